Source: an optimization exercise on an open RTL-to-GDS flow (aim: small area). Production flows keep margins and buffers that such runs may drop. The RTL was checked by simulation tests, not by an equivalence proof against the original design. Runs are listed by start time; runs that overlapped did not see each other's results, and the first one shown may already differ from the original design. Not every run is shown, and edits may drop behaviour that the tests do not exercise. The clock port is modelled as an ideal driver, which makes a skipped or thinned clock tree look cheaper than it is; a real chip needs a root buffer or a tree. No activity file was given, so power comes from the tool's default toggle rates.

## flow/run.sh

```bash
#!/bin/bash
# synth_recipe.tcl (not shown) runs the flow's synth.tcl, then flattens the netlist and writes it again
# the make line also repeats each setting of config.mk as NAME=value (left out here)
make -C /OpenROAD-flow-scripts/flow DESIGN_CONFIG=/design/flow/config.mk WORK_HOME=/design/flow/orfs CLKGATE_MAP_FILE= SYNTH_SCRIPT=/design/flow/synth_recipe.tcl finish
```

## flow/config.mk

```make
export PLATFORM = sky130hd
export DESIGN_NAME = pong_vpg
export DESIGN_NICKNAME = pong_vpg
export VERILOG_FILES = /design/flow/design.v
export SDC_FILE = /design/flow/constraint.sdc
export NUM_CORES = 4
export LEC_CHECK = 0
export CAP_MARGIN = 20
export CORE_MARGIN = 2
export CORE_UTILIZATION = 40
export SLEW_MARGIN = 20
```

## flow/constraint.sdc

```tcl
create_clock -name core_clock -period 4.5 [get_ports {clk}]
set_input_delay 0.9000 -clock core_clock [delete_from_list [all_inputs] [get_ports {clk}]]
set_output_delay 0.9000 -clock core_clock [all_outputs]
set_load 0.01 [all_outputs]
```

## flow/design.v

```verilog
module vga_generator(                                    
  input						clk,                
  input						reset_n,                                                
  input			[11:0]	h_total,           
  input			[11:0]	h_sync,           
  input			[11:0]	h_start,             
  input			[11:0]	h_end,                                                    
  input			[11:0]	v_total,           
  input			[11:0]	v_sync,            
  input			[11:0]	v_start,           
  input			[11:0]	v_end, 
  input			[11:0]	v_active_14, 
  input			[11:0]	v_active_24, 
  input			[11:0]	v_active_34,
		input        [15:0] pongbar1_y_input,
		input        [15:0] pongbar2_y_input,
		input        [15:0] bal_x_input,
		input        [15:0] bal_y_input,
  output	reg				vga_hs,             
  output	reg				vga_vs,           
  output	reg				vga_de,
  output	reg	[7:0]		vga_r,
  output	reg	[7:0]		vga_g,
  output	reg	[7:0]		vga_b  
);
reg	[11:0]	h_count;
wire	[11:0]	teller;
reg	[11:0]	pixel_x;
reg	[8:0]		pixel_y;
reg	[11:0]	v_count;
reg				h_act; 
reg				h_act_d;
reg				v_act; 
reg				v_act_d; 
reg				pre_vga_de;
wire				h_max, hs_end, hr_start, hr_end;
wire				v_max, vs_end, vr_start, vr_end;
wire				v_act_14, v_act_24, v_act_34;
reg				boarder;
reg	[3:0]		color_mode;
localparam [7:0] PONG_RED = 8'hff;
assign h_max = h_count == h_total;
assign teller = h_count == h_total;
assign hs_end = h_count >= h_sync;
assign hr_start = h_count == h_start; 
assign hr_end = h_count == h_end;
assign v_max = v_count == v_total;
assign vs_end = v_count >= v_sync;
assign vr_start = v_count == v_start; 
assign vr_end = v_count == v_end;
assign v_act_14 = v_count == v_active_14; 
assign v_act_24 = v_count == v_active_24; 
assign v_act_34 = v_count == v_active_34;
always @ (posedge clk or negedge reset_n)
	if (!reset_n)
	begin
		h_act_d	<=	1'b0;
		h_count	<=	12'b0;
		pixel_x	<=	8'b0;
		vga_hs	<=	1'b1;
		h_act		<=	1'b0;
	end
	else
	begin
		h_act_d	<=	h_act;
		if (h_max)
			h_count	<=	12'b0;
		else
			h_count	<=	h_count + 12'b1;
		if (h_act_d)
			pixel_x	<=	pixel_x + 8'b1;
		else
			pixel_x	<=	8'b0;
		if (hs_end && !h_max)
			vga_hs	<=	1'b1;
		else
			vga_hs	<=	1'b0;
		if (hr_start)
			h_act		<=	1'b1;
		else if (hr_end)
			h_act		<=	1'b0;
	end
always@(posedge clk or negedge reset_n)
	if(!reset_n)
	begin
		v_act_d		<=	1'b0;
		v_count		<=	12'b0;
		vga_vs		<=	1'b1;
		v_act			<=	1'b0;
		color_mode	<=	4'b0;
	end
	else 
	begin		
		if (h_max)
		begin		  
			v_act_d	  <=	v_act;
			if (v_max)
				v_count	<=	12'b0;
			else
				v_count	<=	v_count + 12'b1;
			if (vs_end && !v_max)
				vga_vs	<=	1'b1;
			else
				vga_vs	<=	1'b0;
			if (v_act_d)
				pixel_y	<=	pixel_y + 8'b1;
			else
				pixel_y	<=	8'b0;
			if (vr_start)
				v_act <=	1'b1;
			else if (vr_end)
				v_act <=	1'b0;
			if (vr_start)
				color_mode[0] <=	1'b1;
			else if (v_act_14)
				color_mode[0] <=	1'b0;
			if (v_act_14)
				color_mode[1] <=	1'b1;
			else if (v_act_24)
				color_mode[1] <=	1'b0;
			if (v_act_24)
				color_mode[2] <=	1'b1;
			else if (v_act_34)
				color_mode[2] <=	1'b0;
			if (v_act_34)
				color_mode[3] <=	1'b1;
			else if (vr_end)
				color_mode[3] <=	1'b0;
		end
	end
always @(posedge clk or negedge reset_n)
begin
	if (!reset_n)
	begin
		vga_de		<=	1'b0;
		pre_vga_de	<=	1'b0;
		boarder		<=	1'b0;		
	end
	else
	begin
		vga_de		<=	pre_vga_de;
		pre_vga_de	<=	v_act && h_act;
		if (pixel_x >= 8'h0 && pixel_x < 8'hA && pixel_y >= pongbar1_y_input && pixel_y < (pongbar1_y_input+ 8'h28)) 
			{vga_r, vga_g, vga_b}	<=	{PONG_RED,8'h00,8'h00};
		else if (pixel_x >= 16'd630 && pixel_x < 16'd640 && pixel_y >= pongbar2_y_input && pixel_y < (pongbar2_y_input+ 8'h28))
			{vga_r, vga_g, vga_b}	<=	{PONG_RED,8'h00,8'h00};
		else if (pixel_x == bal_x_input && pixel_y == bal_y_input)
			{vga_r, vga_g, vga_b}	<=	{PONG_RED,8'h00,8'h00};
		else
		   {vga_r, vga_g, vga_b}	<=	{8'd0,8'd0,8'd125};
	end
end	
endmodule
module pong_vpg(
	input				clk,
	input				reset_n,
	input		[3:0]		mode,
	input		[15:0]		pongbar1_y_input,
	input		[15:0]		pongbar2_y_input,
	input		[15:0]		bal_x_input,
	input		[15:0]		bal_y_input,
	output				vpg_de,
	output				vpg_hs,
	output				vpg_vs,
	output		[7:0]		vpg_r,
	output		[7:0]		vpg_g,
	output		[7:0]		vpg_b
);
reg  [11:0] h_total, h_sync, h_start, h_end;
reg  [11:0] v_total, v_sync, v_start, v_end;
reg  [11:0] v_active_14, v_active_24, v_active_34;
vga_generator u_vga_generator (
	.clk(clk),
	.reset_n(reset_n),
	.h_total(h_total),
	.h_sync(h_sync),
	.h_start(h_start),
	.h_end(h_end),
	.v_total(v_total),
	.v_sync(v_sync),
	.v_start(v_start),
	.v_end(v_end),
	.v_active_14(v_active_14),
	.v_active_24(v_active_24),
	.v_active_34(v_active_34),
	.vga_hs(vpg_hs),
	.vga_vs(vpg_vs),
	.vga_de(vpg_de),
	.vga_r(vpg_r),
	.vga_g(vpg_g),
	.vga_b(vpg_b),
	.pongbar1_y_input(pongbar1_y_input[15:0]),
	.pongbar2_y_input(pongbar2_y_input[15:0]),
	.bal_x_input(bal_x_input[15:0]),
	.bal_y_input(bal_y_input[15:0]));
always @(*)
begin
	case (mode)
		0: begin  
			{h_total, h_sync, h_start, h_end} = {12'd799, 12'd95, 12'd141, 12'd781};
			{v_total, v_sync, v_start, v_end} = {12'd524, 12'd1, 12'd34, 12'd514};
			{v_active_14, v_active_24, v_active_34} = {12'd154, 12'd274, 12'd394};
		end
		1: begin  
			{h_total, h_sync, h_start, h_end} = {12'd857, 12'd61, 12'd119, 12'd839};
			{v_total, v_sync, v_start, v_end} = {12'd524, 12'd5, 12'd35, 12'd515};
			{v_active_14, v_active_24, v_active_34} = {12'd155, 12'd275, 12'd395};
		end
		2: begin  
			{h_total, h_sync, h_start, h_end} = {12'd1343, 12'd135, 12'd293, 12'd1317};
			{v_total, v_sync, v_start, v_end} = {12'd805, 12'd5, 12'd34, 12'd802};
			{v_active_14, v_active_24, v_active_34} = {12'd226, 12'd418, 12'd610};
		end
		3: begin  
			{h_total, h_sync, h_start, h_end} = {12'd1687, 12'd111, 12'd357, 12'd1637};
			{v_total, v_sync, v_start, v_end} = {12'd1065, 12'd2, 12'd40, 12'd1064};
			{v_active_14, v_active_24, v_active_34} = {12'd296, 12'd552, 12'd808};
		end
		4: begin  
			{h_total, h_sync, h_start, h_end} = {12'd2199, 12'd43, 12'd189, 12'd2109};
			{v_total, v_sync, v_start, v_end} = {12'd1124, 12'd4, 12'd40, 12'd1120};
			{v_active_14, v_active_24, v_active_34} = {12'd310, 12'd580, 12'd850};
		end
		default: begin  
			{h_total, h_sync, h_start, h_end} = {12'd2199, 12'd43, 12'd189, 12'd2109};
			{v_total, v_sync, v_start, v_end} = {12'd1124, 12'd4, 12'd40, 12'd1120};
			{v_active_14, v_active_24, v_active_34} = {12'd310, 12'd580, 12'd850};
		end
	endcase
end
endmodule
```

==> results.json, run 1 <==
{
  "antennaDiodeCount": 0,
  "ctsLongestPathBuffers": 2,
  "fillers": 1157,
  "fin_skew_ps": 5.42,
  "critPathKind": "input port to register",
  "cpMaxStageDelayCell": "clkdlybuf4s50_1",
  "yosysTopAreaCell": "dfrtp_1",
  "die_y_um": 114,
  "ys_async_sr_fraction_pct": 80.0,
  "area_growth_pct": 20.4,
  "gp_congestion": 0.885,
  "cts_resized": 0,
  "hold_viol_final": 0,
  "grt_pass1_vias": 4064,
  "path_delay_family": "simple AND/OR/NAND/NOR gates",
  "cts_hold_buf": 0,
  "hold_ws_ps": 357,
  "path_cells": "clkdlybuf4s50_1, nor4b_2, xnor2_1, nand2b_1, nor4_2, buf_4, or4b_1, a21o_1",
  "finalMaxSlewViolations": 0,
  "cts_max_level": 2,
  "first_pass_iters": 4,
  "port_buffers": 86,
  "fin_crit_sh_pct": 81.4,
  "ir_worst_vdd_mv": 0.172,
  "cts_root_buf": "clkbuf_16",
  "relSlewSlack_pct": 58.8,
  "end_kind": "register",
  "synth_top_area_share_pct": 21.6,
  "p_leak_nw": 2.39,
  "grt_antenna_before_repair": 0,
  "sw_frac_of_total_pct": 23.6,
  "fin_ws_ps": 839,
  "rows": 40,
  "report.final.setup_viol": 0,
  "synth-edff-count": 11,
  "via_count": 4170,
  "path_buf_inv": 2,
  "syn-instance-count": 549,
  "crit_path_max_incr_delay_ps": 830,
  "drc": 0,
  "min_path_type": "register to register",
  "status": "complete, no violations",
  "required_ps": 4680,
  "clk_latency_ps": 280,
  "post_cts_buffers": 0,
  "start_kind": "input port",
  "clkPwrFrac_pct": 36.2,
  "intPower_uw": 832,
  "wl_per_cell_um": 16.0,
  "worstPathMaxFanout": 21,
  "worstMarginPinSlew_ps": 617,
  "cts_made_buffers": 5,
  "ant_nets": 0,
  "grt_use_total_pct": 18.9,
  "cts.sinks": 55,
  "seq_area_frac_synth_pct": 29.5,
  "num_io_pins": 97,
  "ys_ff_latch": 55,
  "ys_types": 61,
  "wirelength_um": 12200,
  "initial_utilization_pct": 40.8,
  "core_sq_um": 11900,
  "netlist_top_cells_area": "dfrtp_1 22%, ha_1 12%, xnor2_1 7.0%",
  "grt_pass1_wl_um": 20100,
  "syn_avg_cell_area_sq_um": 8.85,
  "grt_start_max_net_pins": 29,
  "rsz0062_at_grt": "false",
  "yosys-top-cells-count": "47 x ha_1, 42 x dfrtp_1, 39 x xnor2_1",
  "ys_warn_count": 2,
  "min_period_ps": 3660,
  "powerDensity_nw_per_um2": 186,
  "p_switching_uw": 256,
  "pwr-share-comb_pct": 17.0,
  "gr-total-overflow": 0,
  "finalSetupTns_ps": 0,
  "drive_gt1_share_pct": 3.59,
  "drv_cap": 0,
  "cts_tree": "done",
  "viasPerCell": 5.49,
  "seqPwrFrac_pct": 46.9,
  "arrival_ps": 3840,
  "drt-initial-drc-count": 213,
  "hpwl_um": 9490,
  "synth_ff_type": "dfrtp_1",
  "clock.fmax_ghz": 0.273,
  "layout.nets": 729,
  "die-area_sq_um": 13000,
  "synth.cell_area_sq_um": 4860,
  "power_mw": 1.09,
  "chipWidth_um": 114,
  "clk_pin_slew_ps": 70,
  "yosysMostFrequentCell": "ha_1",
  "pre_cts_slack_ps": 526
}
-- power groups by stage --
stage	clock network, mW	registers, mW	logic, mW
2_1_floorplan	0	0.521	0.0918
3_3_place_gp	0	0.520	0.181
3_5_place_dp	0	0.520	0.184
4_1_cts	0.413	0.510	0.186
5_1_grt	0.433	0.510	0.205
6_report	0.393	0.510	0.184
-- per-layer routing --
layer  GRT usage [%]  share of wire [%]  vias to the layer above
met5               0                  0                        -
met3            2.54                5.2                        6
met2            32.3                 46                      117
met4            4.47               0.87                        0
li1                -                  -                     2081
met1            25.4                 48                     1966
-- flip-flops by register name, summed over array words and instances, names as in the netlist, 9 cells and up --
register / cells
u_vga_generator.v_count: 12
u_vga_generator.h_count: 12
u_vga_generator.pixel_y: 9
u_vga_generator.pixel_x: 12
-- path summary, 6_finish.rpt --
| check | startpoint | to | slack (ps) | depth (start not counted) |
|---|---|---|---|---|
| setup / recovery | mode[1] | u_vga_generator.v_act | 840 | 8 |
| hold / removal | u_vga_generator.pre_vga_de | u_vga_generator.vga_de | 360 | 0 |
| setup reg to reg | u_vga_generator.h_count[8] | u_vga_generator.v_act | 1970 | 6 |
| hold reg to reg | u_vga_generator.pre_vga_de | u_vga_generator.vga_de | 360 | 0 |
| max in group asynchronous | reset_n | u_vga_generator.vga_de | 3180 | 2 |
| min in group asynchronous | reset_n | u_vga_generator.pixel_x[10] | 570 | 1 |
-- placed cells by master (no fill, tap or decap), types with 6 or more instances in the layout --
master and instances:
xnor2_1 39, and3_1 10, o21ai_0 29, mux2i_1 6
edfxtp_1 11, xor2_1 22, nor4_1 12, clkdlybuf4s50_1 85
nor2b_1 12, nand2b_1 12, conb_1 10, nor2_1 28
or3_1 9, inv_1 30, ha_1 47, nand4_1 13
a21boi_0 7, a2bb2oi_1 6, and2_1 15, a21oi_1 15
o31ai_1 9, nand2_1 28, nor3_1 15, o211ai_1 6
nand3_1 20, dfrtp_1 42
-- worst register-to-register path, cell delays in order, from the launching register on --
cell	delay, ps
dfrtp_1	540
nor3b_1	280
o2111ai_1	120
and2_1	260
or4_1	770
nor4_1	390
a21o_1	120
-- layout make-up --
cell class	instances	area [sq um]	area share [%]
clock buffer	6	139	2.38
clock inverter	2	16.3	0.278
inverter	31	116	1.99
multi-input combinational	431	3080	52.8
sequential	55	1430	24.5
tap	147	184	3.15
timing repair buffer	88	871	14.9
-- stage by stage --
step           instances  utilization [%]  area [sq um]
2_1_floorplan        558                -          4890
3_3_place_gp         752             47.8          5690
3_5_place_dp         752             47.8          5690
4_1_cts              760             49.1          5840
5_1_grt              760             49.1          5840
6_report             760             49.1          5840
-- logic make-up (layout without fill, tap and decap cells) --
| kind of cell | after synthesis | after routing | share of synthesized area, % |
|---|---|---|---|
| AOI/OAI and AO/OA | 112 | 112 | 15.5 |
| xor gates and xnor gates | 61 | 61 | 11.0 |
| adders and majority gates | 47 | 47 | 12.1 |
| buffers and inverters | 72 | 127 | 7.65 |
| DFF | 55 | 55 | 29.5 |
| muxes | 7 | 7 | 1.47 |
| other | 1 | 10 | 0.0772 |
| and+or+nand+nor | 194 | 194 | 22.6 |
==> inputs of run 2 (changes only) <==
==> flow/design.v (replaced) <==
module vga_generator(
	input				clk,
	input				reset_n,
	input		[3:0]		mode,
	input		[15:0]		pongbar1_y_input,
	input		[15:0]		pongbar2_y_input,
	input		[15:0]		bal_x_input,
	input		[15:0]		bal_y_input,
	output	reg			vga_hs,
	output	reg			vga_vs,
	output	reg			vga_de,
	output		[7:0]		vga_r,
	output		[7:0]		vga_g,
	output		[7:0]		vga_b
);
reg [11:0] U0, UW, WA, HSU;
reg [10:0] Y0, YW, YA, VSU;
always @(*)
begin
	case (mode)
		0: begin
			{U0, UW, WA, HSU} = {12'd3953, 12'd656, 12'd640, 12'd4048};
			{Y0, YW, YA, VSU} = {11'd2012, 11'd488, 11'd478, 11'd2013};
		end
		1: begin
			{U0, UW, WA, HSU} = {12'd3975, 12'd736, 12'd720, 12'd4036};
			{Y0, YW, YA, VSU} = {11'd2011, 11'd487, 11'd478, 11'd2016};
		end
		2: begin
			{U0, UW, WA, HSU} = {12'd3801, 12'd1048, 12'd1024, 12'd3936};
			{Y0, YW, YA, VSU} = {11'd2012, 11'd769, 11'd766, 11'd2017};
		end
		3: begin
			{U0, UW, WA, HSU} = {12'd3737, 12'd1328, 12'd1280, 12'd3848};
			{Y0, YW, YA, VSU} = {11'd2006, 11'd1023, 11'd1022, 11'd2008};
		end
		default: begin
			{U0, UW, WA, HSU} = {12'd3905, 12'd2008, 12'd1920, 12'd3948};
			{Y0, YW, YA, VSU} = {11'd2006, 11'd1082, 11'd1078, 11'd2010};
		end
	endcase
end
reg  [11:0] hx;
reg  [10:0] vy;
reg         lit;
wire h_neg = hx[11];
wire v_neg = vy[10] & vy[9];
wire h_wrap = !h_neg && ((hx[10:0] & UW[10:0]) == UW[10:0]);
wire v_wrap = !v_neg && ((vy & YW) == YW);
always @(posedge clk)
begin
	if (!reset_n || h_wrap)
		hx <= U0;
	else
		hx <= hx + 12'd1;
	if (!reset_n || (h_wrap && v_wrap))
		vy <= Y0;
	else if (h_wrap)
		vy <= vy + 11'd1;
end
wire hs_next = h_neg ? (hx >= HSU) : !h_wrap;
wire vs_next = v_neg ? (vy >= VSU) : !v_wrap;
wire de_next = !h_neg && (hx < WA) && ((vy == 11'h7ff) || (!v_neg && vy <= YA));
always @(posedge clk or negedge reset_n)
	if (!reset_n)
	begin
		vga_hs <= 1'b1;
		vga_vs <= 1'b1;
		vga_de <= 1'b0;
	end
	else
	begin
		vga_hs <= hs_next;
		if (h_wrap)
			vga_vs <= vs_next;
		vga_de <= de_next;
	end
wire [10:0] x = hx[10:0];
wire [8:0]  y = v_neg ? 9'd0 : vy[8:0];
wire        right = x[9];
wire [15:0] bar = right ? pongbar2_y_input : pongbar1_y_input;
wire        bar_col = right ? (x >= 11'd630 && x < 11'd640) : (x < 11'd10);
wire [9:0]  dy = {1'b0, y} - {1'b0, bar[8:0]};
wire        bar_hit = bar_col && bar[15:9] == 7'd0 && !dy[9] && dy[8:0] < 9'd40;
wire        ball_hit = {5'd0, x} == bal_x_input && {7'd0, y} == bal_y_input;
always @(posedge clk)
	lit <= bar_hit || ball_hit;
assign vga_r = {8{lit}};
assign vga_g = 8'h00;
assign vga_b = lit ? 8'h00 : 8'd125;
endmodule
module pong_vpg(
	input				clk,
	input				reset_n,
	input		[3:0]		mode,
	input		[15:0]		pongbar1_y_input,
	input		[15:0]		pongbar2_y_input,
	input		[15:0]		bal_x_input,
	input		[15:0]		bal_y_input,
	output				vpg_de,
	output				vpg_hs,
	output				vpg_vs,
	output		[7:0]		vpg_r,
	output		[7:0]		vpg_g,
	output		[7:0]		vpg_b
);
vga_generator u_vga_generator (
	.clk(clk),
	.reset_n(reset_n),
	.mode(mode),
	.pongbar1_y_input(pongbar1_y_input),
	.pongbar2_y_input(pongbar2_y_input),
	.bal_x_input(bal_x_input),
	.bal_y_input(bal_y_input),
	.vga_hs(vpg_hs),
	.vga_vs(vpg_vs),
	.vga_de(vpg_de),
	.vga_r(vpg_r),
	.vga_g(vpg_g),
	.vga_b(vpg_b));
endmodule
==> run 2 against run 1 <==
Compared with the run above:
- design area is 31% lower
- hold slack better by 160 ps
- power is 36% lower
- global-route usage is 1.0 points higher
- register-to-register slack worse by 210 ps
- combinational power is 32% higher
- non-clock buffer count is 2 higher
- critical endpoint is now u_vga_generator.vy[1]
- highest routed layer unchanged
==> results.json, run 2 <==
{
  "status": "complete, no violations",
  "finalSetupTns_ps": 0,
  "worstMarginPinSlew_ps": 537,
  "die-area_sq_um": 8770,
  "cts_resized": 0,
  "via_count": 2969,
  "netlist_top_cells_area": "ha_1 16%, edfxtp_1 10%, dfxtp_1 8.1%",
  "post_cts_buffers": 0,
  "fin_cells": 565,
  "syn-instance-count": 402,
  "path_cells": "clkdlybuf4s50_1, nor3_1, nor2_1, ha_1, nor3_1, o211ai_1, or4_4, and2_1, inv_2",
  "synth_xor_area_share_pct": 9.54,
  "drc": 0,
  "cts_hold_buf": 0,
  "synth_mux_area_share_pct": 4.36,
  "met1_usage_pct": 27.9,
  "ys_types": 61,
  "cts_made_buffers": 3,
  "required_ps": 4440,
  "reg2reg_slack_ps": 1760,
  "grt_use_total_pct": 19.9,
  "layout_commonest_cell": "clkdlybuf4s50_1",
  "num_io_pins": 97,
  "power_uw": 695,
  "gp_congestion": 0.870,
  "p_leak_nw": 1.73,
  "r2r-start": "u_vga_generator.vy[9]",
  "synth-edff-count": 11,
  "drive_gt1_share_pct": 3.67,
  "report.final.setup_viol": 0,
  "ys_ff_latch": 27,
  "grt_start_max_net_pins": 20,
  "grtUsageMet2_pct": 32.7,
  "fin_skew_ps": 3.43,
  "rsz0062_at_grt": "false",
  "synth_fa_ha_area_share_pct": 16.0,
  "gr-total-overflow": 0,
  "synth_ff_type": "dfxtp_1",
  "end_kind": "register",
  "final_cell_mix": "86 x clkdlybuf4s50_1, 41 x ha_1, 37 x nand2_1",
  "cts_max_level": 1,
  "wirelength_um": 8800,
  "hold_viol_final": 0,
  "cts_tree": "done",
  "powerDensity_nw_per_um2": 171,
  "critPathKind": "input port to register",
  "drt-initial-drc-count": 154,
  "top_register": "u_vga_generator.hx",
  "ir_worst_vdd_mv": 0.118,
  "arrival_ps": 3790,
  "cp_common_cell": "nor3_1",
  "relSlewSlack_pct": 64.0,
  "grt_pass1_wl_um": 14000,
  "fin_crit_sh_pct": 85.4,
  "synth.cell_area_sq_um": 3210,
  "min_path_cells": 1,
  "worstPathMaxFanout": 19,
  "top_regs": "u_vga_generator.hx (12), u_vga_generator.vy (11)",
  "synth_simple_gate_area_share_pct": 21.8,
  "min_period_ps": 3840,
  "rows": 32,
  "hpwl_um": 7000,
  "first_pass_iters": 4,
  "layout.nets": 575,
  "min_path_type": "register to register",
  "core_sq_um": 7770,
  "path_delay_family": "simple AND/OR/NAND/NOR gates",
  "cts_root_buf": "clkbuf_8",
  "clk_pin_slew_ps": 100,
  "hold_end": "u_vga_generator.hx[0]",
  "die_y_um": 93.6,
  "clock.fmax_ghz": 0.260,
  "syn_avg_cell_area_sq_um": 8.00,
  "area_growth_pct": 26.2,
  "grt_antenna_before_repair": 0,
  "clk_latency_ps": 280,
  "cpMaxStageDelayCell": "clkdlybuf4s50_1",
  "hold_path.startpoint": "u_vga_generator.hx[0]",
  "ys_async_sr_fraction_pct": 11.1,
  "placed_cells_incl_taps": 561,
  "wl_per_cell_um": 15.6,
  "seq_area_frac_synth_pct": 20.8,
  "ctsLongestPathBuffers": 2,
  "r2r-end": "u_vga_generator.lit",
  "synth_compound_area_share_pct": 15.9,
  "yosysMostFrequentCell": "ha_1",
  "yosys-top-cells-count": "41 x ha_1, 37 x nand2_1, 28 x inv_1",
  "chipWidth_um": 93.6,
  "synth_top_area_share_pct": 16.0,
  "grt_pass1_vias": 2794,
  "ys_warn_count": 1,
  "largest_reg_flops": 12,
  "cts.sinks": 27,
  "drv_cap": 0,
  "met3_usage_pct": 2.98,
  "initial_utilization_pct": 41.4,
  "synth_top_family_by_area": "simple AND/OR/NAND/NOR gates",
  "crit_path_max_incr_delay_ps": 550,
  "viasPerCell": 5.25,
  "ant_nets": 0,
  "grt_busiest_layer": "met2",
  "port_buffers": 86,
  "path_buf_inv": 2,
  "rr_worst_depth": 9,
  "start_kind": "input port",
  "yosysTopAreaCell": "ha_1",
  "finalMaxSlewViolations": 0,
  "antennaDiodeCount": 0
}
## run 2: cell count changes after synthesis, moves of 13 or more
cell	delta
dfxtp_1	+13
dfrtp_1	-41
xor2_1	-13
xnor2_1	-13
o21ai_0	-17
## run 2: layer usage
metal | wire [um] | part of all wire, %
met1 | 4150 | 47
met2 | 3980 | 45
met5 | 0 | 0
met4 | 106 | 1.2
met3 | 557 | 6.3
## run 2: worst max-delay path by stage
stage	start	endpoint	slack [ps]	cells after the start
finish	mode[0]	u_vga_generator.vy[1]	660	9
detailed placement	mode[0]	u_vga_generator.vy[4]	360	9
CTS	mode[0]	u_vga_generator.vy[4]	650	9
global placement	mode[3]	u_vga_generator.vy[4]	400	9
floorplan	mode[0]	u_vga_generator.vy[1]	1190	12
global route	mode[0]	u_vga_generator.hx[6]	400	11
## run 2: logic make-up (layout without fill, tap and decap cells)
logic type | Yosys count | count (layout)
muxes | 14 | 14
AOI/OAI and AO/OA | 80 | 80
and+or+nand+nor | 132 | 132
other | 1 | 10
xor gates and xnor gates | 35 | 35
adders and majority gates | 41 | 41
buffers and inverters | 72 | 124
DFF | 27 | 27
## run 2: power by group
group	total [mW]	internal [mW]	switching, mW
Clock	0.147	0.0657	0.0808
Combinational	0.242	0.133	0.109
Sequential	0.307	0.271	0.0353
## run 2: cell type report
class	count	area, sq um
Timing Repair Buffer	90	891
Clock buffer	4	46.3
Inverter	30	113
Tap cell	102	128
Multi-Input combinational cell	312	2210
Fill cell	747	3710
Sequential cell	27	668
## run 2: metrics by stage
step / utilization (%) / instance area (sq um) / hold WS (ps) / setup WS [ps]
floorplan: - / 3250 / 435 / 1190
global placement: 51.6 / 4010 / 494 / 397
detailed placement: 51.6 / 4010 / 494 / 360
CTS: 52.2 / 4060 / 521 / 654
global route: 52.2 / 4060 / 555 / 400
finish: 52.2 / 4060 / 515 / 656
==> inputs of run 3 (changes only) <==
==> flow/design.v (replaced) <==
module vga_generator(
	input				clk,
	input				reset_n,
	input		[3:0]		mode,
	input		[15:0]		pongbar1_y_input,
	input		[15:0]		pongbar2_y_input,
	input		[15:0]		bal_x_input,
	input		[15:0]		bal_y_input,
	output	reg			vga_hs,
	output	reg			vga_vs,
	output	reg			vga_de,
	output		[7:0]		vga_r,
	output		[7:0]		vga_g,
	output		[7:0]		vga_b
);
wire m4 = mode[3] | mode[2];
wire m0 = !m4 && mode[1:0] == 2'd0;
wire m1 = !m4 && mode[1:0] == 2'd1;
wire m2 = !m4 && mode[1:0] == 2'd2;
wire m3 = !m4 && mode[1:0] == 2'd3;
reg  [11:0] U0;
reg  [10:0] Y0;
always @(*)
begin
	case ({m4, mode[1:0]})
		3'd0:    begin U0 = 12'd3953; Y0 = 11'd2012; end
		3'd1:    begin U0 = 12'd3975; Y0 = 11'd2011; end
		3'd2:    begin U0 = 12'd3801; Y0 = 11'd2012; end
		3'd3:    begin U0 = 12'd3737; Y0 = 11'd2006; end
		default: begin U0 = 12'd3905; Y0 = 11'd2006; end
	endcase
end
reg  [11:0] hx;
reg  [10:0] vy;
reg         lit;
wire [11:0] h = hx;
wire [10:0] v = vy;
wire h_up = h[11];
wire v_up = v[10] & v[9];
wire h_wrap = !h_up && (
	(m0 && h[9] && h[7] && h[4]) ||
	(m1 && h[9] && h[7] && h[6] && h[5]) ||
	(m2 && h[10] && h[4] && h[3]) ||
	(m3 && h[10] && h[8] && h[5] && h[4]) ||
	(m4 && h[10] && h[9] && h[8] && h[7] && h[6] && h[4] && h[3]));
wire v_wrap = !v_up && (
	(m0 && v[8] && v[7] && v[6] && v[5] && v[3]) ||
	(m1 && v[8] && v[7] && v[6] && v[5] && v[2] && v[1] && v[0]) ||
	(m2 && v[9] && v[8] && v[0]) ||
	(m3 && &v[9:0]) ||
	(m4 && v[10] && v[5] && v[4] && v[3] && v[1]));
wire h_sync_up =
	(m0 && h[7] && h[6] && (h[5] || h[4])) ||
	(m1 && h[6] && (h[5] || h[4] || h[3] || h[2])) ||
	(m2 && h[8] && (h[7] || (h[6] && h[5]))) ||
	(m3 && h[8] && (h[7] || h[6] || h[5] || h[4] || h[3])) ||
	(m4 && (h[7] || (h[6] && h[5] && (h[4] || (h[3] && h[2])))));
wire v_sync_up =
	(m0 && (v[5] || v[1] || v[0])) ||
	(m1 && v[5]) ||
	(m2 && v[5] && (v[4] || v[3] || v[2] || v[1] || v[0])) ||
	(m3 && (v[5] || v[3])) ||
	(m4 && (v[5] || (v[3] && (v[2] || v[1]))));
wire h_past =
	(m0 && h[9] && h[7]) ||
	(m1 && h[9] && h[7] && h[6] && (h[5] || h[4])) ||
	(m2 && h[10]) ||
	(m3 && h[10] && h[8]) ||
	(m4 && h[10] && h[9] && h[8] && h[7]);
wire v_past =
	((m0 || m1) && v[8] && v[7] && v[6] && (v[5] || (v[4] && v[3] && v[2] && v[1] && v[0]))) ||
	(m2 && v[9] && (v[8] || &v[7:0])) ||
	(m3 && &v[9:0]) ||
	(m4 && v[10] && v[5] && v[4] && (v[3] || (v[2] && v[1] && v[0])));
wire v_first = &v[5:0];
always @(posedge clk)
begin
	if (!reset_n || h_wrap)
		hx <= U0;
	else
		hx <= hx + 12'd1;
	if (!reset_n || (h_wrap && v_wrap))
		vy <= Y0;
	else
		vy <= vy + {10'd0, h_wrap};
end
wire hs_next = h_up ? h_sync_up : !h_wrap;
wire vs_next = v_up ? v_sync_up : !v_wrap;
wire de_next = !h_up && !h_past && (v_up ? v_first : !v_past);
always @(posedge clk or negedge reset_n)
	if (!reset_n)
	begin
		vga_hs <= 1'b1;
		vga_vs <= 1'b1;
		vga_de <= 1'b0;
	end
	else
	begin
		vga_hs <= hs_next;
		if (h_wrap)
			vga_vs <= vs_next;
		vga_de <= de_next;
	end
wire [10:0] x = hx[10:0];
wire [8:0]  y = v_up ? 9'd0 : vy[8:0];
wire        right = x[9];
wire [8:0]  bar = right ? pongbar2_y_input[8:0] : pongbar1_y_input[8:0];
wire        bar_hi = right ? (pongbar2_y_input[15:9] == 7'd0) : (pongbar1_y_input[15:9] == 7'd0);
wire        bar_col = !x[10] && (right ?
	(x[8:7] == 2'b00 && x[6] && x[5] && x[4] && (x[3] || (x[2] && x[1]))) :
	(x[8:4] == 5'd0 && !(x[3] && (x[2] || x[1]))));
wire [9:0]  dy = {1'b0, y} - {1'b0, bar};
wire        bar_hit = bar_col && bar_hi && !dy[9] && dy[8:0] < 9'd40;
wire        ball_hit = {5'd0, x} == bal_x_input && {7'd0, y} == bal_y_input;
always @(posedge clk)
	lit <= bar_hit || ball_hit;
assign vga_r = {8{lit}};
assign vga_g = 8'h00;
assign vga_b = lit ? 8'h00 : 8'd125;
endmodule
module pong_vpg(
	input				clk,
	input				reset_n,
	input		[3:0]		mode,
	input		[15:0]		pongbar1_y_input,
	input		[15:0]		pongbar2_y_input,
	input		[15:0]		bal_x_input,
	input		[15:0]		bal_y_input,
	output				vpg_de,
	output				vpg_hs,
	output				vpg_vs,
	output		[7:0]		vpg_r,
	output		[7:0]		vpg_g,
	output		[7:0]		vpg_b
);
vga_generator u_vga_generator (
	.clk(clk),
	.reset_n(reset_n),
	.mode(mode),
	.pongbar1_y_input(pongbar1_y_input),
	.pongbar2_y_input(pongbar2_y_input),
	.bal_x_input(bal_x_input),
	.bal_y_input(bal_y_input),
	.vga_hs(vpg_hs),
	.vga_vs(vpg_vs),
	.vga_de(vpg_de),
	.vga_r(vpg_r),
	.vga_g(vpg_g),
	.vga_b(vpg_b));
endmodule
==> flow/flow/run.sh (new file) <==
#!/bin/bash
# The standard layout (standard.sh) with two changes:
#  - Yosys's technology mapping (abc) runs an area-oriented ABC script,
#    flow/area.abc, instead of ORFS's speed script; the synthesis is
#    otherwise the standard one, so the registers are the same.
#  - the port buffers that global placement inserts are buf_1 cells.
# Each tool's full output is in the ORFS logs under orfs/logs/; make's
# output is in flow_make.log.
set -euo pipefail
here=$(pwd)
{
	head -n 1 synth_recipe.tcl
	echo "proc abc {args} { set i [lsearch \$args -script]; set args [lreplace \$args \$i [expr {\$i + 1}] -script $here/flow/area.abc]; yosys abc {*}\$args }"
	tail -n +2 synth_recipe.tcl
} > area_synth.tcl
sed "s#SYNTH_SCRIPT=[^ ]*#SYNTH_SCRIPT=$here/area_synth.tcl#" standard.sh > area_standard.sh
grep -q "SYNTH_SCRIPT=$here/area_synth.tcl" area_standard.sh
export BUFFER_PORTS_ARGS="-buffer_cell sky130_fd_sc_hd__buf_1"
bash area_standard.sh > flow_make.log 2>&1
==> flow/flow/area.abc (new file) <==
strash
ifraig
dc2
dc2
strash
&get -n
&dch -f
&nf -R 1000 -F 10 -C 32
&put
==> flow/standard.sh (new file) <==
#!/bin/bash
# synth_recipe.tcl (not shown) runs the flow's synth.tcl, then flattens the netlist and writes it again
# the make line also repeats each setting of config.mk as NAME=value (left out here)
make -C /OpenROAD-flow-scripts/flow DESIGN_CONFIG=/design/flow/config.mk WORK_HOME=/design/flow/orfs CLKGATE_MAP_FILE= SYNTH_SCRIPT=/design/flow/synth_recipe.tcl "${@:-finish}"
removed: flow/run.sh
==> run 3 against run 2 <==
Compared with the run above:
- synthesized area is 29% lower
- utilization is 4.6 points lower
- sequential power shrank 8.1%
- maximum frequency is 8.5% higher
- largest power group unchanged
- critical path depth rose by 9
- setup slack better by 300 ps
- combinational power decreased by 57%
- die area decreased by 28%
- sequential share of layout area grew 4.8 points
- synthesized cell count is 25% lower
- clock skew is 1.8 ps higher
==> results.json, run 3 <==
{
  "layout_commonest_cell": "buf_1",
  "pwr-share-comb_pct": 20.0,
  "worstPathMaxFanout": 8,
  "first_pass_iters": 4,
  "ys_ff_latch": 27,
  "chipWidth_um": 79.4,
  "fin_crit_sh_pct": 78.7,
  "sw_frac_of_total_pct": 30.8,
  "yosys-top-cells-count": "42 x nand2_1, 24 x dfxtp_1, 23 x buf_4",
  "required_ps": 4650,
  "viasPerCell": 5.54,
  "drc": 0,
  "largest_reg_flops": 12,
  "grt_pass1_vias": 2182,
  "synth_top_area_share_pct": 21.1,
  "powerDensity_nw_per_um2": 200,
  "fin_cells": 452,
  "clk_latency_ps": 270,
  "seq_area_frac_synth_pct": 24.6,
  "cts_made_buffers": 3,
  "report.final.setup_viol": 0,
  "cts_tree": "done",
  "top_register": "u_vga_generator.hx",
  "multi_input_area_sq_um": 1520,
  "grt_antenna_before_repair": 0,
  "status": "complete, no violations",
  "ir_worst_vdd_mv": 0.116,
  "post_cts_buffers": 0,
  "relSlewSlack_pct": 60.5,
  "drv_cap": 0,
  "ys_async_sr_fraction_pct": 11.1,
  "p_switching_uw": 162,
  "die-area_sq_um": 6300,
  "arrival_ps": 3690,
  "num_io_pins": 97,
  "syn-instance-count": 300,
  "path_buf_inv": 3,
  "crit_path_max_incr_delay_ps": 410,
  "finalMaxSlewViolations": 0,
  "start_kind": "input port",
  "ys_warn_count": 1,
  "critPathKind": "input port to register",
  "drive_gt1_share_pct": 2.37,
  "ys_types": 46,
  "drt-initial-drc-count": 113,
  "fin_skew_ps": 5.23,
  "final_cell_mix": "86 x buf_1, 42 x nand2_1, 24 x dfxtp_1",
  "hold_ws_ps": 457,
  "gr-total-overflow": 0,
  "die_y_um": 79.4,
  "cts_resized": 0,
  "area_growth_pct": 15.4,
  "rsz0062_at_grt": "false",
  "grt_use_total_pct": 20.8,
  "ctsLongestPathBuffers": 2,
  "grt_pass1_wl_um": 10400,
  "yosysTopAreaCell": "dfxtp_1",
  "antennaDiodeCount": 0,
  "path_delay_family": "simple AND/OR/NAND/NOR gates",
  "netlist_top_cells_area": "dfxtp_1 21%, buf_4 7.6%, nand2_1 6.9%",
  "rows": 27,
  "ant_nets": 0,
  "wirelength_um": 6490,
  "hpwl_um": 5220,
  "min_path_type": "input port to async pin",
  "cts.sinks": 27,
  "port_buffers": 86,
  "cts_hold_buf": 0,
  "cts_max_level": 1,
  "synth.cell_area_sq_um": 2270,
  "grt_start_max_net_pins": 15,
  "clock.fmax_ghz": 0.282,
  "seqCellArea_sq_um": 558,
  "initial_utilization_pct": 41.3,
  "core_sq_um": 5510,
  "path_cells": "buf_1, nor2_1, nand2_1, nor2_1, buf_4, nand4_1, o21ai_0, a21oi_1, or2_0, clkinv_1, ha_1, ha_1, nand2_1, nor2_1, nand2_1, nor3_1, xnor2_1, nand2_1",
  "gp_congestion": 0.911,
  "placed_cells_incl_taps": 448,
  "finalSetupTns_ps": 0,
  "synth_ff_type": "dfxtp_1",
  "via_count": 2505,
  "seqPwrFrac_pct": 53.7,
  "worstMarginPinSlew_ps": 587,
  "clk_pin_slew_ps": 90,
  "end_kind": "register",
  "layout.nets": 462,
  "min_period_ps": 3540,
  "cts_root_buf": "clkbuf_8",
  "hold_viol_final": 0,
  "p_leak_nw": 1.01,
  "fillers": 579,
  "cpMaxStageDelayCell": "nor2_1",
  "synth-edff-count": 0,
  "syn_avg_cell_area_sq_um": 7.57,
  "yosysMostFrequentCell": "nand2_1",
  "clkPwrFrac_pct": 26.3,
  "top_regs": "u_vga_generator.hx (12), u_vga_generator.vy (11)",
  "intPower_uw": 363,
  "wl_per_cell_um": 14.3,
  "cp_common_cell": "nand2_1"
}
run 3: cell count changes in the layout (fill, tap and decap cells not counted), sizes merged, moves of 16 or more:
cell	before	now
ha	41	11
clkdlybuf4s50	86	0
clkinv	0	16
xnor2	26	9
inv	30	0
buf	4	90
run 3: routing by layer:
| layer | routed length [um] | global-route usage [%] | part of all wire [%] |
|---|---|---|---|
| met5 | 0 | 0 | 0 |
| met4 | 74 | 5.69 | 1.1 |
| met3 | 475 | 2.83 | 7.3 |
| met2 | 2980 | 35.1 | 46 |
| met1 | 2950 | 27.8 | 45 |
run 3: power by group through the flow:
stage | logic, mW | clock network [mW] | registers, mW
floorplan | 0.0679 | 0 | 0.277
CTS | 0.105 | 0.143 | 0.281
global route | 0.120 | 0.152 | 0.285
detailed placement | 0.104 | 0 | 0.287
global placement | 0.105 | 0 | 0.286
finish | 0.105 | 0.138 | 0.282
run 3: cell families after synthesis:
| kind of cell | after synthesis | synth area share [%] |
|---|---|---|
| AOI/OAI and AO/OA | 72 | 20.6 |
| xor gates and xnor gates | 21 | 8.09 |
| adders and majority gates | 11 | 6.06 |
| buffers and inverters | 39 | 10.2 |
| DFF | 27 | 24.6 |
| muxes | 11 | 5.01 |
| other | 1 | 0.165 |
| and+or+nand+nor | 118 | 25.3 |
run 3: final timing paths:
check / startpoint / endpoint / slack, ps / cells after the start
min in group core_clock: u_vga_generator.hx[0] / u_vga_generator.hx[0] / 460 / 1
min: reset_n / u_vga_generator.vga_de / 460 / 1
max reg2reg: u_vga_generator.hx[7] / u_vga_generator.vy[10] / 1490 / 15
max in group asynchronous: reset_n / u_vga_generator.vga_vs / 3770 / 1
max: mode[2] / u_vga_generator.vy[10] / 960 / 18
min reg2reg: u_vga_generator.hx[0] / u_vga_generator.hx[0] / 460 / 1
run 3: through the flow:
step | power, mW | util [%] | setup slack [ps] | instance area (sq um)
after floorplan | 0.345 | - | 1160 | 2310
after global placement | 0.391 | 46.8 | 903 | 2580
after detailed placement | 0.391 | 46.8 | 727 | 2580
after CTS | 0.529 | 47.6 | 1010 | 2620
after global routing | 0.557 | 47.6 | 620 | 2620
final | 0.525 | 47.6 | 958 | 2620
run 3: final cells by class:
cell class | count | share of cell area (%)
clock buffers | 4 | 1.72
inverters | 16 | 2.29
multi-input cells | 243 | 57.8
flip-flops and latches | 27 | 21.3
well taps | 72 | 3.44
repair buffers | 90 | 13.5
==> inputs of run 4 (changes only) <==
--- a/flow/config.mk
+++ b/flow/config.mk
@@ -8,4 +8,7 @@
 export CAP_MARGIN = 20
 export CORE_MARGIN = 2
 export CORE_UTILIZATION = 40
+export CTS_BUF_LIST = sky130_fd_sc_hd__clkbuf_8
+export CTS_CLUSTER_DIAMETER = 100
+export CTS_CLUSTER_SIZE = 30
 export SLEW_MARGIN = 20
==> run 4 against run 3 <==
Compared with the run above:
- still clean
- combinational power is essentially flat
- hold slack worse by 0.75 ps
- count of clock-buffer cells in the layout shrank 1
- synthesized area unchanged
- sequential share of layout area did not move
- power down 0.42%
- design area did not move
- sequential power hardly changed
- final cell count unchanged
- non-clock buffer count unchanged
- via count grew 0.36%
- flip-flop and latch count unchanged
- largest power group unchanged
==> results.json, run 4 <==
{
  "status": "complete, no violations",
  "relSlewSlack_pct": 60.5,
  "first_pass_iters": 4,
  "worstPathMaxFanout": 8,
  "place_area_sq_um": 2580,
  "cts_resized": 0,
  "ys_async_sr_fraction_pct": 11.1,
  "synth_simple_gate_area_share_pct": 25.3,
  "hpwl_um": 5220,
  "placed_cells_incl_taps": 448,
  "synth_compound_area_share_pct": 20.6,
  "grtUsageMet2_pct": 35.1,
  "die_y_um": 79.4,
  "fin_util_pct": 47.6,
  "layout_commonest_cell": "buf_1",
  "start_kind": "input port",
  "drc": 0,
  "powerDensity_nw_per_um2": 200,
  "endpoint": "u_vga_generator.vy[10]",
  "synth_top_area_share_pct": 21.1,
  "arrival_ps": 3710,
  "ys_warn_count": 1,
  "ctsLongestPathBuffers": 2,
  "critPathKind": "input port to register",
  "ir_worst_vdd_mv": 0.116,
  "grt_pass1_vias": 2182,
  "grt_busiest_layer": "met2",
  "grt_antenna_before_repair": 0,
  "rows": 27,
  "grt_pass1_wl_um": 10400,
  "p_leak_nw": 1.02,
  "synth_fa_ha_area_share_pct": 6.06,
  "gp_congestion": 0.911,
  "clk_pin_slew_ps": 90,
  "required_ps": 4650,
  "area_growth_pct": 15.4,
  "via_count": 2514,
  "yosys-top-cells-count": "42 x nand2_1, 24 x dfxtp_1, 23 x buf_4",
  "chipWidth_um": 79.4,
  "gr-total-overflow": 0,
  "core_sq_um": 5510,
  "viasPerCell": 5.56,
  "port_buffers": 86,
  "grt_use_total_pct": 20.8,
  "path_delay_family": "simple AND/OR/NAND/NOR gates",
  "drt-initial-drc-count": 113,
  "synth_top_family_by_area": "simple AND/OR/NAND/NOR gates",
  "drv_cap": 0,
  "antennaDiodeCount": 0,
  "synth_mux_area_share_pct": 5.01,
  "final_area_sq_um": 2620,
  "cts_made_buffers": 3,
  "synth.cell_area_sq_um": 2270,
  "wirelength_um": 6510,
  "reg2reg_slack_ps": 1470,
  "crit_path_max_incr_delay_ps": 420,
  "cts_hold_buf": 0,
  "worstMarginPinSlew_ps": 587,
  "cts.sinks": 27,
  "netlist_top_cells_area": "dfxtp_1 21%, buf_4 7.6%, nand2_1 6.9%",
  "pre_cts_slack_ps": 727,
  "cts_tree": "done",
  "synth-edff-count": 0,
  "ant_nets": 0,
  "top_regs": "u_vga_generator.hx (12), u_vga_generator.vy (11)",
  "fin_crit_sh_pct": 79.0,
  "largest_reg_flops": 12,
  "path_depth": 18,
  "finalMaxSlewViolations": 0,
  "num_io_pins": 97,
  "finalSetupTns_ps": 0,
  "path_cells": "buf_1, nor2_1, nand2_1, nor2_1, buf_4, nand4_1, o21ai_0, a21oi_1, or2_0, clkinv_1, ha_1, ha_1, nand2_1, nor2_1, nand2_1, nor3_1, xnor2_1, nand2_1",
  "fin_cells": 452,
  "met1_usage_pct": 27.8,
  "r2r-start": "u_vga_generator.hx[7]",
  "end_kind": "register",
  "cp_common_cell": "nand2_1",
  "die-area_sq_um": 6300,
  "layout.nets": 462,
  "cts_max_level": 1,
  "critPathLaunch": "mode[2]",
  "grt_start_max_net_pins": 15,
  "clk_latency_ps": 270,
  "report.final.setup_viol": 0,
  "hold_viol_final": 0,
  "cpMaxStageDelayCell": "nor2_1",
  "cts_root_buf": "clkbuf_8",
  "drive_gt1_share_pct": 2.37,
  "synth_ff_type": "dfxtp_1",
  "yosysMostFrequentCell": "nand2_1",
  "fin_ws_ps": 945,
  "wl_per_cell_um": 14.4,
  "yosysTopAreaCell": "dfxtp_1",
  "clock.fmax_ghz": 0.281,
  "final_cell_mix": "86 x buf_1, 42 x nand2_1, 24 x dfxtp_1",
  "seq_area_frac_synth_pct": 24.6,
  "initial_utilization_pct": 41.3,
  "synth_xor_area_share_pct": 8.09,
  "min_period_ps": 3560,
  "ys_ff_latch": 27,
  "rr_worst_depth": 15,
  "syn_avg_cell_area_sq_um": 7.57,
  "syn-instance-count": 300,
  "rsz0062_at_grt": "false",
  "fin_skew_ps": 4.93,
  "ys_types": 46,
  "r2r-end": "u_vga_generator.vy[10]",
  "top_register": "u_vga_generator.hx",
  "met3_usage_pct": 2.83,
  "min_path_type": "input port to async pin",
  "path_buf_inv": 3,
  "post_cts_buffers": 0
}
-- run 4: changes by cell type in the layout (fill, tap and decap cells not counted), sizes merged --
cell and delta:
clkbuf -1, inv +1
-- run 4: worst min-delay path by stage --
stage | to | cells past startpoint | start | slack, ps
after detailed placement | u_vga_generator.hx[0] | 1 | u_vga_generator.hx[0] | 430
final | u_vga_generator.vga_de | 1 | reset_n | 460
after global placement | u_vga_generator.hx[0] | 1 | u_vga_generator.hx[0] | 420
after global routing | u_vga_generator.vga_de | 1 | reset_n | 460
after CTS | u_vga_generator.vga_de | 1 | reset_n | 450
after floorplan | u_vga_generator.hx[0] | 1 | u_vga_generator.hx[0] | 410
-- run 4: cell families (layout without fill, tap and decap cells) --
logic type                 Yosys count  count (layout)
xor gates and xnor gates            21              21
muxes                               11              11
buffers and inverters               39             110
adders and majority gates           11              11
other                                1              10
DFF                                 27              27
and+or+nand+nor                    118             118
AOI/OAI and AO/OA                   72              72
-- run 4: routing by layer --
metal / share of wire, % / vias to the layer above / routed length, um
met3: 6.6 / 7 / 432
met5: 0 / - / 0
li1: - / 1242 / -
met1: 46 / 1155 / 2990
met2: 46 / 110 / 3010
met4: 1.1 / 0 / 74
-- run 4: power by group --
| group | leakage, nW | switching, mW | internal, mW |
|---|---|---|---|
| combinational | 0.759 | 0.0578 | 0.0475 |
| sequential | 0.232 | 0.0296 | 0.252 |
| clock | 0.0269 | 0.0746 | 0.0613 |
-- run 4: worst register-to-register path: stages (launching register included) --
cell and delay (ps):
dfxtp_1 670, nand3_1 150, nor3_1 250, nand2_1 90, a211oi_1 210, a21oi_1 50
or2_0 280, clkinv_1 100, ha_1 170, ha_1 180, nand2_1 90, nor2_1 130
nand2_1 100, nor3_1 210, xnor2_1 150, nand2_1 70
-- run 4: per-stage QoR --
step	hold WS, ps	power, mW
after floorplan	406	0.345
after global placement	425	0.391
after detailed placement	431	0.391
after CTS	449	0.527
after global routing	462	0.555
final	456	0.523
-- run 4: layout make-up --
| class | count | area [sq um] |
|---|---|---|
| clock buffers | 3 | 41.3 |
| clock inverters | 1 | 3.75 |
| fillers | 579 | 2890 |
| inverters | 16 | 60.1 |
| multi-input cells | 243 | 1520 |
| flip-flops and latches | 27 | 558 |
| well taps | 72 | 90.1 |
| repair buffers | 90 | 353 |
==> inputs of run 5 (changes only) <==
--- a/flow/design.v
+++ b/flow/design.v
@@ -37,18 +37,6 @@
 wire [10:0] v = vy;
 wire h_up = h[11];
 wire v_up = v[10] & v[9];
-wire h_wrap = !h_up && (
-	(m0 && h[9] && h[7] && h[4]) ||
-	(m1 && h[9] && h[7] && h[6] && h[5]) ||
-	(m2 && h[10] && h[4] && h[3]) ||
-	(m3 && h[10] && h[8] && h[5] && h[4]) ||
-	(m4 && h[10] && h[9] && h[8] && h[7] && h[6] && h[4] && h[3]));
-wire v_wrap = !v_up && (
-	(m0 && v[8] && v[7] && v[6] && v[5] && v[3]) ||
-	(m1 && v[8] && v[7] && v[6] && v[5] && v[2] && v[1] && v[0]) ||
-	(m2 && v[9] && v[8] && v[0]) ||
-	(m3 && &v[9:0]) ||
-	(m4 && v[10] && v[5] && v[4] && v[3] && v[1]));
 wire h_sync_up =
 	(m0 && h[7] && h[6] && (h[5] || h[4])) ||
 	(m1 && h[6] && (h[5] || h[4] || h[3] || h[2])) ||
@@ -72,6 +60,18 @@
 	(m2 && v[9] && (v[8] || &v[7:0])) ||
 	(m3 && &v[9:0]) ||
 	(m4 && v[10] && v[5] && v[4] && (v[3] || (v[2] && v[1] && v[0])));
+wire h_wrap = !h_up && h_past && (
+	(m0 && h[4]) ||
+	(m1 && h[5]) ||
+	(m2 && h[4] && h[3]) ||
+	(m3 && h[5] && h[4]) ||
+	(m4 && h[6] && h[4] && h[3]));
+wire v_wrap = !v_up && v_past && (
+	(m0 && v[5] && v[3]) ||
+	(m1 && v[5] && v[2] && v[1] && v[0]) ||
+	(m2 && v[8] && v[0]) ||
+	m3 ||
+	(m4 && v[3] && v[1]));
 wire v_first = &v[5:0];
 always @(posedge clk)
 begin
@@ -109,8 +109,16 @@
 wire        bar_col = !x[10] && (right ?
 	(x[8:7] == 2'b00 && x[6] && x[5] && x[4] && (x[3] || (x[2] && x[1]))) :
 	(x[8:4] == 5'd0 && !(x[3] && (x[2] || x[1]))));
-wire [9:0]  dy = {1'b0, y} - {1'b0, bar};
-wire        bar_hit = bar_col && bar_hi && !dy[9] && dy[8:0] < 9'd40;
+wire [8:0]  nbar = ~bar;
+wire [9:0]  dc;
+wire [8:0]  dy;
+assign dc[0] = 1'b1;
+genvar i;
+generate for (i = 0; i < 9; i = i + 1) begin : g_dy
+	assign dy[i] = y[i] ^ nbar[i] ^ dc[i];
+	assign dc[i+1] = (y[i] & nbar[i]) | (y[i] & dc[i]) | (nbar[i] & dc[i]);
+end endgenerate
+wire        bar_hit = bar_col && bar_hi && dc[9] && dy[8:6] == 3'd0 && !(dy[5] && (dy[4] || dy[3]));
 wire        ball_hit = {5'd0, x} == bal_x_input && {7'd0, y} == bal_y_input;
 always @(posedge clk)
 	lit <= bar_hit || ball_hit;
--- a/flow/config.mk
+++ b/flow/config.mk
@@ -8,7 +8,4 @@
 export CAP_MARGIN = 20
 export CORE_MARGIN = 2
 export CORE_UTILIZATION = 40
-export CTS_BUF_LIST = sky130_fd_sc_hd__clkbuf_8
-export CTS_CLUSTER_DIAMETER = 100
-export CTS_CLUSTER_SIZE = 30
 export SLEW_MARGIN = 20
==> run 5 against run 4 <==
Compared with the run above:
- still clean on timing, DRC and antenna
- power grew 1.4%
- critical path depth shrank 1
- utilization grew 0.17 points
- final cell count shrank 2.4%
- die area shrank 2.6%
- design area shrank 1.5%
- critical path type unchanged
- largest cell class unchanged
- highest routed layer unchanged
==> results.json, run 5 <==
{
  "r2r-start": "u_vga_generator.hx[9]",
  "worstPathMaxFanout": 2,
  "netlist_top_cells_area": "dfxtp_1 22%, nand2_1 8.3%, buf_4 7.8%",
  "initial_utilization_pct": 40.9,
  "top_register": "u_vga_generator.hx",
  "finalSetupTns_ps": 0,
  "path_cells": "buf_1, mux2i_1, nand3_1, a311oi_1, a31oi_1, fa_1, clkinv_1, fa_1, clkinv_1, fa_1, fa_1, fa_1, fa_1, nand4b_1, nor4_1, nand3_1, o41ai_1",
  "drc": 0,
  "clock.fmax_ghz": 0.240,
  "ys_ff_latch": 27,
  "report.final.setup_viol": 0,
  "required_ps": 4670,
  "clk_latency_ps": 270,
  "fin_skew_ps": 4.73,
  "port_buffers": 86,
  "antennaDiodeCount": 0,
  "layout.nets": 449,
  "r2r-end": "u_vga_generator.lit",
  "gp_congestion": 0.862,
  "cts.sinks": 27,
  "grt_pass1_wl_um": 9800,
  "ir_worst_vdd_mv": 0.0961,
  "path_delay_family": "adder cells",
  "hold_end": "u_vga_generator.hx[0]",
  "syn-instance-count": 286,
  "yosysMostFrequentCell": "nand2_1",
  "chipWidth_um": 78.3,
  "rsz0062_at_grt": "false",
  "path_buf_inv": 3,
  "rows": 27,
  "min_path_type": "register to register",
  "drive_gt1_share_pct": 3.25,
  "ys_warn_count": 1,
  "min_path_cells": 1,
  "via_count": 2359,
  "grt_start_max_net_pins": 15,
  "fin_crit_sh_pct": 92.6,
  "drv_cap": 0,
  "final_cell_mix": "86 x buf_1, 49 x nand2_1, 24 x dfxtp_1",
  "hold_viol_final": 0,
  "powerDensity_nw_per_um2": 205,
  "largest_reg_flops": 12,
  "grt_antenna_before_repair": 0,
  "reg2reg_slack_ps": 490,
  "seq_area_frac_synth_pct": 25.2,
  "hold_ws_ps": 438,
  "cts_max_level": 1,
  "cp_common_cell": "fa_1",
  "ys_async_sr_fraction_pct": 11.1,
  "ys_types": 45,
  "grt_use_total_pct": 19.6,
  "num_io_pins": 97,
  "cpMaxStageDelayCell": "fa_1",
  "worstMarginPinSlew_ps": 558,
  "viasPerCell": 5.35,
  "rr_worst_depth": 16,
  "top_regs": "u_vga_generator.hx (12), u_vga_generator.vy (11)",
  "yosysTopAreaCell": "dfxtp_1",
  "hold_path.startpoint": "u_vga_generator.hx[0]",
  "min_period_ps": 4160,
  "die_y_um": 78.3,
  "core_sq_um": 5410,
  "relSlewSlack_pct": 62.8,
  "start_kind": "input port",
  "cts_resized": 0,
  "synth-edff-count": 0,
  "wl_per_cell_um": 13.7,
  "cts_made_buffers": 3,
  "area_growth_pct": 16.8,
  "ctsLongestPathBuffers": 2,
  "clk_pin_slew_ps": 90,
  "ant_nets": 0,
  "syn_avg_cell_area_sq_um": 7.73,
  "cts_tree": "done",
  "wirelength_um": 6050,
  "post_cts_buffers": 0,
  "layout_commonest_cell": "buf_1",
  "end_kind": "register",
  "grt_pass1_vias": 2154,
  "critPathKind": "input port to register",
  "gr-total-overflow": 0,
  "status": "complete, no violations",
  "hpwl_um": 5030,
  "cts_root_buf": "clkbuf_8",
  "p_leak_nw": 0.898,
  "cts_hold_buf": 0,
  "finalMaxSlewViolations": 0,
  "drt-initial-drc-count": 83,
  "yosys-top-cells-count": "49 x nand2_1, 24 x dfxtp_1, 23 x buf_4",
  "first_pass_iters": 4,
  "arrival_ps": 4340,
  "synth_ff_type": "dfxtp_1",
  "synth.cell_area_sq_um": 2210,
  "synth_top_area_share_pct": 21.7,
  "die-area_sq_um": 6140,
  "crit_path_max_incr_delay_ps": 490,
  "fin_util_pct": 47.8
}
## run 5: cell types whose count changed in the layout (fill, tap and decap cells not counted), sizes merged, moves of 5 or more
cell   before  now
nand2      42   49
nand4      11    4
nand3       9   14
fa          0    6
ha         11    3
mux2i       8    3
nor3       11    4
## run 5: area by class of cell
type,instances,area (sq um)
fill,555,2820
tap,72,90.1
sequential,27,558
timing repair buffer,93,375
clock buffer,4,45.0
inverter,15,56.3
multi-input combinational,230,1460
## run 5: worst reg2reg max path, delay by kind of cell (launching register included)
kind | cells | cell delay, ps
compound gates | 3 | 410
fa+ha+maj | 6 | 2180
buf+inv | 2 | 130
flops | 1 | 450
mux | 1 | 260
simple gates | 4 | 460
## run 5: per-stage QoR
step           setup WS, ps  cells  power, mW  cell area, sq um
2_1_floorplan           255    295      0.347              2240
3_3_place_gp           62.7    437      0.394              2540
3_5_place_dp           29.4    437      0.396              2540
4_1_cts                 309    441      0.535              2580
5_1_grt                41.8    441      0.566              2580
6_report                335    441      0.530              2580
## run 5: cell families (layout without fill, tap and decap cells)
family | count (synthesis) | after routing | synth area share [%]
adders and majority gates | 9 | 9 | 7.13
and+or+nand+nor | 114 | 114 | 24.0
other | 1 | 10 | 0.170
xor gates and xnor gates | 22 | 22 | 8.72
AOI/OAI and AO/OA | 65 | 65 | 19.5
buffers and inverters | 38 | 112 | 10.4
DFF | 27 | 27 | 25.2
muxes | 10 | 10 | 4.92
## run 5: how the worst max path moves through the flow
stage | start | end | slack, ps | depth (start not counted)
5_1_grt | pongbar2_y_input[1] | u_vga_generator.lit | 40 | 17
2_1_floorplan | pongbar2_y_input[0] | u_vga_generator.lit | 250 | 15
4_1_cts | pongbar2_y_input[0] | u_vga_generator.lit | 310 | 16
3_3_place_gp | pongbar2_y_input[0] | u_vga_generator.lit | 60 | 16
6_report | pongbar2_y_input[1] | u_vga_generator.lit | 340 | 17
3_5_place_dp | pongbar2_y_input[0] | u_vga_generator.lit | 30 | 16
## run 5: metal layers
layer / vias to the layer above / GRT usage, % / part of all wire [%]
li1: 1180 / - / -
met1: 1095 / 26.7 / 46
met2: 82 / 33.7 / 48
met3: 2 / 2.41 / 5.6
met4: 0 / 3.68 / 0.45
met5: - / 0 / 0
## run 5: power by group
group          switching, mW  total (mW)  leakage [nW]  internal [mW]
logic                 0.0621       0.113         0.643         0.0511
clock network         0.0768       0.140        0.0228         0.0634
registers             0.0242       0.277         0.232          0.253
==> inputs of run 6 (changes only) <==
--- a/flow/config.mk
+++ b/flow/config.mk
@@ -8,4 +8,5 @@
 export CAP_MARGIN = 20
 export CORE_MARGIN = 2
 export CORE_UTILIZATION = 40
+export GPL_TIMING_DRIVEN = 0
 export SLEW_MARGIN = 20
==> run 6 against run 5 <==
Compared with the run above:
- die area did not move
- critical path depth down 1
- first-iteration DRC count up 25%
- global-route usage is 0.083 points higher
- clock power rose by 4%
- register-to-register slack got worse by 150 ps
- maximum frequency fell by 2.2%
- non-clock buffer count grew 16
- clock skew decreased by 2.6 ps
- combinational power hardly changed
- synthesized area unchanged
- wire length grew 0.93%
- critical path type unchanged
- largest cell class unchanged
==> results.json, run 6 <==
{
  "status": "complete, no violations",
  "ant_nets": 0,
  "syn_avg_cell_area_sq_um": 7.73,
  "r2r-start": "u_vga_generator.hx[9]",
  "synth_mux_area_share_pct": 4.92,
  "gp_congestion": 0.864,
  "cts_made_buffers": 3,
  "clk_latency_ps": 280,
  "path_depth": 16,
  "synth_xor_area_share_pct": 8.72,
  "num_io_pins": 97,
  "synth.cell_area_sq_um": 2210,
  "fin_cells": 457,
  "cp_common_cell": "fa_1",
  "synth_top_area_share_pct": 21.7,
  "ctsLongestPathBuffers": 2,
  "hpwl_um": 4910,
  "path_cells": "buf_1, mux2_1, a311oi_1, a31oi_1, fa_1, clkinv_1, fa_1, clkinv_1, fa_1, fa_1, fa_1, fa_1, nand4b_1, nor4_2, nand3_1, o41ai_1",
  "rr_worst_depth": 16,
  "synth-edff-count": 0,
  "yosysTopAreaCell": "dfxtp_1",
  "wl_per_cell_um": 13.4,
  "grt_antenna_before_repair": 0,
  "viasPerCell": 5.22,
  "first_pass_iters": 4,
  "via_count": 2385,
  "arrival_ps": 4440,
  "clk_pin_slew_ps": 100,
  "critPathKind": "input port to register",
  "cts.sinks": 27,
  "die_y_um": 78.3,
  "fin_skew_ps": 2.11,
  "top_regs": "u_vga_generator.hx (12), u_vga_generator.vy (11)",
  "required_ps": 4680,
  "ys_warn_count": 1,
  "report.final.setup_viol": 0,
  "chipWidth_um": 78.3,
  "ys_async_sr_fraction_pct": 11.1,
  "core_sq_um": 5410,
  "placed_cells_incl_taps": 453,
  "start_kind": "input port",
  "gr-total-overflow": 0,
  "powerDensity_nw_per_um2": 197,
  "initial_utilization_pct": 40.9,
  "layout.nets": 465,
  "path_buf_inv": 3,
  "port_buffers": 86,
  "final_cell_mix": "86 x buf_1, 48 x nand2_1, 23 x buf_4, 23 x dfxtp_1, 18 x nor2_1",
  "min_path_type": "input port to async pin",
  "top_register": "u_vga_generator.hx",
  "yosysMostFrequentCell": "nand2_1",
  "grt_pass1_wl_um": 9850,
  "cpMaxStageDelayCell": "fa_1",
  "yosys-top-cells-count": "49 x nand2_1, 24 x dfxtp_1, 23 x buf_4",
  "relSlewSlack_pct": 62.9,
  "synth_simple_gate_area_share_pct": 24.0,
  "die-area_sq_um": 6140,
  "cts_root_buf": "clkbuf_8",
  "hold_viol_final": 0,
  "seq_area_frac_synth_pct": 25.2,
  "crit_path_max_incr_delay_ps": 490,
  "synth_top_family_by_area": "simple AND/OR/NAND/NOR gates",
  "finalMaxSlewViolations": 0,
  "syn-instance-count": 286,
  "path_delay_family": "adder cells",
  "drive_gt1_share_pct": 8.31,
  "ir_worst_vdd_mv": 0.108,
  "reg2reg_slack_ps": 340,
  "worstPathMaxFanout": 1,
  "clock.fmax_ghz": 0.235,
  "min_period_ps": 4260,
  "final_area_sq_um": 2720,
  "rsz0062_at_grt": "false",
  "ys_ff_latch": 27,
  "wirelength_um": 6110,
  "grt_start_max_net_pins": 17,
  "p_leak_nw": 0.983,
  "largest_reg_flops": 12,
  "grt_pass1_vias": 2037,
  "cts_tree": "done",
  "grt_use_total_pct": 19.7,
  "synth_compound_area_share_pct": 19.5,
  "end_kind": "register",
  "drv_cap": 0,
  "ys_types": 45,
  "drt-initial-drc-count": 104,
  "place_area_sq_um": 2660,
  "layout_commonest_cell": "buf_1",
  "drc": 0,
  "antennaDiodeCount": 0,
  "fin_crit_sh_pct": 94.7,
  "netlist_top_cells_area": "dfxtp_1 22%, nand2_1 8.3%, buf_4 7.8%",
  "worstMarginPinSlew_ps": 556,
  "synth_ff_type": "dfxtp_1",
  "rows": 27,
  "synth_fa_ha_area_share_pct": 7.13,
  "cts_hold_buf": 0,
  "r2r-end": "u_vga_generator.lit",
  "cts_max_level": 1,
  "area_growth_pct": 22.9
}
## run 6: cell counts after synthesis
Identical to the previous run, type by type.
## run 6: worst register-to-register path, stage by stage (launching register included)
cell	delay, ps
dfxtp_4	490
mux2i_1	270
nand3_1	100
a311oi_1	280
a31oi_1	80
fa_1	390
clkinv_1	60
fa_1	160
clkinv_1	70
fa_1	400
fa_1	400
fa_1	390
fa_1	490
nand4b_1	120
nor4_2	200
nand3_1	110
o41ai_1	60
## run 6: cell type report
cell class | count | area, sq um
buffer | 23 | 173
clock buffer | 4 | 45.0
fill | 585 | 2690
inverter | 15 | 56.3
multi-input combinational | 230 | 1470
sequential | 27 | 562
tap | 72 | 90.1
timing repair buffer | 86 | 323
## run 6: repair_timing
item / in CTS / in global routing
buffers inserted: 0 / 0
endpoints found under the setup margin: 1 / 4
resized for setup: 1 / 4
## run 6: worst max path at each step
stage / from / to
6_report: pongbar2_y_input[0] / u_vga_generator.lit
5_1_grt: pongbar2_y_input[0] / u_vga_generator.lit
4_1_cts: u_vga_generator.hx[9] / u_vga_generator.lit
3_5_place_dp: pongbar2_y_input[1] / u_vga_generator.lit
3_3_place_gp: pongbar2_y_input[1] / u_vga_generator.lit
2_1_floorplan: pongbar2_y_input[0] / u_vga_generator.lit
## run 6: logic make-up after synthesis
kind of cell,Yosys count
simple gates,114
compound gates,65
buf+inv,38
flops,27
xor+xnor,22
mux,10
fa+ha+maj,9
other cells,1
## run 6: layer usage
metal  vias to the layer above  part of all wire, %  GRT usage [%]
met4                         0                 0.88           4.56
li1                       1206                    -              -
met2                        92                   47           32.8
met1                      1082                   44           27.0
met5                         -                    0              0
met3                         5                  7.7           2.99
## run 6: power by group
part / switching [mW] / internal, mW / total, mW
logic: 0.0580 / 0.0532 / 0.111
clock network: 0.0811 / 0.0637 / 0.145
registers: 0.0283 / 0.252 / 0.280
## run 6: per-stage QoR
step	hold WS [ps]	total power, mW	utilization (%)	setup slack (ps)	TNS (ps)
finish	439	0.536	50.3	239	0
global route	454	0.568	50.3	48.7	0
CTS	442	0.539	50.0	205	0
detailed placement	418	0.396	49.2	-85.7	-85.7
global placement	413	0.395	49.2	-59.4	-89.9
floorplan	392	0.347	-	255	0
==> inputs of run 7 (changes only) <==
--- a/flow/flow/run.sh
+++ b/flow/flow/run.sh
@@ -16,4 +16,5 @@
 sed "s#SYNTH_SCRIPT=[^ ]*#SYNTH_SCRIPT=$here/area_synth.tcl#" standard.sh > area_standard.sh
 grep -q "SYNTH_SCRIPT=$here/area_synth.tcl" area_standard.sh
 export BUFFER_PORTS_ARGS="-buffer_cell sky130_fd_sc_hd__buf_1"
+export CTS_ARGS="-repair_clock_nets -root_buf sky130_fd_sc_hd__clkbuf_8 -buf_list sky130_fd_sc_hd__clkbuf_8"
 bash area_standard.sh > flow_make.log 2>&1
--- a/flow/config.mk
+++ b/flow/config.mk
@@ -8,5 +8,4 @@
 export CAP_MARGIN = 20
 export CORE_MARGIN = 2
 export CORE_UTILIZATION = 40
-export GPL_TIMING_DRIVEN = 0
 export SLEW_MARGIN = 20
==> run 7 against run 6 <==
Compared with the run above:
- still clean
- combinational power about the same
- register-to-register slack improved by 150 ps
- count of clock-buffer cells in the layout decreased by 1
- first-iteration DRC count decreased by 18%
- utilization decreased by 2.5 points
- wire length decreased by 0.70%
- synthesized area unchanged
- largest cell class unchanged
==> results.json, run 7 <==
{
  "netlist_top_cells_area": "dfxtp_1 22%, nand2_1 8.3%, buf_4 7.8%",
  "layout_commonest_cell": "buf_1",
  "critPathLaunch": "pongbar2_y_input[1]",
  "ys_ff_latch": 27,
  "grt_start_max_net_pins": 15,
  "cts_made_buffers": 3,
  "final_cell_mix": "86 x buf_1, 49 x nand2_1, 24 x dfxtp_1",
  "synth-edff-count": 0,
  "ys_async_sr_fraction_pct": 11.1,
  "die-area_sq_um": 6140,
  "largest_reg_flops": 12,
  "start_kind": "input port",
  "synth_top_area_share_pct": 21.7,
  "grt_use_total_pct": 19.6,
  "worstPathMaxFanout": 2,
  "antennaDiodeCount": 0,
  "area_growth_pct": 16.8,
  "critPathKind": "input port to register",
  "drc": 0,
  "min_period_ps": 4160,
  "first_pass_iters": 4,
  "clk_pin_slew_ps": 90,
  "yosysMostFrequentCell": "nand2_1",
  "fin_util_pct": 47.8,
  "finalMaxSlewViolations": 0,
  "drt-initial-drc-count": 85,
  "arrival_ps": 4340,
  "power_uw": 528,
  "gp_congestion": 0.862,
  "cts_hold_buf": 0,
  "cts_max_level": 1,
  "r2r-start": "u_vga_generator.hx[9]",
  "ant_nets": 0,
  "gr-total-overflow": 0,
  "clk_latency_ps": 270,
  "finalSetupTns_ps": 0,
  "fin_crit_sh_pct": 92.5,
  "relSlewSlack_pct": 62.7,
  "rows": 27,
  "hold_viol_final": 0,
  "wl_per_cell_um": 13.8,
  "drive_gt1_share_pct": 3.25,
  "num_io_pins": 97,
  "clock.fmax_ghz": 0.240,
  "rsz0062_at_grt": "false",
  "seq_area_frac_synth_pct": 25.2,
  "end_kind": "register",
  "grt_pass1_vias": 2154,
  "syn_avg_cell_area_sq_um": 7.73,
  "min_path_type": "register to register",
  "post_cts_buffers": 0,
  "yosys-top-cells-count": "49 x nand2_1, 24 x dfxtp_1, 23 x buf_4",
  "top_regs": "u_vga_generator.hx (12), u_vga_generator.vy (11)",
  "drv_cap": 0,
  "fin_skew_ps": 4.71,
  "layout.nets": 449,
  "synth_ff_type": "dfxtp_1",
  "cts_tree": "done",
  "report.final.setup_viol": 0,
  "syn-instance-count": 286,
  "hold_ws_ps": 438,
  "required_ps": 4670,
  "status": "complete, no violations",
  "p_leak_nw": 0.902,
  "top_register": "u_vga_generator.hx",
  "core_sq_um": 5410,
  "port_buffers": 86,
  "ir_worst_vdd_mv": 0.0963,
  "initial_utilization_pct": 40.9,
  "worstMarginPinSlew_ps": 559,
  "chipWidth_um": 78.3,
  "powerDensity_nw_per_um2": 205,
  "ys_warn_count": 1,
  "viasPerCell": 5.33,
  "wirelength_um": 6070,
  "via_count": 2351,
  "reg2reg_slack_ps": 490,
  "grt_antenna_before_repair": 0,
  "cts_root_buf": "clkbuf_8",
  "ctsLongestPathBuffers": 2,
  "grt_pass1_wl_um": 9800,
  "hpwl_um": 5030,
  "cts.sinks": 27,
  "yosysTopAreaCell": "dfxtp_1",
  "die_y_um": 78.3,
  "synth.cell_area_sq_um": 2210,
  "hold_path.startpoint": "u_vga_generator.hx[0]",
  "cts_resized": 0,
  "ys_types": 45
}
-- run 7: worst max-delay path, cell delays in order --
cell and delay, ps:
buf_1 70, mux2i_1 170, nand3_1 90, a311oi_1 270, a31oi_1 80, fa_1 380
clkinv_1 60, fa_1 160, clkinv_1 70, fa_1 380, fa_1 380, fa_1 390
fa_1 490, nand4b_1 100, nor4_1 170, nand3_1 100, o41ai_1 60
-- run 7: layout make-up --
type	instances	area, sq um
inverter	15	56.3
timing repair buffer	93	375
tap	72	90.1
clock buffer	3	41.3
sequential	27	558
clock inverter	1	3.75
fill	555	2820
multi-input combinational	230	1460
-- run 7: final timing paths --
check | to | cells after the start
hold reg to reg | u_vga_generator.hx[0] | 1
max in group asynchronous | u_vga_generator.vga_hs | 1
setup / recovery | u_vga_generator.lit | 17
min in group asynchronous | u_vga_generator.vga_de | 1
setup reg to reg | u_vga_generator.lit | 16
hold / removal | u_vga_generator.hx[0] | 1
-- run 7: cell families after synthesis --
group,synth area share (%)
compound gates,19.5
xor+xnor,8.72
fa+ha+maj,7.13
buf+inv,10.4
flops,25.2
mux,4.92
other cells,0.170
simple gates,24.0
-- run 7: layer usage --
metal / global-route usage [%] / up-vias / part of all wire [%]
li1: - / 1179 / -
met1: 26.7 / 1086 / 46
met2: 33.7 / 84 / 48
met3: 2.41 / 2 / 5.8
met4: 3.68 / 0 / 0.45
met5: 0 / - / 0
-- run 7: power by group --
group	switching, mW	leakage [nW]	total (mW)	internal, mW
logic	0.0622	0.643	0.113	0.0511
clock network	0.0772	0.0269	0.138	0.0612
registers	0.0242	0.232	0.277	0.253
-- run 7: through the flow --
stage	instance area (sq um)	worst slack, ps	cells
after floorplan	2240	255	295
after global placement	2540	62.7	437
after detailed placement	2540	29.4	437
after CTS	2580	309	441
after global routing	2580	42.0	441
final	2580	337	441
==> inputs of run 8 (changes only) <==
--- a/flow/flow/run.sh
+++ b/flow/flow/run.sh
@@ -16,5 +16,4 @@
 sed "s#SYNTH_SCRIPT=[^ ]*#SYNTH_SCRIPT=$here/area_synth.tcl#" standard.sh > area_standard.sh
 grep -q "SYNTH_SCRIPT=$here/area_synth.tcl" area_standard.sh
 export BUFFER_PORTS_ARGS="-buffer_cell sky130_fd_sc_hd__buf_1"
-export CTS_ARGS="-repair_clock_nets -root_buf sky130_fd_sc_hd__clkbuf_8 -buf_list sky130_fd_sc_hd__clkbuf_8"
 bash area_standard.sh > flow_make.log 2>&1
--- a/flow/config.mk
+++ b/flow/config.mk
@@ -5,7 +5,7 @@
 export SDC_FILE = /design/flow/constraint.sdc
 export NUM_CORES = 4
 export LEC_CHECK = 0
-export CAP_MARGIN = 20
+export CAP_MARGIN = 0
 export CORE_MARGIN = 2
 export CORE_UTILIZATION = 40
-export SLEW_MARGIN = 20
+export SLEW_MARGIN = 0
==> run 8 against run 7 <==
Compared with the run above:
- combinational power about the same
- count of clock-buffer cells in the layout rose by 1
- sequential share of layout area is the same
- non-clock buffer count unchanged
- power rose by 0.32%
- setup slack lost 2.3 ps
- critical path depth unchanged
- first-iteration DRC count down 2.4%
- synthesized area unchanged
- register-to-register slack about the same
- clock skew about the same
- largest cell class unchanged
==> results.json, run 8 <==
{
  "chipWidth_um": 78.3,
  "end_kind": "register",
  "die-area_sq_um": 6140,
  "wirelength_um": 6050,
  "fin_util_pct": 47.8,
  "synth_top_area_share_pct": 21.7,
  "critPathKind": "input port to register",
  "rr_worst_depth": 16,
  "hpwl_um": 5030,
  "powerDensity_nw_per_um2": 205,
  "fin_skew_ps": 4.73,
  "grt_pass1_wl_um": 9800,
  "cp_common_cell": "fa_1",
  "placed_cells_incl_taps": 437,
  "ctsLongestPathBuffers": 2,
  "drc": 0,
  "hold_end": "u_vga_generator.hx[0]",
  "grt_use_total_pct": 19.6,
  "top_register": "u_vga_generator.hx",
  "cpMaxStageDelayCell": "fa_1",
  "status": "complete, no violations",
  "met1Wirelength_um": 2800,
  "layout.nets": 449,
  "cts_made_buffers": 3,
  "finalSetupTns_ps": 0,
  "cts_hold_buf": 0,
  "top_regs": "u_vga_generator.hx (12), u_vga_generator.vy (11)",
  "num_io_pins": 97,
  "cts_root_buf": "clkbuf_8",
  "via_count": 2359,
  "ir_worst_vdd_mv": 0.0961,
  "syn_avg_cell_area_sq_um": 7.73,
  "ys_async_sr_fraction_pct": 11.1,
  "fin_cells": 441,
  "die_y_um": 78.3,
  "cts_max_level": 1,
  "yosysMostFrequentCell": "nand2_1",
  "cts_resized": 0,
  "grt_start_max_net_pins": 15,
  "start_kind": "input port",
  "min_path_cells": 1,
  "synth-edff-count": 0,
  "report.final.setup_viol": 0,
  "routed-wl-met2_um": 2880,
  "syn-instance-count": 286,
  "largest_reg_flops": 12,
  "grt_pass1_vias": 2154,
  "core_sq_um": 5410,
  "yosysTopAreaCell": "dfxtp_1",
  "fin_ws_ps": 335,
  "first_pass_iters": 4,
  "rows": 27,
  "place_area_sq_um": 2540,
  "r2r-end": "u_vga_generator.lit",
  "cts.sinks": 27,
  "rsz0062_at_grt": "false",
  "worstMarginPinSlew_ps": 558,
  "finalMaxSlewViolations": 0,
  "required_ps": 4670,
  "final_area_sq_um": 2580,
  "clock.fmax_ghz": 0.240,
  "ant_nets": 0,
  "initial_utilization_pct": 40.9,
  "area_growth_pct": 16.8,
  "fin_crit_sh_pct": 92.6,
  "r2r-start": "u_vga_generator.hx[9]",
  "hold_path.startpoint": "u_vga_generator.hx[0]",
  "port_buffers": 86,
  "gp_congestion": 0.862,
  "pre_cts_slack_ps": 29.4,
  "drive_gt1_share_pct": 3.25,
  "post_cts_buffers": 0,
  "seq_area_frac_synth_pct": 25.2,
  "worstPathMaxFanout": 2,
  "p_leak_nw": 0.898,
  "hold_viol_final": 0,
  "crit_path_max_incr_delay_ps": 490,
  "route.met3.wl_um": 340,
  "relSlewSlack_pct": 62.8,
  "arrival_ps": 4340,
  "path_cells": "buf_1, mux2i_1, nand3_1, a311oi_1, a31oi_1, fa_1, clkinv_1, fa_1, clkinv_1, fa_1, fa_1, fa_1, fa_1, nand4b_1, nor4_1, nand3_1, o41ai_1",
  "drt-initial-drc-count": 83,
  "antennaDiodeCount": 0,
  "gr-total-overflow": 0,
  "viasPerCell": 5.35,
  "clk_latency_ps": 270,
  "power_uw": 530,
  "drv_cap": 0,
  "yosys-top-cells-count": "49 x nand2_1, 24 x dfxtp_1, 23 x buf_4",
  "cts_tree": "done",
  "final_cell_mix": "86 x buf_1, 49 x nand2_1, 24 x dfxtp_1",
  "grt_antenna_before_repair": 0,
  "wl_per_cell_um": 13.7,
  "ys_types": 45,
  "synth.cell_area_sq_um": 2210,
  "min_period_ps": 4160,
  "min_path_type": "register to register",
  "ys_ff_latch": 27,
  "synth_ff_type": "dfxtp_1",
  "hold_ws_ps": 438,
  "ys_warn_count": 1,
  "top_layer_used": "met4",
  "reg2reg_slack_ps": 490,
  "layout_commonest_cell": "buf_1",
  "clk_pin_slew_ps": 90,
  "netlist_top_cells_area": "dfxtp_1 22%, nand2_1 8.3%, buf_4 7.8%"
}
run 8: per-layer routing:
metal	GRT usage, %	vias up
met5	0	-
met1	26.7	1095
met3	2.41	2
li1	-	1180
met4	3.68	0
met2	33.7	82
run 8: cells by family (layout without fill, tap and decap cells):
group | after synthesis | after routing | synth area share, %
mux | 10 | 10 | 4.92
compound gates | 65 | 65 | 19.5
fa+ha+maj | 9 | 9 | 7.13
buf+inv | 38 | 112 | 10.4
flops | 27 | 27 | 25.2
simple gates | 114 | 114 | 24.0
other cells | 1 | 10 | 0.170
xor+xnor | 22 | 22 | 8.72
run 8: worst max-delay path by stage:
stage / startpoint / end / slack [ps]
3_3_place_gp: pongbar2_y_input[0] / u_vga_generator.lit / 60
6_report: pongbar2_y_input[1] / u_vga_generator.lit / 340
2_1_floorplan: pongbar2_y_input[0] / u_vga_generator.lit / 250
5_1_grt: pongbar2_y_input[1] / u_vga_generator.lit / 40
3_5_place_dp: pongbar2_y_input[0] / u_vga_generator.lit / 30
4_1_cts: pongbar2_y_input[0] / u_vga_generator.lit / 310
run 8: where the power goes:
part | internal, mW | total (mW) | switching [mW]
Clock | 0.0634 | 0.140 | 0.0768
Sequential | 0.253 | 0.277 | 0.0242
Combinational | 0.0511 | 0.113 | 0.0621
run 8: layout make-up:
cell class,count,area (sq um)
tap,72,90.1
fill,555,2820
clock buffer,4,45.0
sequential,27,558
inverter,15,56.3
multi-input combinational,230,1460
timing repair buffer,93,375
run 8: worst max-delay path: cells and delay by family:
| kind | cells | cell delay (ps) |
|---|---|---|
| AO/OA/AOI/OAI | 3 | 410 |
| adder cells (fa/ha/maj) | 6 | 2180 |
| buffers and inverters | 3 | 200 |
| multiplexers | 1 | 170 |
| AND/OR/NAND/NOR | 4 | 460 |
==> inputs of run 9 (changes only) <==
--- a/flow/flow/run.sh
+++ b/flow/flow/run.sh
@@ -4,6 +4,8 @@
 #    flow/area.abc, instead of ORFS's speed script; the synthesis is
 #    otherwise the standard one, so the registers are the same.
 #  - the port buffers that global placement inserts are buf_1 cells.
+#  - global placement is not timing-driven (the later repair steps still
+#    fix timing); flow/pre_gpl.tcl removes synthesis's buffers before it.
 # Each tool's full output is in the ORFS logs under orfs/logs/; make's
 # output is in flow_make.log.
 set -euo pipefail
@@ -16,4 +18,6 @@
 sed "s#SYNTH_SCRIPT=[^ ]*#SYNTH_SCRIPT=$here/area_synth.tcl#" standard.sh > area_standard.sh
 grep -q "SYNTH_SCRIPT=$here/area_synth.tcl" area_standard.sh
 export BUFFER_PORTS_ARGS="-buffer_cell sky130_fd_sc_hd__buf_1"
+export GPL_TIMING_DRIVEN=0
+export PRE_GLOBAL_PLACE_TCL=$here/flow/pre_gpl.tcl
 bash area_standard.sh > flow_make.log 2>&1
==> flow/flow/pre_gpl.tcl (new file) <==
# Global placement runs without its timing-driven mode (GPL_TIMING_DRIVEN 0),
# which is what normally removes synthesis's buffers first; remove them here.
remove_buffers
--- a/flow/config.mk
+++ b/flow/config.mk
@@ -5,7 +5,7 @@
 export SDC_FILE = /design/flow/constraint.sdc
 export NUM_CORES = 4
 export LEC_CHECK = 0
-export CAP_MARGIN = 0
+export CAP_MARGIN = 20
 export CORE_MARGIN = 2
 export CORE_UTILIZATION = 40
-export SLEW_MARGIN = 0
+export SLEW_MARGIN = 20
==> run 9 against run 8 <==
Compared with the run above:
- clock skew decreased by 2.4 ps
- maximum frequency decreased by 3.7%
- wire length decreased by 5.8%
- synthesized cell count unchanged
- power decreased by 0.94%
- largest power group unchanged
==> results.json, run 9 <==
{
  "status": "complete, no violations",
  "finalMaxSlewViolations": 0,
  "ir_worst_vdd_mv": 0.130,
  "fin_skew_ps": 2.29,
  "cp_common_cell": "fa_1",
  "wl_per_cell_um": 13.1,
  "path_delay_family": "adder cells",
  "grt_pass1_vias": 2004,
  "via_count": 2293,
  "yosys-top-cells-count": "49 x nand2_1, 24 x dfxtp_1, 23 x buf_4",
  "gp_congestion": 0.887,
  "place_area_sq_um": 2480,
  "required_ps": 4680,
  "clock.fmax_ghz": 0.231,
  "worstPathMaxFanout": 2,
  "layout.nets": 442,
  "first_pass_iters": 4,
  "top_register": "u_vga_generator.hx",
  "path_buf_inv": 3,
  "core_sq_um": 5410,
  "end_kind": "register",
  "syn-instance-count": 286,
  "fin_util_pct": 46.9,
  "final_cell_mix": "86 x buf_1, 49 x nand2_1, 23 x dfxtp_1",
  "final_area_sq_um": 2540,
  "relSlewSlack_pct": 63.8,
  "gr-total-overflow": 0,
  "ys_warn_count": 1,
  "grt_use_total_pct": 18.7,
  "yosysMostFrequentCell": "nand2_1",
  "start_kind": "input port",
  "drv_cap": 0,
  "cts.sinks": 27,
  "min_period_ps": 4320,
  "p_leak_nw": 0.864,
  "synth.cell_area_sq_um": 2210,
  "top_regs": "u_vga_generator.hx (12), u_vga_generator.vy (11)",
  "port_buffers": 86,
  "reg2reg_slack_ps": 250,
  "r2r-start": "u_vga_generator.vy[9]",
  "grt_pass1_wl_um": 9200,
  "drc": 0,
  "ant_nets": 0,
  "arrival_ps": 4500,
  "grt_start_max_net_pins": 17,
  "area_growth_pct": 14.7,
  "report.final.setup_viol": 0,
  "num_io_pins": 97,
  "worstMarginPinSlew_ps": 543,
  "synth-edff-count": 0,
  "die-area_sq_um": 6140,
  "drive_gt1_share_pct": 1.93,
  "rsz0062_at_grt": "false",
  "chipWidth_um": 78.3,
  "min_path_type": "register to register",
  "ctsLongestPathBuffers": 2,
  "rows": 27,
  "netlist_top_cells_area": "dfxtp_1 22%, nand2_1 8.3%, buf_4 7.8%",
  "wirelength_um": 5700,
  "synth_top_area_share_pct": 21.7,
  "powerDensity_nw_per_um2": 207,
  "cpMaxStageDelayCell": "fa_1",
  "crit_path_max_incr_delay_ps": 490,
  "path_cells": "buf_1, mux2i_1, nand3_1, a311oi_1, a31oi_1, fa_1, clkinv_1, fa_1, clkinv_1, fa_1, fa_1, fa_1, fa_1, nand4b_1, nor4_1, nand3_1, o41ai_1",
  "antennaDiodeCount": 0,
  "grt_antenna_before_repair": 0,
  "cts_hold_buf": 0,
  "cts_root_buf": "clkbuf_8",
  "cts_made_buffers": 3,
  "rr_worst_depth": 16,
  "ys_async_sr_fraction_pct": 11.1,
  "layout_commonest_cell": "buf_1",
  "largest_reg_flops": 12,
  "finalSetupTns_ps": 0,
  "critPathLaunch": "pongbar2_y_input[1]",
  "seq_area_frac_synth_pct": 25.2,
  "ys_types": 45,
  "fin_crit_sh_pct": 96.1,
  "cts_max_level": 1,
  "critPathKind": "input port to register",
  "endpoint": "u_vga_generator.lit",
  "viasPerCell": 5.28,
  "clk_pin_slew_ps": 90,
  "r2r-end": "u_vga_generator.lit",
  "yosysTopAreaCell": "dfxtp_1",
  "syn_avg_cell_area_sq_um": 7.73,
  "hpwl_um": 4690,
  "initial_utilization_pct": 40.9,
  "die_y_um": 78.3,
  "path_depth": 17,
  "synth_ff_type": "dfxtp_1",
  "ys_ff_latch": 27,
  "clk_latency_ps": 280,
  "hold_viol_final": 0,
  "drt-initial-drc-count": 148,
  "cts_tree": "done"
}
==> run 9: changes by cell type in the layout (fill, tap and decap cells not counted) <==
cell and delta:
dfxtp_4 +1, nor2_1 -1, buf_4 -7, dfxtp_1 -1, nor2_2 +1
==> run 9: worst min-delay path by stage <==
| stage | startpoint | endpoint | slack [ps] | cells past startpoint |
|---|---|---|---|---|
| 2_1_floorplan | u_vga_generator.hx[0] | u_vga_generator.hx[0] | 390 | 1 |
| 3_3_place_gp | u_vga_generator.hx[0] | u_vga_generator.hx[0] | 410 | 1 |
| 3_5_place_dp | u_vga_generator.hx[0] | u_vga_generator.hx[0] | 410 | 1 |
| 4_1_cts | reset_n | u_vga_generator.vga_de | 440 | 1 |
| 5_1_grt | u_vga_generator.hx[0] | u_vga_generator.hx[0] | 460 | 1 |
| 6_report | u_vga_generator.hx[0] | u_vga_generator.hx[0] | 430 | 1 |
==> run 9: logic make-up (layout without fill, tap and decap cells) <==
kind of cell    count (synthesis)  in the layout  synth area share [%]
compound gates                 65             65                  19.5
xor+xnor                       22             22                  8.72
fa+ha+maj                       9              9                  7.13
buf+inv                        38            105                  10.4
flops                          27             27                  25.2
mux                            10             10                  4.92
other cells                     1             10                 0.170
simple gates                  114            114                  24.0
==> run 9: cell type report <==
type                       instances  area (sq um)
inverter                          15          56.3
clock buffer                       4          45.0
fill                             564          2870
tap                               72          90.1
sequential                        27           562
multi-input combinational        230          1460
timing repair buffer              86           323
==> run 9: stage by stage <==
| stage | hold WS (ps) | instances | power, mW | setup slack, ps |
|---|---|---|---|---|
| final | 430 | 434 | 0.525 | 177 |
| after floorplan | 392 | 295 | 0.347 | 255 |
| after global routing | 463 | 434 | 0.556 | 14.8 |
| after detailed placement | 414 | 430 | 0.388 | -119 |
| after CTS | 437 | 434 | 0.533 | 159 |
| after global placement | 412 | 430 | 0.388 | -91.2 |
==> run 9: where the power goes <==
group | switching (mW) | internal [mW]
sequential | 0.0271 | 0.252
clock | 0.0792 | 0.0636
combinational | 0.0559 | 0.0474
total | 0.162 | 0.363
==> run 9: routing by layer <==
metal / vias to the layer above / wire length [um] / GRT usage [%]
li1: 1161 / - / -
met1: 1030 / 2590 / 25.2
met2: 97 / 2690 / 31.6
met3: 5 / 373 / 2.53
met4: 0 / 49 / 4.74
met5: - / 0 / 0
==> run 9: repair_timing <==
action                     4_1_cts  5_1_grt
setup buffers                    0        0
resized for setup                1        2
pin swaps                        0        0
setup endpoints to repair        1        3
==> inputs of run 10 (changes only) <==
--- a/flow/design.v
+++ b/flow/design.v
@@ -7,7 +7,7 @@
 	input		[15:0]		bal_x_input,
 	input		[15:0]		bal_y_input,
 	output	reg			vga_hs,
-	output	reg			vga_vs,
+	output				vga_vs,
 	output	reg			vga_de,
 	output		[7:0]		vga_r,
 	output		[7:0]		vga_g,
@@ -44,11 +44,11 @@
 	(m3 && h[8] && (h[7] || h[6] || h[5] || h[4] || h[3])) ||
 	(m4 && (h[7] || (h[6] && h[5] && (h[4] || (h[3] && h[2])))));
 wire v_sync_up =
-	(m0 && (v[5] || v[1] || v[0])) ||
-	(m1 && v[5]) ||
-	(m2 && v[5] && (v[4] || v[3] || v[2] || v[1] || v[0])) ||
-	(m3 && (v[5] || v[3])) ||
-	(m4 && (v[5] || (v[3] && (v[2] || v[1]))));
+	(m0 && (v[5] || v[1])) ||
+	(m1 && v[5] && (v[4] || v[3] || v[2] || v[1] || v[0])) ||
+	(m2 && v[5] && (v[4] || v[3] || v[2] || v[1])) ||
+	(m3 && (v[5] || (v[3] && (v[2] || v[1] || v[0])))) ||
+	(m4 && (v[5] || (v[3] && (v[2] || (v[1] && v[0])))));
 wire h_past =
 	(m0 && h[9] && h[7]) ||
 	(m1 && h[9] && h[7] && h[6] && (h[5] || h[4])) ||
@@ -73,42 +73,60 @@
 	m3 ||
 	(m4 && v[3] && v[1]));
 wire v_first = &v[5:0];
+wire [12:0] hc;
+wire [11:0] hx_inc;
+wire [11:0] vc;
+wire [10:0] vy_inc;
+assign hc[0] = 1'b1;
+assign vc[0] = h_wrap;
+genvar k;
+generate
+	for (k = 0; k < 12; k = k + 1) begin : g_hinc
+		assign hx_inc[k] = hx[k] ^ hc[k];
+		assign hc[k+1] = hx[k] & hc[k];
+	end
+	for (k = 0; k < 11; k = k + 1) begin : g_vinc
+		assign vy_inc[k] = vy[k] ^ vc[k];
+		if (k < 10) begin : g_c
+			assign vc[k+1] = vy[k] & vc[k];
+		end
+	end
+endgenerate
 always @(posedge clk)
 begin
 	if (!reset_n || h_wrap)
 		hx <= U0;
 	else
-		hx <= hx + 12'd1;
+		hx <= hx_inc;
 	if (!reset_n || (h_wrap && v_wrap))
 		vy <= Y0;
 	else
-		vy <= vy + {10'd0, h_wrap};
+		vy <= vy_inc;
 end
 wire hs_next = h_up ? h_sync_up : !h_wrap;
-wire vs_next = v_up ? v_sync_up : !v_wrap;
+reg  first_line;
+assign vga_vs = first_line || !v_up || v_sync_up;
 wire de_next = !h_up && !h_past && (v_up ? v_first : !v_past);
 always @(posedge clk or negedge reset_n)
 	if (!reset_n)
 	begin
 		vga_hs <= 1'b1;
-		vga_vs <= 1'b1;
+		first_line <= 1'b1;
 		vga_de <= 1'b0;
 	end
 	else
 	begin
 		vga_hs <= hs_next;
 		if (h_wrap)
-			vga_vs <= vs_next;
+			first_line <= 1'b0;
 		vga_de <= de_next;
 	end
 wire [10:0] x = hx[10:0];
 wire [8:0]  y = v_up ? 9'd0 : vy[8:0];
-wire        right = x[9];
-wire [8:0]  bar = right ? pongbar2_y_input[8:0] : pongbar1_y_input[8:0];
-wire        bar_hi = right ? (pongbar2_y_input[15:9] == 7'd0) : (pongbar1_y_input[15:9] == 7'd0);
-wire        bar_col = !x[10] && (right ?
-	(x[8:7] == 2'b00 && x[6] && x[5] && x[4] && (x[3] || (x[2] && x[1]))) :
-	(x[8:4] == 5'd0 && !(x[3] && (x[2] || x[1]))));
+wire        left_col = x[10:4] == 7'd0 && !(x[3] && (x[2] || x[1]));
+wire        right_col = x[10:7] == 4'b0100 && x[6] && x[5] && x[4] && (x[3] || (x[2] && x[1]));
+wire [8:0]  bar = ({9{left_col}} & pongbar1_y_input[8:0]) | ({9{right_col}} & pongbar2_y_input[8:0]);
+wire        bar_on = (left_col && pongbar1_y_input[15:9] == 7'd0) || (right_col && pongbar2_y_input[15:9] == 7'd0);
 wire [8:0]  nbar = ~bar;
 wire [9:0]  dc;
 wire [8:0]  dy;
@@ -118,7 +136,7 @@
 	assign dy[i] = y[i] ^ nbar[i] ^ dc[i];
 	assign dc[i+1] = (y[i] & nbar[i]) | (y[i] & dc[i]) | (nbar[i] & dc[i]);
 end endgenerate
-wire        bar_hit = bar_col && bar_hi && dc[9] && dy[8:6] == 3'd0 && !(dy[5] && (dy[4] || dy[3]));
+wire        bar_hit = bar_on && dc[9] && dy[8:6] == 3'd0 && !(dy[5] && (dy[4] || dy[3]));
 wire        ball_hit = {5'd0, x} == bal_x_input && {7'd0, y} == bal_y_input;
 always @(posedge clk)
 	lit <= bar_hit || ball_hit;
--- a/flow/flow/run.sh
+++ b/flow/flow/run.sh
@@ -1,7 +1,8 @@
 #!/bin/bash
-# The standard layout (standard.sh) with two changes:
+# The standard layout (standard.sh) with these changes:
 #  - Yosys's technology mapping (abc) runs an area-oriented ABC script,
-#    flow/area.abc, instead of ORFS's speed script; the synthesis is
+#    flow/area.abc, instead of ORFS's speed script, and the synthesis
+#    skips extract_fa, leaving the adders' gates to ABC; the synthesis is
 #    otherwise the standard one, so the registers are the same.
 #  - the port buffers that global placement inserts are buf_1 cells.
 #  - global placement is not timing-driven (the later repair steps still
@@ -12,6 +13,7 @@
 here=$(pwd)
 {
 	head -n 1 synth_recipe.tcl
+	echo "proc extract_fa {args} { }"
 	echo "proc abc {args} { set i [lsearch \$args -script]; set args [lreplace \$args \$i [expr {\$i + 1}] -script $here/flow/area.abc]; yosys abc {*}\$args }"
 	tail -n +2 synth_recipe.tcl
 } > area_synth.tcl
--- a/flow/config.mk
+++ b/flow/config.mk
@@ -8,4 +8,5 @@
 export CAP_MARGIN = 20
 export CORE_MARGIN = 2
 export CORE_UTILIZATION = 40
+export SETUP_SLACK_MARGIN = 0.15
 export SLEW_MARGIN = 20
==> run 10 against run 9 <==
Compared with the run above:
- combinational power decreased by 9.8%
- critical path depth decreased by 6
- hold slack improved by 14 ps
- register-to-register slack gained 930 ps
- die area is 3.0% lower
- largest cell class unchanged
- first-iteration DRC count increased by 16%
- synthesized area down 3.1%
==> results.json, run 10 <==
{
  "gr-total-overflow": 0,
  "final_cell_mix": "86 x buf_1, 40 x nand2_1, 24 x dfxtp_1",
  "top_regs": "u_vga_generator.hx (12), u_vga_generator.vy (11)",
  "synth_top_area_share_pct": 22.4,
  "grt_start_max_net_pins": 22,
  "drt-initial-drc-count": 171,
  "required_ps": 4640,
  "grt_antenna_before_repair": 0,
  "path_delay_family": "simple AND/OR/NAND/NOR gates",
  "yosys-top-cells-count": "40 x nand2_1, 24 x dfxtp_1, 23 x buf_4",
  "rr_worst_depth": 14,
  "synth.cell_area_sq_um": 2140,
  "first_pass_iters": 5,
  "hpwl_um": 4800,
  "ant_nets": 0,
  "finalMaxSlewViolations": 0,
  "fillers": 542,
  "r2r-end": "u_vga_generator.lit",
  "sw_frac_of_total_pct": 30.4,
  "yosysMostFrequentCell": "nand2_1",
  "area_growth_pct": 15.7,
  "power_uw": 515,
  "reg2reg_slack_ps": 1180,
  "ys_ff_latch": 27,
  "ctsLongestPathBuffers": 2,
  "p_leak_nw": 0.835,
  "worstPathMaxFanout": 15,
  "crit_path_max_incr_delay_ps": 560,
  "wl_per_cell_um": 14.5,
  "arrival_ps": 3900,
  "synth_ff_type": "dfxtp_1",
  "num_io_pins": 97,
  "seq_area_frac_synth_pct": 26.1,
  "drv_cap": 0,
  "cts_max_level": 1,
  "path_depth": 11,
  "critPathKind": "input port to register",
  "powerDensity_nw_per_um2": 208,
  "viasPerCell": 5.57,
  "grt_pass1_wl_um": 10200,
  "antennaDiodeCount": 0,
  "rows": 26,
  "chipWidth_um": 77.2,
  "ys_warn_count": 1,
  "ir_worst_vdd_mv": 0.137,
  "cts_hold_buf": 0,
  "pwr-share-comb_pct": 18.0,
  "clk_pin_slew_ps": 100,
  "r2r-start": "u_vga_generator.hx[6]",
  "hold_viol_final": 0,
  "min_path_type": "input port to async pin",
  "syn-instance-count": 288,
  "rsz0062_at_grt": "false",
  "cts_tree": "done",
  "end_kind": "register",
  "die_y_um": 77.2,
  "drc": 0,
  "status": "complete, no violations",
  "yosysTopAreaCell": "dfxtp_1",
  "wirelength_um": 6300,
  "grt_pass1_vias": 2128,
  "ys_types": 49,
  "p_switching_uw": 157,
  "grt_use_total_pct": 20.9,
  "cts_resized": 0,
  "ys_async_sr_fraction_pct": 11.1,
  "final_area_sq_um": 2480,
  "cts_root_buf": "clkbuf_8",
  "start_kind": "input port",
  "layout.nets": 436,
  "synth-edff-count": 0,
  "place_area_sq_um": 2420,
  "clock.fmax_ghz": 0.266,
  "layout_commonest_cell": "buf_1",
  "clkPwrFrac_pct": 28.1,
  "drive_gt1_share_pct": 2.47,
  "relSlewSlack_pct": 33.8,
  "path_cells": "buf_1, nor2_1, nand2_1, nor2_1, o211ai_1, nand2_1, a32oi_1, nor3_2, a21boi_1, nor3b_1, o21bai_1",
  "syn_avg_cell_area_sq_um": 7.44,
  "fin_util_pct": 48.2,
  "min_period_ps": 3760,
  "cpMaxStageDelayCell": "nor2_1",
  "path_buf_inv": 1,
  "initial_utilization_pct": 41.7,
  "report.final.setup_viol": 0,
  "cts_made_buffers": 3,
  "die-area_sq_um": 5960,
  "seqCellArea_sq_um": 558,
  "core_sq_um": 5140,
  "top_register": "u_vga_generator.hx",
  "via_count": 2425,
  "largest_reg_flops": 12,
  "port_buffers": 86,
  "seqPwrFrac_pct": 53.8,
  "fin_crit_sh_pct": 83.5,
  "intPower_uw": 359,
  "fin_skew_ps": 8.41,
  "multi_input_area_sq_um": 1410,
  "cts.sinks": 27,
  "clk_latency_ps": 290,
  "post_cts_buffers": 0,
  "worstMarginPinSlew_ps": 991,
  "netlist_top_cells_area": "dfxtp_1 22%, buf_4 8.1%, nand2_1 7.0%",
  "gp_congestion": 0.873
}
-- run 10: cell types whose count changed in the layout (fill, tap and decap cells not counted), sizes merged, moves of 4 or more --
cell   previous run  this run
nand2            49        40
a21oi            14        22
a22oi             2         9
mux2              7         0
fa                6         0
xor2             11         5
a21o              3         7
and3              4         8
o21ai            14        18
-- run 10: layout make-up --
class                           instances  share of cell area [%]
Timing Repair Buffer                   87                    13.2
Multi-Input combinational cell        235                    56.9
Inverter                               12                    1.82
Clock inverter                          1                   0.303
Sequential cell                        27                    22.5
Tap cell                               70                    3.53
Clock buffer                            3                    1.67
-- run 10: worst max-delay path by stage --
| stage | startpoint | to |
|---|---|---|
| after CTS | mode[2] | u_vga_generator.vy[1] |
| final | mode[2] | u_vga_generator.vy[1] |
| after global placement | mode[2] | u_vga_generator.vy[1] |
| after global routing | mode[2] | u_vga_generator.vy[10] |
| after floorplan | mode[2] | u_vga_generator.vy[1] |
| after detailed placement | mode[2] | u_vga_generator.vy[1] |
-- run 10: power groups by stage --
stage | clock, mW | sequential, mW | combinational (mW)
after floorplan | 0 | 0.273 | 0.0612
after global placement | 0 | 0.281 | 0.0908
after detailed placement | 0 | 0.282 | 0.0924
after CTS | 0.149 | 0.276 | 0.0930
after global routing | 0.156 | 0.280 | 0.104
final | 0.145 | 0.278 | 0.0929
-- run 10: metrics by stage --
step           setup WS, ps  instances  setup TNS, ps  hold WS [ps]
2_1_floorplan           874        297              0           413
3_3_place_gp           -305        430           -934           449
3_5_place_dp          -50.1        431          -50.1           456
4_1_cts                 240        435              0           443
5_1_grt                 357        435              0           460
6_report                741        435              0           444
-- run 10: logic make-up after synthesis --
logic type	count (synthesis)	share of synthesized area, %
AOI/OAI and AO/OA	98	30.9
buffers and inverters	35	10.2
other	1	0.175
xor gates and xnor gates	20	8.88
and+or+nand+nor	106	23.4
adders and majority gates	1	0.467
DFF	27	26.1
-- run 10: routing by layer --
layer  up-vias  track usage [%]  part of all wire [%]
met5         -                0                     0
met4         0             5.71                   1.1
met3         5             2.94                   8.0
met2       117             33.4                    45
met1      1101             29.2                    46
li1       1202                -                     -
-- run 10: worst reg2reg max path: cells and delay by family (launching register included) --
family          cells  cell delay, ps
buf+inv             1             270
simple gates        6             980
fa+ha+maj           1             220
flops               1             610
compound gates      5            1070
xor+xnor            1              70
==> inputs of run 11 (changes only) <==
--- a/flow/flow/run.sh
+++ b/flow/flow/run.sh
@@ -5,8 +5,6 @@
 #    skips extract_fa, leaving the adders' gates to ABC; the synthesis is
 #    otherwise the standard one, so the registers are the same.
 #  - the port buffers that global placement inserts are buf_1 cells.
-#  - global placement is not timing-driven (the later repair steps still
-#    fix timing); flow/pre_gpl.tcl removes synthesis's buffers before it.
 # Each tool's full output is in the ORFS logs under orfs/logs/; make's
 # output is in flow_make.log.
 set -euo pipefail
@@ -20,6 +18,4 @@
 sed "s#SYNTH_SCRIPT=[^ ]*#SYNTH_SCRIPT=$here/area_synth.tcl#" standard.sh > area_standard.sh
 grep -q "SYNTH_SCRIPT=$here/area_synth.tcl" area_standard.sh
 export BUFFER_PORTS_ARGS="-buffer_cell sky130_fd_sc_hd__buf_1"
-export GPL_TIMING_DRIVEN=0
-export PRE_GLOBAL_PLACE_TCL=$here/flow/pre_gpl.tcl
 bash area_standard.sh > flow_make.log 2>&1
--- a/flow/config.mk
+++ b/flow/config.mk
@@ -8,5 +8,4 @@
 export CAP_MARGIN = 20
 export CORE_MARGIN = 2
 export CORE_UTILIZATION = 40
-export SETUP_SLACK_MARGIN = 0.15
 export SLEW_MARGIN = 20
removed: flow/flow/pre_gpl.tcl
==> run 11 against run 10 <==
Compared with the run above:
- still clean on timing, DRC and antenna
- sequential power barely moved
- critical endpoint is now vpg_vs
- largest power group unchanged
- largest cell class unchanged
- clock skew decreased by 3.0 ps
- final cell count rose by 0.46%
==> results.json, run 11 <==
{
  "clk_latency_ps": 270,
  "synth_top_area_share_pct": 22.4,
  "powerDensity_nw_per_um2": 204,
  "crit_path_max_incr_delay_ps": 540,
  "rows": 26,
  "rsz0062_at_grt": "false",
  "synth-edff-count": 0,
  "initial_utilization_pct": 41.7,
  "grt_pass1_wl_um": 10300,
  "synth_compound_area_share_pct": 30.9,
  "synth_fa_ha_area_share_pct": 0.467,
  "start_kind": "input port",
  "wirelength_um": 6310,
  "first_pass_iters": 4,
  "cpMaxStageDelayCell": "nor2_1",
  "cts_root_buf": "clkbuf_8",
  "grt_use_total_pct": 20.7,
  "r2r-start": "u_vga_generator.hx[6]",
  "finalSetupTns_ps": 0,
  "drv_cap": 0,
  "seqCellArea_sq_um": 558,
  "netlist_top_cells_area": "dfxtp_1 22%, buf_4 8.1%, nand2_1 7.0%",
  "synth_mux_area_share_pct": 0,
  "synth_top_family_by_area": "compound AO/OA/AOI/OAI gates",
  "top_register": "u_vga_generator.hx",
  "syn-instance-count": 288,
  "path_buf_inv": 2,
  "min_period_ps": 3440,
  "ant_nets": 0,
  "grt_pass1_vias": 2227,
  "cts_tree": "done",
  "grt_antenna_before_repair": 0,
  "hold_path.startpoint": "u_vga_generator.hx[0]",
  "yosys-top-cells-count": "40 x nand2_1, 24 x dfxtp_1, 23 x buf_4",
  "layout_commonest_cell": "buf_1",
  "cts_made_buffers": 3,
  "route.met3.wl_um": 700,
  "worstPathMaxFanout": 10,
  "fin_skew_ps": 5.40,
  "r2r-end": "u_vga_generator.lit",
  "critPathKind": "input port to primary output",
  "drive_gt1_share_pct": 2.18,
  "ir_worst_vdd_mv": 0.130,
  "synth_simple_gate_area_share_pct": 23.4,
  "met1Wirelength_um": 2820,
  "post_cts_buffers": 0,
  "cts_hold_buf": 0,
  "drc": 0,
  "die_y_um": 77.2,
  "grt_start_max_net_pins": 22,
  "fin_crit_sh_pct": 76.4,
  "port_buffers": 86,
  "fillers": 563,
  "ys_ff_latch": 27,
  "yosysMostFrequentCell": "nand2_1",
  "ctsLongestPathBuffers": 2,
  "synth_xor_area_share_pct": 8.88,
  "num_io_pins": 97,
  "pre_cts_slack_ps": 947,
  "ys_warn_count": 1,
  "gp_congestion": 0.877,
  "top_regs": "u_vga_generator.hx (12), u_vga_generator.vy (11)",
  "status": "complete, no violations",
  "layout.nets": 438,
  "seq_area_frac_synth_pct": 26.1,
  "end_kind": "primary output",
  "core_sq_um": 5140,
  "relSlewSlack_pct": 50.0,
  "clock.fmax_ghz": 0.291,
  "path_cells": "buf_1, nor2_1, nand2_1, nor2_1, o21ai_0, a211o_1, buf_1",
  "report.final.setup_viol": 0,
  "cts_resized": 0,
  "ys_async_sr_fraction_pct": 11.1,
  "die-area_sq_um": 5960,
  "via_count": 2472,
  "worstMarginPinSlew_ps": 744,
  "arrival_ps": 2540,
  "p_leak_nw": 0.845,
  "fin_util_pct": 48.3,
  "synth.cell_area_sq_um": 2140,
  "synth_ff_type": "dfxtp_1",
  "path_delay_family": "simple AND/OR/NAND/NOR gates",
  "cts.sinks": 27,
  "finalMaxSlewViolations": 0,
  "multi_input_area_sq_um": 1400,
  "min_path_type": "register to register",
  "viasPerCell": 5.66,
  "drt-initial-drc-count": 108,
  "cts_max_level": 1,
  "antennaDiodeCount": 0,
  "reg2reg_slack_ps": 1240,
  "hold_viol_final": 0,
  "largest_reg_flops": 12,
  "hold_end": "u_vga_generator.hx[0]",
  "gr-total-overflow": 0,
  "required_ps": 3600,
  "chipWidth_um": 77.2,
  "clk_pin_slew_ps": 90,
  "top_layer_used": "met4",
  "ys_types": 49,
  "routed-wl-met2_um": 2720,
  "rr_worst_depth": 13,
  "area_growth_pct": 15.8,
  "fin_ws_ps": 1060,
  "final_cell_mix": "86 x buf_1, 40 x nand2_1, 24 x dfxtp_1",
  "yosysTopAreaCell": "dfxtp_1",
  "hpwl_um": 4880,
  "wl_per_cell_um": 14.4,
  "min_path_cells": 1,
  "syn_avg_cell_area_sq_um": 7.44
}
==> run 11: logic make-up (layout without fill, tap and decap cells) <==
logic type,count (synthesis),after routing
AND/OR/NAND/NOR,106,106
buffers and inverters,35,105
other,1,10
flip-flops,27,27
adder cells (fa/ha/maj),1,1
XOR/XNOR,20,20
AO/OA/AOI/OAI,98,98
==> run 11: layout make-up <==
type	count	share of cell area [%]
Tap cell	70	3.53
Multi-Input combinational cell	235	56.4
Clock buffer	4	1.82
Timing Repair Buffer	89	13.9
Inverter	12	1.82
Sequential cell	27	22.5
==> run 11: stage by stage <==
step	cell area [sq um]	hold slack (ps)	cells	total power, mW
after detailed placement	2440	445	433	0.374
after global placement	2440	449	433	0.373
after CTS	2480	468	437	0.511
after floorplan	2180	413	297	0.334
after global routing	2480	483	437	0.538
final	2480	468	437	0.505
==> run 11: report_power, final <==
group	internal [mW]	switching [mW]
sequential	0.251	0.0261
clock	0.0633	0.0722
combinational	0.0452	0.0477
total	0.359	0.146
==> run 11: layer usage <==
layer / global-route usage [%] / vias up
li1: - / 1207
met5: 0 / -
met3: 3.41 / 8
met1: 28.6 / 1116
met4: 5.36 / 0
met2: 33.5 / 141
==> run 11: worst max-delay path by stage <==
stage | start | to | slack, ps | cells after the start
after floorplan | mode[2] | u_vga_generator.vy[1] | 870 | 10
after global placement | mode[2] | u_vga_generator.vy[5] | 990 | 12
after detailed placement | mode[2] | u_vga_generator.vy[5] | 950 | 14
after CTS | mode[2] | vpg_vs | 1070 | 7
after global routing | u_vga_generator.hx[6] | u_vga_generator.lit | 830 | 13
final | mode[2] | vpg_vs | 1060 | 7
==> inputs of run 12 (changes only) <==
==> flow/flow/area.abc (replaced) <==
strash
ifraig
dc2
dc2
strash
dch -f
map -a
&get -n
&dch -f
&nf -R 1000 -F 10 -C 32
&put
==> run 12 against run 11 <==
Compared with the run above:
- via count down 4.7%
- hold slack worse by 20 ps
- sequential share of layout area up 0.35 points
- largest power group unchanged
- highest routed layer unchanged
==> results.json, run 12 <==
{
  "cts_tree": "done",
  "gp_congestion": 0.895,
  "worstPathMaxFanout": 7,
  "drv_cap": 0,
  "ys_warn_count": 1,
  "yosysMostFrequentCell": "nand2_1",
  "die_y_um": 76.7,
  "syn-instance-count": 281,
  "cts_hold_buf": 0,
  "yosys-top-cells-count": "33 x nand2_1, 25 x a21oi_1, 24 x dfxtp_1",
  "critPathKind": "input port to register",
  "grt_start_max_net_pins": 15,
  "path_cells": "buf_1, nor2_1, nand2_1, nor2_1, o21ai_0, o22ai_1, nand2_1, clkinv_1, and3_1, and3_1, and4_1, nand2_1, a21boi_0, o21ai_0",
  "grt_use_total_pct": 20.9,
  "cts_resized": 0,
  "pwr-share-comb_pct": 18.9,
  "pre_cts_slack_ps": 854,
  "grt_antenna_before_repair": 0,
  "clkPwrFrac_pct": 27.4,
  "arrival_ps": 3550,
  "p_leak_nw": 0.803,
  "hold_viol_final": 0,
  "cts.sinks": 27,
  "critPathLaunch": "mode[2]",
  "chipWidth_um": 76.7,
  "required_ps": 4660,
  "num_io_pins": 97,
  "cts_made_buffers": 3,
  "finalSetupTns_ps": 0,
  "ant_nets": 0,
  "synth_top_area_share_pct": 22.7,
  "layout_commonest_cell": "buf_1",
  "clock.fmax_ghz": 0.294,
  "status": "complete, no violations",
  "antennaDiodeCount": 0,
  "viasPerCell": 5.49,
  "reg2reg_slack_ps": 1320,
  "ys_async_sr_fraction_pct": 11.1,
  "fillers": 526,
  "ys_types": 45,
  "seqCellArea_sq_um": 558,
  "synth_ff_type": "dfxtp_1",
  "start_kind": "input port",
  "core_sq_um": 5110,
  "layout.nets": 430,
  "hpwl_um": 4880,
  "drive_gt1_share_pct": 1.95,
  "report.final.setup_viol": 0,
  "initial_utilization_pct": 41.4,
  "grt_pass1_wl_um": 10100,
  "port_buffers": 86,
  "rows": 26,
  "largest_reg_flops": 12,
  "path_buf_inv": 2,
  "min_period_ps": 3400,
  "powerDensity_nw_per_um2": 207,
  "drc": 0,
  "ir_worst_vdd_mv": 0.121,
  "area_growth_pct": 15.7,
  "p_switching_uw": 149,
  "fin_ws_ps": 1100,
  "multi_input_area_sq_um": 1360,
  "top_regs": "u_vga_generator.hx (12), u_vga_generator.vy (11)",
  "rsz0062_at_grt": "false",
  "crit_path_max_incr_delay_ps": 380,
  "via_count": 2356,
  "rr_worst_depth": 11,
  "wl_per_cell_um": 14.3,
  "cp_common_cell": "nand2_1",
  "end_kind": "register",
  "cpMaxStageDelayCell": "nor2_1",
  "r2r-end": "u_vga_generator.lit",
  "synth-edff-count": 0,
  "gr-total-overflow": 0,
  "sw_frac_of_total_pct": 29.5,
  "seqPwrFrac_pct": 53.7,
  "syn_avg_cell_area_sq_um": 7.52,
  "first_pass_iters": 4,
  "intPower_uw": 356,
  "seq_area_frac_synth_pct": 26.4,
  "top_register": "u_vga_generator.hx",
  "die-area_sq_um": 5880,
  "yosysTopAreaCell": "dfxtp_1",
  "cts_max_level": 1,
  "final_cell_mix": "86 x buf_1, 33 x nand2_1, 25 x a21oi_1",
  "post_cts_buffers": 0,
  "cts_root_buf": "clkbuf_8",
  "finalMaxSlewViolations": 0,
  "r2r-start": "u_vga_generator.hx[5]",
  "path_delay_family": "simple AND/OR/NAND/NOR gates",
  "fin_crit_sh_pct": 75.5,
  "wirelength_um": 6130,
  "ys_ff_latch": 27,
  "clk_pin_slew_ps": 100,
  "clk_latency_ps": 270,
  "min_path_type": "input port to async pin",
  "drt-initial-drc-count": 119,
  "synth.cell_area_sq_um": 2110,
  "netlist_top_cells_area": "dfxtp_1 23%, buf_4 8.2%, a21oi_1 5.9%",
  "grt_pass1_vias": 2095,
  "ctsLongestPathBuffers": 2,
  "fin_skew_ps": 7.82
}
==> run 12: layout make-up <==
| class | count | share of cell area [%] |
|---|---|---|
| flip-flops and latches | 27 | 22.8 |
| clock buffers | 4 | 1.84 |
| inverters | 14 | 2.15 |
| well taps | 70 | 3.58 |
| repair buffers | 88 | 13.8 |
| multi-input cells | 226 | 55.8 |
==> run 12: through the flow <==
step                      hold WS (ps)  instances  util (%)  cell area (sq um)  power, mW
after CTS                          454        429      47.8               2440      0.508
after floorplan                    412        290         -               2150      0.331
final                              447        429      47.8               2440      0.505
after detailed placement           446        425      47.0               2400      0.371
after global routing               450        429      47.8               2440      0.531
after global placement             433        425      47.0               2400      0.371
==> run 12: logic make-up (layout without fill, tap and decap cells) <==
logic type | Yosys count | after routing | share of synthesized area [%]
compound gates | 97 | 97 | 30.5
simple gates | 92 | 92 | 20.9
buf+inv | 37 | 106 | 10.7
flops | 27 | 27 | 26.4
xor+xnor | 25 | 25 | 10.4
fa+ha+maj | 2 | 2 | 0.948
other cells | 1 | 10 | 0.178
==> run 12: worst max path at each step <==
stage | endpoint | cells after the start
2_1_floorplan | u_vga_generator.vy[10] | 13
3_3_place_gp | u_vga_generator.vy[10] | 14
3_5_place_dp | u_vga_generator.vy[10] | 14
4_1_cts | u_vga_generator.vy[10] | 14
5_1_grt | u_vga_generator.vy[10] | 16
6_report | u_vga_generator.vy[10] | 14
==> run 12: worst reg2reg max path: cells and delay by family, from the launching register on <==
kind / cells / cell delay, ps
AO/OA/AOI/OAI: 6 / 890
AND/OR/NAND/NOR: 2 / 880
adder cells (fa/ha/maj): 2 / 650
flip-flops: 1 / 440
XOR/XNOR: 1 / 190
==> run 12: power groups by stage <==
stage | sequential [mW] | combinational, mW | clock (mW)
6_report | 0.271 | 0.0956 | 0.138
5_1_grt | 0.273 | 0.107 | 0.151
4_1_cts | 0.271 | 0.0950 | 0.142
3_5_place_dp | 0.276 | 0.0944 | 0
3_3_place_gp | 0.276 | 0.0948 | 0
2_1_floorplan | 0.270 | 0.0613 | 0
==> run 12: routing by layer <==
layer / track usage [%] / wire [um] / up-vias
met5: 0 / 0 / -
met3: 2.94 / 480 / 4
li1: - / - / 1188
met2: 34.2 / 2770 / 116
met1: 29.3 / 2830 / 1048
met4: 4.00 / 47 / 0
==> inputs of run 13 (changes only) <==
--- a/flow/config.mk
+++ b/flow/config.mk
@@ -5,7 +5,7 @@
 export SDC_FILE = /design/flow/constraint.sdc
 export NUM_CORES = 4
 export LEC_CHECK = 0
-export CAP_MARGIN = 20
+export CAP_MARGIN = 0
 export CORE_MARGIN = 2
 export CORE_UTILIZATION = 40
-export SLEW_MARGIN = 20
+export SLEW_MARGIN = 0
==> run 13 against run 12 <==
Compared with the run above:
- still clean
- design area stayed put
- synthesized cell count stayed put
- setup slack stayed put
- register-to-register slack hardly changed
- die area stayed put
- first-iteration DRC count stayed put
- critical path type unchanged
==> results.json, run 13 <==
{
  "status": "complete, no violations",
  "ant_nets": 0,
  "finalMaxSlewViolations": 0,
  "yosysTopAreaCell": "dfxtp_1",
  "gr-total-overflow": 0,
  "r2r-end": "u_vga_generator.lit",
  "cp_common_cell": "nand2_1",
  "path_cells": "buf_1, nor2_1, nand2_1, nor2_1, o21ai_0, o22ai_1, nand2_1, clkinv_1, and3_1, and3_1, and4_1, nand2_1, a21boi_0, o21ai_0",
  "area_growth_pct": 15.7,
  "seqPwrFrac_pct": 53.7,
  "grt_use_total_pct": 20.9,
  "core_sq_um": 5110,
  "layout_commonest_cell": "buf_1",
  "synth_simple_gate_area_share_pct": 20.9,
  "layout.nets": 430,
  "clk_latency_ps": 270,
  "finalSetupTns_ps": 0,
  "cts_max_level": 1,
  "yosys-top-cells-count": "33 x nand2_1, 25 x a21oi_1, 24 x dfxtp_1",
  "ir_worst_vdd_mv": 0.121,
  "cts_made_buffers": 3,
  "top_register": "u_vga_generator.hx",
  "drive_gt1_share_pct": 1.95,
  "crit_path_max_incr_delay_ps": 380,
  "drt-initial-drc-count": 119,
  "top_regs": "u_vga_generator.hx (12), u_vga_generator.vy (11)",
  "fin_crit_sh_pct": 75.5,
  "num_io_pins": 97,
  "ys_warn_count": 1,
  "ys_types": 45,
  "rows": 26,
  "cts_root_buf": "clkbuf_8",
  "cpMaxStageDelayCell": "nor2_1",
  "synth_mux_area_share_pct": 0,
  "min_period_ps": 3400,
  "end_kind": "register",
  "synth_xor_area_share_pct": 10.4,
  "min_path_type": "input port to async pin",
  "report.final.setup_viol": 0,
  "hold_ws_ps": 447,
  "p_leak_nw": 0.803,
  "syn-instance-count": 281,
  "wl_per_cell_um": 14.3,
  "viasPerCell": 5.49,
  "pwr-share-comb_pct": 18.9,
  "grt_pass1_wl_um": 10100,
  "cts.sinks": 27,
  "start_kind": "input port",
  "pre_cts_slack_ps": 854,
  "placed_cells_incl_taps": 425,
  "ys_async_sr_fraction_pct": 11.1,
  "rsz0062_at_grt": "false",
  "die_y_um": 76.7,
  "first_pass_iters": 4,
  "intPower_uw": 356,
  "synth_compound_area_share_pct": 30.5,
  "clock.fmax_ghz": 0.294,
  "drc": 0,
  "initial_utilization_pct": 41.4,
  "critPathKind": "input port to register",
  "wirelength_um": 6130,
  "grt_start_max_net_pins": 15,
  "grt_pass1_vias": 2095,
  "antennaDiodeCount": 0,
  "ctsLongestPathBuffers": 2,
  "gp_congestion": 0.895,
  "drv_cap": 0,
  "worstPathMaxFanout": 7,
  "synth_ff_type": "dfxtp_1",
  "port_buffers": 86,
  "arrival_ps": 3550,
  "hold_viol_final": 0,
  "post_cts_buffers": 0,
  "fin_ws_ps": 1100,
  "clkPwrFrac_pct": 27.4,
  "path_delay_family": "simple AND/OR/NAND/NOR gates",
  "ys_ff_latch": 27,
  "cts_resized": 0,
  "r2r-start": "u_vga_generator.hx[5]",
  "grt_antenna_before_repair": 0,
  "cts_tree": "done",
  "reg2reg_slack_ps": 1320,
  "synth_top_family_by_area": "compound AO/OA/AOI/OAI gates",
  "synth_top_area_share_pct": 22.7,
  "clk_pin_slew_ps": 100,
  "synth.cell_area_sq_um": 2110,
  "final_cell_mix": "86 x buf_1, 33 x nand2_1, 25 x a21oi_1",
  "die-area_sq_um": 5880,
  "sw_frac_of_total_pct": 29.5,
  "seq_area_frac_synth_pct": 26.4,
  "rr_worst_depth": 11,
  "netlist_top_cells_area": "dfxtp_1 23%, buf_4 8.2%, a21oi_1 5.9%",
  "synth_fa_ha_area_share_pct": 0.948,
  "synth-edff-count": 0,
  "via_count": 2356,
  "required_ps": 4660,
  "syn_avg_cell_area_sq_um": 7.52,
  "largest_reg_flops": 12,
  "powerDensity_nw_per_um2": 207,
  "p_switching_uw": 149,
  "fin_cells": 429,
  "cts_hold_buf": 0,
  "hpwl_um": 4880,
  "fin_skew_ps": 7.82,
  "yosysMostFrequentCell": "nand2_1",
  "path_buf_inv": 2,
  "chipWidth_um": 76.7
}
==> run 13: cell counts in the layout (fill, tap and decap cells not counted) <==
Identical to the previous run, type by type.
==> run 13: worst reg2reg max path, stage by stage, from the launching register on <==
cell	delay, ps
dfxtp_1	440
nor4_1	380
and4_1	500
a22o_1	210
o22ai_1	70
o21ai_0	300
maj3_1	290
a21o_1	110
o21ai_0	110
maj3_1	360
xor2_1	190
o22ai_1	90
==> run 13: how the worst max path moves through the flow <==
stage / from / cells after the start / to
after floorplan: mode[2] / 13 / u_vga_generator.vy[10]
after global placement: mode[2] / 14 / u_vga_generator.vy[10]
after detailed placement: mode[2] / 14 / u_vga_generator.vy[10]
after CTS: mode[2] / 14 / u_vga_generator.vy[10]
after global routing: mode[2] / 16 / u_vga_generator.vy[10]
final: mode[2] / 14 / u_vga_generator.vy[10]
==> run 13: layout make-up <==
| type | count | area (sq um) |
|---|---|---|
| Fill cell | 526 | 2660 |
| Multi-Input combinational cell | 226 | 1360 |
| Sequential cell | 27 | 558 |
| Timing Repair Buffer | 88 | 338 |
| Tap cell | 70 | 87.6 |
| Inverter | 14 | 52.6 |
| Clock buffer | 4 | 45.0 |
==> run 13: metrics by stage <==
step	util (%)	instance area, sq um	total power [mW]
after floorplan	-	2150	0.331
after detailed placement	47.0	2400	0.371
after CTS	47.8	2440	0.508
after global routing	47.8	2440	0.531
final	47.8	2440	0.505
after global placement	47.0	2400	0.371
==> run 13: power by group through the flow <==
stage,Combinational [mW],Sequential [mW],Clock [mW]
2_1_floorplan,0.0613,0.270,0
3_3_place_gp,0.0948,0.276,0
3_5_place_dp,0.0944,0.276,0
4_1_cts,0.0950,0.271,0.142
5_1_grt,0.107,0.273,0.151
6_report,0.0956,0.271,0.138
==> run 13: logic make-up (layout without fill, tap and decap cells) <==
logic type	Yosys count	in the layout
other	1	10
buffers and inverters	37	106
xor gates and xnor gates	25	25
DFF	27	27
adders and majority gates	2	2
and+or+nand+nor	92	92
AOI/OAI and AO/OA	97	97
==> run 13: layer usage <==
metal  share of wire (%)  track usage (%)
met1                  46             29.3
met2                  45             34.2
met3                 7.8             2.94
met4                0.77             4.00
met5                   0                0
==> inputs of run 14 (changes only) <==
--- a/flow/flow/run.sh
+++ b/flow/flow/run.sh
@@ -5,6 +5,8 @@
 #    skips extract_fa, leaving the adders' gates to ABC; the synthesis is
 #    otherwise the standard one, so the registers are the same.
 #  - the port buffers that global placement inserts are buf_1 cells.
+#  - global placement is not timing-driven (the later repair steps still
+#    fix timing); flow/pre_gpl.tcl removes synthesis's buffers before it.
 # Each tool's full output is in the ORFS logs under orfs/logs/; make's
 # output is in flow_make.log.
 set -euo pipefail
@@ -18,4 +20,6 @@
 sed "s#SYNTH_SCRIPT=[^ ]*#SYNTH_SCRIPT=$here/area_synth.tcl#" standard.sh > area_standard.sh
 grep -q "SYNTH_SCRIPT=$here/area_synth.tcl" area_standard.sh
 export BUFFER_PORTS_ARGS="-buffer_cell sky130_fd_sc_hd__buf_1"
+export GPL_TIMING_DRIVEN=0
+export PRE_GLOBAL_PLACE_TCL=$here/flow/pre_gpl.tcl
 bash area_standard.sh > flow_make.log 2>&1
==> flow/flow/pre_gpl.tcl (new file) <==
# Global placement runs without its timing-driven mode (GPL_TIMING_DRIVEN 0),
# which is what normally removes synthesis's buffers first; remove them here.
remove_buffers
--- a/flow/config.mk
+++ b/flow/config.mk
@@ -5,7 +5,7 @@
 export SDC_FILE = /design/flow/constraint.sdc
 export NUM_CORES = 4
 export LEC_CHECK = 0
-export CAP_MARGIN = 0
+export CAP_MARGIN = 20
 export CORE_MARGIN = 2
 export CORE_UTILIZATION = 40
-export SLEW_MARGIN = 0
+export SLEW_MARGIN = 20
==> run 14 against run 13 <==
Compared with the run above:
- still clean on timing, DRC and antenna
- synthesized area did not move
- flip-flop and latch count stayed put
- utilization down 0.073 points
- clock skew decreased by 4.3 ps
- die area did not move
- largest cell class unchanged
- highest routed layer unchanged
==> results.json, run 14 <==
{
  "status": "complete, no violations",
  "top_register": "u_vga_generator.hx",
  "largest_reg_flops": 12,
  "cts.sinks": 27,
  "clkPwrFrac_pct": 27.8,
  "rsz0062_at_grt": "false",
  "grt_pass1_vias": 2131,
  "layout_commonest_cell": "buf_1",
  "ir_worst_vdd_mv": 0.103,
  "ys_warn_count": 1,
  "grt_pass1_wl_um": 10000,
  "yosysTopAreaCell": "dfxtp_1",
  "grt_start_max_net_pins": 15,
  "clk_latency_ps": 280,
  "fillers": 541,
  "pwr-share-comb_pct": 18.8,
  "multi_input_area_sq_um": 1370,
  "die_y_um": 76.7,
  "top_regs": "u_vga_generator.hx (12), u_vga_generator.vy (11)",
  "routed-wl-met2_um": 2880,
  "first_pass_iters": 4,
  "p_leak_nw": 0.798,
  "ys_async_sr_fraction_pct": 11.1,
  "critPathKind": "input port to register",
  "start_kind": "input port",
  "seq_area_frac_synth_pct": 26.4,
  "reg2reg_slack_ps": 1400,
  "netlist_top_cells_area": "dfxtp_1 23%, buf_4 8.2%, a21oi_1 5.9%",
  "crit_path_max_incr_delay_ps": 800,
  "port_buffers": 86,
  "fin_ws_ps": 729,
  "wirelength_um": 6150,
  "arrival_ps": 3940,
  "ys_types": 45,
  "chipWidth_um": 76.7,
  "sw_frac_of_total_pct": 29.9,
  "end_kind": "register",
  "r2r-start": "u_vga_generator.hx[5]",
  "fin_crit_sh_pct": 83.8,
  "hold_viol_final": 0,
  "hpwl_um": 4920,
  "antennaDiodeCount": 0,
  "met1Wirelength_um": 2750,
  "wl_per_cell_um": 14.4,
  "core_sq_um": 5110,
  "rows": 26,
  "intPower_uw": 356,
  "ctsLongestPathBuffers": 2,
  "grt_antenna_before_repair": 0,
  "report.final.setup_viol": 0,
  "clock.fmax_ghz": 0.265,
  "cts_hold_buf": 0,
  "clk_pin_slew_ps": 90,
  "finalSetupTns_ps": 0,
  "drive_gt1_share_pct": 1.96,
  "post_cts_buffers": 0,
  "gp_congestion": 0.883,
  "power_uw": 508,
  "synth_top_area_share_pct": 22.7,
  "syn-instance-count": 281,
  "rr_worst_depth": 11,
  "powerDensity_nw_per_um2": 208,
  "drt-initial-drc-count": 115,
  "viasPerCell": 5.53,
  "cts_resized": 0,
  "synth_ff_type": "dfxtp_1",
  "pre_cts_slack_ps": 445,
  "p_switching_uw": 152,
  "ant_nets": 0,
  "top_layer_used": "met4",
  "cts_tree": "done",
  "min_period_ps": 3770,
  "syn_avg_cell_area_sq_um": 7.52,
  "seqPwrFrac_pct": 53.4,
  "drc": 0,
  "min_path_type": "input port to async pin",
  "path_cells": "buf_1, or2_0, nor3_1, a32o_1, o21ai_0, o22ai_1, nand2_1, clkinv_1, and3_1, and3_1, and4_1, nand2_1, a21boi_0, o21ai_0",
  "ys_ff_latch": 27,
  "initial_utilization_pct": 41.4,
  "cpMaxStageDelayCell": "nor3_1",
  "cts_made_buffers": 3,
  "fin_skew_ps": 3.49,
  "worstPathMaxFanout": 9,
  "layout.nets": 429,
  "cts_root_buf": "clkbuf_8",
  "via_count": 2366,
  "drv_cap": 0,
  "worstMarginPinSlew_ps": 978,
  "area_growth_pct": 15.5,
  "die-area_sq_um": 5880,
  "yosysMostFrequentCell": "nand2_1",
  "num_io_pins": 97,
  "relSlewSlack_pct": 34.3,
  "finalMaxSlewViolations": 0,
  "gr-total-overflow": 0,
  "seqCellArea_sq_um": 558,
  "synth.cell_area_sq_um": 2110,
  "required_ps": 4670,
  "grt_use_total_pct": 20.8,
  "cts_max_level": 1,
  "final_cell_mix": "86 x buf_1, 33 x nand2_1, 25 x a21oi_1",
  "synth-edff-count": 0,
  "yosys-top-cells-count": "33 x nand2_1, 25 x a21oi_1, 24 x dfxtp_1",
  "r2r-end": "u_vga_generator.lit",
  "route.met3.wl_um": 437
}
run 14: critical path, delay by kind of cell:
family	cells	cell delay [ps]
compound gates	5	700
buf+inv	2	220
simple gates	7	2130
run 14: kinds of logic (layout without fill, tap and decap cells):
group	Yosys count	after routing	synth area share, %
flops	27	27	26.4
buf+inv	37	105	10.7
compound gates	97	97	30.5
fa+ha+maj	2	2	0.948
other cells	1	10	0.178
xor+xnor	25	25	10.4
simple gates	92	92	20.9
run 14: worst max-delay path by stage:
stage / start / to / slack (ps) / depth (start not counted)
floorplan: mode[2] / u_vga_generator.vy[10] / 1130 / 13
global placement: mode[2] / u_vga_generator.vy[10] / 420 / 14
detailed placement: mode[2] / u_vga_generator.vy[10] / 450 / 14
CTS: mode[2] / u_vga_generator.vy[10] / 750 / 14
global route: mode[2] / u_vga_generator.vy[10] / 360 / 14
finish: mode[2] / u_vga_generator.vy[10] / 730 / 14
run 14: stage by stage:
| step | instance area (sq um) | instances | util, % | hold slack (ps) |
|---|---|---|---|---|
| global route | 2440 | 428 | 47.8 | 444 |
| global placement | 2380 | 423 | 46.7 | 438 |
| CTS | 2440 | 428 | 47.8 | 449 |
| detailed placement | 2390 | 424 | 46.9 | 441 |
| floorplan | 2150 | 290 | - | 412 |
| finish | 2440 | 428 | 47.8 | 452 |
run 14: power groups by stage:
stage,Combinational (mW),Clock (mW),Sequential [mW]
floorplan,0.0613,0,0.270
global placement,0.0934,0,0.275
detailed placement,0.0946,0,0.276
CTS,0.0955,0.147,0.270
global route,0.108,0.158,0.274
finish,0.0955,0.141,0.271
run 14: per-layer routing:
| layer | up-vias | track usage [%] |
|---|---|---|
| li1 | 1186 | - |
| met1 | 1066 | 28.2 |
| met2 | 107 | 34.7 |
| met3 | 7 | 2.59 |
| met4 | 0 | 6.00 |
| met5 | - | 0 |
run 14: area by class of cell:
type                       count  share of cell area, %
clock buffer                   4                   1.85
multi-input combinational    226                   56.1
tap                           70                   3.59
inverter                      14                   2.15
sequential                    27                   22.9
timing repair buffer          87                   13.4
==> inputs of run 15 (changes only) <==
--- a/flow/flow/run.sh
+++ b/flow/flow/run.sh
@@ -5,8 +5,8 @@
 #    skips extract_fa, leaving the adders' gates to ABC; the synthesis is
 #    otherwise the standard one, so the registers are the same.
 #  - the port buffers that global placement inserts are buf_1 cells.
-#  - global placement is not timing-driven (the later repair steps still
-#    fix timing); flow/pre_gpl.tcl removes synthesis's buffers before it.
+#  - the outputs that are constant 0 share synthesis's one tie cell
+#    (SKIP_REPAIR_TIE_FANOUT).
 # Each tool's full output is in the ORFS logs under orfs/logs/; make's
 # output is in flow_make.log.
 set -euo pipefail
@@ -20,6 +20,5 @@
 sed "s#SYNTH_SCRIPT=[^ ]*#SYNTH_SCRIPT=$here/area_synth.tcl#" standard.sh > area_standard.sh
 grep -q "SYNTH_SCRIPT=$here/area_synth.tcl" area_standard.sh
 export BUFFER_PORTS_ARGS="-buffer_cell sky130_fd_sc_hd__buf_1"
-export GPL_TIMING_DRIVEN=0
-export PRE_GLOBAL_PLACE_TCL=$here/flow/pre_gpl.tcl
+export SKIP_REPAIR_TIE_FANOUT=1
 bash area_standard.sh > flow_make.log 2>&1
removed: flow/flow/pre_gpl.tcl
==> run 15 against run 14 <==
Compared with the run above:
- via count is 0.72% lower
- clock skew is 0.63 ps lower
- hold slack gained 3.6 ps
- critical endpoint unchanged
- highest routed layer unchanged
- largest cell class unchanged
==> results.json, run 15 <==
{
  "min_period_ps": 3430,
  "wl_per_cell_um": 14.2,
  "ctsLongestPathBuffers": 2,
  "fillers": 532,
  "p_leak_nw": 0.774,
  "relSlewSlack_pct": 64.2,
  "end_kind": "register",
  "drc": 0,
  "clock.fmax_ghz": 0.292,
  "drv_cap": 0,
  "final_cell_mix": "86 x buf_1, 33 x nand2_1, 25 x a21oi_1",
  "antennaDiodeCount": 0,
  "grt_antenna_before_repair": 0,
  "seq_area_frac_synth_pct": 26.4,
  "cts_hold_buf": 0,
  "grt_pass1_vias": 2053,
  "yosysMostFrequentCell": "nand2_1",
  "ys_warn_count": 1,
  "fin_util_pct": 47.2,
  "post_cts_buffers": 0,
  "cts_tree": "done",
  "ant_nets": 0,
  "start_kind": "input port",
  "finalMaxSlewViolations": 0,
  "yosysTopAreaCell": "dfxtp_1",
  "cts_root_buf": "clkbuf_8",
  "critPathLaunch": "mode[2]",
  "finalSetupTns_ps": 0,
  "cts_resized": 0,
  "rows": 26,
  "chipWidth_um": 76.7,
  "hold_ws_ps": 455,
  "worstMarginPinSlew_ps": 533,
  "powerDensity_nw_per_um2": 210,
  "grt_use_total_pct": 19.9,
  "drive_gt1_share_pct": 2.00,
  "arrival_ps": 3590,
  "fin_skew_ps": 2.86,
  "top_regs": "u_vga_generator.hx (12), u_vga_generator.vy (11)",
  "required_ps": 4660,
  "synth-edff-count": 0,
  "synth_top_area_share_pct": 22.7,
  "via_count": 2349,
  "min_path_type": "input port to async pin",
  "area_growth_pct": 14.1,
  "layout.nets": 421,
  "first_pass_iters": 4,
  "netlist_top_cells_area": "dfxtp_1 23%, buf_4 8.2%, a21oi_1 5.9%",
  "die_y_um": 76.7,
  "grt_pass1_wl_um": 9730,
  "status": "complete, no violations",
  "core_sq_um": 5110,
  "syn_avg_cell_area_sq_um": 7.52,
  "clk_pin_slew_ps": 90,
  "initial_utilization_pct": 41.4,
  "port_buffers": 86,
  "die-area_sq_um": 5880,
  "wirelength_um": 5970,
  "num_io_pins": 97,
  "gp_congestion": 0.920,
  "drt-initial-drc-count": 121,
  "viasPerCell": 5.59,
  "cts_made_buffers": 3,
  "ys_types": 45,
  "cts_max_level": 1,
  "synth_ff_type": "dfxtp_1",
  "grt_start_max_net_pins": 15,
  "largest_reg_flops": 12,
  "ys_async_sr_fraction_pct": 11.1,
  "rsz0062_at_grt": "false",
  "top_register": "u_vga_generator.hx",
  "critPathKind": "input port to register",
  "yosys-top-cells-count": "33 x nand2_1, 25 x a21oi_1, 24 x dfxtp_1",
  "ir_worst_vdd_mv": 0.126,
  "synth.cell_area_sq_um": 2110,
  "r2r-start": "u_vga_generator.hx[5]",
  "gr-total-overflow": 0,
  "layout_commonest_cell": "buf_1",
  "clk_latency_ps": 270,
  "ys_ff_latch": 27,
  "cts.sinks": 27,
  "syn-instance-count": 281,
  "worstPathMaxFanout": 7,
  "hold_viol_final": 0,
  "fin_crit_sh_pct": 76.2,
  "report.final.setup_viol": 0,
  "hpwl_um": 4690
}
==> run 15: layout make-up <==
class / instances / area [sq um] / area share (%)
tap: 70 / 87.6 / 3.63
sequential: 27 / 558 / 23.2
clock buffer: 4 / 45.0 / 1.87
timing repair buffer: 88 / 338 / 14.0
multi-input combinational: 217 / 1330 / 55.1
inverter: 14 / 52.6 / 2.18
==> run 15: path summary, 6_finish.rpt <==
| kind | to | slack [ps] | cells after the start |
|---|---|---|---|
| max in group asynchronous | u_vga_generator.vga_hs | 3780 | 1 |
| max reg2reg | u_vga_generator.lit | 1330 | 11 |
| min in group core_clock | u_vga_generator.hx[0] | 470 | 1 |
| max | u_vga_generator.vy[10] | 1070 | 14 |
| min reg2reg | u_vga_generator.hx[0] | 470 | 1 |
| min | u_vga_generator.vga_de | 460 | 1 |
==> run 15: metal layers <==
metal / vias to the layer above / share of wire [%] / track usage [%]
li1: 1172 / - / -
met3: 9 / 8.6 / 3.76
met2: 125 / 43 / 30.3
met4: 0 / 1.8 / 7.27
met1: 1043 / 47 / 28.0
met5: - / 0 / 0
==> run 15: stage by stage <==
step,power [mW],cells,setup slack [ps],instance area [sq um]
2_1_floorplan,0.331,281,1130,2110
3_3_place_gp,0.370,416,964,2360
3_5_place_dp,0.370,416,838,2360
4_1_cts,0.507,420,1100,2410
5_1_grt,0.532,420,748,2410
6_report,0.506,420,1070,2410
==> run 15: kinds of logic after synthesis <==
group	synth area share [%]
xor gates and xnor gates	10.4
and+or+nand+nor	20.9
DFF	26.4
AOI/OAI and AO/OA	30.5
other	0.178
buffers and inverters	10.7
adders and majority gates	0.948
==> run 15: critical path: stages <==
cell      delay [ps]
buf_1             80
nor2_1           370
nand2_1          190
nor2_1           380
o21ai_0          160
o22ai_1          180
nand2_1          180
clkinv_1         130
and3_1           190
and3_1           250
and4_1           270
nand2_1           80
a21boi_0         150
o21ai_0           90
==> run 15: power breakdown <==
group | switching [mW] | leakage [nW] | internal [mW]
combinational | 0.0525 | 0.520 | 0.0419
sequential | 0.0217 | 0.232 | 0.251
clock | 0.0762 | 0.0228 | 0.0635
total | 0.150 | 0.774 | 0.356
==> inputs of run 16 (changes only) <==
--- a/flow/flow/run.sh
+++ b/flow/flow/run.sh
@@ -7,6 +7,8 @@
 #  - the port buffers that global placement inserts are buf_1 cells.
 #  - the outputs that are constant 0 share synthesis's one tie cell
 #    (SKIP_REPAIR_TIE_FANOUT).
+#  - after clock tree synthesis, flow/post_cts.tcl takes the tree's leaf
+#    buffers out, so its root buffer drives all the registers' clocks.
 # Each tool's full output is in the ORFS logs under orfs/logs/; make's
 # output is in flow_make.log.
 set -euo pipefail
@@ -21,4 +23,5 @@
 grep -q "SYNTH_SCRIPT=$here/area_synth.tcl" area_standard.sh
 export BUFFER_PORTS_ARGS="-buffer_cell sky130_fd_sc_hd__buf_1"
 export SKIP_REPAIR_TIE_FANOUT=1
+export POST_CTS_TCL=$here/flow/post_cts.tcl
 bash area_standard.sh > flow_make.log 2>&1
==> flow/flow/post_cts.tcl (new file) <==
# After clock tree synthesis: the tree is a root buffer driving two leaf
# buffers, which drive the registers. Take the leaf buffers (and the dummy
# loads CTS adds to balance them) out, so that the root buffer drives every
# register's clock pin directly, and make that buffer a clkbuf_16; every
# register's clock then comes through the same single buffer.
set block [ord::get_db_block]
set root [$block findInst clkbuf_0_clk]
if { $root == "NULL" } {
	utl::error FLW 1 "post_cts.tcl: no root clock buffer clkbuf_0_clk"
}
set root_net [[$root findITerm X] getNet]
set leaves {}
foreach it [$root_net getITerms] {
	set inst [$it getInst]
	if { $inst != $root && [string match "clkbuf_*" [$inst getName]] } {
		lappend leaves $inst
	}
}
foreach leaf $leaves {
	set out_net [[$leaf findITerm X] getNet]
	foreach it [$out_net getITerms] {
		set inst [$it getInst]
		if { $inst == $leaf } { continue }
		if { [string match "clkload*" [$inst getName]] } { continue }
		$it disconnect
		$it connect $root_net
	}
	foreach it [$out_net getITerms] {
		set inst [$it getInst]
		if { $inst != $leaf && [string match "clkload*" [$inst getName]] } {
			odb::dbInst_destroy $inst
		}
	}
	odb::dbInst_destroy $leaf
	odb::dbNet_destroy $out_net
}
# dummy loads left on the root net
foreach it [$root_net getITerms] {
	set inst [$it getInst]
	if { [string match "clkload*" [$inst getName]] } {
		odb::dbInst_destroy $inst
	}
}
puts "post_cts.tcl: removed [llength $leaves] leaf clock buffers"
# the root buffer now drives all the registers: make it a clkbuf_16
$root swapMaster [[ord::get_db] findMaster sky130_fd_sc_hd__clkbuf_16]
detailed_placement
check_placement -verbose
estimate_parasitics -placement
report_clock_skew
report_check_types -max_slew -max_capacitance -max_fanout -violators
==> run 16 against run 15 <==
Compared with the run above:
- maximum frequency is 4.2% lower
- setup slack worse by 150 ps
- die area stayed put
- combinational power hardly changed
- count of clock-buffer cells in the layout is 3 lower
- highest routed layer unchanged
- still clean on timing, DRC and antenna
- clock skew is 6.1 ps higher
- sequential power hardly changed
==> results.json, run 16 <==
{
  "relSlewSlack_pct": 64.2,
  "worstPathMaxFanout": 7,
  "grt_use_total_pct": 21.0,
  "status": "complete, no violations",
  "multi_input_area_sq_um": 1330,
  "gp_congestion": 0.920,
  "synth.cell_area_sq_um": 2110,
  "p_leak_nw": 0.764,
  "finalSetupTns_ps": 0,
  "top_regs": "u_vga_generator.hx (12), u_vga_generator.vy (11)",
  "synth_top_area_share_pct": 22.7,
  "die_y_um": 76.7,
  "initial_utilization_pct": 41.4,
  "final_area_sq_um": 2390,
  "first_pass_iters": 7,
  "fin_crit_sh_pct": 79.5,
  "grt_busiest_layer": "met2",
  "syn_avg_cell_area_sq_um": 7.52,
  "clk_latency_ps": 170,
  "fin_cells": 417,
  "drt-initial-drc-count": 198,
  "fin_util_pct": 46.8,
  "ys_ff_latch": 27,
  "fin_skew_ps": 8.98,
  "min_path_type": "register to register",
  "netlist_top_cells_area": "dfxtp_1 23%, buf_4 8.2%, a21oi_1 5.9%",
  "via_count": 2366,
  "top_register": "u_vga_generator.hx",
  "min_period_ps": 3580,
  "met1_usage_pct": 30.4,
  "grt_antenna_before_repair": 0,
  "grtUsageMet2_pct": 33.2,
  "area_growth_pct": 13.2,
  "port_buffers": 86,
  "ir_worst_vdd_mv": 0.162,
  "gr-total-overflow": 0,
  "ys_async_sr_fraction_pct": 11.1,
  "finalMaxSlewViolations": 0,
  "yosysMostFrequentCell": "nand2_1",
  "wl_per_cell_um": 14.4,
  "critPathKind": "input port to register",
  "synth-edff-count": 0,
  "drv_cap": 0,
  "report.final.setup_viol": 0,
  "grt_pass1_vias": 2025,
  "viasPerCell": 5.67,
  "required_ps": 4560,
  "layout.nets": 419,
  "clock.fmax_ghz": 0.280,
  "clk_pin_slew_ps": 100,
  "ys_types": 45,
  "cts.sinks": 27,
  "yosysTopAreaCell": "dfxtp_1",
  "power_uw": 470,
  "end_kind": "register",
  "antennaDiodeCount": 0,
  "arrival_ps": 3640,
  "seqCellArea_sq_um": 558,
  "reg2reg_slack_ps": 1310,
  "rows": 26,
  "drive_gt1_share_pct": 1.44,
  "hpwl_um": 4690,
  "core_sq_um": 5110,
  "rsz0062_at_grt": "false",
  "start_kind": "input port",
  "hold_viol_final": 0,
  "die-area_sq_um": 5880,
  "ys_warn_count": 1,
  "wirelength_um": 5990,
  "largest_reg_flops": 12,
  "fillers": 531,
  "worstMarginPinSlew_ps": 533,
  "seq_area_frac_synth_pct": 26.4,
  "chipWidth_um": 76.7,
  "grt_pass1_wl_um": 9650,
  "layout_commonest_cell": "buf_1",
  "drc": 0,
  "fin_ws_ps": 923,
  "hold_ws_ps": 473,
  "ant_nets": 0,
  "pre_cts_slack_ps": 838,
  "powerDensity_nw_per_um2": 197,
  "place_area_sq_um": 2360,
  "grt_start_max_net_pins": 28,
  "placed_cells_incl_taps": 416,
  "syn-instance-count": 281,
  "num_io_pins": 97,
  "final_cell_mix": "86 x buf_1, 33 x nand2_1, 25 x a21oi_1",
  "synth_ff_type": "dfxtp_1",
  "met3_usage_pct": 3.06,
  "yosys-top-cells-count": "33 x nand2_1, 25 x a21oi_1, 24 x dfxtp_1"
}
-- run 16: cell counts after synthesis --
No cell type changed its count.
-- run 16: critical path: stages --
cell,delay [ps]
buf_1,80
nor2_1,400
nand2_1,200
nor2_1,380
o21ai_0,160
o22ai_1,180
nand2_1,180
clkinv_1,130
and3_1,190
and3_1,260
and4_1,270
nand2_1,80
a21boi_0,140
o21ai_0,90
-- run 16: final timing paths --
check | end | cells after the start | start
setup / recovery | u_vga_generator.vy[10] | 14 | mode[2]
hold / removal | u_vga_generator.hx[0] | 1 | u_vga_generator.hx[0]
setup reg to reg | u_vga_generator.lit | 11 | u_vga_generator.hx[5]
hold reg to reg | u_vga_generator.hx[0] | 1 | u_vga_generator.hx[0]
max in group asynchronous | u_vga_generator.first_line | 1 | reset_n
min in group asynchronous | u_vga_generator.vga_de | 1 | reset_n
-- run 16: cell families (layout without fill, tap and decap cells) --
| family | after synthesis | count (layout) | synth area share [%] |
|---|---|---|---|
| other | 1 | 1 | 0.178 |
| adders and majority gates | 2 | 2 | 0.948 |
| AOI/OAI and AO/OA | 97 | 97 | 30.5 |
| and+or+nand+nor | 92 | 92 | 20.9 |
| buffers and inverters | 37 | 103 | 10.7 |
| xor gates and xnor gates | 25 | 25 | 10.4 |
| DFF | 27 | 27 | 26.4 |
-- run 16: area by class of cell --
type / count / area share (%)
well taps: 70 / 3.66
flip-flops and latches: 27 / 23.4
multi-input cells: 217 / 55.6
inverters: 14 / 2.20
repair buffers: 88 / 14.1
clock buffers: 1 / 1.05
-- run 16: routing by layer --
layer,wire length [um],share of wire [%]
met1,2690,45
met2,2650,44
met3,587,9.8
met4,63,1.1
met5,0,0
-- run 16: where the power goes --
part           leakage, nW  switching [mW]  internal (mW)
clock network       0.0123          0.0618         0.0412
registers            0.232          0.0217          0.251
logic                0.520          0.0527         0.0419
total                0.764           0.136          0.334
==> inputs of run 17 (changes only) <==
--- a/flow/flow/run.sh
+++ b/flow/flow/run.sh
@@ -7,8 +7,8 @@
 #  - the port buffers that global placement inserts are buf_1 cells.
 #  - the outputs that are constant 0 share synthesis's one tie cell
 #    (SKIP_REPAIR_TIE_FANOUT).
-#  - after clock tree synthesis, flow/post_cts.tcl takes the tree's leaf
-#    buffers out, so its root buffer drives all the registers' clocks.
+#  - after clock tree synthesis, flow/post_cts.tcl takes the tree's root
+#    buffer out, so the clock port drives the two leaf buffers.
 # Each tool's full output is in the ORFS logs under orfs/logs/; make's
 # output is in flow_make.log.
 set -euo pipefail
==> flow/flow/post_cts.tcl (replaced) <==
# After clock tree synthesis: the tree is a root buffer driving two leaf
# buffers, which drive the registers. Take the root buffer out, so that the
# clock port drives the two leaf buffers directly (the port still feeds only
# buffers, two of them), and take out the dummy loads CTS adds to balance
# the leaves.
set block [ord::get_db_block]
set root [$block findInst clkbuf_0_clk]
if { $root == "NULL" } {
	utl::error FLW 1 "post_cts.tcl: no root clock buffer clkbuf_0_clk"
}
set in_net [[$root findITerm A] getNet]
set root_net [[$root findITerm X] getNet]
foreach it [$root_net getITerms] {
	set inst [$it getInst]
	if { $inst == $root } { continue }
	if { [string match "clkload*" [$inst getName]] } {
		odb::dbInst_destroy $inst
		continue
	}
	$it disconnect
	$it connect $in_net
}
odb::dbInst_destroy $root
odb::dbNet_destroy $root_net
foreach inst [$block getInsts] {
	if { [string match "clkload*" [$inst getName]] } {
		odb::dbInst_destroy $inst
	}
}
set n 0
foreach it [$in_net getITerms] { incr n }
puts "post_cts.tcl: root clock buffer removed; the clock port drives $n cell pins"
estimate_parasitics -placement
report_clock_skew
report_check_types -max_slew -max_capacitance -max_fanout -violators
==> run 17 against run 16 <==
Compared with the run above:
- still clean
- sequential power about the same
- non-clock buffer count stayed put
- critical path depth stayed put
- setup slack improved by 1.5 ps
- first-iteration DRC count is 49% lower
- flip-flop and latch count is the same
- largest cell class unchanged
- largest power group unchanged
==> results.json, run 17 <==
{
  "report.final.setup_viol": 0,
  "powerDensity_nw_per_um2": 197,
  "ys_warn_count": 1,
  "syn-instance-count": 281,
  "viasPerCell": 5.62,
  "layout.nets": 420,
  "grt_use_total_pct": 19.5,
  "synth_top_area_share_pct": 22.7,
  "hpwl_um": 4690,
  "core_sq_um": 5110,
  "path_cells": "buf_1, nor2_1, nand2_1, nor2_1, o21ai_0, o22ai_1, nand2_1, clkinv_1, and3_1, and3_1, and4_1, nand2_1, a21boi_0, o21ai_0",
  "rows": 26,
  "yosysTopAreaCell": "dfxtp_1",
  "cts.sinks": 27,
  "grt_start_max_net_pins": 15,
  "synth.cell_area_sq_um": 2110,
  "layout_commonest_cell": "buf_1",
  "min_path_type": "register to register",
  "fin_skew_ps": 8.13,
  "clk_pin_slew_ps": 90,
  "status": "complete, no violations",
  "min_path_cells": 1,
  "required_ps": 4540,
  "die_y_um": 76.7,
  "yosys-top-cells-count": "33 x nand2_1, 25 x a21oi_1, 24 x dfxtp_1",
  "relSlewSlack_pct": 64.0,
  "drt-initial-drc-count": 100,
  "gp_congestion": 0.920,
  "first_pass_iters": 4,
  "power_uw": 471,
  "cp_common_cell": "nand2_1",
  "largest_reg_flops": 12,
  "critPathKind": "input port to register",
  "fin_cells": 418,
  "pre_cts_slack_ps": 838,
  "hold_path.startpoint": "u_vga_generator.hx[0]",
  "synth-edff-count": 0,
  "p_leak_nw": 0.766,
  "top_register": "u_vga_generator.hx",
  "finalSetupTns_ps": 0,
  "place_area_sq_um": 2360,
  "via_count": 2351,
  "yosysMostFrequentCell": "nand2_1",
  "top_regs": "u_vga_generator.hx (12), u_vga_generator.vy (11)",
  "drv_cap": 0,
  "area_growth_pct": 13.3,
  "placed_cells_incl_taps": 416,
  "hold_end": "u_vga_generator.hx[0]",
  "wl_per_cell_um": 14.3,
  "min_period_ps": 3580,
  "fin_util_pct": 46.8,
  "worstMarginPinSlew_ps": 535,
  "chipWidth_um": 76.7,
  "cpMaxStageDelayCell": "nor2_1",
  "fin_ws_ps": 924,
  "start_kind": "input port",
  "ir_worst_vdd_mv": 0.126,
  "crit_path_max_incr_delay_ps": 390,
  "path_buf_inv": 2,
  "worstPathMaxFanout": 7,
  "netlist_top_cells_area": "dfxtp_1 23%, buf_4 8.2%, a21oi_1 5.9%",
  "final_cell_mix": "86 x buf_1, 33 x nand2_1, 25 x a21oi_1",
  "clock.fmax_ghz": 0.280,
  "syn_avg_cell_area_sq_um": 7.52,
  "r2r-start": "u_vga_generator.hx[5]",
  "num_io_pins": 97,
  "wirelength_um": 5960,
  "drc": 0,
  "ys_types": 45,
  "fin_crit_sh_pct": 79.5,
  "port_buffers": 86,
  "ant_nets": 0,
  "drive_gt1_share_pct": 1.72,
  "hold_ws_ps": 471,
  "path_delay_family": "simple AND/OR/NAND/NOR gates",
  "seq_area_frac_synth_pct": 26.4,
  "grt_antenna_before_repair": 0,
  "end_kind": "register",
  "finalMaxSlewViolations": 0,
  "gr-total-overflow": 0,
  "grt_pass1_vias": 2028,
  "ys_ff_latch": 27,
  "initial_utilization_pct": 41.4,
  "die-area_sq_um": 5880,
  "synth_ff_type": "dfxtp_1",
  "clk_latency_ps": 150,
  "final_area_sq_um": 2390,
  "r2r-end": "u_vga_generator.lit",
  "arrival_ps": 3620,
  "grt_pass1_wl_um": 9680,
  "rsz0062_at_grt": "false",
  "rr_worst_depth": 11,
  "hold_viol_final": 0,
  "antennaDiodeCount": 0,
  "ys_async_sr_fraction_pct": 11.1,
  "reg2reg_slack_ps": 1340
}
==> run 17: cell count changes in the layout (fill, tap and decap cells not counted), sizes merged <==
cell | before | now
clkbuf | 1 | 2
==> run 17: worst register-to-register path, delay by kind of cell (launching register included) <==
family,cells,cell delay (ps)
AO/OA/AOI/OAI,6,1000
AND/OR/NAND/NOR,2,840
adder cells (fa/ha/maj),2,660
flip-flops,1,440
XOR/XNOR,1,150
==> run 17: kinds of logic after synthesis <==
family	share of synthesized area, %
flip-flops	26.4
buffers and inverters	10.7
other	0.178
AND/OR/NAND/NOR	20.9
XOR/XNOR	10.4
adder cells (fa/ha/maj)	0.948
AO/OA/AOI/OAI	30.5
==> run 17: final cells by class <==
type / count / area (sq um)
fillers: 531 / 2720
multi-input cells: 217 / 1330
flip-flops and latches: 27 / 558
repair buffers: 88 / 338
well taps: 70 / 87.6
inverters: 14 / 52.6
clock buffers: 2 / 27.5
==> run 17: power by group <==
part	internal, mW	switching [mW]	leakage [nW]
Clock	0.0410	0.0629	0.0144
Combinational	0.0419	0.0528	0.520
Sequential	0.251	0.0220	0.232
==> run 17: worst max-delay path by stage <==
stage | slack, ps | cells after the start | end | start
global placement | 960 | 16 | u_vga_generator.vy[10] | mode[2]
global route | 630 | 14 | u_vga_generator.vy[10] | mode[2]
detailed placement | 840 | 16 | u_vga_generator.vy[10] | mode[2]
floorplan | 1130 | 13 | u_vga_generator.vy[10] | mode[2]
finish | 920 | 14 | u_vga_generator.vy[10] | mode[2]
==> run 17: per-layer routing <==
| metal | vias to the layer above | global-route usage [%] | routed length [um] |
|---|---|---|---|
| li1 | 1171 | - | - |
| met1 | 1055 | 28.4 | 2780 |
| met2 | 121 | 30.8 | 2650 |
| met3 | 4 | 2.82 | 496 |
| met4 | 0 | 3.27 | 43 |
| met5 | - | 0 | 0 |
==> inputs of run 18 (changes only) <==
--- a/flow/flow/run.sh
+++ b/flow/flow/run.sh
@@ -9,6 +9,8 @@
 #    (SKIP_REPAIR_TIE_FANOUT).
 #  - after clock tree synthesis, flow/post_cts.tcl takes the tree's root
 #    buffer out, so the clock port drives the two leaf buffers.
+#  - global placement is not timing-driven (the later repair steps still
+#    fix timing); flow/pre_gpl.tcl removes synthesis's buffers before it.
 # Each tool's full output is in the ORFS logs under orfs/logs/; make's
 # output is in flow_make.log.
 set -euo pipefail
@@ -24,4 +26,6 @@
 export BUFFER_PORTS_ARGS="-buffer_cell sky130_fd_sc_hd__buf_1"
 export SKIP_REPAIR_TIE_FANOUT=1
 export POST_CTS_TCL=$here/flow/post_cts.tcl
+export GPL_TIMING_DRIVEN=0
+export PRE_GLOBAL_PLACE_TCL=$here/flow/pre_gpl.tcl
 bash area_standard.sh > flow_make.log 2>&1
==> flow/flow/pre_gpl.tcl (new file) <==
# Global placement runs without its timing-driven mode (GPL_TIMING_DRIVEN 0),
# which is what normally removes synthesis's buffers first; remove them here.
remove_buffers
==> run 18 against run 17 <==
Compared with the run above:
- non-clock buffer count fell by 1
- critical endpoint unchanged
- still clean
- largest power group unchanged
- utilization fell by 0.073 points
- synthesized area did not move
- largest cell class unchanged
==> results.json, run 18 <==
{
  "arrival_ps": 3990,
  "die-area_sq_um": 5880,
  "viasPerCell": 5.53,
  "layout.nets": 419,
  "yosysMostFrequentCell": "nand2_1",
  "ant_nets": 0,
  "critPathKind": "input port to register",
  "netlist_top_cells_area": "dfxtp_1 23%, buf_4 8.2%, a21oi_1 5.9%",
  "rsz0062_at_grt": "false",
  "path_cells": "buf_1, or2_0, nor3_1, a32o_1, o21ai_0, o22ai_1, nand2_1, clkinv_1, and3_1, and3_1, and4_1, nand2_1, a21boi_0, o21ai_0",
  "pwr-share-comb_pct": 20.1,
  "top_regs": "u_vga_generator.hx (12), u_vga_generator.vy (11)",
  "seqPwrFrac_pct": 57.6,
  "chipWidth_um": 76.7,
  "via_count": 2308,
  "cts.sinks": 27,
  "grt_busiest_layer": "met2",
  "clock.fmax_ghz": 0.254,
  "initial_utilization_pct": 41.4,
  "gp_congestion": 0.866,
  "synth-edff-count": 0,
  "hold_viol_final": 0,
  "synth_top_area_share_pct": 22.7,
  "min_path_type": "register to register",
  "wl_per_cell_um": 13.9,
  "num_io_pins": 97,
  "r2r-end": "u_vga_generator.lit",
  "grt_use_total_pct": 19.9,
  "final_cell_mix": "86 x buf_1, 33 x nand2_1, 25 x a21oi_1",
  "first_pass_iters": 4,
  "top_register": "u_vga_generator.hx",
  "hold_ws_ps": 466,
  "synth.cell_area_sq_um": 2110,
  "ys_types": 45,
  "sw_frac_of_total_pct": 28.9,
  "clk_pin_slew_ps": 90,
  "grt_start_max_net_pins": 15,
  "met1_usage_pct": 28.7,
  "layout_commonest_cell": "buf_1",
  "die_y_um": 76.7,
  "fin_skew_ps": 8.53,
  "grt_antenna_before_repair": 0,
  "clkPwrFrac_pct": 22.4,
  "clk_latency_ps": 150,
  "report.final.setup_viol": 0,
  "yosysTopAreaCell": "dfxtp_1",
  "ys_async_sr_fraction_pct": 11.1,
  "ys_ff_latch": 27,
  "yosys-top-cells-count": "33 x nand2_1, 25 x a21oi_1, 24 x dfxtp_1",
  "syn_avg_cell_area_sq_um": 7.52,
  "grtUsageMet2_pct": 32.4,
  "status": "complete, no violations",
  "crit_path_max_incr_delay_ps": 820,
  "min_period_ps": 3940,
  "intPower_uw": 333,
  "p_leak_nw": 0.761,
  "drv_cap": 0,
  "fin_crit_sh_pct": 87.6,
  "area_growth_pct": 13.1,
  "rows": 26,
  "seq_area_frac_synth_pct": 26.4,
  "cpMaxStageDelayCell": "nor3_1",
  "worstMarginPinSlew_ps": 1010,
  "endpoint": "u_vga_generator.vy[10]",
  "gr-total-overflow": 0,
  "reg2reg_slack_ps": 1390,
  "met3_usage_pct": 2.24,
  "antennaDiodeCount": 0,
  "worstPathMaxFanout": 9,
  "drt-initial-drc-count": 106,
  "start_kind": "input port",
  "r2r-start": "u_vga_generator.hx[5]",
  "drc": 0,
  "p_switching_uw": 136,
  "grt_pass1_wl_um": 9920,
  "required_ps": 4540,
  "end_kind": "register",
  "drive_gt1_share_pct": 1.73,
  "critPathLaunch": "mode[2]",
  "relSlewSlack_pct": 31.8,
  "synth_ff_type": "dfxtp_1",
  "finalSetupTns_ps": 0,
  "syn-instance-count": 281,
  "core_sq_um": 5110,
  "grt_pass1_vias": 2141,
  "ir_worst_vdd_mv": 0.105,
  "placed_cells_incl_taps": 415,
  "finalMaxSlewViolations": 0,
  "port_buffers": 86,
  "largest_reg_flops": 12,
  "powerDensity_nw_per_um2": 196,
  "rr_worst_depth": 11,
  "fin_cells": 417,
  "hpwl_um": 4620,
  "ys_warn_count": 1,
  "wirelength_um": 5780
}
run 18: area by class of cell:
cell class	count	area, sq um
flip-flops and latches	27	558
well taps	70	87.6
repair buffers	87	328
multi-input cells	217	1340
inverters	14	52.6
clock buffers	2	27.5
fillers	544	2720
run 18: critical path: cells and delay by family:
| kind | cells | cell delay (ps) |
|---|---|---|
| buffers and inverters | 2 | 240 |
| AOI/OAI and AO/OA | 5 | 690 |
| and+or+nand+nor | 7 | 2140 |
run 18: power groups by stage:
stage	Clock [mW]	Sequential [mW]	Combinational [mW]
after global routing	0.120	0.273	0.106
after detailed placement	0	0.275	0.0932
after floorplan	0	0.270	0.0613
after global placement	0	0.275	0.0925
final	0.105	0.270	0.0941
run 18: stage by stage:
step	worst slack [ps]	total power [mW]	utilization [%]	instance area (sq um)
after floorplan	1130	0.331	-	2110
after global placement	354	0.368	46.0	2350
after detailed placement	418	0.368	46.2	2360
after global routing	176	0.499	46.8	2390
final	558	0.469	46.8	2390
run 18: kinds of logic after synthesis:
kind of cell	count (synthesis)	share of synthesized area, %
AND/OR/NAND/NOR	92	20.9
other	1	0.178
adder cells (fa/ha/maj)	2	0.948
AO/OA/AOI/OAI	97	30.5
buffers and inverters	37	10.7
XOR/XNOR	25	10.4
flip-flops	27	26.4
run 18: metal layers:
layer,wire (um),up-vias
li1,-,1164
met1,2800,1040
met2,2540,101
met3,401,3
met4,41,0
met5,0,-
run 18: how the worst min path moves through the flow:
stage / from / end / cells past startpoint
finish: u_vga_generator.hx[0] / u_vga_generator.hx[0] / 1
global route: u_vga_generator.hx[0] / u_vga_generator.hx[0] / 1
detailed placement: u_vga_generator.hx[0] / u_vga_generator.hx[0] / 1
global placement: u_vga_generator.hx[0] / u_vga_generator.hx[0] / 1
floorplan: u_vga_generator.hx[0] / u_vga_generator.hx[0] / 1

what the ideal ports hide:
The flow's constraints put no driver on any port. The routed layouts listed below were extracted and timed again, unchanged, in two steps. Step 1 sets driving cells, clkbuf_16 on the clock port and buf_2 on the other inputs (assumed; they add their load-dependent delay and slew). Step 2 moves the port delays by t, midway between the first and last clock arrival at a register: inputs arrive t later, outputs are due t later. That takes back most of the time a late clock gives input paths. a / b / c = no drivers / after step 1 / after step 2; a / b = the first two.
run | shift t [ns] | setup WS [ns] | worst hold slack (ns) | clock arrival spread, ns | pins driven straight from the clock port
run 1 | 0.318 | 0.839 / 0.853 / 0.535 | 0.357 / 0.357 / 0.357 | 0.006 / 0.005 | 1
run 2 | 0.301 | 0.656 / 0.661 / 0.360 | 0.515 / 0.515 / 0.515 | 0.003 / 0.003 | 1
run 3 | 0.301 | 0.958 / 0.966 / 0.664 | 0.457 / 0.450 / 0.457 | 0.005 / 0.005 | 1
run 4 | 0.301 | 0.945 / 0.952 / 0.651 | 0.456 / 0.449 / 0.457 | 0.005 / 0.005 | 1
run 5 | 0.294 | 0.335 / 0.342 / 0.047 | 0.438 / 0.438 / 0.438 | 0.005 / 0.005 | 1
run 6 | 0.305 | 0.239 / 0.245 / -0.060 | 0.439 / 0.434 / 0.439 | 0.002 / 0.002 | 1
run 7 | 0.295 | 0.337 / 0.344 / 0.049 | 0.438 / 0.438 / 0.438 | 0.005 / 0.004 | 1
run 8 | 0.294 | 0.335 / 0.342 / 0.047 | 0.438 / 0.438 / 0.438 | 0.005 / 0.005 | 1
run 9 | 0.303 | 0.177 / 0.184 / -0.119 | 0.430 / 0.430 / 0.430 | 0.002 / 0.002 | 1
run 10 | 0.310 | 0.741 / 0.749 / 0.439 | 0.444 / 0.437 / 0.487 | 0.008 / 0.008 | 1
run 11 | 0.294 | 1.061 / 1.041 / 0.894 | 0.468 / 0.468 / 0.468 | 0.005 / 0.006 | 1
run 12 | 0.295 | 1.104 / 1.093 / 0.817 | 0.447 / 0.443 / 0.465 | 0.008 / 0.008 | 1
run 13 | 0.295 | 1.104 / 1.093 / 0.817 | 0.447 / 0.443 / 0.465 | 0.008 / 0.008 | 1
run 14 | 0.303 | 0.729 / 0.738 / 0.434 | 0.452 / 0.447 / 0.463 | 0.003 / 0.003 | 1
run 15 | 0.298 | 1.072 / 1.069 / 0.781 | 0.455 / 0.450 / 0.471 | 0.003 / 0.002 | 1
run 16 | 0.195 | 0.923 / 0.934 / 0.740 | 0.473 / 0.473 / 0.473 | 0.009 / 0.009 | 1
run 17 | 0.179 | 0.924 / 0.936 / 0.757 | 0.471 / 0.471 / 0.471 | 0.009 / 0.008 | 2
run 18 | 0.183 | 0.558 / 0.575 / 0.391 | 0.466 / 0.466 / 0.466 | 0.008 / 0.009 | 2
Met with ideal ports but missed after step 2: setup timing in run 6 and run 9. The setup slack of run 1, which loses most, moves by +0.014 ns with the drivers and by -0.304 ns with both steps.
